From an optimization exercise on the open Yosys and OpenROAD flow, aimed at small area; shortcuts taken in it are not production practice. RTL that was checked went through simulation tests only; none was proved equivalent to the original. Order is by start time. A run may have started before the one above it ended, and the first run may already hold edits. Not every run is shown, and edits may drop behaviour that the tests do not exercise. Only the layout flow was run in run 3; the RTL was not checked for function there. The clock cells of runs 12 to 21 come from the design's own scripts or RTL, not from TritonCTS. The flow treats the clock pin as an ideal source. Dropping or thinning the clock tree relies on that and would not hold on a real chip. Power is estimated from default activity; no workload was simulated.

**flow/design.v**
```verilog
`timescale 1ns / 1ps
module sev_seg_dis(
    input rst,
    input btnU,
    input btnC,
    input btnD,
    input clk,
    input btnL,
    input btnR,
    output reg [6:0] seg,
    output reg [3:0] an,
    output reg [15:0] led
    );
    wire [1:0] s;
    wire [3:0] s1;
    wire [3:0] aen;
    reg [4:0]  seg_0;
    reg [4:0]  seg_1;
    reg [4:0]  seg_2;
    reg [4:0]  seg_3;
    reg [4:0]  digit;
    reg [6:0]  clkdiv;
    reg [8:0]  clkdiv2;
    reg [9:0]  move_left;
    reg [4:0]  rand_no;
    reg [12:0] score;
    reg [1:0] display_score;
    reg [9:0]  snr;
    reg prev_btnU;
    reg prev_btnD;
    reg prev_btnL;
    reg prev_btnR;
    reg [4:0]rmd;
    reg [4:0]rmd1;
    reg [4:0]rmd2;
    reg [4:0]rmd3;
    assign s1 = clkdiv2[8:5];
    assign s = clkdiv[6:5];
    assign aen = 4'b1111;    
    always @(posedge clk)
    begin
    if (rst)
    begin
        seg_0 = 5'b11111;
        seg_1 = 5'b11111;
        seg_2 = 5'b11111;
        seg_3 = 5'b00001;
        digit = 0;
        clkdiv = 0;
        clkdiv2 = 0;
        move_left = 0;
        rand_no = 0;
        score = 0;
        display_score = 0;
        snr = 10'b1111111111;
        prev_btnU = 0;
        prev_btnD = 0;
        prev_btnL = 0;
        prev_btnR = 0;
        led = 16'b1000000000000001;
        rmd = 5'b01010;
        rmd1 = 5'b10111;
        rmd2 = 5'b10110;
        rmd3 = 5'b00110;
    end
    else
    begin
        case(s1)
           0: led = 16'b1111111111111111;
           1: led = 16'b0100000000000010;
           2: led = 16'b0010000000000100;
           3: led = 16'b0001000000001000;
           4: led = 16'b0000100000010000;
           5: led = 16'b0000010000100000;
           6: led = 16'b0000001001000000;
           7: led = 16'b0000000110000000;
           8: led = 16'b0000001001000000;
           9: led = 16'b0000010000100000;
           10: led = 16'b0000100000010000;
           11: led = 16'b0001000000001000;
           12: led = 16'b0010000000000100;
           13: led = 16'b0100000000000010;
           14: led = 16'b1000000000000001;
           15: led = 16'b1000000000000001;
      default: led = 16'b1111111111111111;
        endcase
   if(clkdiv[4]==1) rmd = rmd+7;
   if(move_left[8]==1) rmd1 = rmd1+3;
   if(clkdiv[6]==1) rmd3 = rmd3*s;
        if( btnC == 1 )
        begin
            seg_0=5'b11111;
            seg_1=5'b11111;
            seg_2=5'b11111;
            seg_3=5'b00001;
            move_left=0;
            snr =10'b1111111111;
            score=0;
            display_score=0;
        end
        move_left = move_left + 1;
        if( prev_btnU==0 && btnU==1 )
        begin
            prev_btnU = 1;
            if(seg_3==5'b00001)
                seg_3 = 5'b00000;
            else if(seg_3==5'b00010)
                seg_3 = 5'b00001;
            else if(seg_3==5'b00100)
                seg_3 = 5'b00011;
            else if(seg_3==5'b00011)
                seg_3 = 5'b00000;
        end
        else if( prev_btnD==0 && btnD==1 )
        begin
            prev_btnD = 1;
            if(seg_3==5'b00000)
                seg_3 = 5'b00001;
            else if(seg_3==5'b00001)
                seg_3 = 5'b00010;
            else if(seg_3==5'b00011)
                seg_3 = 5'b00100;
            else if(seg_3==5'b00100)
                seg_3 = 5'b00010;
        end
                else if( prev_btnL==0 && btnL==1 )
        begin
            prev_btnL = 1;
            if(seg_3==5'b00000)
                seg_3 = 5'b00011;
            else if(seg_3==5'b00001)
                seg_3 = 5'b00100;
            else if(seg_3==5'b00010)
                seg_3 = 5'b00100;
        end
                else if( prev_btnR==0 && btnR==1 )
        begin
            prev_btnR = 1;
            if(seg_3==5'b00100)
                seg_3 = 5'b00001;
            else if(seg_3==5'b00011)
                seg_3 = 5'b00001;
        end
        if( seg_3 > 4 && seg_3 < 9 )         
            seg_3 = 5'b00001;
        if(btnU==0)
            prev_btnU = 0;
        if(btnD==0)
            prev_btnD = 0;
        if(btnL==0)
            prev_btnL = 0;
        if(btnR==0)
            prev_btnR = 0;
        rand_no = ( rand_no*rmd + rand_no*s +rmd3+rmd3*seg_0+rmd3*rand_no+rmd2+rmd2*rand_no + clkdiv[6:2] +clkdiv[3:0]+s*clkdiv[2:0]+ seg_0*rmd + rmd*seg_1 + rand_no*rmd1 +  seg_0*rmd1 + rmd1*seg_1+ seg_2 +seg_3 +rmd1+ rmd*btnU + rmd*btnD + rmd*btnL + rmd*btnR + rmd  + 113) % 16 ;
        if(score==7) snr= 10'b1100000000;
        else if(score==17) snr= 10'b1000000000;
        else if(score==27) snr= 10'b0111111111;
        if(move_left==snr)
        begin
                    move_left = 10'b0000000000;
            if( ( seg_3 == 0 && ( seg_2 == 0 || seg_2 == 6 || seg_2 == 5 || seg_2 == 6 || seg_2 == 10 || seg_2 == 15) ) || ( seg_3 == 1 && ( seg_2 == 1 || seg_2 == 6 || seg_2 == 7 || seg_2 == 13 || seg_2 == 14 || seg_2 == 15) ) || ( seg_3 == 2 && ( seg_2 == 2 || seg_2 == 7 || seg_2 == 5 || seg_2 == 11 || seg_2 == 12 || seg_2 == 15) ) || (seg_3 == 3  && (seg_2 ==3 || seg_2 == 8 || seg_2 == 9 || seg_2 == 11 || seg_2 == 13)) || (seg_3 == 4 && (seg_2 == 4 || seg_2 == 8 || seg_2 == 10 || seg_2 == 12 || seg_2 == 14)) || display_score == 1 )
            begin
                seg_3 = 16;
                seg_2 = 17;
                seg_1 = 18;
                seg_0 = 19;
                display_score = display_score + 1;
            end
            else if( display_score == 2 )
            begin
                score = score - 3;
                seg_0 = ( score % 10 ) + 20;
                score = score / 10;
                seg_1 = ( score % 10 ) + 20;
                score = score / 10;
                seg_2 = ( score % 10 ) + 20;
                score = score / 10;
                seg_3 = ( score % 10 ) + 20;
                display_score = display_score + 1;       
            end
            else if( display_score != 3 )
            begin
                seg_2 = seg_1;
                seg_1 = seg_0;
                seg_0 = rand_no;
                score = score + 1;
            end
        end
        case(s)
            0:begin digit = seg_0;end
            1:begin digit = seg_1;end
            2:begin digit = seg_2;end
            3:begin digit = seg_3;end
            default:digit = seg_0;
        endcase
        clkdiv = clkdiv+1;
        if(btnC == 1 || display_score == 2 || display_score == 3)
        begin
            clkdiv2 = 0;
        end
        else
        begin
            clkdiv2 = clkdiv2 +1;
        end
    end
    end
    always @(*)
    begin
        case(digit)
            0:  seg = 7'b1111110;
            1:  seg = 7'b0111111;
            2:  seg = 7'b1110111;
            3:  seg = 7'b1011111;
            4:  seg = 7'b1101111;
            5:  seg = 7'b1110110;
            6:  seg = 7'b0111110;
            7:  seg = 7'b0110111;
            8:  seg = 7'b1001111;
            9:  seg = 7'b1011110;
            10: seg = 7'b1001110;
            11: seg = 7'b1000111;
            12: seg = 7'b1100111;
            13: seg = 7'b0011111;
            14: seg = 7'b0101111;
            15: seg = 7'b0110110;
            16:  seg = 7'b1000111;      
            17:  seg = 7'b1000000;      
            18:  seg = 7'b0010010;      
            19:  seg = 7'b0000110;      
            20: seg = 7'b1000000;      
            21: seg = 7'b1111001;      
            22: seg = 7'b0100100;      
            23: seg = 7'b0110000;      
            24: seg = 7'b0011001;      
            25: seg = 7'b0010010;      
            26: seg = 7'b0000010;      
            27: seg = 7'b1111000;      
            28: seg = 7'b0000000;      
            29: seg = 7'b0011000;      
            default: seg = 7'b1111111;
        endcase
        an=4'b1111;
        if(aen[s] == 1)
            an[s] = 0;
    end
endmodule
```
**flow/run.sh**
```bash
#!/bin/bash
# synth_recipe.tcl (not shown) runs the flow's synth.tcl, then flattens the netlist and writes it again
# the make line also repeats each setting of config.mk as NAME=value (left out here)
make -C /OpenROAD-flow-scripts/flow DESIGN_CONFIG=/design/flow/config.mk WORK_HOME=/design/flow/orfs CLKGATE_MAP_FILE= SYNTH_SCRIPT=/design/flow/synth_recipe.tcl finish
```
**flow/config.mk**
```make
export PLATFORM = sky130hd
export DESIGN_NAME = sev_seg_dis
export DESIGN_NICKNAME = sev_seg_dis
export VERILOG_FILES = /design/flow/design.v
export SDC_FILE = /design/flow/constraint.sdc
export NUM_CORES = 4
export LEC_CHECK = 0
export CAP_MARGIN = 20
export CORE_MARGIN = 2
export CORE_UTILIZATION = 40
export SLEW_MARGIN = 20
```
**flow/constraint.sdc**
```tcl
create_clock -name core_clock -period 15.0 [get_ports {clk}]
set_input_delay 3.0000 -clock core_clock [delete_from_list [all_inputs] [get_ports {clk}]]
set_output_delay 3.0000 -clock core_clock [all_outputs]
set_load 0.01 [all_outputs]
```
==> summary.md, run 1 <==
| Metric | Value |
|---|---|
| Peak supply drop | `approximately 340 uV` |
| Total die area | `around 0.039 mm2` |
| Pwr Density | `between 200 and 250 mW/mm2` |
| CP max FO | `8` |
| Hold worst-path end | `clkdiv2[0]` |
| Post-synth ARST share | `0` |
| Diode count | `0` |
| Fin util | `0.444` |
| Final hold violations | `0` |
| Final period utilization | `0.964` |
| CP Launch Type | `input port` |
| IO Count | `34` |
| Num CTS Buffers | `9` |
| CTS Hold Buffers Added | `0` |
| DPL Wire Length | `approximately 35,000 um` |
| Chip height | `slightly below 200 um` |
| Min-Delay Path Class | `reg2reg` |
| DRT antenna net count | `0` |
| Peak Freq | `0.0692 GHz` |
| Min Tclk post-route | `14.46 ns` |
| Worst Reg-to-Reg Cells | `between 40 and 50` |
| Clock latency on the worst-skew pair | `approximately 0.37 ns` |
| Register area share after synthesis | `0.142` |
| Most used flip-flop cell after synthesis | `dfxtp_1` |
| GRT Overall Usage | `0.231` |
| R2R setup slack | `~2.6 ns` |
| CTS tree | `built` |
| WP data required | `~15 ns` |
| DR iter-0 viols | `~1,600` |
| Ys Warns | `1` |
| Via Count | `between 10,000 and 15,000` |
| Nets | `around 2,100` |
| Post-Route WL | `~46,000 um` |
| Initial antenna violation count | `0` |
| Starting Density | `0.406` |
| Slew Limit Headroom | `0.367` |
| Arr. time, crit path | `~15 ns` |
| Hold Path Origin | `clkdiv2[0]` |
| Run status | `no timing/DRC/antenna violations` |
| Die Wd | `approximately 200 um` |
| Core area | `0.0367 mm2` |
| WL/cell | `~19 um` |
| Remaining DRCs | `0` |
| RR Endpoint | `seg[4]` |
| Area delta synth->final | `9.18%` |
| CP peak stage delay | `0.54 ns` |
| Clock transition at path regs | `0.07 ns` |
| Via density | `6.00` |
| Leakage power | `approximately 6.4 nW` |
| Root Buffer Master | `clkbuf_16` |
| Gr ovfl total | `0` |
| CTS Buffer Depth | `2` |
| DRT Pass-1 Iters | `7` |
| Mean Syn Cell Area | `between 7 and 8 um2` |
| #FFs+latches synth | `~110` |
| Post-Syn Nets | `2,145` |
| Max_cap viols | `0` |
| Worst reg2reg path startpoint | `score[7]` |
| Pwr Total | `around 3.5 mW` |
| Finish-stage setup viols | `0` |
| Critical path type | `in2reg` |
| Vias in the first global route | `~14,000` |
| H-tree Lvls | `3` |
| I/O Buffers | `33` |
| Hold path cells | `1` |
| Layout cells sized above 1 | `0.105` |
| Worst slew pin tran | `0.923 ns` |
| Fill cells | `3,724` |
| Gpl congestion | `0.962` |
| Clock Sinks | `between 100 and 150` |
| CP max stage cell | `or4_4` |
| Placement row count | `70` |
| Number of synthesized flops with an enable pin | `0` |
| Clock skew | `roughly 0.012 ns` |
| Max-slew violations | `0` |
| First-pass GRT wire length | `73,100 um` |
| Cell Area, Synth | `around 0.015 mm2` |
| Cell count after synthesis | `approximately 2,000` |
| Netlist cell types | `approximately 110` |
| Largest net degree at the start of global routing | `49` |
| CP Capture Type | `register` |
final cells by class:
cell class / count / area, um2 / share of cell area
Clock inverter: 5 / 67.6 / 0.00415
Sequential cell: 106 / 2120 / 0.130
Multi-Input combinational cell: 1643 / 12000 / 0.735
Timing Repair Buffer: 99 / 816 / 0.0501
Clock buffer: 11 / 243 / 0.0149
Tap cell: 468 / 586 / 0.0360
Inverter: 128 / 484 / 0.0297
per-layer routing:
metal  global-route usage  wire length [um]
met3               0.0391              3020
met5                    0                 0
met4               0.0524               920
met1                0.316             20500
met2                0.382             21200
registers in the layout, indices dropped and copies added (netlist names), 7 cells and up:
signal and count:
score 13, move_left 10, snr 10, clkdiv2 9, led 8, clkdiv 7, seg 7
metrics by stage:
stage          hold WS [ns]  instance area [um2]  instances  worst slack (ns)  TNS, ns
4_1_cts               0.474                15900       2439             0.211        0
3_5_place_dp          0.457                15600       2423            -0.382    -2.27
6_report              0.476                16300       2460             0.541        0
2_1_floorplan         0.430                14900       1997            0.0319        0
3_3_place_gp          0.447                15600       2423           -0.0621   -0.220
5_1_grt               0.494                16300       2460           -0.0940   -0.342
what timing repair did:
action	CTS	global route
setup endpoints to repair	4	7
pin swaps	0	9
buffers inserted	0	21
gates resized for setup	1	31
placed cells by master, fill, tap and decap left out, types with 22 or more instances in the layout:
cell | netlist | layout
nor2b_1 | 43 | 43
or2_2 | 22 | 22
and3_1 | 25 | 25
nand2b_1 | 34 | 34
nor3_1 | 73 | 70
ha_1 | 74 | 74
a211oi_1 | 24 | 22
and2_1 | 33 | 33
dfxtp_1 | 106 | 106
a21oi_1 | 110 | 110
fa_1 | 67 | 67
nor2_1 | 236 | 235
nand3_1 | 68 | 66
inv_1 | 123 | 121
o21ai_0 | 88 | 87
a31oi_1 | 38 | 37
xnor2_1 | 110 | 110
buf_4 | 10 | 66
xor2_1 | 37 | 37
nand2_1 | 168 | 165
clkdlybuf4s50_1 | 0 | 31
worst max-delay path, delay by kind of cell:
family	cells	cell delay, ns
adder cells (fa/ha/maj)	4	1.04
XOR/XNOR	1	0.12
AO/OA/AOI/OAI	17	3.46
buffers and inverters	9	1.14
multiplexers	4	1.51
AND/OR/NAND/NOR	19	4.40
worst max-delay path by stage:
stage / end / slack (ns) / startpoint / cells after the start
detailed placement: seg[6] / -0.38 / btnC / 51
finish: seg[4] / 0.54 / btnC / 54
CTS: seg[6] / 0.21 / btnC / 51
global route: seg[4] / -0.09 / btnC / 52
floorplan: seg[0] / 0.03 / btnC / 61
global placement: seg[5] / -0.06 / btnC / 51
synth_stat cells (all sizes together), types with 23 or more instances:
cell | number | area share
o21ai | 103 | 0.035
xor2 | 37 | 0.022
buf | 44 | 0.018
a21oi | 111 | 0.038
nand2 | 168 | 0.042
inv | 125 | 0.031
and2 | 33 | 0.014
a31oi | 41 | 0.020
nand3 | 71 | 0.025
ha | 74 | 0.062
clkbuf | 76 | 0.019
nand2b | 34 | 0.014
xnor2 | 113 | 0.069
nor2b | 44 | 0.019
dfxtp | 106 | 0.14
or2 | 25 | 0.011
fa | 67 | 0.090
o211ai | 23 | 0.013
a211oi | 29 | 0.017
nor2 | 237 | 0.060
nor3 | 80 | 0.030
and3 | 26 | 0.011
power by group:
| group | internal [mW] | switching [mW] |
|---|---|---|
| clock | 0.137 | 0.119 |
| combinational | 1.42 | 1.49 |
| sequential | 0.307 | 0.0227 |
| total | 1.87 | 1.63 |
cells by family after synthesis:
logic type               synth area share
XOR/XNOR                           0.0904
adder cells (fa/ha/maj)             0.156
flip-flops                          0.142
AO/OA/AOI/OAI                       0.248
AND/OR/NAND/NOR                     0.267
buffers and inverters              0.0692
multiplexers                       0.0264
==> run 2: changes to the inputs <==
==> flow/design.v (replaced) <==
`timescale 1ns / 1ps
module sev_seg_dis(
    input rst,
    input btnU,
    input btnC,
    input btnD,
    input clk,
    input btnL,
    input btnR,
    output reg [6:0] seg,
    output reg [3:0] an,
    output reg [15:0] led
    );
    reg [4:0] seg_0, seg_1, seg_2, seg_3;
    reg [6:0] cprev;
    reg [8:0] q;
    reg       f;
    reg       jr;
    reg       fe;
    reg [9:0] move_left;
    reg [3:0] rand_no;
    reg [3:0] rmd1;
    reg [3:0] v0, v1, v2, v3;
    reg [1:0] ds;
    reg [1:0] sn;
    reg [3:0] prev;
    wire [6:0] c = cprev + 7'd1;
    wire [1:0] s = c[6:5];
    wire [8:0] clkdiv2 = (f | ds[1]) ? 9'd0 : q + 9'd1;
    wire eU = btnU & ~prev[0];
    wire eD = btnD & ~prev[1];
    wire eL = btnL & ~prev[2];
    wire eR = btnR & ~prev[3];
    wire [4:0] s0b = btnC ? 5'd31 : seg_0;
    wire [4:0] s1b = btnC ? 5'd31 : seg_1;
    wire [4:0] s2b = btnC ? 5'd31 : seg_2;
    wire [4:0] s3b = btnC ? 5'd1  : seg_3;
    reg  [4:0] s3n;
    always @(*) begin
        s3n = s3b;
        if (eU) begin
            case (s3b)
                5'd1: s3n = 5'd0;
                5'd2: s3n = 5'd1;
                5'd4: s3n = 5'd3;
                5'd3: s3n = 5'd0;
                default: ;
            endcase
        end else if (eD) begin
            case (s3b)
                5'd0: s3n = 5'd1;
                5'd1: s3n = 5'd2;
                5'd3: s3n = 5'd4;
                5'd4: s3n = 5'd2;
                default: ;
            endcase
        end else if (eL) begin
            case (s3b)
                5'd0: s3n = 5'd3;
                5'd1: s3n = 5'd4;
                5'd2: s3n = 5'd4;
                default: ;
            endcase
        end else if (eR) begin
            case (s3b)
                5'd4: s3n = 5'd1;
                5'd3: s3n = 5'd1;
                default: ;
            endcase
        end
    end
    wire [3:0] rmd_n  = c[4] ? (4'd10 + 4'd7 * (c[3:0] + 4'd1)) : 4'd10;
    wire [3:0] rmd1_n = rmd1 + (move_left[8] ? 4'd3 : 4'd0);
    wire [3:0] rmd3_n = fe ? (c[6] ? (c[0] ? 4'd8 : 4'd12) : 4'd6) : 4'd0;
    wire [2:0] nb = btnU + btnD + btnL + btnR;
    wire [3:0] rand_n = rand_no * (rmd_n + s + rmd3_n + 4'd6 + rmd1_n)
                      + s0b[3:0] * (rmd3_n + rmd_n + rmd1_n)
                      + s1b[3:0] * (rmd_n + rmd1_n)
                      + rmd_n * (4'd1 + nb)
                      + rmd3_n + 4'd6 + c[5:2] + c[3:0] + s * c[2:0]
                      + s2b[3:0] + s3n[3:0] + rmd1_n + 4'd1;
    wire ds3 = (ds == 2'd3);
    wire sc7  = ds3 ? (v3 == 4'd11) : (v3 == 4'd4 && v2 == 4'd4 && v1 == 4'd4 && v0 == 4'd8);
    wire sc17 = !ds3 && v3 == 4'd4 && v2 == 4'd4 && v1 == 4'd5 && v0 == 4'd8;
    wire sc27 = !ds3 && v3 == 4'd4 && v2 == 4'd4 && v1 == 4'd6 && v0 == 4'd8;
    wire [1:0] sn_n = btnC ? 2'd0 : sc7 ? 2'd1 : sc17 ? 2'd2 : sc27 ? 2'd3 : sn;
    reg  [9:0] snr;
    always @(*) begin
        case (sn_n)
            2'd0: snr = 10'd1023;
            2'd1: snr = 10'd768;
            2'd2: snr = 10'd512;
            default: snr = 10'd511;
        endcase
    end
    wire [9:0] ml1 = (btnC ? 10'd0 : move_left) + 10'd1;
    wire ev = (ml1 == snr);
    wire hit = (s3n == 5'd0 && (seg_2 == 5'd0 || seg_2 == 5'd5 || seg_2 == 5'd6 || seg_2 == 5'd10 || seg_2 == 5'd15))
            || (s3n == 5'd1 && (seg_2 == 5'd1 || seg_2 == 5'd6 || seg_2 == 5'd7 || seg_2 == 5'd13 || seg_2 == 5'd14 || seg_2 == 5'd15))
            || (s3n == 5'd2 && (seg_2 == 5'd2 || seg_2 == 5'd5 || seg_2 == 5'd7 || seg_2 == 5'd11 || seg_2 == 5'd12 || seg_2 == 5'd15))
            || (s3n == 5'd3 && (seg_2 == 5'd3 || seg_2 == 5'd8 || seg_2 == 5'd9 || seg_2 == 5'd11 || seg_2 == 5'd13))
            || (s3n == 5'd4 && (seg_2 == 5'd4 || seg_2 == 5'd8 || seg_2 == 5'd10 || seg_2 == 5'd12 || seg_2 == 5'd14));
    wire lose = hit || ds == 2'd1;
    wire wrap = (v3 == 4'd12 && v2 == 4'd5 && v1 == 4'd13 && v0 == 4'd5);
    wire c0 = (v0 == 4'd13);
    wire c1 = c0 && (v1 == 4'd13);
    wire c2 = c1 && (v2 == 4'd13);
    wire [3:0] v0i = wrap ? 4'd4 : c0 ? 4'd4 : v0 + 4'd1;
    wire [3:0] v1i = wrap ? 4'd4 : c0 ? (c1 ? 4'd4 : v1 + 4'd1) : v1;
    wire [3:0] v2i = wrap ? 4'd4 : c1 ? (c2 ? 4'd4 : v2 + 4'd1) : v2;
    wire [3:0] v3i = wrap ? 4'd4 : c2 ? v3 + 4'd1 : v3;
    wire [4:0] dsel = jr ? 5'd0 :
                      cprev[6:5] == 2'd0 ? seg_0 :
                      cprev[6:5] == 2'd1 ? seg_1 :
                      cprev[6:5] == 2'd2 ? seg_2 : seg_3;
    always @(*) begin
        case (dsel)
            0:  seg = 7'b1111110;
            1:  seg = 7'b0111111;
            2:  seg = 7'b1110111;
            3:  seg = 7'b1011111;
            4:  seg = 7'b1101111;
            5:  seg = 7'b1110110;
            6:  seg = 7'b0111110;
            7:  seg = 7'b0110111;
            8:  seg = 7'b1001111;
            9:  seg = 7'b1011110;
            10: seg = 7'b1001110;
            11: seg = 7'b1000111;
            12: seg = 7'b1100111;
            13: seg = 7'b0011111;
            14: seg = 7'b0101111;
            15: seg = 7'b0110110;
            16: seg = 7'b1000111;
            17: seg = 7'b1000000;
            18: seg = 7'b0010010;
            19: seg = 7'b0000110;
            20: seg = 7'b1000000;
            21: seg = 7'b1111001;
            22: seg = 7'b0100100;
            23: seg = 7'b0110000;
            24: seg = 7'b0011001;
            25: seg = 7'b0010010;
            26: seg = 7'b0000010;
            27: seg = 7'b1111000;
            28: seg = 7'b0000000;
            29: seg = 7'b0011000;
            default: seg = 7'b1111111;
        endcase
        an = 4'b1111;
        an[s] = 1'b0;
        case (q[8:5])
            0:  led = 16'b1111111111111111;
            1:  led = 16'b0100000000000010;
            2:  led = 16'b0010000000000100;
            3:  led = 16'b0001000000001000;
            4:  led = 16'b0000100000010000;
            5:  led = 16'b0000010000100000;
            6:  led = 16'b0000001001000000;
            7:  led = 16'b0000000110000000;
            8:  led = 16'b0000001001000000;
            9:  led = 16'b0000010000100000;
            10: led = 16'b0000100000010000;
            11: led = 16'b0001000000001000;
            12: led = 16'b0010000000000100;
            13: led = 16'b0100000000000010;
            default: led = 16'b1000000000000001;
        endcase
    end
    always @(posedge clk) begin
        if (rst) begin
            seg_0 <= 5'd31;
            seg_1 <= 5'd31;
            seg_2 <= 5'd31;
            seg_3 <= 5'd1;
            cprev <= 7'd127;
            q <= 9'd511;
            fe <= 1'b1;
            move_left <= 10'd0;
            rand_no <= 4'd0;
            rmd1 <= 4'd7;
            v3 <= 4'd12; v2 <= 4'd5; v1 <= 4'd12; v0 <= 4'd13;
            ds <= 2'd0;
            sn <= 2'd0;
            prev <= 4'd0;
        end else begin
            cprev <= c;
            q <= clkdiv2;
            fe <= fe & ~(c[6] & c[0]);
            rmd1 <= rmd1_n;
            rand_no <= rand_n;
            sn <= sn_n;
            prev[0] <= btnU;
            prev[1] <= btnD & (prev[1] | ~eU);
            prev[2] <= btnL & (prev[2] | ~(eU | eD));
            prev[3] <= btnR & (prev[3] | ~(eU | eD | eL));
            seg_0 <= s0b;
            seg_1 <= s1b;
            seg_2 <= s2b;
            seg_3 <= s3n;
            move_left <= ml1;
            if (btnC) begin
                v3 <= 4'd12; v2 <= 4'd5; v1 <= 4'd12; v0 <= 4'd13;
                ds <= 2'd0;
            end
            if (ev) begin
                move_left <= 10'd0;
                if (lose) begin
                    seg_3 <= 5'd16;
                    seg_2 <= 5'd17;
                    seg_1 <= 5'd18;
                    seg_0 <= 5'd19;
                    ds <= ds + 2'd1;
                end else if (ds == 2'd2) begin
                    seg_0 <= {1'b1, v0};
                    seg_1 <= {1'b1, v1};
                    seg_2 <= {1'b1, v2};
                    seg_3 <= {1'b1, v3};
                    ds <= 2'd3;
                end else if (ds != 2'd3) begin
                    seg_2 <= seg_1;
                    seg_1 <= seg_0;
                    seg_0 <= {1'b0, rand_n};
                    v0 <= v0i; v1 <= v1i; v2 <= v2i; v3 <= v3i;
                end
            end
        end
    end
    always @(posedge clk) begin
        f <= btnC;
        jr <= rst;
    end
endmodule
==> summary.md, run 2 <==
| Metric | Value |
|---|---|
| Ranking of synthesized cells by area | `dfxtp_1, fa_1, ha_1` |
| Most used flip-flop cell after synthesis | `dfxtp_1` |
| Largest net degree at the start of global routing | `56` |
| H-tree Lvls | `3` |
| Via density | `5.35` |
| Placement row count | `52` |
| Initial antenna violation count | `0` |
| Slew Limit Headroom | `0.379` |
| Clock skew | `just over 0.01 ns` |
| Arr. time, crit path | `roughly 10 ns` |
| GRT Overall Usage | `0.194` |
| CTS resizes | `0` |
| Finish-stage setup viols | `0` |
| CTS tree | `built` |
| Area delta synth->final | `8.52%` |
| Post-synth ARST share | `0` |
| Met2 Use GR | `0.297` |
| Max-slew violations | `0` |
| Run status | `no timing/DRC/antenna violations` |
| Max_cap viols | `0` |
| Commonest cells in the netlist | `nor2_1, inv_1, dfxtp_1` |
| Gr ovfl total | `0` |
| WL/cell | `roughly 16 um` |
| Starting Density | `0.408` |
| Setup Buffers After CTS | `0` |
| CTS Buffer Depth | `2` |
| First-pass GRT wire length | `33,800 um` |
| Ys Warns | `1` |
| Most frequent cells in the layout | `nor2_1, inv_1, dfxtp_1` |
| Diode count | `0` |
| Cell count after synthesis | `~1,000` |
| RSZ-0062 raised after global routing | `false` |
| Register area share after synthesis | `0.216` |
| Commonest non-fill, non-tap cell in the layout | `nor2_1` |
| Final hold violations | `0` |
| Netlist cell types | `82` |
| Remaining DRCs | `0` |
| DPL Wire Length | `approximately 15,000 um` |
| Final WS setup | `between 4 and 5 ns` |
| Layout cells sized above 1 | `0.0679` |
| Post-Route WL | `about 20,000 um` |
| Share of the synthesized area in the top cell type | `0.216` |
| Mean Syn Cell Area | `8.20 um2` |
| Peak Freq | `just under 0.1 GHz` |
| Finished Layout Cells | `about 1,300` |
| Min Tclk post-route | `about 10 ns` |
| Min-Delay Path Class | `reg2reg` |
| Post-Syn Nets | `1,121` |
| Root Buffer Master | `clkbuf_16` |
| Vias in the first global route | `about 6,500` |
| Leading area contributor after synthesis | `dfxtp_1` |
| Nets | `~1,100` |
| Grt peak-use layer | `met2` |
| CP max FO | `3` |
| Via Count | `between 6,000 and 7,000` |
| Core area | `slightly above 0.02 mm2` |
| Total die area | `around 0.022 mm2` |
| Most common cell in the netlist | `nor2_1` |
| IO Count | `34` |
| DRT Pass-1 Iters | `6` |
| I/O Buffers | `33` |
| Number of synthesized flops with an enable pin | `0` |
| WP data required | `15.29 ns` |
| Chip height | `roughly 150 um` |
| Max reg flops | `10` |
| Placed cell area | `a little under 0.009 mm2` |
| Clock latency on the worst-skew pair | `roughly 0.36 ns` |
| Die Wd | `approximately 150 um` |
| Worst slew pin tran | `0.929 ns` |
| DR iter-0 viols | `roughly 500` |
| #FFs+latches synth | `between 80 and 90` |
| Gpl congestion | `roughly 0.90` |
| Cell Area, Synth | `around 0.0083 mm2` |
| Cell area after layout | `roughly 0.0090 mm2` |
| CTS Hold Buffers Added | `0` |
| Dpl cells | `roughly 1,300` |
| DRT antenna net count | `0` |
| Total negative setup slack | `0 ns` |
| Final period utilization | `0.673` |
| GRT met3 Usage | `0.0321` |
| Clock Sinks | `between 80 and 90` |
| CP Capture Type | `register` |
| Worst slack at placement | `around 4.6 ns` |
| Num CTS Buffers | `9` |
| M1 GR Usage | `0.275` |
| Critical path type | `in2reg` |
| Clock transition at path regs | `about 0.07 ns` |
| CP Launch Type | `input port` |
run 2: cell count changes after synthesis, sizes merged, moves of 25 or more:
cell    delta
nor2     -130
nand2     -96
a21oi     -63
xnor2     -60
nor3      -58
o21ai     -50
clkbuf    -36
a31oi     -32
nand3     -32
nor2b     -28
and2      -27
fa        -25
run 2: layout make-up:
cell class                 count  area (um2)
clock buffer                  10         239
inverter                     107         402
timing repair buffer          40         378
tap                          270         338
clock inverter                 5        41.3
fill                        1993       11300
multi-input combinational    750        5780
sequential                    89        1780
run 2: critical path, stage by stage:
cell and delay [ns]:
clkdlybuf4s50_1 0.47, inv_1 0.06, ha_1 0.30, fa_1 0.35, inv_1 0.06, ha_1 0.17, nand3_1 0.11, fa_1 0.55
fa_1 0.54, inv_1 0.04, ha_1 0.30, fa_1 0.50, inv_1 0.06, fa_1 0.52, fa_1 0.53, fa_1 0.45
xnor2_1 0.14, xnor2_1 0.20, xnor2_1 0.16, xnor2_1 0.16, xnor2_1 0.15, xnor3_1 0.42, xnor2_1 0.15, xnor3_1 0.42
mux2_2 0.27, o21ai_1 0.11, a311o_1 0.17
run 2: final timing paths:
path | slack, ns | from | to | depth (start not counted)
max reg2reg | 5.09 | cprev[0] | seg_0[3] | 32
max | 4.90 | btnU | seg_0[3] | 27
min reg2reg | 0.48 | seg_1[4] | seg_2[4] | 2
min | 0.48 | seg_1[4] | seg_2[4] | 2
run 2: routing by layer:
metal,vias to the layer above,wire (um)
met3,37,860
met5,-,0
met2,163,8920
met1,3236,9780
li1,3370,-
met4,0,537
run 2: cell families (layout without fill, tap and decap cells):
family / count (synthesis) / count (layout) / synth area share
adder cells (fa/ha/maj): 108 / 108 / 0.202
flip-flops: 89 / 89 / 0.216
AND/OR/NAND/NOR: 344 / 344 / 0.205
XOR/XNOR: 86 / 86 / 0.103
multiplexers: 15 / 15 / 0.0265
buffers and inverters: 168 / 162 / 0.0847
AO/OA/AOI/OAI: 197 / 197 / 0.163
run 2: stage by stage:
step,hold slack [ns],utilization
2_1_floorplan,0.435,-
3_3_place_gp,0.461,0.429
3_5_place_dp,0.466,0.429
4_1_cts,0.479,0.443
5_1_grt,0.490,0.443
6_report,0.480,0.443
Power of run 2 is not shown: default switching activity piles up to over one toggle a cycle in this logic, so the estimate is an artifact.
==> run 3: changes to the inputs <==
==> flow/design.v (replaced) <==
`timescale 1ns / 1ps
module sev_seg_dis(
    input rst,
    input btnU,
    input btnC,
    input btnD,
    input clk,
    input btnL,
    input btnR,
    output reg [6:0] seg,
    output [3:0] an,
    output [15:0] led
    );
    reg [4:0] seg_0, seg_1, seg_2, seg_3;
    reg [6:0] cp;
    reg [8:0] q;
    reg       f;
    reg       jr;
    reg       fe;
    reg [9:0] ml;
    reg [3:0] r;
    reg [3:0] e;
    reg [3:0] v0, v1, v2, v3;
    reg [1:0] ds;
    reg [1:0] sn;
    reg [3:0] prev;
    wire [6:0] c = cp ^ {&cp[5:0], &cp[4:0], &cp[3:0], &cp[2:0], &cp[1:0], cp[0], 1'b1};
    wire [1:0] s = c[6:5];
    wire       kclr = f | ds[1];
    wire [8:0] qi = q ^ {&q[7:0], &q[6:0], &q[5:0], &q[4:0], &q[3:0], &q[2:0], &q[1:0], q[0], 1'b1};
    wire [8:0] k = kclr ? 9'd0 : qi;
    wire eU = btnU & ~prev[0];
    wire eD = btnD & ~prev[1];
    wire eL = btnL & ~prev[2];
    wire eR = btnR & ~prev[3];
    wire [4:0] s3b = btnC ? 5'd1 : seg_3;
    wire [2:0] p = s3b[2:0];
    reg  [2:0] pn;
    always @(*) begin
        pn = p;
        if (eU) begin
            case (p)
                3'd1: pn = 3'd0;
                3'd2: pn = 3'd1;
                3'd3: pn = 3'd0;
                3'd4: pn = 3'd3;
                default: ;
            endcase
        end else if (eD) begin
            case (p)
                3'd0: pn = 3'd1;
                3'd1: pn = 3'd2;
                3'd3: pn = 3'd4;
                3'd4: pn = 3'd2;
                default: ;
            endcase
        end else if (eL) begin
            case (p)
                3'd0: pn = 3'd3;
                3'd1: pn = 3'd4;
                3'd2: pn = 3'd4;
                default: ;
            endcase
        end else if (eR) begin
            case (p)
                3'd3: pn = 3'd1;
                3'd4: pn = 3'd1;
                default: ;
            endcase
        end
    end
    wire [4:0] s3n = s3b[4] ? s3b : {2'b00, pn};
    wire [3:0] s0b = btnC ? 4'd15 : seg_0[3:0];
    wire [3:0] s1b = btnC ? 4'd15 : seg_1[3:0];
    wire [3:0] s2b = btnC ? 4'd15 : seg_2[3:0];
    reg [3:0] rmd;
    always @(*) begin
        case (c[4:0])
            5'd0: rmd = 4'd10;
            5'd1: rmd = 4'd10;
            5'd2: rmd = 4'd10;
            5'd3: rmd = 4'd10;
            5'd4: rmd = 4'd10;
            5'd5: rmd = 4'd10;
            5'd6: rmd = 4'd10;
            5'd7: rmd = 4'd10;
            5'd8: rmd = 4'd10;
            5'd9: rmd = 4'd10;
            5'd10: rmd = 4'd10;
            5'd11: rmd = 4'd10;
            5'd12: rmd = 4'd10;
            5'd13: rmd = 4'd10;
            5'd14: rmd = 4'd10;
            5'd15: rmd = 4'd10;
            5'd16: rmd = 4'd1;
            5'd17: rmd = 4'd8;
            5'd18: rmd = 4'd15;
            5'd19: rmd = 4'd6;
            5'd20: rmd = 4'd13;
            5'd21: rmd = 4'd4;
            5'd22: rmd = 4'd11;
            5'd23: rmd = 4'd2;
            5'd24: rmd = 4'd9;
            5'd25: rmd = 4'd0;
            5'd26: rmd = 4'd7;
            5'd27: rmd = 4'd14;
            5'd28: rmd = 4'd5;
            5'd29: rmd = 4'd12;
            5'd30: rmd = 4'd3;
            5'd31: rmd = 4'd10;
            default: rmd = 4'd0;
        endcase
    end
    wire [3:0] g = {fe ^ s[1], ~s[1] | (fe & ~c[0]), ~fe & ~s[1], s[0]};
    wire ea_1s = e[0] ^ c[4] ^ ml[8];
    wire ea_1c = (e[0] & c[4]) | (e[0] & ml[8]) | (c[4] & ml[8]);
    wire ea_2s = e[1] ^ c[4] ^ ml[8];
    wire ea_2c = (e[1] & c[4]) | (e[1] & ml[8]) | (c[4] & ml[8]);
    wire ea_3s = ea_1c ^ ea_2s;
    wire ea_3c = ea_1c & ea_2s;
    wire ea_4s = e[2] ^ c[4] ^ ea_2c;
    wire ea_4c = (e[2] & c[4]) | (e[2] & ea_2c) | (c[4] & ea_2c);
    wire ea_5s = ea_3c ^ ea_4s;
    wire ea_5c = ea_3c & ea_4s;
    wire ea_6s = e[3] ^ ea_4c ^ ea_5c;
    wire [3:0] en = {ea_6s, ea_5s, ea_3s, ea_1s};
    wire xa_1s = r[0] ^ s0b[0] ^ s1b[0];
    wire xa_1c = (r[0] & s0b[0]) | (r[0] & s1b[0]) | (s0b[0] & s1b[0]);
    wire xa_2s = 1'b1 ^ xa_1s;
    wire xa_2c = 1'b1 & xa_1s;
    wire xa_3s = r[1] ^ s0b[1] ^ s1b[1];
    wire xa_3c = (r[1] & s0b[1]) | (r[1] & s1b[1]) | (s0b[1] & s1b[1]);
    wire xa_4s = xa_1c ^ xa_2c ^ xa_3s;
    wire xa_4c = (xa_1c & xa_2c) | (xa_1c & xa_3s) | (xa_2c & xa_3s);
    wire xa_5s = r[2] ^ s0b[2] ^ s1b[2];
    wire xa_5c = (r[2] & s0b[2]) | (r[2] & s1b[2]) | (s0b[2] & s1b[2]);
    wire xa_6s = xa_3c ^ xa_4c ^ xa_5s;
    wire xa_6c = (xa_3c & xa_4c) | (xa_3c & xa_5s) | (xa_4c & xa_5s);
    wire xa_7s = r[3] ^ s0b[3] ^ s1b[3];
    wire xa_8s = xa_5c ^ xa_6c ^ xa_7s;
    wire [3:0] x = {xa_8s, xa_6s, xa_4s, xa_2s};
    wire na_1s = btnU ^ btnD ^ btnL;
    wire na_1c = (btnU & btnD) | (btnU & btnL) | (btnD & btnL);
    wire na_2s = btnR ^ na_1s;
    wire na_2c = btnR & na_1s;
    wire na_3s = na_1c ^ na_2c;
    wire na_3c = na_1c & na_2c;
    wire [2:0] nb = {na_3c, na_3s, na_2s};
    wire ra_1s = (en[0] & x[0]) ^ (r[0] & g[0]) ^ (rmd[0] & nb[0]);
    wire ra_1c = ((en[0] & x[0]) & (r[0] & g[0])) | ((en[0] & x[0]) & (rmd[0] & nb[0])) | ((r[0] & g[0]) & (rmd[0] & nb[0]));
    wire ra_2s = c[2] ^ c[0] ^ (s[0] & c[0]);
    wire ra_2c = (c[2] & c[0]) | (c[2] & (s[0] & c[0])) | (c[0] & (s[0] & c[0]));
    wire ra_3s = s2b[0] ^ s3n[0] ^ 1'b1;
    wire ra_3c = (s2b[0] & s3n[0]) | (s2b[0] & 1'b1) | (s3n[0] & 1'b1);
    wire ra_4s = ra_1s ^ ra_2s ^ ra_3s;
    wire ra_4c = (ra_1s & ra_2s) | (ra_1s & ra_3s) | (ra_2s & ra_3s);
    wire ra_5s = (en[0] & x[1]) ^ (en[1] & x[0]) ^ (r[0] & g[1]);
    wire ra_5c = ((en[0] & x[1]) & (en[1] & x[0])) | ((en[0] & x[1]) & (r[0] & g[1])) | ((en[1] & x[0]) & (r[0] & g[1]));
    wire ra_6s = (r[1] & g[0]) ^ (rmd[0] & nb[1]) ^ (rmd[1] & nb[0]);
    wire ra_6c = ((r[1] & g[0]) & (rmd[0] & nb[1])) | ((r[1] & g[0]) & (rmd[1] & nb[0])) | ((rmd[0] & nb[1]) & (rmd[1] & nb[0]));
    wire ra_7s = c[3] ^ c[1] ^ (s[0] & c[1]);
    wire ra_7c = (c[3] & c[1]) | (c[3] & (s[0] & c[1])) | (c[1] & (s[0] & c[1]));
    wire ra_8s = (s[1] & c[0]) ^ s2b[1] ^ s3n[1];
    wire ra_8c = ((s[1] & c[0]) & s2b[1]) | ((s[1] & c[0]) & s3n[1]) | (s2b[1] & s3n[1]);
    wire ra_9s = ra_1c ^ ra_2c ^ ra_3c;
    wire ra_9c = (ra_1c & ra_2c) | (ra_1c & ra_3c) | (ra_2c & ra_3c);
    wire ra_10s = ra_4c ^ 1'b1 ^ ra_5s;
    wire ra_10c = (ra_4c & 1'b1) | (ra_4c & ra_5s) | (1'b1 & ra_5s);
    wire ra_11s = ra_6s ^ ra_7s ^ ra_8s;
    wire ra_11c = (ra_6s & ra_7s) | (ra_6s & ra_8s) | (ra_7s & ra_8s);
    wire ra_12s = ra_9s ^ ra_10s ^ ra_11s;
    wire ra_12c = (ra_9s & ra_10s) | (ra_9s & ra_11s) | (ra_10s & ra_11s);
    wire ra_13s = (en[0] & x[2]) ^ (en[1] & x[1]) ^ (en[2] & x[0]);
    wire ra_13c = ((en[0] & x[2]) & (en[1] & x[1])) | ((en[0] & x[2]) & (en[2] & x[0])) | ((en[1] & x[1]) & (en[2] & x[0]));
    wire ra_14s = (r[0] & g[2]) ^ (r[1] & g[1]) ^ (r[2] & g[0]);
    wire ra_14c = ((r[0] & g[2]) & (r[1] & g[1])) | ((r[0] & g[2]) & (r[2] & g[0])) | ((r[1] & g[1]) & (r[2] & g[0]));
    wire ra_15s = (rmd[0] & nb[2]) ^ (rmd[1] & nb[1]) ^ (rmd[2] & nb[0]);
    wire ra_15c = ((rmd[0] & nb[2]) & (rmd[1] & nb[1])) | ((rmd[0] & nb[2]) & (rmd[2] & nb[0])) | ((rmd[1] & nb[1]) & (rmd[2] & nb[0]));
    wire ra_16s = c[4] ^ c[2] ^ (s[0] & c[2]);
    wire ra_16c = (c[4] & c[2]) | (c[4] & (s[0] & c[2])) | (c[2] & (s[0] & c[2]));
    wire ra_17s = (s[1] & c[1]) ^ s2b[2] ^ s3n[2];
    wire ra_17c = ((s[1] & c[1]) & s2b[2]) | ((s[1] & c[1]) & s3n[2]) | (s2b[2] & s3n[2]);
    wire ra_18s = ra_5c ^ ra_6c ^ ra_7c;
    wire ra_18c = (ra_5c & ra_6c) | (ra_5c & ra_7c) | (ra_6c & ra_7c);
    wire ra_19s = ra_8c ^ ra_9c ^ ra_10c;
    wire ra_19c = (ra_8c & ra_9c) | (ra_8c & ra_10c) | (ra_9c & ra_10c);
    wire ra_20s = ra_11c ^ ra_12c ^ 1'b1;
    wire ra_20c = (ra_11c & ra_12c) | (ra_11c & 1'b1) | (ra_12c & 1'b1);
    wire ra_21s = ra_13s ^ ra_14s ^ ra_15s;
    wire ra_21c = (ra_13s & ra_14s) | (ra_13s & ra_15s) | (ra_14s & ra_15s);
    wire ra_22s = ra_16s ^ ra_17s ^ ra_18s;
    wire ra_22c = (ra_16s & ra_17s) | (ra_16s & ra_18s) | (ra_17s & ra_18s);
    wire ra_23s = ra_19s ^ ra_20s ^ ra_21s;
    wire ra_23c = (ra_19s & ra_20s) | (ra_19s & ra_21s) | (ra_20s & ra_21s);
    wire ra_24s = ra_22s ^ ra_23s;
    wire ra_24c = ra_22s & ra_23s;
    wire ra_25s = (en[0] & x[3]) ^ (en[1] & x[2]) ^ (en[2] & x[1]);
    wire ra_26s = (en[3] & x[0]) ^ (r[0] & g[3]) ^ (r[1] & g[2]);
    wire ra_27s = (r[2] & g[1]) ^ (r[3] & g[0]) ^ (rmd[1] & nb[2]);
    wire ra_28s = (rmd[2] & nb[1]) ^ (rmd[3] & nb[0]) ^ c[5];
    wire ra_29s = c[3] ^ (s[1] & c[2]) ^ s2b[3];
    wire ra_30s = s3n[3] ^ ra_13c ^ ra_14c;
    wire ra_31s = ra_15c ^ ra_16c ^ ra_17c;
    wire ra_32s = ra_18c ^ ra_19c ^ ra_20c;
    wire ra_33s = ra_21c ^ ra_22c ^ ra_23c;
    wire ra_34s = ra_24c ^ ra_25s ^ ra_26s;
    wire ra_35s = ra_27s ^ ra_28s ^ ra_29s;
    wire ra_36s = ra_30s ^ ra_31s ^ ra_32s;
    wire ra_37s = ra_33s ^ ra_34s ^ ra_35s;
    wire ra_38s = ra_36s ^ ra_37s;
    wire [3:0] rn = {ra_38s, ra_24s, ra_12s, ra_4s};
    wire ds3 = ds == 2'd3;
    wire low = v3 == 4'd0 && v2 == 4'd0 && v0 == 4'd4;
    wire sc7  = ds3 ? v3 == 4'd7 : low && v1 == 4'd0;
    wire sc17 = !ds3 && low && v1 == 4'd1;
    wire sc27 = !ds3 && low && v1 == 4'd2;
    reg  mt;
    always @(*) begin
        case (sn)
            2'd0: mt = ml[9:8] == 2'b11 && !ml[0];
            2'd1: mt = ml[9:8] == 2'b10 &&  ml[0];
            2'd2: mt = ml[9:8] == 2'b01 &&  ml[0];
            default: mt = ml[9:8] == 2'b01 && !ml[0];
        endcase
    end
    wire ev = !btnC && (&ml[7:1]) && mt;
    wire [9:0] mli = ml ^ {&ml[8:0], &ml[7:0], &ml[6:0], &ml[5:0], &ml[4:0], &ml[3:0], &ml[2:0], &ml[1:0], ml[0], 1'b1};
    reg hit;
    always @(*) begin
        case (pn)
            3'd0: hit = seg_2 == 5'd0 || seg_2 == 5'd5 || seg_2 == 5'd6 || seg_2 == 5'd10 || seg_2 == 5'd15;
            3'd1: hit = seg_2 == 5'd1 || seg_2 == 5'd6 || seg_2 == 5'd7 || seg_2 == 5'd13 || seg_2 == 5'd14 || seg_2 == 5'd15;
            3'd2: hit = seg_2 == 5'd2 || seg_2 == 5'd5 || seg_2 == 5'd7 || seg_2 == 5'd11 || seg_2 == 5'd12 || seg_2 == 5'd15;
            3'd3: hit = seg_2 == 5'd3 || seg_2 == 5'd8 || seg_2 == 5'd9 || seg_2 == 5'd11 || seg_2 == 5'd13;
            3'd4: hit = seg_2 == 5'd4 || seg_2 == 5'd8 || seg_2 == 5'd10 || seg_2 == 5'd12 || seg_2 == 5'd14;
            default: hit = 1'b0;
        endcase
    end
    wire lose = (hit && !s3b[4]) || ds == 2'd1;
    wire n0 = v0[3] & v0[0];
    wire n1 = v1[3] & v1[0];
    wire n2 = v2[3] & v2[0];
    wire wrap = v3[3] & ~v2[3] & ~v2[2] & ~v2[1] & v2[0] & n1 & ~v0[3] & ~v0[2] & ~v0[1] & v0[0];
    wire i1 = n0;
    wire i2 = n0 & n1;
    wire i3 = n0 & n1 & n2;
    wire [3:0] v0i = wrap ? 4'd0 : {(v0[3] & ~v0[0]) | (v0[2] & v0[1] & v0[0]), v0[2] ^ (v0[1] & v0[0]), (v0[1] ^ v0[0]) & ~v0[3], ~v0[0]};
    wire [3:0] v1i = wrap ? 4'd0 : !i1 ? v1 : {(v1[3] & ~v1[0]) | (v1[2] & v1[1] & v1[0]), v1[2] ^ (v1[1] & v1[0]), (v1[1] ^ v1[0]) & ~v1[3], ~v1[0]};
    wire [3:0] v2i = wrap ? 4'd0 : !i2 ? v2 : {(v2[3] & ~v2[0]) | (v2[2] & v2[1] & v2[0]), v2[2] ^ (v2[1] & v2[0]), (v2[1] ^ v2[0]) & ~v2[3], ~v2[0]};
    wire [3:0] v3i = wrap ? 4'd0 : !i3 ? v3 : v3 + 4'd1;
    wire [1:0] sp = cp[6:5];
    wire [4:0] dsel = jr ? 5'd0 :
                      sp == 2'd0 ? seg_0 :
                      sp == 2'd1 ? seg_1 :
                      sp == 2'd2 ? seg_2 : seg_3;
    always @(*) begin
        case (dsel)
            0:  seg = 7'b1111110;
            1:  seg = 7'b0111111;
            2:  seg = 7'b1110111;
            3:  seg = 7'b1011111;
            4:  seg = 7'b1101111;
            5:  seg = 7'b1110110;
            6:  seg = 7'b0111110;
            7:  seg = 7'b0110111;
            8:  seg = 7'b1001111;
            9:  seg = 7'b1011110;
            10: seg = 7'b1001110;
            11: seg = 7'b1000111;
            12: seg = 7'b1100111;
            13: seg = 7'b0011111;
            14: seg = 7'b0101111;
            15: seg = 7'b0110110;
            16: seg = 7'b1000111;
            17: seg = 7'b1000000;
            18: seg = 7'b0010010;
            19: seg = 7'b0000110;
            20: seg = 7'b1000000;
            21: seg = 7'b1111001;
            22: seg = 7'b0100100;
            23: seg = 7'b0110000;
            24: seg = 7'b0011001;
            25: seg = 7'b0010010;
            26: seg = 7'b0000010;
            27: seg = 7'b1111000;
            28: seg = 7'b0000000;
            29: seg = 7'b0011000;
            default: seg = 7'b1111111;
        endcase
    end
    assign an = {s != 2'd3, s != 2'd2, s != 2'd1, s != 2'd0};
    wire [3:0] lk = q[8:5];
    wire [7:0] l;
    assign l[0] = lk == 4'd0 || lk == 4'd14 || lk == 4'd15;
    assign l[1] = lk == 4'd0 || lk == 4'd1 || lk == 4'd13;
    assign l[2] = lk == 4'd0 || lk == 4'd2 || lk == 4'd12;
    assign l[3] = lk == 4'd0 || lk == 4'd3 || lk == 4'd11;
    assign l[4] = lk == 4'd0 || lk == 4'd4 || lk == 4'd10;
    assign l[5] = lk == 4'd0 || lk == 4'd5 || lk == 4'd9;
    assign l[6] = lk == 4'd0 || lk == 4'd6 || lk == 4'd8;
    assign l[7] = lk == 4'd0 || lk == 4'd7;
    assign led = {l[0], l[1], l[2], l[3], l[4], l[5], l[6], l[7],
                  l[7], l[6], l[5], l[4], l[3], l[2], l[1], l[0]};
    always @(posedge clk) begin
        if (rst) begin
            seg_0 <= 5'd31;
            seg_1 <= 5'd31;
            seg_2 <= 5'd31;
            seg_3 <= 5'd1;
            cp <= 7'd127;
            q <= 9'd511;
            fe <= 1'b1;
            ml <= 10'd0;
            r <= 4'd0;
            e <= 4'd1;
            v3 <= 4'd8; v2 <= 4'd1; v1 <= 4'd8; v0 <= 4'd9;
            ds <= 2'd0;
            sn <= 2'd0;
            prev <= 4'd0;
        end else begin
            cp <= c;
            q <= k;
            fe <= fe & ~(c[6] & c[0]);
            e <= en;
            r <= rn;
            sn <= btnC ? 2'd0 : sc7 ? 2'd1 : sc17 ? 2'd2 : sc27 ? 2'd3 : sn;
            prev[0] <= btnU;
            prev[1] <= btnD & (prev[1] | ~eU);
            prev[2] <= btnL & (prev[2] | ~(eU | eD));
            prev[3] <= btnR & (prev[3] | ~(eU | eD | eL));
            seg_0 <= {seg_0[4] | btnC, s0b};
            seg_1 <= {seg_1[4] | btnC, s1b};
            seg_2 <= {seg_2[4] | btnC, s2b};
            seg_3 <= s3n;
            if (btnC) begin
                ml <= 10'd1;
                v3 <= 4'd8; v2 <= 4'd1; v1 <= 4'd8; v0 <= 4'd9;
                ds <= 2'd0;
            end else if (ev) begin
                ml <= 10'd0;
                if (lose) begin
                    seg_3 <= 5'd16;
                    seg_2 <= 5'd17;
                    seg_1 <= 5'd18;
                    seg_0 <= 5'd19;
                    ds <= ds + 2'd1;
                end else if (ds == 2'd2) begin
                    seg_0 <= {1'b1, v0[3] ^ v0[2], ~v0[2], v0[1:0]};
                    seg_1 <= {1'b1, v1[3] ^ v1[2], ~v1[2], v1[1:0]};
                    seg_2 <= {1'b1, v2[3] ^ v2[2], ~v2[2], v2[1:0]};
                    seg_3 <= {1'b1, v3[3] ^ v3[2], ~v3[2], v3[1:0]};
                    ds <= 2'd3;
                end else if (ds == 2'd0) begin
                    seg_2 <= seg_1;
                    seg_1 <= seg_0;
                    seg_0 <= {1'b0, rn};
                    v0 <= v0i; v1 <= v1i; v2 <= v2i; v3 <= v3i;
                end
            end else begin
                ml <= mli;
            end
        end
    end
    always @(posedge clk) begin
        f <= btnC;
        jr <= rst;
    end
endmodule
==> flow/flow/run.sh (new file) <==
#!/bin/bash
# Own layout flow: the standard flow, except that synthesis maps the logic
# for area (no full-adder extraction or Kogge-Stone carry chains, and an ABC
# script with &deepsyn and area-oriented mapping). Registers are untouched, so
# they keep the standard synthesis's names and cell types. Every tool's output
# goes to a log in this folder (orfs/logs/... and the *.log files here).
set -euo pipefail
W=$(pwd)
F=$W/flow

# synthesis body: ORFS's synth.tcl with the two changes above
python3 - "$FLOW_HOME/scripts/synth.tcl" "$W/synth_body.tcl" "$F/abc_area.script" <<'PY'
import sys
src, dst, scr = sys.argv[1:4]
t = open(src).read()
a = '"-extra-map $::env(FLOW_HOME)/platforms/common/lcu_kogge_stone.v"'
assert t.count(a) == 1
t = t.replace(a, '""')
a = "if {\n  [env_var_exists_and_non_empty ADDER_MAP_FILE] &&"
assert t.count(a) == 1
t = t.replace(a, "if {\n  0 && [env_var_exists_and_non_empty ADDER_MAP_FILE] &&")
a = "  log_cmd abc {*}$abc_args\n"
assert t.count(a) == 1
t = t.replace(a, "  set abc_args [lreplace $abc_args 1 1 {%s}]\n" % scr + a)
open(dst, "w").write(t)
PY
sed "s#source \$::env(SCRIPTS_DIR)/synth.tcl#source {$W/synth_body.tcl}#" synth_recipe.tcl > my_synth.tcl
grep -q "synth_body.tcl" my_synth.tcl
sed "s#SYNTH_SCRIPT=[^ ]*#SYNTH_SCRIPT=$W/my_synth.tcl#" standard.sh > my_standard.sh
grep -q "SYNTH_SCRIPT=$W/my_synth.tcl" my_standard.sh

bash my_standard.sh finish > flow_make.log 2>&1
==> flow/flow/abc_area.script (new file) <==
strash
&get -n
&st
&deepsyn -J 20 -T 200
&dch -f
&nf -a -R 1000
&put
==> flow/standard.sh (new file) <==
#!/bin/bash
# synth_recipe.tcl (not shown) runs the flow's synth.tcl, then flattens the netlist and writes it again
# the make line also repeats each setting of config.mk as NAME=value (left out here)
make -C /OpenROAD-flow-scripts/flow DESIGN_CONFIG=/design/flow/config.mk WORK_HOME=/design/flow/orfs CLKGATE_MAP_FILE= SYNTH_SCRIPT=/design/flow/synth_recipe.tcl "${@:-finish}"
removed: flow/run.sh
==> summary.md, run 3 <==
| Metric | Value |
|---|---|
| Remaining DRCs | `0` |
| Final hold slack | `between 0.5 and 0.6 ns` |
| RSZ-0062 raised after global routing | `false` |
| DRT antenna net count | `0` |
| Vias in the first global route | `4,892` |
| Netlist cell types | `49` |
| Hold Path Origin | `seg_0[4]` |
| Cell count after synthesis | `slightly above 700` |
| Clock skew | `about 0.008 ns` |
| Finish-stage setup viols | `0` |
| Gr ovfl total | `0` |
| Min Tclk post-route | `approximately 8.6 ns` |
| DR iter-0 viols | `~510` |
| Max reg flops | `10` |
| Cell Area, Synth | `~0.0053 mm2` |
| CP max FO | `22` |
| Complex-gate fraction of the synthesized area | `0.204` |
| Leakage power | `roughly 2.2 nW` |
| Worst Reg-to-Reg Cells | `24` |
| Share of the synthesized area in the top cell type | `0.304` |
| Leading area contributor after synthesis | `dfxtp_1` |
| Mean Syn Cell Area | `~7.4 um2` |
| Chip height | `approximately 120 um` |
| Number of synthesized flops with an enable pin | `0` |
| Post-Route WL | `~14,000 um` |
| Ranking of synthesized cells by area | `dfxtp_1, xnor2_1, nand2_1` |
| Gpl congestion | `roughly 0.94` |
| Max_cap viols | `0` |
| Clock transition at path regs | `roughly 0.06 ns` |
| Hold path cells | `1` |
| Hold worst-path end | `seg_0[4]` |
| Setup Buffers After CTS | `0` |
| Core area | `approximately 0.013 mm2` |
| First-pass GRT wire length | `roughly 24,000 um` |
| #FFs+latches synth | `roughly 80` |
| WL/cell | `approximately 15 um` |
| GRT Overall Usage | `0.204` |
| Main combinational cell family by area after synthesis | `simple AND/OR/NAND/NOR gates` |
| Cell area after layout | `0.00618 mm2` |
| CP Capture Type | `register` |
| Nets | `between 700 and 800` |
| CTS Hold Buffers Added | `0` |
| Worst slew pin tran | `roughly 1.1 ns` |
| Critical path type | `in2reg` |
| GRT met3 Usage | `0.0499` |
| Max-slew violations | `0` |
| IO Count | `34` |
| Register area share after synthesis | `0.304` |
| Post-Syn Nets | `~730` |
| Xor/xnor cell area share of the yosys netlist | `0.144` |
| Fin util | `0.470` |
| CTS resizes | `0` |
| DPL Wire Length | `around 11,000 um` |
| Largest net degree at the start of global routing | `23` |
| Synth Area in Simple Gates | `0.302` |
| CTS tree | `built` |
| H-tree Lvls | `3` |
| Mux cell area share after synthesis | `0.00375` |
| Total negative setup slack | `0 ns` |
| Root Buffer Master | `clkbuf_16` |
| Num CTS Buffers | `9` |
| Via Count | `between 5,000 and 6,000` |
| I/O Buffers | `33` |
| Register area | `between 0.0015 and 0.002 mm2` |
| Clock Sinks | `81` |
| Pwr Density | `around 220 mW/mm2` |
| Initial antenna violation count | `0` |
| Final period utilization | `0.571` |
| Layout cells sized above 1 | `0.0235` |
| Min-Delay Path Class | `reg2reg` |
| Multi-input gate area | `0.00360 mm2` |
| Worst reg2reg path startpoint | `seg_3[1]` |
| Peak Freq | `between 0.1 and 0.15 GHz` |
| Slew Limit Headroom | `0.260` |
| Clock latency on the worst-skew pair | `around 0.35 ns` |
| Peak supply drop | `136 uV` |
| CP Launch Type | `input port` |
| Post-synth ARST share | `0` |
| Most common cell in the netlist | `nand2_1` |
| Commonest non-fill, non-tap cell in the layout | `nand2_1` |
| Arr. time, crit path | `8.75 ns` |
| Ys Warns | `1` |
| Most frequent cells in the layout | `nand2_1, nor2_1, dfxtp_1` |
| Most used flip-flop cell after synthesis | `dfxtp_1` |
| Met2 Use GR | `0.335` |
| Area delta synth->final | `15.8%` |
| WP data required | `approximately 15 ns` |
| Via density | `~5.6` |
| Pwr Total | `roughly 1.4 mW` |
| Commonest cells in the netlist | `nand2_1, nor2_1, dfxtp_1` |
| Run status | `no timing/DRC/antenna violations` |
| CTS Buffer Depth | `2` |
| Die Wd | `between 100 and 150 um` |
| Placed cell area | `between 0.005 and 0.006 mm2` |
| Total die area | `around 0.014 mm2` |
| Diode count | `0` |
| Adder-Cell Fraction of Synth Area | `0.0206` |
| M1 GR Usage | `0.273` |
| R2R setup slack | `9.55 ns` |
| Fill cells | `between 1,000 and 1,500` |
| Final hold violations | `0` |
| RR Endpoint | `v3[2]` |
| DRT Pass-1 Iters | `5` |
| Placement row count | `42` |
| Starting Density | `0.406` |
| Grt peak-use layer | `met2` |
[run 3: changes by cell type after synthesis, sizes merged, moves of 10 or more]
cell | before | now
nand3 | 39 | 22
fa | 42 | 0
clkinv | 0 | 15
a21oi | 48 | 60
nand2 | 72 | 95
buf | 21 | 8
ha | 65 | 0
nor2 | 107 | 94
maj3 | 1 | 11
inv | 107 | 0
clkbuf | 40 | 0
[run 3: per-stage QoR]
stage / cells / worst slack, ns
floorplan: 724 / 7.86
global placement: 927 / 6.42
detailed placement: 927 / 6.16
CTS: 943 / 6.53
global route: 943 / 5.89
finish: 943 / 6.44
[run 3: how the worst max path moves through the flow]
| stage | endpoint | cells past startpoint | slack (ns) | from |
|---|---|---|---|---|
| 2_1_floorplan | v3[3] | 23 | 7.86 | btnC |
| 3_3_place_gp | v3[2] | 23 | 6.42 | btnC |
| 3_5_place_dp | v3[2] | 23 | 6.16 | btnC |
| 4_1_cts | v3[2] | 23 | 6.53 | btnC |
| 5_1_grt | v3[2] | 23 | 5.89 | btnC |
| 6_report | v3[2] | 23 | 6.44 | btnC |
[run 3: area by class of cell]
cell class | instances | area share
Clock inverter | 5 | 0.0140
Multi-Input combinational cell | 620 | 0.584
Clock buffer | 11 | 0.0393
Tap cell | 176 | 0.0356
Inverter | 15 | 0.00911
Sequential cell | 81 | 0.263
Timing Repair Buffer | 35 | 0.0559
[run 3: kinds of logic after synthesis]
group / count (synthesis)
buffers and inverters: 23
flip-flops: 81
XOR/XNOR: 86
AO/OA/AOI/OAI: 183
adder cells (fa/ha/maj): 11
multiplexers: 2
AND/OR/NAND/NOR: 338
[run 3: layer usage]
| metal | up-vias | share of wire |
|---|---|---|
| met3 | 14 | 0.055 |
| li1 | 2640 | - |
| met4 | 0 | 0.0077 |
| met1 | 2493 | 0.47 |
| met2 | 180 | 0.47 |
| met5 | - | 0 |
[run 3: power by group]
group          total (mW)  switching, mW  internal [mW]
clock network       0.244         0.0924          0.152
logic               0.879          0.480          0.399
registers           0.265         0.0285          0.236
total                1.39          0.601          0.787
[run 3: worst max-delay path, cell delays in order]
cell             delay, ns
clkdlybuf4s50_1       0.83
or3_1                 0.57
nor2_1                0.14
a221oi_1              0.09
o21ai_0               0.10
nand2_1               0.14
nand3_1               0.12
nand2_1               0.10
o21ai_0               0.17
o211ai_1              0.19
nand2b_1              0.21
a31oi_1               0.16
nor3_1                0.10
or3_1                 0.45
nor2_1                0.45
and2_0                0.27
nor2b_1               0.22
and2_0                0.34
and3_1                0.35
and3_1                0.28
nand3_1               0.12
and2_0                0.19
nor3b_1               0.14
==> run 4: changes to the inputs <==
--- a/flow/design.v
+++ b/flow/design.v
@@ -34,5 +34,6 @@
     wire eL = btnL & ~prev[2];
     wire eR = btnR & ~prev[3];
-    wire [4:0] s3b = btnC ? 5'd1 : seg_3;
+    wire clr = btnC | rst;
+    wire [4:0] s3b = clr ? 5'd1 : seg_3;
     wire [2:0] p = s3b[2:0];
     reg  [2:0] pn;
@@ -71,7 +72,7 @@
     end
     wire [4:0] s3n = s3b[4] ? s3b : {2'b00, pn};
-    wire [3:0] s0b = btnC ? 4'd15 : seg_0[3:0];
-    wire [3:0] s1b = btnC ? 4'd15 : seg_1[3:0];
-    wire [3:0] s2b = btnC ? 4'd15 : seg_2[3:0];
+    wire [3:0] s0b = clr ? 4'd15 : seg_0[3:0];
+    wire [3:0] s1b = clr ? 4'd15 : seg_1[3:0];
+    wire [3:0] s2b = clr ? 4'd15 : seg_2[3:0];
     reg [3:0] rmd;
     always @(*) begin
@@ -224,5 +225,5 @@
         endcase
     end
-    wire ev = !btnC && (&ml[7:1]) && mt;
+    wire ev = !clr && (&ml[7:1]) && mt;
     wire [9:0] mli = ml ^ {&ml[8:0], &ml[7:0], &ml[6:0], &ml[5:0], &ml[4:0], &ml[3:0], &ml[2:0], &ml[1:0], ml[0], 1'b1};
     reg hit;
@@ -304,65 +305,53 @@
     always @(posedge clk) begin
         if (rst) begin
-            seg_0 <= 5'd31;
-            seg_1 <= 5'd31;
-            seg_2 <= 5'd31;
             seg_3 <= 5'd1;
             cp <= 7'd127;
-            q <= 9'd511;
             fe <= 1'b1;
             ml <= 10'd0;
             r <= 4'd0;
             e <= 4'd1;
-            v3 <= 4'd8; v2 <= 4'd1; v1 <= 4'd8; v0 <= 4'd9;
-            ds <= 2'd0;
-            sn <= 2'd0;
             prev <= 4'd0;
         end else begin
+            seg_3 <= s3n;
             cp <= c;
-            q <= k;
             fe <= fe & ~(c[6] & c[0]);
-            e <= en;
+            ml <= btnC ? 10'd1 : ev ? 10'd0 : mli;
             r <= rn;
-            sn <= btnC ? 2'd0 : sc7 ? 2'd1 : sc17 ? 2'd2 : sc27 ? 2'd3 : sn;
+            e <= en;
             prev[0] <= btnU;
             prev[1] <= btnD & (prev[1] | ~eU);
             prev[2] <= btnL & (prev[2] | ~(eU | eD));
             prev[3] <= btnR & (prev[3] | ~(eU | eD | eL));
-            seg_0 <= {seg_0[4] | btnC, s0b};
-            seg_1 <= {seg_1[4] | btnC, s1b};
-            seg_2 <= {seg_2[4] | btnC, s2b};
-            seg_3 <= s3n;
-            if (btnC) begin
-                ml <= 10'd1;
-                v3 <= 4'd8; v2 <= 4'd1; v1 <= 4'd8; v0 <= 4'd9;
-                ds <= 2'd0;
-            end else if (ev) begin
-                ml <= 10'd0;
-                if (lose) begin
-                    seg_3 <= 5'd16;
-                    seg_2 <= 5'd17;
-                    seg_1 <= 5'd18;
-                    seg_0 <= 5'd19;
-                    ds <= ds + 2'd1;
-                end else if (ds == 2'd2) begin
-                    seg_0 <= {1'b1, v0[3] ^ v0[2], ~v0[2], v0[1:0]};
-                    seg_1 <= {1'b1, v1[3] ^ v1[2], ~v1[2], v1[1:0]};
-                    seg_2 <= {1'b1, v2[3] ^ v2[2], ~v2[2], v2[1:0]};
-                    seg_3 <= {1'b1, v3[3] ^ v3[2], ~v3[2], v3[1:0]};
-                    ds <= 2'd3;
-                end else if (ds == 2'd0) begin
-                    seg_2 <= seg_1;
-                    seg_1 <= seg_0;
-                    seg_0 <= {1'b0, rn};
-                    v0 <= v0i; v1 <= v1i; v2 <= v2i; v3 <= v3i;
-                end
-            end else begin
-                ml <= mli;
-            end
         end
-    end
-    always @(posedge clk) begin
-        f <= btnC;
+        q <= {k[8:6] | {3{rst}}, k[5:0]};
+        f <= clr;
         jr <= rst;
+        seg_0 <= {seg_0[4] | clr, s0b};
+        seg_1 <= {seg_1[4] | clr, s1b};
+        seg_2 <= {seg_2[4] | clr, s2b};
+        sn <= clr ? 2'd0 : sc7 ? 2'd1 : sc17 ? 2'd2 : sc27 ? 2'd3 : sn;
+        if (clr) begin
+            v3 <= 4'd8; v2 <= 4'd1; v1 <= 4'd8; v0 <= 4'd9;
+            ds <= 2'd0;
+        end else if (ev) begin
+            if (lose) begin
+                seg_3 <= 5'd16;
+                seg_2 <= 5'd17;
+                seg_1 <= 5'd18;
+                seg_0 <= 5'd19;
+                ds <= ds + 2'd1;
+            end else if (ds == 2'd2) begin
+                seg_0 <= {1'b1, v0[3] ^ v0[2], ~v0[2], v0[1:0]};
+                seg_1 <= {1'b1, v1[3] ^ v1[2], ~v1[2], v1[1:0]};
+                seg_2 <= {1'b1, v2[3] ^ v2[2], ~v2[2], v2[1:0]};
+                seg_3 <= {1'b1, v3[3] ^ v3[2], ~v3[2], v3[1:0]};
+                ds <= 2'd3;
+            end else if (ds == 2'd0) begin
+                seg_2 <= seg_1;
+                seg_1 <= seg_0;
+                seg_0 <= {1'b0, rn};
+                v0 <= v0i; v1 <= v1i; v2 <= v2i; v3 <= v3i;
+            end
+        end
     end
 endmodule
==> summary.md, run 4 <==
| Metric | Value |
|---|---|
| Main combinational cell family by area after synthesis | `simple AND/OR/NAND/NOR gates` |
| Die Wd | `approximately 120 um` |
| Leakage power | `2.10 nW` |
| R2R setup slack | `roughly 9.8 ns` |
| Hold path cells | `1` |
| Fill cells | `between 1,000 and 1,500` |
| Register area | `between 0.0015 and 0.002 mm2` |
| Largest net degree at the start of global routing | `30` |
| WP data required | `around 15 ns` |
| Clock share of power | `0.162` |
| Number of synthesized flops with an enable pin | `0` |
| Complex-gate fraction of the synthesized area | `0.229` |
| Multi-input gate area | `approximately 0.0035 mm2` |
| DR iter-0 viols | `between 500 and 600` |
| Seq pwr share | `0.200` |
| Mean Syn Cell Area | `7.36 um2` |
| Setup Buffers After CTS | `0` |
| CP Launch Type | `input port` |
| Final period utilization | `0.550` |
| Cell area after layout | `roughly 0.0060 mm2` |
| Run status | `no timing/DRC/antenna violations` |
| GRT met3 Usage | `0.0492` |
| IO Count | `34` |
| Clock Sinks | `81` |
| DRT Pass-1 Iters | `5` |
| Diode count | `0` |
| M1 GR Usage | `0.265` |
| Final hold violations | `0` |
| Sw Ratio | `0.445` |
| Vias in the first global route | `4,878` |
| Adder-Cell Fraction of Synth Area | `0.0133` |
| Mux cell area share after synthesis | `0.00786` |
| GRT Overall Usage | `0.207` |
| Root Buffer Master | `clkbuf_16` |
| Netlist cell types | `47` |
| Worst reg2reg path startpoint | `seg_3[0]` |
| Remaining DRCs | `0` |
| Starting Density | `0.413` |
| CP max FO | `29` |
| Peak supply drop | `roughly 130 uV` |
| Hold Path Origin | `q[0]` |
| Cell count after synthesis | `between 700 and 800` |
| Gpl congestion | `slightly above 0.9` |
| Nets | `759` |
| #FFs+latches synth | `about 80` |
| Ys Warns | `1` |
| Switching power total | `589 uW` |
| Core area | `around 0.013 mm2` |
| Dpl cells | `a little over 900` |
| Slew Limit Headroom | `0.345` |
| Clock latency on the worst-skew pair | `between 0.3 and 0.4 ns` |
| Commonest cells in the netlist | `nor2_1, dfxtp_1, nand2_1` |
| Total die area | `between 0.01 and 0.015 mm2` |
| Ranking of synthesized cells by area | `dfxtp_1, xnor2_1, nor2_1` |
| Most frequent cells in the layout | `nor2_1, nand2_1, dfxtp_1` |
| Share of the synthesized area in the top cell type | `0.308` |
| Grt peak-use layer | `met2` |
| WL/cell | `15.4 um` |
| Max_cap viols | `0` |
| Critical path type | `in2reg` |
| Placement row count | `41` |
| Pwr Density | `roughly 220 mW/mm2` |
| Placed cell area | `0.00576 mm2` |
| Post-Syn Nets | `roughly 700` |
| Max reg flops | `10` |
| Cell Area, Synth | `approximately 0.0053 mm2` |
| CTS Hold Buffers Added | `0` |
| Min-Delay Path Class | `reg2reg` |
| First-pass GRT wire length | `23,700 um` |
| Hold worst-path end | `q[0]` |
| Most common cell in the netlist | `nor2_1` |
| Finish-stage setup viols | `0` |
| Peak Freq | `0.121 GHz` |
| Finished Layout Cells | `929` |
| RR Endpoint | `v3[3]` |
| RSZ-0062 raised after global routing | `false` |
| Num CTS Buffers | `9` |
| Min Tclk post-route | `8.25 ns` |
| Arr. time, crit path | `8.53 ns` |
| Register area share after synthesis | `0.308` |
| DRT antenna net count | `0` |
| CTS resizes | `0` |
| CTS tree | `built` |
| Clock transition at path regs | `0.06 ns` |
| Via density | `5.60` |
| Synth Area in Simple Gates | `0.269` |
| Commonest non-fill, non-tap cell in the layout | `nor2_1` |
| Leading area contributor after synthesis | `dfxtp_1` |
| Most used flip-flop cell after synthesis | `dfxtp_1` |
| Via Count | `~5,200` |
| H-tree Lvls | `3` |
| Clock skew | `a little under 0.01 ns` |
| Internal power | `roughly 730 uW` |
| DPL Wire Length | `10,800 um` |
| Worst slew pin tran | `about 0.97 ns` |
| Max-slew violations | `0` |
| CTS Buffer Depth | `2` |
| Combinational Power Share | `0.638` |
| Met2 Use GR | `0.340` |
| Layout cells sized above 1 | `0.0225` |
| CP Capture Type | `register` |
| I/O Buffers | `33` |
| Post-Route WL | `~14,000 um` |
| Gr ovfl total | `0` |
| Xor/xnor cell area share of the yosys netlist | `0.143` |
| Post-synth ARST share | `0` |
| Total negative setup slack | `0 ns` |
| Chip height | `approximately 120 um` |
| Area delta synth->final | `15.0%` |
| Initial antenna violation count | `0` |
| Worst Reg-to-Reg Cells | `24` |
run 4: power groups by stage:
stage	logic, mW	registers (mW)	clock network [mW]
floorplan	0.659	0.259	0
global placement	0.826	0.267	0
detailed placement	0.831	0.268	0
CTS	0.842	0.263	0.220
global route	0.934	0.267	0.226
finish	0.844	0.264	0.214
run 4: how the worst max path moves through the flow:
stage,slack [ns],to,from,cells past startpoint
after floorplan,7.23,v3[2],btnC,18
after global placement,6.71,v3[2],rst,20
after detailed placement,6.47,v3[2],rst,20
after CTS,6.83,v3[2],rst,20
after global routing,6.12,v3[3],rst,26
final,6.75,v3[2],rst,20
run 4: kinds of logic (layout without fill, tap and decap cells):
family          count (synthesis)  count (layout)
simple gates                  301             301
compound gates                202             202
xor+xnor                       86              86
flops                          81              81
buf+inv                        33              76
fa+ha+maj                       7               7
mux                             4               4
run 4: layer usage:
layer / wire length, um / share of wire / vias to the layer above
met2: 6670 / 0.47 / 155
met1: 6580 / 0.46 / 2396
li1: - / - / 2619
met3: 774 / 0.054 / 36
met5: 0 / 0 / -
met4: 298 / 0.021 / 0
run 4: cell type report:
cell class	count	area share
clock buffer	13	0.0431
multi-input combinational	600	0.576
sequential	81	0.268
clock inverter	3	0.00393
timing repair buffer	35	0.0571
tap	172	0.0356
inverter	25	0.0155
run 4: through the flow:
stage	hold WS (ns)	setup WS, ns	utilization	total power [mW]
final	0.471	6.75	0.475	1.32
after global routing	0.495	6.12	0.475	1.43
after CTS	0.467	6.83	0.475	1.33
after detailed placement	0.453	6.47	0.453	1.10
after global placement	0.440	6.71	0.453	1.09
after floorplan	0.430	7.23	-	0.918
run 4: worst max-delay path, cell delays in order:
cell and delay (ns):
clkdlybuf4s50_1 0.70, nor2_2 0.18, buf_4 0.32, clkinv_1 0.54
o41ai_1 0.57, a32o_1 0.33, o21ai_0 0.11, o21ai_0 0.17
nand3_1 0.11, a31oi_1 0.20, a41oi_1 0.06, or3_1 0.41
and3_1 0.30, and3_1 0.24, and2_0 0.28, and3_1 0.31
and3_1 0.23, and2_0 0.19, nand2_1 0.10, nor3b_1 0.16
==> run 5: changes to the inputs <==
--- a/flow/flow/run.sh
+++ b/flow/flow/run.sh
@@ -30,3 +30,3 @@
 grep -q "SYNTH_SCRIPT=$W/my_synth.tcl" my_standard.sh
 
-bash my_standard.sh finish > flow_make.log 2>&1
+bash my_standard.sh BUFFER_PORTS_ARGS="-buffer_cell sky130_fd_sc_hd__buf_1" finish > flow_make.log 2>&1
--- a/flow/config.mk
+++ b/flow/config.mk
@@ -9,3 +9,4 @@
 export CORE_MARGIN = 2
 export CORE_UTILIZATION = 40
+export CTS_BUF_LIST = sky130_fd_sc_hd__clkbuf_4 sky130_fd_sc_hd__clkbuf_8
 export SLEW_MARGIN = 20
==> summary.md, run 5 <==
| Metric | Value |
|---|---|
| Setup Buffers After CTS | `0` |
| Hold path cells | `1` |
| CP max FO | `29` |
| Max_cap viols | `0` |
| Leakage power | `1.98 nW` |
| Number of synthesized flops with an enable pin | `0` |
| Starting Density | `0.413` |
| Cell count after synthesis | `714` |
| Pwr Total | `approximately 1.3 mW` |
| First-pass GRT wire length | `~23,000 um` |
| Met3 WL | `between 600 and 700 um` |
| Nets | `759` |
| Remaining DRCs | `0` |
| Commonest cells in the netlist | `nor2_1, dfxtp_1, nand2_1` |
| Most frequent cells in the layout | `nor2_1, nand2_1, dfxtp_1` |
| Vias in the first global route | `roughly 4,800` |
| Post-Route WL | `~14,000 um` |
| Worst Reg-to-Reg Cells | `24` |
| Largest net degree at the start of global routing | `30` |
| WP data required | `between 15 and 20 ns` |
| Peak Freq | `between 0.1 and 0.15 GHz` |
| GRT Overall Usage | `0.203` |
| Final period utilization | `0.528` |
| H-tree Lvls | `3` |
| Finish-stage setup viols | `0` |
| DPL Wire Length | `10,800 um` |
| Clock latency on the worst-skew pair | `approximately 0.37 ns` |
| CTS Buffer Depth | `2` |
| DRT antenna net count | `0` |
| WL/cell | `15.2 um` |
| DRT Pass-1 Iters | `5` |
| Placed cell area | `roughly 0.0056 mm2` |
| RSZ-0062 raised after global routing | `false` |
| Total die area | `0.0141 mm2` |
| Num CTS Buffers | `9` |
| Initial antenna violation count | `0` |
| Layout cells sized above 1 | `0.0264` |
| Slew Limit Headroom | `0.509` |
| I/O Buffers | `33` |
| Diode count | `0` |
| Commonest non-fill, non-tap cell in the layout | `nor2_1` |
| Min-Delay Path Class | `reg2reg` |
| CP Launch Type | `input port` |
| Ys Warns | `1` |
| CP dominant cell by count | `and3_1` |
| Max reg flops | `10` |
| Ranking of synthesized cells by area | `dfxtp_1, xnor2_1, nor2_1` |
| Post-Route M1 WL | `6580 um` |
| CTS Hold Buffers Added | `0` |
| Mean Syn Cell Area | `7.36 um2` |
| IO Count | `34` |
| Peak supply drop | `approximately 160 uV` |
| Clock Sinks | `81` |
| Met2 wire len | `6630 um` |
| Clock skew | `between 0.015 and 0.02 ns` |
| Final hold violations | `0` |
| Die Wd | `119 um` |
| Gpl congestion | `0.885` |
| DR top layer | `met4` |
| #FFs+latches synth | `81` |
| Arr. time, crit path | `8.18 ns` |
| CTS resizes | `0` |
| Gr ovfl total | `0` |
| Final hold slack | `between 0.4 and 0.5 ns` |
| Leading area contributor after synthesis | `dfxtp_1` |
| Run status | `no timing/DRC/antenna violations` |
| Share of the synthesized area in the top cell type | `0.308` |
| Root Buffer Master | `clkbuf_8` |
| Post-synth ARST share | `0` |
| Register area share after synthesis | `0.308` |
| Cell Area, Synth | `about 0.0053 mm2` |
| Pwr Density | `219 mW/mm2` |
| Fin util | `0.451` |
| Min Tclk post-route | `~7.9 ns` |
| Critical path type | `in2reg` |
| Post-Syn Nets | `721` |
| Clock transition at path regs | `approximately 0.08 ns` |
| Max-slew violations | `0` |
| Worst slew pin tran | `approximately 0.73 ns` |
| DR iter-0 viols | `385` |
| Total negative setup slack | `0 ns` |
| Via density | `approximately 5.6` |
| Area delta synth->final | `9.26%` |
| CP Capture Type | `register` |
| Netlist cell types | `47` |
| Core area | `0.0127 mm2` |
| Most common cell in the netlist | `nor2_1` |
| Cell area after layout | `0.00574 mm2` |
| CTS tree | `built` |
| CP peak stage delay | `about 0.50 ns` |
| CP max stage cell | `buf_1` |
| Placement row count | `just over 40` |
| Chip height | `119 um` |
| Most used flip-flop cell after synthesis | `dfxtp_1` |
| Via Count | `5,177` |
run 5: cell count changes in the layout (fill, tap and decap cells not counted), moves of 2 or more:
cell and delta:
clkbuf_8 +8, buf_1 +33, clkbuf_1 -2, clkdlybuf4s50_1 -33
clkbuf_16 -9, clkinv_4 +3, clkinvlp_4 -2
run 5: stage by stage:
step	worst slack [ns]	cells
after floorplan	7.23	714
after global placement	7.09	913
after detailed placement	6.83	913
after CTS	7.19	929
after global routing	6.54	929
final	7.08	929
run 5: area by class of cell:
class	count	area, um2
clock inverters	5	40.0
inverters	25	93.8
well taps	172	215
clock buffers	11	145
repair buffers	35	139
flip-flops and latches	81	1620
multi-input cells	600	3490
fillers	1341	6980
run 5: final timing paths:
| kind | slack [ns] | startpoint | to |
|---|---|---|---|
| setup / recovery | 7.08 | rst | v3[3] |
| setup reg to reg | 9.71 | seg_3[0] | v3[3] |
| hold / removal | 0.47 | q[3] | q[3] |
| hold reg to reg | 0.47 | q[3] | q[3] |
run 5: cell families after synthesis:
logic type | Yosys count | synth area share
flops | 81 | 0.308
fa+ha+maj | 7 | 0.0133
xor+xnor | 86 | 0.143
mux | 4 | 0.00786
buf+inv | 33 | 0.0293
simple gates | 301 | 0.269
compound gates | 202 | 0.229
run 5: per-layer routing:
layer,vias up,track usage
met1,2413,0.264
met3,18,0.0444
met5,-,0
met2,137,0.338
li1,2609,-
met4,0,0.0543
run 5: worst max-delay path, delay by kind of cell:
| kind | cells | cell delay (ns) |
|---|---|---|
| AO/OA/AOI/OAI | 9 | 1.74 |
| XOR/XNOR | 1 | 0.15 |
| buffers and inverters | 2 | 0.75 |
| AND/OR/NAND/NOR | 14 | 2.52 |
run 5: report_power, final:
| part | internal, mW | total, mW | switching, mW |
|---|---|---|---|
| Combinational | 0.352 | 0.846 | 0.494 |
| Sequential | 0.236 | 0.264 | 0.0284 |
| Clock | 0.0676 | 0.149 | 0.0813 |
| Total | 0.655 | 1.26 | 0.604 |
==> run 6: changes to the inputs <==
--- a/flow/config.mk
+++ b/flow/config.mk
@@ -9,4 +9,4 @@
 export CORE_MARGIN = 2
 export CORE_UTILIZATION = 40
-export CTS_BUF_LIST = sky130_fd_sc_hd__clkbuf_4 sky130_fd_sc_hd__clkbuf_8
+export CTS_BUF_LIST = sky130_fd_sc_hd__clkbuf_8
 export SLEW_MARGIN = 20
==> summary.md, run 6 <==
| Metric | Value |
|---|---|
| Peak supply drop | `~160 uV` |
| Worst slew pin tran | `about 0.74 ns` |
| Root Buffer Master | `clkbuf_8` |
| DR top layer | `met4` |
| Most frequent cells in the layout | `nor2_1, nand2_1, dfxtp_1` |
| Cell Area, Synth | `about 0.0053 mm2` |
| WP data required | `15.26 ns` |
| I/O Buffers | `33` |
| Fin util | `0.451` |
| Dpl cells | `913` |
| Min Tclk post-route | `between 7 and 8 ns` |
| CP max FO | `29` |
| Commonest cells in the netlist | `nor2_1, dfxtp_1, nand2_1` |
| Worst reg2reg path startpoint | `seg_3[0]` |
| Clock latency on the worst-skew pair | `0.37 ns` |
| Critical path type | `in2reg` |
| Ranking of synthesized cells by area | `dfxtp_1, xnor2_1, nor2_1` |
| Final period utilization | `0.531` |
| Arr. time, crit path | `8.23 ns` |
| Met2 wire len | `around 6700 um` |
| Run status | `no timing/DRC/antenna violations` |
| Remaining DRCs | `0` |
| Clock skew | `between 0.015 and 0.02 ns` |
| Slew Limit Headroom | `0.508` |
| Setup Buffers After CTS | `0` |
| Post-Route WL | `14,200 um` |
| Pwr Total | `~1.3 mW` |
| DR iter-0 viols | `419` |
| Vias in the first global route | `roughly 4,800` |
| Most used flip-flop cell after synthesis | `dfxtp_1` |
| Placement row count | `slightly above 40` |
| Via density | `between 5 and 6` |
| WL/cell | `15.3 um` |
| Finish-stage setup viols | `0` |
| Post-synth ARST share | `0` |
| Post-Syn Nets | `between 700 and 800` |
| Cell count after synthesis | `approximately 710` |
| Share of the synthesized area in the top cell type | `0.308` |
| Num CTS Buffers | `9` |
| Fill cells | `between 1,000 and 1,500` |
| Clock Sinks | `81` |
| Min-Delay Path Class | `reg2reg` |
| Post-Route M1 WL | `between 6000 and 7000 um` |
| #FFs+latches synth | `81` |
| Crit path launch | `rst` |
| Finished Layout Cells | `between 900 and 1,000` |
| CTS tree | `built` |
| Register area share after synthesis | `0.308` |
| Leading area contributor after synthesis | `dfxtp_1` |
| Area delta synth->final | `9.19%` |
| Diode count | `0` |
| Final hold violations | `0` |
| Chip height | `around 120 um` |
| Nets | `~760` |
| CTS resizes | `0` |
| Register area | `around 0.0016 mm2` |
| Met3 WL | `733 um` |
| Initial antenna violation count | `0` |
| CTS Buffer Depth | `2` |
| CP max stage cell | `buf_1` |
| CTS Hold Buffers Added | `0` |
| Netlist cell types | `47` |
| Max reg flops | `10` |
| Multi-input gate area | `around 0.0035 mm2` |
| Gpl congestion | `~0.89` |
| Max-slew violations | `0` |
| Peak Freq | `0.125 GHz` |
| CP Capture Type | `register` |
| DRT antenna net count | `0` |
| RSZ-0062 raised after global routing | `false` |
| CP peak stage delay | `about 0.5 ns` |
| Mean Syn Cell Area | `roughly 7.4 um2` |
| IO Count | `34` |
| CP Launch Type | `input port` |
| Most common cell in the netlist | `nor2_1` |
| First-pass GRT wire length | `about 23,000 um` |
| Crit path capture | `v3[3]` |
| Total die area | `0.0141 mm2` |
| Commonest non-fill, non-tap cell in the layout | `nor2_1` |
| Total negative setup slack | `0 ns` |
| DRT Pass-1 Iters | `7` |
| Largest net degree at the start of global routing | `30` |
| Max_cap viols | `0` |
| H-tree Lvls | `3` |
| GRT Overall Usage | `0.203` |
| Ys Warns | `1` |
| Gr ovfl total | `0` |
| Layout cells sized above 1 | `0.0251` |
| CP dominant cell by count | `and3_1` |
| Worst Reg-to-Reg Cells | `24` |
| Placed cell area | `~0.0056 mm2` |
| R2R setup slack | `around 9.6 ns` |
| Leakage power | `just under 2 nW` |
| Clock transition at path regs | `0.08 ns` |
| Core area | `around 0.013 mm2` |
| Die Wd | `roughly 120 um` |
| Pwr Density | `between 200 and 250 mW/mm2` |
| DPL Wire Length | `between 10,000 and 15,000 um` |
| Starting Density | `0.413` |
| Via Count | `5,207` |
| Cell area after layout | `0.00574 mm2` |
| RR Endpoint | `v3[3]` |
| Number of synthesized flops with an enable pin | `0` |
run 6: how the worst min path moves through the flow:
stage / from / end / slack [ns] / depth (start not counted)
final: q[1] / q[1] / 0.47 / 1
after global routing: q[3] / q[3] / 0.49 / 1
after CTS: q[3] / q[3] / 0.47 / 1
after detailed placement: q[3] / q[3] / 0.46 / 1
after global placement: q[0] / q[0] / 0.44 / 1
after floorplan: q[0] / q[0] / 0.43 / 1
run 6: logic make-up after synthesis:
logic type / after synthesis / synth area share
compound gates: 202 / 0.229
xor+xnor: 86 / 0.143
mux: 4 / 0.00786
flops: 81 / 0.308
fa+ha+maj: 7 / 0.0133
simple gates: 301 / 0.269
buf+inv: 33 / 0.0293
run 6: worst max-delay path: cells and delay by family:
| kind | cells | cell delay [ns] |
|---|---|---|
| XOR/XNOR | 1 | 0.15 |
| AND/OR/NAND/NOR | 14 | 2.53 |
| buffers and inverters | 2 | 0.74 |
| AO/OA/AOI/OAI | 9 | 1.78 |
run 6: stage by stage:
| step | setup WS [ns] | hold WS, ns |
|---|---|---|
| finish | 7.03 | 0.469 |
| global route | 6.54 | 0.486 |
| CTS | 7.20 | 0.468 |
| detailed placement | 6.83 | 0.456 |
| global placement | 7.09 | 0.441 |
| floorplan | 7.23 | 0.430 |
run 6: routing by layer:
metal	vias up	global-route usage
met3	17	0.0444
met1	2426	0.264
li1	2613	-
met2	151	0.338
met4	0	0.0543
met5	-	0
run 6: report_power, final:
| group | internal [mW] | total [mW] | switching (mW) |
|---|---|---|---|
| Combinational | 0.352 | 0.846 | 0.494 |
| Sequential | 0.236 | 0.264 | 0.0284 |
| Clock | 0.0651 | 0.146 | 0.0812 |
| Total | 0.653 | 1.26 | 0.604 |
run 6: area by class of cell:
class,count,share of cell area
inverter,25,0.0164
clock inverter,6,0.00763
timing repair buffer,35,0.0242
tap,172,0.0375
sequential,81,0.283
clock buffer,10,0.0240
multi-input combinational,600,0.608
==> run 7: changes to the inputs <==
--- a/flow/design.v
+++ b/flow/design.v
@@ -16,5 +16,4 @@
     reg [8:0] q;
     reg       f;
-    reg       jr;
     reg       fe;
     reg [9:0] ml;
@@ -212,6 +211,6 @@
     wire [3:0] rn = {ra_38s, ra_24s, ra_12s, ra_4s};
     wire ds3 = ds == 2'd3;
-    wire low = v3 == 4'd0 && v2 == 4'd0 && v0 == 4'd4;
-    wire sc7  = ds3 ? v3 == 4'd7 : low && v1 == 4'd0;
+    wire low = v3 == 4'd0 && v2 == 4'd0 && v0[2:0] == 3'd4;
+    wire sc7  = ds3 ? &v3[2:0] : low && v1 == 4'd0;
     wire sc17 = !ds3 && low && v1 == 4'd1;
     wire sc27 = !ds3 && low && v1 == 4'd2;
@@ -242,5 +241,5 @@
     wire n1 = v1[3] & v1[0];
     wire n2 = v2[3] & v2[0];
-    wire wrap = v3[3] & ~v2[3] & ~v2[2] & ~v2[1] & v2[0] & n1 & ~v0[3] & ~v0[2] & ~v0[1] & v0[0];
+    wire wrap = v3[3] & v2[0] & n1 & v0[0];
     wire i1 = n0;
     wire i2 = n0 & n1;
@@ -251,5 +250,6 @@
     wire [3:0] v3i = wrap ? 4'd0 : !i3 ? v3 : v3 + 4'd1;
     wire [1:0] sp = cp[6:5];
-    wire [4:0] dsel = jr ? 5'd0 :
+    wire jr0 = fe & ~|c;
+    wire [4:0] dsel = jr0 ? 5'd0 :
                       sp == 2'd0 ? seg_0 :
                       sp == 2'd1 ? seg_1 :
@@ -316,5 +316,5 @@
             cp <= c;
             fe <= fe & ~(c[6] & c[0]);
-            ml <= btnC ? 10'd1 : ev ? 10'd0 : mli;
+            ml[0] <= btnC | (~ev & mli[0]);
             r <= rn;
             e <= en;
@@ -326,5 +326,5 @@
         q <= {k[8:6] | {3{rst}}, k[5:0]};
         f <= clr;
-        jr <= rst;
+        ml[9:1] <= (clr | ev) ? 9'd0 : mli[9:1];
         seg_0 <= {seg_0[4] | clr, s0b};
         seg_1 <= {seg_1[4] | clr, s1b};
==> summary.md, run 7 <==
| Metric | Value |
|---|---|
| Peak supply drop | `between 150 and 200 uV` |
| I/O Buffers | `33` |
| Num CTS Buffers | `9` |
| CTS Buffer Depth | `2` |
| CTS Hold Buffers Added | `0` |
| Commonest cells in the netlist | `nor2_1, dfxtp_1, nand2_1` |
| Final hold violations | `0` |
| Layout cells sized above 1 | `0.0256` |
| Vias in the first global route | `4,868` |
| Diode count | `0` |
| Starting Density | `0.409` |
| #FFs+latches synth | `80` |
| First-pass GRT wire length | `between 20,000 and 25,000 um` |
| Via Count | `a little over 5,000` |
| Cell count after synthesis | `698` |
| Pwr Total | `between 1 and 1.5 mW` |
| Most common cell in the netlist | `nor2_1` |
| Nets | `between 700 and 800` |
| Worst Reg-to-Reg Cells | `19` |
| Clock skew | `between 0.01 and 0.015 ns` |
| Run status | `no timing/DRC/antenna violations` |
| Post-Syn Nets | `705` |
| Number of synthesized flops with an enable pin | `0` |
| Worst reg2reg path startpoint | `cp[0]` |
| H-tree Lvls | `3` |
| GRT Overall Usage | `0.207` |
| Clock transition at path regs | `roughly 0.08 ns` |
| Largest net degree at the start of global routing | `23` |
| Netlist cell types | `50` |
| DRT Pass-1 Iters | `5` |
| Final period utilization | `0.488` |
| Ys Warns | `1` |
| Leading area contributor after synthesis | `dfxtp_1` |
| Core area | `about 0.013 mm2` |
| Share of the synthesized area in the top cell type | `0.310` |
| Fin util | `0.448` |
| R2R setup slack | `a little under 10 ns` |
| Most used flip-flop cell after synthesis | `dfxtp_1` |
| Post-Route WL | `approximately 14,000 um` |
| CP Launch Type | `input port` |
| Clock Sinks | `80` |
| Pwr Density | `240 mW/mm2` |
| Setup Buffers After CTS | `0` |
| Crit path capture | `v2[2]` |
| Leakage power | `approximately 1.9 nW` |
| Finished Layout Cells | `about 900` |
| Crit path launch | `rst` |
| Clock latency on the worst-skew pair | `0.38 ns` |
| Multi-input gate area | `between 0.003 and 0.004 mm2` |
| WP data required | `roughly 15 ns` |
| Register area share after synthesis | `0.310` |
| Dpl cells | `roughly 900` |
| Worst slew pin tran | `about 0.96 ns` |
| Finish-stage setup viols | `0` |
| DR iter-0 viols | `402` |
| Max_cap viols | `0` |
| CP Capture Type | `register` |
| RSZ-0062 raised after global routing | `false` |
| Fill cells | `1,328` |
| Ranking of synthesized cells by area | `dfxtp_1, xnor2_1, nor2_1` |
| WL/cell | `15.3 um` |
| RR Endpoint | `seg_0[3]` |
| Root Buffer Master | `clkbuf_8` |
| DPL Wire Length | `10,500 um` |
| Commonest non-fill, non-tap cell in the layout | `nor2_1` |
| Critical path type | `in2reg` |
| Mean Syn Cell Area | `~7.4 um2` |
| Min-Delay Path Class | `reg2reg` |
| Register area | `0.00160 mm2` |
| Area delta synth->final | `9.48%` |
| Arr. time, crit path | `7.60 ns` |
| Final hold slack | `approximately 0.47 ns` |
| Initial antenna violation count | `0` |
| Total negative setup slack | `0 ns` |
| Gr ovfl total | `0` |
| Max-slew violations | `0` |
| Min Tclk post-route | `roughly 7.3 ns` |
| Chip height | `between 100 and 150 um` |
| Gpl congestion | `approximately 0.87` |
| Via density | `5.55` |
| Remaining DRCs | `0` |
| Placement row count | `41` |
| DRT antenna net count | `0` |
| Peak Freq | `around 0.14 GHz` |
| CTS tree | `built` |
| Most frequent cells in the layout | `nor2_1, nand2_1, dfxtp_1` |
| CTS resizes | `0` |
| Total die area | `around 0.014 mm2` |
| IO Count | `34` |
| Cell Area, Synth | `0.00516 mm2` |
| Max reg flops | `10` |
| Die Wd | `~120 um` |
| Slew Limit Headroom | `0.355` |
| CP max FO | `18` |
| Post-synth ARST share | `0` |
-- run 7: changes by cell type after synthesis, moves of 6 or more --
| cell | change |
|---|---|
| o21ai_0 | -13 |
| and3_1 | -8 |
| o211ai_1 | +6 |
| a31oi_1 | -6 |
| or2_0 | +8 |
| nand3_1 | +8 |
-- run 7: how the worst min path moves through the flow --
stage	start	to	slack, ns	depth (start not counted)
finish	q[0]	q[0]	0.47	1
global route	q[3]	q[3]	0.52	1
CTS	q[1]	q[1]	0.48	1
detailed placement	q[1]	q[1]	0.47	1
global placement	q[0]	q[0]	0.44	1
floorplan	q[0]	q[0]	0.43	1
-- run 7: cell families (layout without fill, tap and decap cells) --
group	count (synthesis)	count (layout)	share of synthesized area
and+or+nand+nor	303	303	0.272
xor gates and xnor gates	85	85	0.144
adders and majority gates	12	12	0.0233
buffers and inverters	32	77	0.0291
AOI/OAI and AO/OA	182	182	0.213
muxes	4	4	0.00800
DFF	80	80	0.310
-- run 7: area by class of cell --
type | instances | share of cell area
multi-input combinational | 586 | 0.605
sequential | 80 | 0.283
clock buffer | 10 | 0.0244
tap | 172 | 0.0381
inverter | 24 | 0.0159
clock inverter | 6 | 0.00642
timing repair buffer | 37 | 0.0272
-- run 7: report_power, final --
part           total, mW  internal [mW]  switching, mW
clock              0.146         0.0637         0.0825
combinational      0.949          0.414          0.534
sequential         0.264          0.234         0.0305
total               1.36          0.712          0.647
-- run 7: worst max-delay path, stage by stage --
cell and delay [ns]:
buf_1 0.48, nor2_1 0.12, buf_4 0.24, o21ai_0 0.09, a21oi_1 0.07, nand2_1 0.12, nand2b_1 0.08, o22ai_1 0.47
xnor2_1 0.19, nor4_1 0.24, a311oi_1 0.09, a2111oi_0 0.51, a21oi_1 0.13, nor2_1 0.27, nor4_2 0.06, buf_4 0.20
xnor2_1 0.14, nand2_1 0.08, a21oi_1 0.34, nand4_1 0.24, a21o_1 0.22, o31ai_1 0.20
-- run 7: layer usage --
layer / vias to the layer above / GRT usage / wire [um]
met2: 118 / 0.352 / 6690
met4: 0 / 0.0791 / 260
met5: - / 0 / 0
li1: 2548 / - / -
met1: 2389 / 0.260 / 6480
met3: 23 / 0.0373 / 548
-- run 7: stage by stage --
stage / setup slack, ns / cell area, um2
after detailed placement: 7.13 / 5480
final: 7.68 / 5650
after global routing: 7.13 / 5650
after global placement: 7.43 / 5480
after CTS: 7.48 / 5650
after floorplan: 6.82 / 5160
==> run 8: changes to the inputs <==
--- a/flow/design.v
+++ b/flow/design.v
@@ -245,8 +245,11 @@
     wire i2 = n0 & n1;
     wire i3 = n0 & n1 & n2;
-    wire [3:0] v0i = wrap ? 4'd0 : {(v0[3] & ~v0[0]) | (v0[2] & v0[1] & v0[0]), v0[2] ^ (v0[1] & v0[0]), (v0[1] ^ v0[0]) & ~v0[3], ~v0[0]};
-    wire [3:0] v1i = wrap ? 4'd0 : !i1 ? v1 : {(v1[3] & ~v1[0]) | (v1[2] & v1[1] & v1[0]), v1[2] ^ (v1[1] & v1[0]), (v1[1] ^ v1[0]) & ~v1[3], ~v1[0]};
-    wire [3:0] v2i = wrap ? 4'd0 : !i2 ? v2 : {(v2[3] & ~v2[0]) | (v2[2] & v2[1] & v2[0]), v2[2] ^ (v2[1] & v2[0]), (v2[1] ^ v2[0]) & ~v2[3], ~v2[0]};
-    wire [3:0] v3i = wrap ? 4'd0 : !i3 ? v3 : v3 + 4'd1;
+    wire [3:0] v0i = {((v0[3] & ~v0[0]) | (v0[2] & v0[1] & v0[0])) & ~wrap, v0[2] ^ (v0[1] & v0[0]), (v0[1] ^ v0[0]) & ~v0[3] & ~wrap, ~v0[0]};
+    wire [3:0] v1n = !i1 ? v1 : {(v1[3] & ~v1[0]) | (v1[2] & v1[1] & v1[0]), v1[2] ^ (v1[1] & v1[0]), (v1[1] ^ v1[0]) & ~v1[3], ~v1[0]};
+    wire [3:0] v1i = {v1n[3] & ~wrap, v1n[2:1], v1n[0] & ~wrap};
+    wire [3:0] v2n = !i2 ? v2 : {(v2[3] & ~v2[0]) | (v2[2] & v2[1] & v2[0]), v2[2] ^ (v2[1] & v2[0]), (v2[1] ^ v2[0]) & ~v2[3], ~v2[0]};
+    wire [3:0] v2i = {v2n[3] & ~wrap, v2n[2:1], v2n[0] & ~wrap};
+    wire [3:0] v3n = !i3 ? v3 : v3 + 4'd1;
+    wire [3:0] v3i = {v3n[3] & ~wrap, v3n[2:0]};
     wire [1:0] sp = cp[6:5];
     wire jr0 = fe & ~|c;
@@ -292,13 +295,16 @@
     assign an = {s != 2'd3, s != 2'd2, s != 2'd1, s != 2'd0};
     wire [3:0] lk = q[8:5];
+    wire [2:0] ka = lk[2:0];
+    wire [2:0] kt = lk[3] ? ~ka - 3'd1 : ka;
+    wire       kz = lk == 4'd0;
     wire [7:0] l;
-    assign l[0] = lk == 4'd0 || lk == 4'd14 || lk == 4'd15;
-    assign l[1] = lk == 4'd0 || lk == 4'd1 || lk == 4'd13;
-    assign l[2] = lk == 4'd0 || lk == 4'd2 || lk == 4'd12;
-    assign l[3] = lk == 4'd0 || lk == 4'd3 || lk == 4'd11;
-    assign l[4] = lk == 4'd0 || lk == 4'd4 || lk == 4'd10;
-    assign l[5] = lk == 4'd0 || lk == 4'd5 || lk == 4'd9;
-    assign l[6] = lk == 4'd0 || lk == 4'd6 || lk == 4'd8;
-    assign l[7] = lk == 4'd0 || lk == 4'd7;
+    assign l[0] = kz | (lk[3] & ka[2] & ka[1]);
+    assign l[1] = kz | (kt == 3'd1);
+    assign l[2] = kz | (kt == 3'd2);
+    assign l[3] = kz | (kt == 3'd3);
+    assign l[4] = kz | (kt == 3'd4);
+    assign l[5] = kz | (kt == 3'd5);
+    assign l[6] = kz | (kt == 3'd6);
+    assign l[7] = kz | (lk == 4'd7);
     assign led = {l[0], l[1], l[2], l[3], l[4], l[5], l[6], l[7],
                   l[7], l[6], l[5], l[4], l[3], l[2], l[1], l[0]};
==> flow/flow/run.sh (replaced) <==
#!/bin/bash
# Own layout flow: the standard flow, except that synthesis maps the logic
# for area: no full-adder extraction or Kogge-Stone carry chains, and ABC runs
# an area script (&deepsyn, then area-oriented mapping) from four random seeds,
# keeping the smallest result. Registers are untouched, so they keep the
# standard synthesis's names and cell types. Port buffers are buf_1 cells.
# Every tool's output goes to a log in this folder (flow_make.log and the ORFS
# logs under orfs/logs/).
set -euo pipefail
W=$(pwd)
F=$W/flow

for s in 0 1 2 3; do
  sed "s/&deepsyn \(.*\)/\&deepsyn \1 -S $s/" "$F/abc_area.script" > "$W/abc_seed$s.script"
done

# synthesis body: ORFS's synth.tcl with the changes above
python3 - "$FLOW_HOME/scripts/synth.tcl" "$W/synth_body.tcl" "$W" <<'PY'
import sys
src, dst, w = sys.argv[1:4]
t = open(src).read()
a = '"-extra-map $::env(FLOW_HOME)/platforms/common/lcu_kogge_stone.v"'
assert t.count(a) == 1
t = t.replace(a, '""')
a = "if {\n  [env_var_exists_and_non_empty ADDER_MAP_FILE] &&"
assert t.count(a) == 1
t = t.replace(a, "if {\n  0 && [env_var_exists_and_non_empty ADDER_MAP_FILE] &&")
a = "  log_cmd abc {*}$abc_args\n"
assert t.count(a) == 1
t = t.replace(a, """  design -save my_pre_abc
  set my_best -1
  foreach my_seed {0 1 2 3} {
    design -load my_pre_abc
    log_cmd abc {*}[lreplace $abc_args 1 1 "%s/abc_seed${my_seed}.script"]
    set my_stat [tee -q -s result.string stat {*}$lib_args]
    if {![regexp {Chip area for module [^:]*: ([0-9.]+)} $my_stat -> my_area]} {
      error "no area in stat output"
    }
    puts "abc seed $my_seed: area $my_area"
    if {$my_best < 0 || $my_area < $my_best} {
      set my_best $my_area
      design -save my_best_abc
    }
  }
  design -load my_best_abc
  puts "abc: kept area $my_best"
""" % w)
open(dst, "w").write(t)
PY
sed "s#source \$::env(SCRIPTS_DIR)/synth.tcl#source {$W/synth_body.tcl}#" synth_recipe.tcl > my_synth.tcl
grep -q "synth_body.tcl" my_synth.tcl
sed "s#SYNTH_SCRIPT=[^ ]*#SYNTH_SCRIPT=$W/my_synth.tcl#" standard.sh > my_standard.sh
grep -q "SYNTH_SCRIPT=$W/my_synth.tcl" my_standard.sh

bash my_standard.sh BUFFER_PORTS_ARGS="-buffer_cell sky130_fd_sc_hd__buf_1" finish > flow_make.log 2>&1
==> summary.md, run 8 <==
| Metric | Value |
|---|---|
| Max-slew violations | `0` |
| Cell area after layout | `about 0.0057 mm2` |
| Worst reg2reg path startpoint | `cp[0]` |
| CTS tree | `built` |
| DR iter-0 viols | `~360` |
| Peak Freq | `about 0.12 GHz` |
| Placement row count | `between 40 and 50` |
| IO Count | `34` |
| Min-Delay Path Class | `reg2reg` |
| Final hold slack | `between 0.4 and 0.5 ns` |
| Core area | `0.0127 mm2` |
| Run status | `no timing/DRC/antenna violations` |
| Finished Layout Cells | `~910` |
| CTS Hold Buffers Added | `0` |
| Die Wd | `around 120 um` |
| Placed cell area | `roughly 0.0055 mm2` |
| Cell count after synthesis | `690` |
| Post-Route WL | `about 14,000 um` |
| Dpl cells | `890` |
| Mean Syn Cell Area | `roughly 7.6 um2` |
| Ys Warns | `1` |
| GRT Overall Usage | `0.202` |
| Root Buffer Master | `clkbuf_8` |
| Worst slack at placement | `approximately 6.6 ns` |
| Number of synthesized flops with an enable pin | `0` |
| RSZ-0062 raised after global routing | `false` |
| CTS Buffer Depth | `2` |
| Leading area contributor after synthesis | `dfxtp_1` |
| Share of the synthesized area in the top cell type | `0.307` |
| Most common cell in the netlist | `nand2_1` |
| Remaining DRCs | `0` |
| CTS resizes | `0` |
| Commonest cells in the netlist | `nand2_1, dfxtp_1, nor2_1` |
| Worst Reg-to-Reg Cells | `18` |
| Register area | `around 0.0016 mm2` |
| Most frequent cells in the layout | `nand2_1, dfxtp_1, nor2_1` |
| Commonest non-fill, non-tap cell in the layout | `nand2_1` |
| Via Count | `around 5,100` |
| Register area share after synthesis | `0.307` |
| Ranking of synthesized cells by area | `dfxtp_1, xnor2_1, nand2_1` |
| Hold Path Origin | `q[1]` |
| First-pass GRT wire length | `roughly 23,000 um` |
| WL/cell | `15.4 um` |
| Via density | `~5.7` |
| Starting Density | `0.412` |
| Fin util | `0.452` |
| Worst slew pin tran | `0.946 ns` |
| Layout cells sized above 1 | `0.0272` |
| RR Endpoint | `seg_0[3]` |
| Peak supply drop | `around 200 uV` |
| CP max FO | `26` |
| Post-synth ARST share | `0` |
| Leakage power | `slightly below 2 nW` |
| Slew Limit Headroom | `0.369` |
| WP data required | `between 15 and 20 ns` |
| Setup Buffers After CTS | `0` |
| Chip height | `between 100 and 150 um` |
| Gpl congestion | `0.891` |
| Final period utilization | `0.541` |
| Final WS setup | `slightly below 7 ns` |
| Critical path type | `in2reg` |
| Pwr Total | `1.38 mW` |
| Fill cells | `roughly 1,300` |
| Post-Syn Nets | `roughly 700` |
| Multi-input gate area | `between 0.003 and 0.004 mm2` |
| Num CTS Buffers | `9` |
| Initial antenna violation count | `0` |
| Min Tclk post-route | `between 8 and 9 ns` |
| Most used flip-flop cell after synthesis | `dfxtp_1` |
| Diode count | `0` |
| Max_cap viols | `0` |
| Final hold violations | `0` |
| Finish-stage setup viols | `0` |
| Arr. time, crit path | `8.37 ns` |
| Vias in the first global route | `~4,700` |
| Hold worst-path end | `q[1]` |
| Clock latency on the worst-skew pair | `around 0.38 ns` |
| Cell Area, Synth | `~0.0052 mm2` |
| Netlist cell types | `around 50` |
| CP Capture Type | `register` |
| Largest net degree at the start of global routing | `27` |
| H-tree Lvls | `3` |
| Total die area | `0.0140 mm2` |
| CP Launch Type | `input port` |
| Hold path cells | `1` |
| I/O Buffers | `33` |
| Total negative setup slack | `0 ns` |
| R2R setup slack | `9.66 ns` |
| DRT antenna net count | `0` |
| Pwr Density | `241 mW/mm2` |
| DRT Pass-1 Iters | `5` |
| Gr ovfl total | `0` |
| Clock Sinks | `80` |
| Area delta synth->final | `9.68%` |
| Clock transition at path regs | `~0.080 ns` |
| #FFs+latches synth | `80` |
| Clock skew | `0.0148 ns` |
| Nets | `around 740` |
| Max reg flops | `10` |
| DPL Wire Length | `approximately 10,000 um` |
[run 8: cell types whose count changed after synthesis, moves of 6 or more]
| cell | before | now |
|---|---|---|
| clkinv_1 | 24 | 16 |
| nand2b_1 | 17 | 25 |
| nand3_1 | 25 | 16 |
| nor2_1 | 98 | 76 |
| nor2b_1 | 8 | 17 |
| o21ai_0 | 48 | 55 |
| xor2_1 | 27 | 21 |
[run 8: cell families after synthesis]
group,after synthesis,synth area share
compound gates,200,0.239
xor+xnor,84,0.141
fa+ha+maj,13,0.0249
buf+inv,24,0.0230
flops,80,0.307
mux,1,0.00192
simple gates,288,0.263
[run 8: power by group]
group / leakage [nW] / switching [mW] / internal, mW
sequential: 0.653 / 0.0275 / 0.234
clock: 0.0961 / 0.0841 / 0.0771
combinational: 1.19 / 0.549 / 0.409
total: 1.93 / 0.661 / 0.720
[run 8: cell type report]
cell class | count | share of cell area
Sequential cell | 80 | 0.280
Tap cell | 172 | 0.0376
Timing Repair Buffer | 37 | 0.0264
Clock buffer | 9 | 0.0216
Clock inverter | 6 | 0.0120
Inverter | 16 | 0.0105
Multi-Input combinational cell | 586 | 0.612
[run 8: critical path: stages]
cell,delay (ns)
buf_1,0.07
buf_4,0.22
nor2_1,0.13
buf_4,0.26
clkinv_1,0.66
a21oi_1,0.30
o21ai_0,0.12
a21oi_1,0.45
mux2i_1,0.23
and2_0,0.26
nor2_1,0.21
nor2_1,0.10
nor3_1,0.34
nor2_1,0.15
maj3_1,0.40
xor2_1,0.27
xnor2_1,0.19
nand2_1,0.08
a32oi_1,0.19
xnor2_1,0.19
o21ai_0,0.14
a221o_1,0.36
[run 8: worst max-delay path by stage]
stage               start  endpoint  slack [ns]  cells after the start
global placement      rst  seg_0[3]        6.89                     22
finish                rst  seg_0[3]        6.88                     22
CTS                   rst  seg_0[3]        6.97                     22
floorplan             rst     v3[2]        7.07                     18
global route          rst  seg_0[3]        6.44                     22
detailed placement    rst  seg_0[3]        6.59                     22
[run 8: routing by layer]
| layer | track usage | vias up | wire, um | part of all wire |
|---|---|---|---|---|
| met2 | 0.328 | 157 | 6470 | 0.46 |
| li1 | - | 2564 | - | - |
| met4 | 0.107 | 0 | 580 | 0.041 |
| met5 | 0 | - | 0 | 0 |
| met3 | 0.0386 | 44 | 701 | 0.050 |
| met1 | 0.251 | 2372 | 6230 | 0.45 |
==> run 9: changes to the inputs <==
--- a/flow/design.v
+++ b/flow/design.v
@@ -245,11 +245,8 @@
     wire i2 = n0 & n1;
     wire i3 = n0 & n1 & n2;
-    wire [3:0] v0i = {((v0[3] & ~v0[0]) | (v0[2] & v0[1] & v0[0])) & ~wrap, v0[2] ^ (v0[1] & v0[0]), (v0[1] ^ v0[0]) & ~v0[3] & ~wrap, ~v0[0]};
-    wire [3:0] v1n = !i1 ? v1 : {(v1[3] & ~v1[0]) | (v1[2] & v1[1] & v1[0]), v1[2] ^ (v1[1] & v1[0]), (v1[1] ^ v1[0]) & ~v1[3], ~v1[0]};
-    wire [3:0] v1i = {v1n[3] & ~wrap, v1n[2:1], v1n[0] & ~wrap};
-    wire [3:0] v2n = !i2 ? v2 : {(v2[3] & ~v2[0]) | (v2[2] & v2[1] & v2[0]), v2[2] ^ (v2[1] & v2[0]), (v2[1] ^ v2[0]) & ~v2[3], ~v2[0]};
-    wire [3:0] v2i = {v2n[3] & ~wrap, v2n[2:1], v2n[0] & ~wrap};
-    wire [3:0] v3n = !i3 ? v3 : v3 + 4'd1;
-    wire [3:0] v3i = {v3n[3] & ~wrap, v3n[2:0]};
+    wire [3:0] v0i = wrap ? 4'd0 : {(v0[3] & ~v0[0]) | (v0[2] & v0[1] & v0[0]), v0[2] ^ (v0[1] & v0[0]), (v0[1] ^ v0[0]) & ~v0[3], ~v0[0]};
+    wire [3:0] v1i = wrap ? 4'd0 : !i1 ? v1 : {(v1[3] & ~v1[0]) | (v1[2] & v1[1] & v1[0]), v1[2] ^ (v1[1] & v1[0]), (v1[1] ^ v1[0]) & ~v1[3], ~v1[0]};
+    wire [3:0] v2i = wrap ? 4'd0 : !i2 ? v2 : {(v2[3] & ~v2[0]) | (v2[2] & v2[1] & v2[0]), v2[2] ^ (v2[1] & v2[0]), (v2[1] ^ v2[0]) & ~v2[3], ~v2[0]};
+    wire [3:0] v3i = wrap ? 4'd0 : !i3 ? v3 : v3 + 4'd1;
     wire [1:0] sp = cp[6:5];
     wire jr0 = fe & ~|c;
@@ -295,16 +292,13 @@
     assign an = {s != 2'd3, s != 2'd2, s != 2'd1, s != 2'd0};
     wire [3:0] lk = q[8:5];
-    wire [2:0] ka = lk[2:0];
-    wire [2:0] kt = lk[3] ? ~ka - 3'd1 : ka;
-    wire       kz = lk == 4'd0;
     wire [7:0] l;
-    assign l[0] = kz | (lk[3] & ka[2] & ka[1]);
-    assign l[1] = kz | (kt == 3'd1);
-    assign l[2] = kz | (kt == 3'd2);
-    assign l[3] = kz | (kt == 3'd3);
-    assign l[4] = kz | (kt == 3'd4);
-    assign l[5] = kz | (kt == 3'd5);
-    assign l[6] = kz | (kt == 3'd6);
-    assign l[7] = kz | (lk == 4'd7);
+    assign l[0] = lk == 4'd0 || lk == 4'd14 || lk == 4'd15;
+    assign l[1] = lk == 4'd0 || lk == 4'd1 || lk == 4'd13;
+    assign l[2] = lk == 4'd0 || lk == 4'd2 || lk == 4'd12;
+    assign l[3] = lk == 4'd0 || lk == 4'd3 || lk == 4'd11;
+    assign l[4] = lk == 4'd0 || lk == 4'd4 || lk == 4'd10;
+    assign l[5] = lk == 4'd0 || lk == 4'd5 || lk == 4'd9;
+    assign l[6] = lk == 4'd0 || lk == 4'd6 || lk == 4'd8;
+    assign l[7] = lk == 4'd0 || lk == 4'd7;
     assign led = {l[0], l[1], l[2], l[3], l[4], l[5], l[6], l[7],
                   l[7], l[6], l[5], l[4], l[3], l[2], l[1], l[0]};
==> flow/flow/run.sh (replaced) <==
#!/bin/bash
# Own layout flow: the standard flow, except that synthesis maps the logic
# for area (no full-adder extraction or Kogge-Stone carry chains, and an ABC
# script with &deepsyn and area-oriented mapping). Registers are untouched, so
# they keep the standard synthesis's names and cell types. Every tool's output
# goes to a log in this folder (orfs/logs/... and the *.log files here).
set -euo pipefail
W=$(pwd)
F=$W/flow

# synthesis body: ORFS's synth.tcl with the two changes above
python3 - "$FLOW_HOME/scripts/synth.tcl" "$W/synth_body.tcl" "$F/abc_area.script" <<'PY'
import sys
src, dst, scr = sys.argv[1:4]
t = open(src).read()
a = '"-extra-map $::env(FLOW_HOME)/platforms/common/lcu_kogge_stone.v"'
assert t.count(a) == 1
t = t.replace(a, '""')
a = "if {\n  [env_var_exists_and_non_empty ADDER_MAP_FILE] &&"
assert t.count(a) == 1
t = t.replace(a, "if {\n  0 && [env_var_exists_and_non_empty ADDER_MAP_FILE] &&")
a = "  log_cmd abc {*}$abc_args\n"
assert t.count(a) == 1
t = t.replace(a, "  set abc_args [lreplace $abc_args 1 1 {%s}]\n" % scr + a)
open(dst, "w").write(t)
PY
sed "s#source \$::env(SCRIPTS_DIR)/synth.tcl#source {$W/synth_body.tcl}#" synth_recipe.tcl > my_synth.tcl
grep -q "synth_body.tcl" my_synth.tcl
sed "s#SYNTH_SCRIPT=[^ ]*#SYNTH_SCRIPT=$W/my_synth.tcl#" standard.sh > my_standard.sh
grep -q "SYNTH_SCRIPT=$W/my_synth.tcl" my_standard.sh

bash my_standard.sh CTS_ARGS="-sink_clustering_enable -repair_clock_nets -buf_list sky130_fd_sc_hd__clkbuf_16 -sink_clustering_size 40 -sink_clustering_max_diameter 200 -sink_buffer_max_cap_derate 1.0 -sink_clustering_levels 1" BUFFER_PORTS_ARGS="-buffer_cell sky130_fd_sc_hd__buf_1" finish > flow_make.log 2>&1
==> summary.md, run 9 <==
| Metric | Value |
|---|---|
| Run status | `no timing/DRC/antenna violations` |
| Min Tclk post-route | `around 7.3 ns` |
| DPL Wire Length | `about 11,000 um` |
| Max reg flops | `10` |
| Gr ovfl total | `0` |
| Hold path cells | `1` |
| Placement row count | `41` |
| DR iter-0 viols | `401` |
| Final WS setup | `roughly 7.7 ns` |
| Total die area | `between 0.01 and 0.015 mm2` |
| Main combinational cell family by area after synthesis | `simple AND/OR/NAND/NOR gates` |
| Worst Reg-to-Reg Cells | `19` |
| Most used flip-flop cell after synthesis | `dfxtp_1` |
| Gpl congestion | `approximately 0.87` |
| Post-Syn Nets | `slightly above 700` |
| CP Capture Type | `register` |
| Arr. time, crit path | `7.60 ns` |
| Diode count | `0` |
| Cell Area, Synth | `0.00516 mm2` |
| Vias in the first global route | `about 4,900` |
| Via Count | `between 5,000 and 6,000` |
| Nets | `roughly 750` |
| Share of the synthesized area in the top cell type | `0.310` |
| Core area | `0.0126 mm2` |
| Most frequent cells in the layout | `nor2_1, nand2_1, dfxtp_1` |
| CP peak stage delay | `approximately 0.51 ns` |
| Pwr Density | `246 mW/mm2` |
| CP max stage cell | `a2111oi_0` |
| Clock latency on the worst-skew pair | `0.35 ns` |
| Largest net degree at the start of global routing | `23` |
| Clock Sinks | `80` |
| RSZ-0062 raised after global routing | `false` |
| Ys Warns | `1` |
| Mean Syn Cell Area | `7.39 um2` |
| Worst path cell trace | `buf_1 -> nor2_1 -> buf_4 -> o21ai_0 -> a21oi_1 -> nand2_1 -> nand2b_1 -> o22ai_1 -> xnor2_1 -> nor4_1 -> a311oi_1 -> a2111oi_0 -> a21oi_1 -> nor2_1 -> nor4_2 -> buf_4 -> xnor2_1 -> nand2_1 -> a21oi_1 -> nand4_1 -> a21o_1 -> o31ai_1` |
| Initial antenna violation count | `0` |
| Critical path type | `in2reg` |
| RR Endpoint | `seg_0[3]` |
| Finished Layout Cells | `just over 900` |
| WL/cell | `about 15 um` |
| CTS tree | `built` |
| Complex-gate fraction of the synthesized area | `0.213` |
| CP max FO | `18` |
| Post-synth ARST share | `0` |
| GRT Overall Usage | `0.207` |
| CTS Hold Buffers Added | `0` |
| H-tree Lvls | `3` |
| Root Buffer Master | `clkbuf_16` |
| Num CTS Buffers | `9` |
| Peak Freq | `~0.14 GHz` |
| #FFs+latches synth | `80` |
| Max-slew violations | `0` |
| Commonest non-fill, non-tap cell in the layout | `nor2_1` |
| CTS resizes | `0` |
| Worst reg2reg path startpoint | `cp[0]` |
| DRT Pass-1 Iters | `7` |
| Hold worst-path end | `q[0]` |
| Total negative setup slack | `0 ns` |
| DRT antenna net count | `0` |
| Synth Area in Simple Gates | `0.272` |
| Finish-stage setup viols | `0` |
| Starting Density | `0.409` |
| R2R setup slack | `a little under 10 ns` |
| Worst slack at placement | `~7.1 ns` |
| Final period utilization | `0.490` |
| Crit path launch | `rst` |
| Remaining DRCs | `0` |
| Mux cell area share after synthesis | `0.00800` |
| Post-Route WL | `approximately 14,000 um` |
| Ranking of synthesized cells by area | `dfxtp_1, xnor2_1, nor2_1` |
| Register area share after synthesis | `0.310` |
| CP dominant cell by count | `a21oi_1` |
| Setup Buffers After CTS | `0` |
| Hold Path Origin | `q[0]` |
| Leading area contributor after synthesis | `dfxtp_1` |
| Worst slew pin tran | `roughly 0.94 ns` |
| First-pass GRT wire length | `around 24,000 um` |
| Chip height | `118 um` |
| Slew Limit Headroom | `0.369` |
| Leakage power | `1.96 nW` |
| Peak supply drop | `~170 uV` |
| Die Wd | `between 100 and 150 um` |
| Clock transition at path regs | `0.06 ns` |
| Commonest cells in the netlist | `nor2_1, dfxtp_1, nand2_1` |
| Max_cap viols | `0` |
| Clock skew | `between 0.009 and 0.01 ns` |
| WP data required | `around 15 ns` |
| I/O Buffers | `33` |
| Layout cells sized above 1 | `0.0242` |
| Xor/xnor cell area share of the yosys netlist | `0.144` |
| Number of synthesized flops with an enable pin | `0` |
| Adder-Cell Fraction of Synth Area | `0.0233` |
| Min-Delay Path Class | `reg2reg` |
| Most common cell in the netlist | `nor2_1` |
| Dpl cells | `~900` |
| Final hold violations | `0` |
| Area delta synth->final | `11.2%` |
| Netlist cell types | `50` |
| Cell count after synthesis | `698` |
| CP Launch Type | `input port` |
| Via density | `5.61` |
| IO Count | `34` |
| CTS Buffer Depth | `2` |
## run 9: per-layer routing
metal  track usage  vias up  routed length (um)
li1              -     2549                   -
met1         0.260     2400                6370
met2         0.352      151                6660
met3        0.0460       31                 682
met4        0.0648        0                 254
met5             0        -                   0
## run 9: kinds of logic after synthesis
group                      count (synthesis)
DFF                                       80
buffers and inverters                     32
and+or+nand+nor                          303
AOI/OAI and AO/OA                        182
adders and majority gates                 12
muxes                                      4
xor gates and xnor gates                  85
## run 9: how the worst max path moves through the flow
stage,to,slack (ns),depth (start not counted)
after global routing,v2[2],7.09,22
final,v2[2],7.65,22
after CTS,seg_0[3],7.44,20
after global placement,seg_0[3],7.43,20
after detailed placement,seg_0[3],7.13,20
after floorplan,v2[3],6.82,19
## run 9: layout make-up
class                      count  area [um2]
clock inverter                 7        40.0
timing repair buffer          37         154
inverter                      24        90.1
tap                          172         215
clock buffer                   9         225
sequential                    80        1600
fill                        1311        6880
multi-input combinational    586        3420
## run 9: worst max-delay path: cells and delay by family
kind / cells / cell delay [ns]
buffers and inverters: 3 / 0.92
xor gates and xnor gates: 2 / 0.33
AOI/OAI and AO/OA: 9 / 2.11
and+or+nand+nor: 8 / 1.20
## run 9: metrics by stage
step | hold WS, ns | instance area, um2 | utilization | power (mW)
floorplan | 0.430 | 5160 | - | 1.02
global placement | 0.443 | 5480 | 0.434 | 1.19
detailed placement | 0.466 | 5480 | 0.434 | 1.21
CTS | 0.474 | 5740 | 0.455 | 1.41
global route | 0.512 | 5740 | 0.455 | 1.53
finish | 0.469 | 5740 | 0.455 | 1.41
## run 9: where the power goes
part | leakage (nW) | internal [mW] | switching (mW)
logic | 1.18 | 0.414 | 0.536
clock network | 0.132 | 0.110 | 0.0889
registers | 0.653 | 0.234 | 0.0303
total | 1.96 | 0.759 | 0.655
==> run 10: changes to the inputs <==
--- a/flow/flow/run.sh
+++ b/flow/flow/run.sh
@@ -30,3 +30,3 @@
 grep -q "SYNTH_SCRIPT=$W/my_synth.tcl" my_standard.sh
 
-bash my_standard.sh CTS_ARGS="-sink_clustering_enable -repair_clock_nets -buf_list sky130_fd_sc_hd__clkbuf_16 -sink_clustering_size 40 -sink_clustering_max_diameter 200 -sink_buffer_max_cap_derate 1.0 -sink_clustering_levels 1" BUFFER_PORTS_ARGS="-buffer_cell sky130_fd_sc_hd__buf_1" finish > flow_make.log 2>&1
+bash my_standard.sh CTS_ARGS="-sink_clustering_enable -repair_clock_nets -buf_list sky130_fd_sc_hd__clkbuf_8 -sink_clustering_size 30 -sink_clustering_max_diameter 200 -sink_buffer_max_cap_derate 1.0" BUFFER_PORTS_ARGS="-buffer_cell sky130_fd_sc_hd__buf_1" finish > flow_make.log 2>&1
==> summary.md, run 10 <==
| Metric | Value |
|---|---|
| Diode count | `0` |
| Placement row count | `just over 40` |
| Dpl cells | `around 900` |
| WP data required | `approximately 15 ns` |
| CP dominant cell by count | `a21oi_1` |
| CTS Buffer Depth | `2` |
| IO Count | `34` |
| Ranking of synthesized cells by area | `dfxtp_1, xnor2_1, nor2_1` |
| Internal power | `slightly above 700 uW` |
| Cell Area, Synth | `about 0.0052 mm2` |
| Final period utilization | `0.488` |
| Met2 Use GR | `0.352` |
| Root Buffer Master | `clkbuf_8` |
| Most frequent cells in the layout | `nor2_1, nand2_1, dfxtp_1` |
| Total die area | `about 0.014 mm2` |
| DR iter-0 viols | `402` |
| Slew Limit Headroom | `0.355` |
| Post-synth ARST share | `0` |
| Arr. time, crit path | `approximately 7.6 ns` |
| Leading area contributor after synthesis | `dfxtp_1` |
| CP Capture Type | `register` |
| Largest net degree at the start of global routing | `23` |
| Share of the synthesized area in the top cell type | `0.310` |
| Total negative setup slack | `0 ns` |
| Clock share of power | `0.108` |
| Worst slack at placement | `a little over 7 ns` |
| Clock Sinks | `80` |
| Register area share after synthesis | `0.310` |
| Via density | `~5.5` |
| Post-Route WL | `14,000 um` |
| Cell count after synthesis | `about 700` |
| Sw Ratio | `0.476` |
| Number of synthesized flops with an enable pin | `0` |
| CP max stage cell | `a2111oi_0` |
| Netlist cell types | `50` |
| Clock latency on the worst-skew pair | `between 0.3 and 0.4 ns` |
| CP Launch Type | `input port` |
| Nets | `745` |
| Commonest cells in the netlist | `nor2_1, dfxtp_1, nand2_1` |
| Layout cells sized above 1 | `0.0256` |
| Clock skew | `0.0132 ns` |
| GRT met3 Usage | `0.0373` |
| Chip height | `between 100 and 150 um` |
| Core area | `0.0126 mm2` |
| Gpl congestion | `0.866` |
| Switching power total | `647 uW` |
| Max_cap viols | `0` |
| Final WS setup | `slightly below 8 ns` |
| Run status | `no timing/DRC/antenna violations` |
| Min-Delay Path Class | `reg2reg` |
| Max reg flops | `10` |
| Num CTS Buffers | `9` |
| Die Wd | `about 120 um` |
| Finished Layout Cells | `around 920` |
| Initial antenna violation count | `0` |
| Seq pwr share | `0.194` |
| CTS tree | `built` |
| Family with the most delay on the worst path | `compound AO/OA/AOI/OAI gates` |
| Remaining DRCs | `0` |
| DPL Wire Length | `roughly 11,000 um` |
| H-tree Lvls | `3` |
| Setup Buffers After CTS | `0` |
| Post-Syn Nets | `705` |
| First-pass GRT wire length | `23,600 um` |
| Worst slew pin tran | `about 0.96 ns` |
| Ys Warns | `1` |
| RSZ-0062 raised after global routing | `false` |
| CTS Hold Buffers Added | `0` |
| Commonest non-fill, non-tap cell in the layout | `nor2_1` |
| Min Tclk post-route | `~7.3 ns` |
| CTS resizes | `0` |
| Area delta synth->final | `9.48%` |
| Fill cells | `1,328` |
| Peak supply drop | `about 160 uV` |
| Max-slew violations | `0` |
| Starting Density | `0.409` |
| Critical path type | `in2reg` |
| Clock transition at path regs | `around 0.080 ns` |
| Most used flip-flop cell after synthesis | `dfxtp_1` |
| Vias in the first global route | `approximately 4,900` |
| DRT Pass-1 Iters | `5` |
| #FFs+latches synth | `80` |
| CP peak stage delay | `0.51 ns` |
| Pwr Density | `~240 mW/mm2` |
| Worst Path Buf+Inv | `3` |
| Final hold violations | `0` |
| Peak Freq | `about 0.14 GHz` |
| Most common cell in the netlist | `nor2_1` |
| Combinational Power Share | `0.698` |
| CP max FO | `18` |
| Fin util | `0.448` |
| M1 GR Usage | `0.260` |
| Gr ovfl total | `0` |
| Leakage power | `approximately 1.9 nW` |
| Worst path cell trace | `buf_1 -> nor2_1 -> buf_4 -> o21ai_0 -> a21oi_1 -> nand2_1 -> nand2b_1 -> o22ai_1 -> xnor2_1 -> nor4_1 -> a311oi_1 -> a2111oi_0 -> a21oi_1 -> nor2_1 -> nor4_2 -> buf_4 -> xnor2_1 -> nand2_1 -> a21oi_1 -> nand4_1 -> a21o_1 -> o31ai_1` |
| Finish-stage setup viols | `0` |
| DRT antenna net count | `0` |
| I/O Buffers | `33` |
| Via Count | `a little over 5,000` |
| WL/cell | `~15 um` |
| GRT Overall Usage | `0.207` |
| Grt peak-use layer | `met2` |
| Mean Syn Cell Area | `7.39 um2` |
run 10: cell count changes in the layout (fill, tap and decap cells not counted):
cell / previous run / this run
clkbuf_8: 0 / 10
clkinv_1: 25 / 24
clkbuf_16: 9 / 0
run 10: cell type report:
class | count | area (um2) | area share
Multi-Input combinational cell | 586 | 3420 | 0.605
Sequential cell | 80 | 1600 | 0.283
Tap cell | 172 | 215 | 0.0381
Timing Repair Buffer | 37 | 154 | 0.0272
Clock buffer | 10 | 138 | 0.0244
Inverter | 24 | 90.1 | 0.0159
Clock inverter | 6 | 36.3 | 0.00642
run 10: worst reg2reg max path, stage by stage (launching register included):
cell,delay [ns]
dfxtp_1,0.58
and3_1,0.34
nand2_1,0.10
xor2_1,0.64
xnor2_1,0.17
xnor2_1,0.44
or2_0,0.25
xnor2_1,0.19
clkinv_1,0.11
maj3_1,0.38
xor2_1,0.18
maj3_1,0.39
xnor2_1,0.24
xnor2_1,0.10
nor2b_1,0.15
o211ai_1,0.18
o21ai_0,0.13
xnor2_1,0.16
xnor2_1,0.28
o221ai_1,0.14
run 10: final timing paths:
kind,startpoint,to,slack (ns),cells past startpoint
worst max-delay path,rst,v2[2],7.68,22
worst min-delay path,q[0],q[0],0.47,1
worst max register to register,cp[0],seg_0[3],9.74,19
worst min register to register,q[0],q[0],0.47,1
run 10: kinds of logic (layout without fill, tap and decap cells):
family,Yosys count,count (layout),synth area share
AND/OR/NAND/NOR,303,303,0.272
AO/OA/AOI/OAI,182,182,0.213
XOR/XNOR,85,85,0.144
flip-flops,80,80,0.310
buffers and inverters,32,77,0.0291
adder cells (fa/ha/maj),12,12,0.0233
multiplexers,4,4,0.00800
run 10: metal layers:
layer	routed length, um	part of all wire
met5	0	0
met4	260	0.019
met3	548	0.039
met2	6690	0.48
met1	6480	0.46
run 10: through the flow:
stage	power [mW]	hold WS (ns)	cell area [um2]
after floorplan	1.02	0.430	5160
after global placement	1.19	0.443	5480
after detailed placement	1.21	0.466	5480
after CTS	1.36	0.477	5650
after global routing	1.47	0.517	5650
final	1.36	0.473	5650
run 10: power groups by stage:
stage          combinational (mW)  sequential (mW)  clock, mW
3_5_place_dp                0.938            0.268          0
4_1_cts                     0.945            0.263      0.151
6_report                    0.949            0.264      0.146
3_3_place_gp                0.926            0.267          0
2_1_floorplan               0.760            0.259          0
5_1_grt                      1.05            0.268      0.159
==> run 11: changes to the inputs <==
--- a/flow/flow/run.sh
+++ b/flow/flow/run.sh
@@ -30,3 +30,3 @@
 grep -q "SYNTH_SCRIPT=$W/my_synth.tcl" my_standard.sh
 
-bash my_standard.sh CTS_ARGS="-sink_clustering_enable -repair_clock_nets -buf_list sky130_fd_sc_hd__clkbuf_8 -sink_clustering_size 30 -sink_clustering_max_diameter 200 -sink_buffer_max_cap_derate 1.0" BUFFER_PORTS_ARGS="-buffer_cell sky130_fd_sc_hd__buf_1" finish > flow_make.log 2>&1
+bash my_standard.sh BUFFER_PORTS_ARGS="-buffer_cell sky130_fd_sc_hd__buf_1" finish > flow_make.log 2>&1
--- a/flow/config.mk
+++ b/flow/config.mk
@@ -6,7 +6,8 @@
 export NUM_CORES = 4
 export LEC_CHECK = 0
-export CAP_MARGIN = 20
+export CAP_MARGIN = 0
 export CORE_MARGIN = 2
 export CORE_UTILIZATION = 40
 export CTS_BUF_LIST = sky130_fd_sc_hd__clkbuf_8
-export SLEW_MARGIN = 20
+export GPL_TIMING_DRIVEN = 0
+export SLEW_MARGIN = 0
==> summary.md, run 11 <==
| Metric | Value |
|---|---|
| Run status | `no timing/DRC/antenna violations` |
| Diode count | `0` |
| H-tree Lvls | `3` |
| CTS resizes | `0` |
| Max-slew violations | `0` |
| Family with the most delay on the worst path | `compound AO/OA/AOI/OAI gates` |
| Worst slack at placement | `between 6 and 7 ns` |
| WP data required | `15.27 ns` |
| Share of the synthesized area in the top cell type | `0.310` |
| Slew Limit Headroom | `0.281` |
| Critical path type | `in2reg` |
| Placed cell area | `between 0.005 and 0.006 mm2` |
| Worst path cell trace | `buf_1 -> nor2_1 -> clkinv_1 -> a21oi_1 -> a21o_1 -> nand2_1 -> o22ai_1 -> o21ai_0 -> o211ai_1 -> a21oi_1 -> a41oi_1 -> o221ai_1 -> a21oi_1 -> nor2_1 -> nor4_2 -> buf_4 -> xnor2_1 -> nand2_1 -> a21oi_1 -> nand4_1 -> xor2_1 -> a211oi_1` |
| Post-Syn Nets | `~710` |
| Min Tclk post-route | `between 8 and 9 ns` |
| Clock skew | `0.0152 ns` |
| Placement row count | `41` |
| Clock transition at path regs | `roughly 0.09 ns` |
| Nets | `751` |
| CP Capture Type | `register` |
| DR iter-0 viols | `between 200 and 250` |
| RSZ-0062 raised after global routing | `false` |
| Core area | `~0.013 mm2` |
| DRT Pass-1 Iters | `5` |
| Hold path cells | `1` |
| Total negative setup slack | `0 ns` |
| CP max stage cell | `clkinv_1` |
| Commonest cells in the netlist | `nor2_1, dfxtp_1, nand2_1` |
| CP Launch Type | `input port` |
| CTS Buffer Depth | `2` |
| Register area share after synthesis | `0.310` |
| CP Depth | `22` |
| Final period utilization | `0.576` |
| GRT Overall Usage | `0.204` |
| Gpl congestion | `0.827` |
| Cell area after layout | `~0.0057 mm2` |
| Cell Area, Synth | `0.00516 mm2` |
| Worst Reg-to-Reg Cells | `19` |
| DPL Wire Length | `between 10,000 and 15,000 um` |
| Via Count | `between 5,000 and 6,000` |
| Max reg flops | `10` |
| Min-Delay Path Class | `reg2reg` |
| Total die area | `between 0.01 and 0.015 mm2` |
| Chip height | `118 um` |
| CTS tree | `built` |
| Fin util | `0.454` |
| Netlist cell types | `50` |
| Ys Warns | `1` |
| CP peak stage delay | `slightly below 0.8 ns` |
| Starting Density | `0.409` |
| CP dominant cell by count | `a21oi_1` |
| Worst Path Buf+Inv | `3` |
| Remaining DRCs | `0` |
| Die Wd | `~120 um` |
| Final WS setup | `between 6 and 7 ns` |
| Final hold violations | `0` |
| Layout cells sized above 1 | `0.0347` |
| Post-synth ARST share | `0` |
| Vias in the first global route | `around 4,800` |
| Max_cap viols | `0` |
| Via density | `between 5 and 6` |
| Largest net degree at the start of global routing | `23` |
| DRT antenna net count | `0` |
| Root Buffer Master | `clkbuf_8` |
| Most used flip-flop cell after synthesis | `dfxtp_1` |
| Post-Route WL | `approximately 14,000 um` |
| #FFs+latches synth | `80` |
| Fill cells | `1,330` |
| Leading area contributor after synthesis | `dfxtp_1` |
| Finish-stage setup viols | `0` |
| Area delta synth->final | `11.0%` |
| Most common cell in the netlist | `nor2_1` |
| Clock latency on the worst-skew pair | `around 0.38 ns` |
| Cell count after synthesis | `around 700` |
| Num CTS Buffers | `9` |
| Initial antenna violation count | `0` |
| Number of synthesized flops with an enable pin | `0` |
| I/O Buffers | `33` |
| Mean Syn Cell Area | `between 7 and 8 um2` |
| Clock Sinks | `80` |
| CTS Hold Buffers Added | `0` |
| Commonest non-fill, non-tap cell in the layout | `nor2_1` |
| IO Count | `34` |
| Gr ovfl total | `0` |
| Ranking of synthesized cells by area | `dfxtp_1, xnor2_1, nor2_1` |
| CP max FO | `22` |
| Setup Buffers After CTS | `0` |
| First-pass GRT wire length | `about 23,000 um` |
| Peak Freq | `roughly 0.12 GHz` |
| Most frequent cells in the layout | `nor2_1, nand2_1, dfxtp_1` |
| Arr. time, crit path | `between 8 and 9 ns` |
| WL/cell | `15.0 um` |
| Worst slew pin tran | `between 1 and 1.5 ns` |
run 11: path summary, 6_finish.rpt:
path / start / endpoint / slack, ns
setup / recovery: rst / v2[1] / 6.37
setup reg to reg: cp[0] / seg_0[3] / 9.69
hold / removal: q[0] / q[0] / 0.47
hold reg to reg: q[0] / q[0] / 0.47
run 11: logic make-up (layout without fill, tap and decap cells):
group                      Yosys count  after routing  share of synthesized area
adders and majority gates           12             12                     0.0233
and+or+nand+nor                    303            303                      0.272
AOI/OAI and AO/OA                  182            182                      0.213
DFF                                 80             80                      0.310
muxes                                4              4                    0.00800
buffers and inverters               32             83                     0.0291
xor gates and xnor gates            85             85                      0.144
run 11: routing by layer:
| metal | global-route usage | part of all wire | up-vias |
|---|---|---|---|
| met3 | 0.0296 | 0.038 | 25 |
| met2 | 0.337 | 0.47 | 128 |
| met4 | 0.0941 | 0.026 | 0 |
| met1 | 0.264 | 0.47 | 2407 |
| met5 | 0 | 0 | - |
| li1 | - | - | 2570 |
run 11: per-stage QoR:
step           std cells  hold slack, ns
2_1_floorplan        698           0.430
3_3_place_gp         903           0.443
3_5_place_dp         905           0.459
4_1_cts              921           0.471
5_1_grt              921           0.494
6_report             921           0.471
run 11: cell type report:
class | instances | area (um2) | area share
tap | 172 | 215 | 0.0376
clock inverter | 6 | 67.6 | 0.0118
inverter | 24 | 90.1 | 0.0157
clock buffer | 10 | 138 | 0.0240
timing repair buffer | 35 | 139 | 0.0243
sequential | 80 | 1600 | 0.280
multi-input combinational | 586 | 3420 | 0.596
buffer | 8 | 60.1 | 0.0105
Power of run 11 is not shown: the default activity estimate is doubtful for this run.
==> run 12: changes to the inputs <==
--- a/flow/flow/run.sh
+++ b/flow/flow/run.sh
@@ -3,5 +3,7 @@
 # for area (no full-adder extraction or Kogge-Stone carry chains, and an ABC
 # script with &deepsyn and area-oriented mapping). Registers are untouched, so
-# they keep the standard synthesis's names and cell types. Every tool's output
+# they keep the standard synthesis's names and cell types. Port buffers are
+# buf_1 cells, and the clock reaches the registers through one level of
+# clkbuf_16 cells (cts_fix.tcl) instead of CTS's tree. Every tool's output
 # goes to a log in this folder (orfs/logs/... and the *.log files here).
 set -euo pipefail
@@ -30,3 +32,13 @@
 grep -q "SYNTH_SCRIPT=$W/my_synth.tcl" my_standard.sh
 
+# layout up to clock tree synthesis, then a one-level clock tree in place of
+# CTS's (cts_fix.tcl), then the rest of the standard flow
+bash my_standard.sh BUFFER_PORTS_ARGS="-buffer_cell sky130_fd_sc_hd__buf_1" cts > flow_make_cts.log 2>&1
+R=$W/orfs/results/$FLOW_PLATFORM/sev_seg_dis/base
+cp "$R/4_cts.odb" "$W/4_cts_ctstool.odb"
+IN="$W/4_cts_ctstool.odb" OUT="$R/4_cts.odb" NBUF=4 NX=2 \
+  BUFCELL=sky130_fd_sc_hd__clkbuf_16 CLKNET=clk \
+  LIB="$FLOW_HOME/platforms/$FLOW_PLATFORM/lib/sky130_fd_sc_hd__tt_025C_1v80.lib" \
+  openroad -no_init -exit "$F/cts_fix.tcl" > cts_fix.log 2>&1
+touch "$R/4_cts.odb"
 bash my_standard.sh BUFFER_PORTS_ARGS="-buffer_cell sky130_fd_sc_hd__buf_1" finish > flow_make.log 2>&1
==> flow/flow/cts_fix.tcl (new file) <==
# Rebuild the clock tree built by CTS as a single level: the clock port drives
# NBUF clock buffers, each driving the flip-flops of one vertical strip of the
# core. Reads $IN, writes $OUT.
read_liberty $::env(LIB)
read_db $::env(IN)
set db [ord::get_db]
set block [ord::get_db_block]
set nbuf $::env(NBUF)
set master [$db findMaster $::env(BUFCELL)]
set clk [$block findNet $::env(CLKNET)]

# the CTS buffers: everything reached from the clock net through buffers
set bufs {}
set sinks {}
set nets [list $clk]
set seen [dict create]
while {[llength $nets]} {
  set n [lindex $nets 0]
  set nets [lrange $nets 1 end]
  foreach it [$n getITerms] {
    set inst [$it getInst]
    set m [[$inst getMaster] getName]
    if {[$it isOutputSignal]} { continue }
    set drives 0
    foreach o [$inst getITerms] {
      if {[$o isOutputSignal] && [$o getNet] != "NULL"} { set drives 1 }
    }
    set name [$inst getName]
    if {!$drives && ![string match "*df*" $m]} {
      # CTS's dummy loads: cells on the clock whose output drives nothing
      if {![dict exists $seen $name]} { dict set seen $name 1; lappend bufs $inst }
      continue
    }
    if {[string match "*clkbuf*" $m] || [string match "sky130_fd_sc_hd__buf_*" $m]} {
      if {[dict exists $seen $name]} { continue }
      dict set seen $name 1
      lappend bufs $inst
      foreach o [$inst getITerms] {
        if {[$o isOutputSignal] && [$o getNet] != "NULL"} { lappend nets [$o getNet] }
      }
    } else {
      lappend sinks $it
    }
  }
}
puts "cts_fix: [llength $bufs] buffers, [llength $sinks] sinks"

# sinks sorted by x, split into nbuf strips
set xs {}
foreach it $sinks {
  set inst [$it getInst]
  set loc [$inst getLocation]
  lappend xs [list [lindex $loc 0] [lindex $loc 1] $it]
}
set xs [lsort -integer -index 0 $xs]

# remove the old tree
foreach inst $bufs {
  foreach it [$inst getITerms] {
    set n [$it getNet]
    if {$n != "NULL" && $n != $clk} {
      foreach s [$n getITerms] { $s disconnect }
      odb::dbNet_destroy $n
    }
  }
  odb::dbInst_destroy $inst
}

set nx $::env(NX)
set ny [expr {$nbuf / $nx}]
set groups {}
set percol [expr {int(ceil(double([llength $xs]) / $nx))}]
for {set i 0} {$i < $nx} {incr i} {
  set col [lsort -integer -index 1 [lrange $xs [expr {$i * $percol}] [expr {($i + 1) * $percol - 1}]]]
  set perrow [expr {int(ceil(double([llength $col]) / $ny))}]
  for {set j 0} {$j < $ny} {incr j} {
    lappend groups [lrange $col [expr {$j * $perrow}] [expr {($j + 1) * $perrow - 1}]]
  }
}
for {set b 0} {$b < $nbuf} {incr b} {
  set group [lindex $groups $b]
  if {![llength $group]} { continue }
  set sx 0; set sy 0
  foreach g $group { incr sx [lindex $g 0]; incr sy [lindex $g 1] }
  set cx [expr {$sx / [llength $group]}]
  set cy [expr {$sy / [llength $group]}]
  set inst [odb::dbInst_create $block $master "clkfix_buf_$b"]
  $inst setLocation $cx $cy
  $inst setPlacementStatus PLACED
  set net [odb::dbNet_create $block "clkfix_net_$b"]
  $net setSigType CLOCK
  [$inst findITerm A] connect $clk
  [$inst findITerm X] connect $net
  foreach g $group { [lindex $g 2] connect $net }
  puts "cts_fix: buffer $b at $cx $cy drives [llength $group] sinks"
  foreach g $group { set ii [[lindex $g 2] getInst]; if {![string match "*df*" [[$ii getMaster] getName]]} { puts "cts_fix: non-flop sink [$ii getName] [[$ii getMaster] getName]" } }
}
detailed_placement
check_placement
write_db $::env(OUT)
--- a/flow/config.mk
+++ b/flow/config.mk
@@ -6,8 +6,7 @@
 export NUM_CORES = 4
 export LEC_CHECK = 0
-export CAP_MARGIN = 0
+export CAP_MARGIN = 20
 export CORE_MARGIN = 2
 export CORE_UTILIZATION = 40
 export CTS_BUF_LIST = sky130_fd_sc_hd__clkbuf_8
-export GPL_TIMING_DRIVEN = 0
-export SLEW_MARGIN = 0
+export SLEW_MARGIN = 20
==> summary.md, run 12 <==
| Metric | Value |
|---|---|
| CTS Hold Buffers Added | `0` |
| Chip height | `118 um` |
| Nets | `740` |
| Cell count after synthesis | `roughly 700` |
| CP Capture Type | `register` |
| Worst Reg-to-Reg Cells | `19` |
| Post-Route WL | `13,900 um` |
| Min Tclk post-route | `7.53 ns` |
| IO Count | `34` |
| GRT met3 Usage | `0.0320` |
| CP Launch Type | `input port` |
| DPL Wire Length | `roughly 11,000 um` |
| Commonest cells in the netlist | `nor2_1, dfxtp_1, nand2_1` |
| Max-slew violations | `0` |
| Grt peak-use layer | `met2` |
| Initial antenna violation count | `0` |
| Ys Warns | `1` |
| I/O Buffers | `33` |
| CP dominant cell by count | `a21oi_1` |
| Crit path capture | `v2[2]` |
| CP max FO | `18` |
| Total negative setup slack | `0 ns` |
| Placement row count | `41` |
| Worst slack at placement | `between 7 and 8 ns` |
| #FFs+latches synth | `80` |
| Commonest non-fill, non-tap cell in the layout | `nor2_1` |
| DRT antenna net count | `0` |
| Combinational Power Share | `0.719` |
| Fill cells | `about 1,300` |
| R2R setup slack | `between 9 and 10 ns` |
| Run status | `no timing/DRC/antenna violations` |
| Switching power total | `623 uW` |
| Clock share of power | `0.081` |
| Total die area | `0.0138 mm2` |
| Via Count | `5,055` |
| Final hold violations | `0` |
| Leading area contributor after synthesis | `dfxtp_1` |
| Internal power | `roughly 700 uW` |
| WP data required | `15.06 ns` |
| Max_cap viols | `0` |
| Layout cells sized above 1 | `0.0123` |
| Slew Limit Headroom | `0.358` |
| Finish-stage setup viols | `0` |
| Largest net degree at the start of global routing | `23` |
| Min-Delay Path Class | `reg2reg` |
| Most frequent cells in the layout | `nor2_1, nand2_1, dfxtp_1` |
| CP max stage cell | `a2111oi_0` |
| Final hold slack | `between 0.4 and 0.5 ns` |
| Diode count | `0` |
| Setup Buffers After CTS | `0` |
| Number of synthesized flops with an enable pin | `0` |
| Crit path launch | `rst` |
| Gr ovfl total | `0` |
| Leakage power | `~1.9 nW` |
| Multi-input gate area | `~0.0034 mm2` |
| Clock transition at path regs | `approximately 0.08 ns` |
| GRT Overall Usage | `0.202` |
| Remaining DRCs | `0` |
| DR iter-0 viols | `398` |
| M1 GR Usage | `0.263` |
| Worst path cell trace | `buf_1 -> nor2_1 -> buf_4 -> o21ai_0 -> a21oi_1 -> nand2_1 -> nand2b_1 -> o22ai_1 -> xnor2_1 -> nor4_1 -> a311oi_1 -> a2111oi_0 -> a21oi_1 -> nor2_1 -> nor4_2 -> buf_4 -> xnor2_1 -> nand2_1 -> a21oi_1 -> nand4_1 -> a21o_1 -> o31ai_1` |
| Max reg flops | `10` |
| Gpl congestion | `around 0.87` |
| RR Endpoint | `seg_0[3]` |
| Share of the synthesized area in the top cell type | `0.310` |
| WL/cell | `approximately 15 um` |
| Ranking of synthesized cells by area | `dfxtp_1, xnor2_1, nor2_1` |
| Worst reg2reg path startpoint | `cp[0]` |
| First-pass GRT wire length | `approximately 23,000 um` |
| Clock latency on the worst-skew pair | `about 0.16 ns` |
| Post-Syn Nets | `between 700 and 800` |
| Starting Density | `0.409` |
| Register area | `about 0.0016 mm2` |
| Pwr Density | `between 200 and 250 mW/mm2` |
| Met2 Use GR | `0.348` |
| Area delta synth->final | `8.05%` |
| Final period utilization | `0.502` |
| Arr. time, crit path | `7.59 ns` |
| Via density | `around 5.6` |
| Core area | `0.0126 mm2` |
| Netlist cell types | `50` |
| CTS resizes | `0` |
| Most common cell in the netlist | `nor2_1` |
| Seq pwr share | `0.200` |
| Worst slew pin tran | `about 0.95 ns` |
| Cell Area, Synth | `around 0.0052 mm2` |
| Post-synth ARST share | `0` |
| Clock Sinks | `80` |
| Vias in the first global route | `~4,800` |
| Final WS setup | `roughly 7.5 ns` |
| Sw Ratio | `0.472` |
| Fin util | `0.442` |
| Critical path type | `in2reg` |
| RSZ-0062 raised after global routing | `false` |
| Peak supply drop | `~160 uV` |
| Clock skew | `0.0193 ns` |
| Peak Freq | `around 0.13 GHz` |
| Register area share after synthesis | `0.310` |
| DRT Pass-1 Iters | `5` |
| Mean Syn Cell Area | `around 7.4 um2` |
| CP peak stage delay | `0.51 ns` |
| Die Wd | `118 um` |
| Most used flip-flop cell after synthesis | `dfxtp_1` |
[run 12: final cells by class]
| type | count | area share |
|---|---|---|
| multi-input cells | 586 | 0.613 |
| flip-flops and latches | 80 | 0.287 |
| well taps | 172 | 0.0386 |
| repair buffers | 37 | 0.0276 |
| plain buffers | 4 | 0.0179 |
| inverters | 24 | 0.0162 |
[run 12: how the worst min path moves through the flow]
stage,end,slack (ns),start,cells past startpoint
after global routing,q[3],0.52,q[3],1
after detailed placement,q[1],0.47,q[1],1
final,q[0],0.48,q[0],1
after floorplan,q[0],0.43,q[0],1
after CTS,q[1],0.48,q[1],1
after global placement,q[0],0.44,q[0],1
[run 12: per-stage QoR]
stage	power [mW]	instances	instance area [um2]
floorplan	1.02	698	5160
global placement	1.19	899	5480
detailed placement	1.21	899	5480
CTS	1.36	915	5650
global route	1.43	903	5580
finish	1.32	903	5580
[run 12: kinds of logic (layout without fill, tap and decap cells)]
| family | count (synthesis) | after routing | synth area share |
|---|---|---|---|
| xor gates and xnor gates | 85 | 85 | 0.144 |
| muxes | 4 | 4 | 0.00800 |
| DFF | 80 | 80 | 0.310 |
| and+or+nand+nor | 303 | 303 | 0.272 |
| buffers and inverters | 32 | 65 | 0.0291 |
| adders and majority gates | 12 | 12 | 0.0233 |
| AOI/OAI and AO/OA | 182 | 182 | 0.213 |
[run 12: critical path, delay by kind of cell]
kind                   cells  cell delay, ns
XOR/XNOR                   2            0.33
AO/OA/AOI/OAI              9            2.11
buffers and inverters      3            0.93
AND/OR/NAND/NOR            8            1.22
[run 12: power by group through the flow]
stage	Sequential, mW	Combinational, mW	Clock [mW]
floorplan	0.259	0.760	0
global placement	0.267	0.926	0
detailed placement	0.268	0.938	0
CTS	0.263	0.945	0.151
global route	0.268	1.05	0.116
finish	0.264	0.948	0.107
[run 12: routing by layer]
metal | vias to the layer above | wire (um)
li1 | 2541 | -
met1 | 2368 | 6490
met2 | 125 | 6590
met3 | 21 | 570
met4 | 0 | 247
met5 | - | 0
==> run 13: changes to the inputs <==
--- a/flow/flow/run.sh
+++ b/flow/flow/run.sh
@@ -37,5 +37,5 @@
 R=$W/orfs/results/$FLOW_PLATFORM/sev_seg_dis/base
 cp "$R/4_cts.odb" "$W/4_cts_ctstool.odb"
-IN="$W/4_cts_ctstool.odb" OUT="$R/4_cts.odb" NBUF=4 NX=2 \
+IN="$W/4_cts_ctstool.odb" OUT="$R/4_cts.odb" NBUF=3 NX=3 \
   BUFCELL=sky130_fd_sc_hd__clkbuf_16 CLKNET=clk \
   LIB="$FLOW_HOME/platforms/$FLOW_PLATFORM/lib/sky130_fd_sc_hd__tt_025C_1v80.lib" \
==> summary.md, run 13 <==
| Metric | Value |
|---|---|
| Dpl cells | `between 800 and 900` |
| Ranking of synthesized cells by area | `dfxtp_1, xnor2_1, nor2_1` |
| Slew Limit Headroom | `0.368` |
| RSZ-0062 raised after global routing | `false` |
| Initial antenna violation count | `0` |
| Max-slew violations | `0` |
| Leading area contributor after synthesis | `dfxtp_1` |
| Core area | `0.0126 mm2` |
| Worst slew pin tran | `approximately 0.94 ns` |
| Setup Buffers After CTS | `0` |
| CP max stage cell | `a2111oi_0` |
| Register area share after synthesis | `0.310` |
| First-pass GRT wire length | `23,400 um` |
| Final WS setup | `between 7 and 8 ns` |
| Cell area after layout | `0.00555 mm2` |
| Clock skew | `roughly 0.014 ns` |
| GRT met3 Usage | `0.0194` |
| CTS resizes | `0` |
| Starting Density | `0.409` |
| Most common cell in the netlist | `nor2_1` |
| CP dominant cell by count | `a21oi_1` |
| Area delta synth->final | `7.56%` |
| Max_cap viols | `0` |
| Finish-stage setup viols | `0` |
| Number of synthesized flops with an enable pin | `0` |
| Gpl congestion | `0.866` |
| Largest net degree at the start of global routing | `28` |
| Clock latency on the worst-skew pair | `approximately 0.17 ns` |
| Layout cells sized above 1 | `0.0110` |
| DRT Pass-1 Iters | `5` |
| Die Wd | `between 100 and 150 um` |
| Post-synth ARST share | `0` |
| Most used flip-flop cell after synthesis | `dfxtp_1` |
| GRT Overall Usage | `0.199` |
| M1 GR Usage | `0.263` |
| Nets | `roughly 740` |
| #FFs+latches synth | `80` |
| Total negative setup slack | `0 ns` |
| WP data required | `15.08 ns` |
| Pwr Density | `approximately 240 mW/mm2` |
| CP Capture Type | `register` |
| Arr. time, crit path | `~7.6 ns` |
| Mean Syn Cell Area | `roughly 7.4 um2` |
| Placement row count | `41` |
| Clock transition at path regs | `0.11 ns` |
| Ys Warns | `1` |
| CP peak stage delay | `between 0.5 and 0.6 ns` |
| Cell Area, Synth | `0.00516 mm2` |
| CTS Hold Buffers Added | `0` |
| Grt peak-use layer | `met2` |
| Worst path cell trace | `buf_1 -> nor2_1 -> buf_4 -> o21ai_0 -> a21oi_1 -> nand2_1 -> nand2b_1 -> o22ai_1 -> xnor2_1 -> nor4_1 -> a311oi_1 -> a2111oi_0 -> a21oi_1 -> nor2_1 -> nor4_2 -> buf_4 -> xnor2_1 -> nand2_1 -> a21oi_1 -> nand4_1 -> a21o_1 -> o31ai_1` |
| Netlist cell types | `50` |
| Met2 Use GR | `0.352` |
| Min Tclk post-route | `around 7.5 ns` |
| Via Count | `5,048` |
| Fin util | `0.440` |
| Final hold violations | `0` |
| Worst Path Buf+Inv | `3` |
| Min-Delay Path Class | `reg2reg` |
| IO Count | `34` |
| Cell count after synthesis | `between 600 and 700` |
| WL/cell | `15.3 um` |
| CP Launch Type | `input port` |
| DRT antenna net count | `0` |
| Share of the synthesized area in the top cell type | `0.310` |
| R2R setup slack | `around 9.7 ns` |
| Gr ovfl total | `0` |
| Peak Freq | `0.133 GHz` |
| CP max FO | `18` |
| Via density | `about 5.6` |
| I/O Buffers | `33` |
| Commonest non-fill, non-tap cell in the layout | `nor2_1` |
| DPL Wire Length | `~11,000 um` |
| Worst slack at placement | `a little over 7 ns` |
| Diode count | `0` |
| Critical path type | `in2reg` |
| Post-Route WL | `13,800 um` |
| Leakage power | `around 1.9 nW` |
| Post-Syn Nets | `705` |
| Fill cells | `between 1,000 and 1,500` |
| Run status | `no timing/DRC/antenna violations` |
| Most frequent cells in the layout | `nor2_1, nand2_1, dfxtp_1` |
| Vias in the first global route | `slightly below 5,000` |
| Chip height | `around 120 um` |
| Family with the most delay on the worst path | `compound AO/OA/AOI/OAI gates` |
| Clock Sinks | `80` |
| Commonest cells in the netlist | `nor2_1, dfxtp_1, nand2_1` |
| Remaining DRCs | `0` |
| Peak supply drop | `197 uV` |
| Total die area | `between 0.01 and 0.015 mm2` |
| DR iter-0 viols | `between 300 and 400` |
| Final period utilization | `0.503` |
| Finished Layout Cells | `902` |
| Placed cell area | `0.00548 mm2` |
| Max reg flops | `10` |
run 13: cell counts after synthesis:
Identical to the previous run, type by type.
run 13: kinds of logic after synthesis:
logic type               after synthesis  synth area share
adder cells (fa/ha/maj)               12            0.0233
multiplexers                           4           0.00800
AO/OA/AOI/OAI                        182             0.213
XOR/XNOR                              85             0.144
flip-flops                            80             0.310
buffers and inverters                 32            0.0291
AND/OR/NAND/NOR                      303             0.272
run 13: cell type report:
cell class | instances | area, um2 | area share
Buffer | 3 | 75.1 | 0.0135
Inverter | 24 | 90.1 | 0.0162
Multi-Input combinational cell | 586 | 3420 | 0.615
Sequential cell | 80 | 1600 | 0.288
Tap cell | 172 | 215 | 0.0388
Timing Repair Buffer | 37 | 154 | 0.0277
run 13: path summary, 6_finish.rpt:
check,end,start,cells after the start
setup / recovery,v2[2],rst,22
hold / removal,q[0],q[0],1
setup reg to reg,seg_0[3],cp[0],19
hold reg to reg,q[0],q[0],1
run 13: report_power, final:
part	switching, mW	total [mW]	internal (mW)
sequential	0.0302	0.264	0.234
combinational	0.538	0.953	0.414
clock	0.0569	0.0940	0.0371
run 13: per-stage QoR:
stage,power [mW],hold slack (ns)
6_report,1.31,0.481
5_1_grt,1.42,0.525
4_1_cts,1.36,0.477
3_5_place_dp,1.21,0.466
3_3_place_gp,1.19,0.443
2_1_floorplan,1.02,0.430
run 13: metal layers:
| layer | vias to the layer above | part of all wire |
|---|---|---|
| li1 | 2532 | - |
| met1 | 2363 | 0.47 |
| met2 | 131 | 0.48 |
| met3 | 22 | 0.036 |
| met4 | 0 | 0.016 |
| met5 | - | 0 |
==> run 14: changes to the inputs <==
--- a/flow/flow/cts_fix.tcl
+++ b/flow/flow/cts_fix.tcl
@@ -1,5 +1,6 @@
-# Rebuild the clock tree built by CTS as a single level: the clock port drives
-# NBUF clock buffers, each driving the flip-flops of one vertical strip of the
-# core. Reads $IN, writes $OUT.
+# Rebuilds the clock tree that CTS built as a single level: the clock port
+# drives NBUF clock buffers (BUFCELL), each driving the flip-flops of one of
+# NX columns by NBUF/NX rows of the core. CTS's buffers and dummy loads are
+# removed. Reads $IN, writes $OUT.
 read_liberty $::env(LIB)
 read_db $::env(IN)
==> summary.md, run 14 <==
| Metric | Value |
|---|---|
| Run status | `no timing/DRC/antenna violations` |
| Diode count | `0` |
| Min Tclk post-route | `7.54 ns` |
| Die Wd | `~120 um` |
| Post-Route WL | `13,800 um` |
| WL/cell | `~15 um` |
| Core area | `0.0126 mm2` |
| Seq pwr share | `0.201` |
| Cell count after synthesis | `698` |
| Cell Area, Synth | `between 0.005 and 0.006 mm2` |
| Clock transition at path regs | `0.11 ns` |
| Worst reg2reg path startpoint | `cp[0]` |
| Finish-stage setup viols | `0` |
| WP data required | `about 15 ns` |
| RSZ-0062 raised after global routing | `false` |
| CTS Hold Buffers Added | `0` |
| Post-synth ARST share | `0` |
| Placement row count | `slightly above 40` |
| DRT antenna net count | `0` |
| Peak supply drop | `~200 uV` |
| Min-Delay Path Class | `reg2reg` |
| I/O Buffers | `33` |
| Crit path launch | `rst` |
| Chip height | `118 um` |
| Commonest non-fill, non-tap cell in the layout | `nor2_1` |
| Commonest cells in the netlist | `nor2_1, dfxtp_1, nand2_1` |
| Ys Warns | `1` |
| Internal power | `685 uW` |
| Via Count | `between 5,000 and 6,000` |
| Arr. time, crit path | `7.61 ns` |
| Via density | `5.60` |
| Most common cell in the netlist | `nor2_1` |
| Gr ovfl total | `0` |
| Starting Density | `0.409` |
| Critical path type | `in2reg` |
| Dpl cells | `approximately 900` |
| Switching power total | `625 uW` |
| Share of the synthesized area in the top cell type | `0.310` |
| Placed cell area | `0.00548 mm2` |
| First-pass GRT wire length | `23,400 um` |
| Area delta synth->final | `7.56%` |
| Cell area after layout | `between 0.005 and 0.006 mm2` |
| Number of synthesized flops with an enable pin | `0` |
| Pwr Density | `about 240 mW/mm2` |
| CP Capture Type | `register` |
| R2R setup slack | `about 9.7 ns` |
| Leading area contributor after synthesis | `dfxtp_1` |
| CTS resizes | `0` |
| IO Count | `34` |
| DPL Wire Length | `around 11,000 um` |
| Mean Syn Cell Area | `about 7.4 um2` |
| Final period utilization | `0.503` |
| Slew Limit Headroom | `0.368` |
| Clock share of power | `0.072` |
| Netlist cell types | `50` |
| Register area share after synthesis | `0.310` |
| #FFs+latches synth | `80` |
| Hold path cells | `1` |
| Remaining DRCs | `0` |
| Max-slew violations | `0` |
| Layout cells sized above 1 | `0.0110` |
| DRT Pass-1 Iters | `5` |
| Hold Path Origin | `q[0]` |
| Max reg flops | `10` |
| Leakage power | `1.87 nW` |
| Gpl congestion | `between 0.8 and 0.9` |
| Post-Syn Nets | `between 700 and 800` |
| Fill cells | `roughly 1,300` |
| Combinational Power Share | `0.727` |
| Most frequent cells in the layout | `nor2_1, nand2_1, dfxtp_1` |
| Hold worst-path end | `q[0]` |
| Final hold violations | `0` |
| Sw Ratio | `0.477` |
| Max_cap viols | `0` |
| Clock Sinks | `80` |
| GRT Overall Usage | `0.199` |
| CP max FO | `18` |
| Setup Buffers After CTS | `0` |
| Ranking of synthesized cells by area | `dfxtp_1, xnor2_1, nor2_1` |
| Clock skew | `between 0.01 and 0.015 ns` |
| Finished Layout Cells | `~900` |
| Total negative setup slack | `0 ns` |
| Initial antenna violation count | `0` |
| Peak Freq | `approximately 0.13 GHz` |
| RR Endpoint | `seg_0[3]` |
| Largest net degree at the start of global routing | `28` |
| Clock latency on the worst-skew pair | `0.17 ns` |
| Total die area | `0.0138 mm2` |
| Worst slew pin tran | `about 0.94 ns` |
| CP Launch Type | `input port` |
| Nets | `roughly 740` |
| Most used flip-flop cell after synthesis | `dfxtp_1` |
| Worst Reg-to-Reg Cells | `19` |
| Vias in the first global route | `slightly below 5,000` |
| DR iter-0 viols | `approximately 400` |
run 14: cell counts in the layout (fill, tap and decap cells not counted):
Identical to the previous run, type by type.
run 14: critical path: stages:
cell	delay (ns)
buf_1	0.48
nor2_1	0.12
buf_4	0.24
o21ai_0	0.09
a21oi_1	0.07
nand2_1	0.12
nand2b_1	0.08
o22ai_1	0.48
xnor2_1	0.20
nor4_1	0.24
a311oi_1	0.09
a2111oi_0	0.51
a21oi_1	0.14
nor2_1	0.27
nor4_2	0.06
buf_4	0.20
xnor2_1	0.14
nand2_1	0.08
a21oi_1	0.33
nand4_1	0.24
a21o_1	0.22
o31ai_1	0.20
run 14: per-stage QoR:
| step | total power, mW | setup WS, ns | hold WS (ns) | util |
|---|---|---|---|---|
| finish | 1.31 | 7.46 | 0.481 | 0.440 |
| global route | 1.42 | 6.91 | 0.525 | 0.440 |
| CTS | 1.36 | 7.48 | 0.477 | 0.448 |
| detailed placement | 1.21 | 7.13 | 0.466 | 0.434 |
| global placement | 1.19 | 7.43 | 0.443 | 0.434 |
| floorplan | 1.02 | 6.82 | 0.430 | - |
run 14: area by class of cell:
type,instances,area (um2),area share
Inverter,24,90.1,0.0162
Sequential cell,80,1600,0.288
Timing Repair Buffer,37,154,0.0277
Multi-Input combinational cell,586,3420,0.615
Buffer,3,75.1,0.0135
Tap cell,172,215,0.0388
run 14: kinds of logic (layout without fill, tap and decap cells):
family | count (synthesis) | in the layout | share of synthesized area
AOI/OAI and AO/OA | 182 | 182 | 0.213
xor gates and xnor gates | 85 | 85 | 0.144
adders and majority gates | 12 | 12 | 0.0233
buffers and inverters | 32 | 64 | 0.0291
DFF | 80 | 80 | 0.310
muxes | 4 | 4 | 0.00800
and+or+nand+nor | 303 | 303 | 0.272
run 14: metal layers:
layer  track usage  up-vias  part of all wire  routed length [um]
li1              -     2532                 -                   -
met1         0.263     2363              0.47                6420
met2         0.352      131              0.48                6670
met3        0.0194       22             0.036                 492
met4        0.0452        0             0.016                 217
met5             0        -                 0                   0
run 14: worst max-delay path by stage:
stage	depth (start not counted)	to	slack, ns
6_report	22	v2[2]	7.46
4_1_cts	20	seg_0[3]	7.48
2_1_floorplan	19	v2[3]	6.82
3_5_place_dp	20	seg_0[3]	7.13
3_3_place_gp	20	seg_0[3]	7.43
5_1_grt	22	v2[2]	6.91
run 14: power by group through the flow:
stage	clock network (mW)	logic [mW]	registers (mW)
2_1_floorplan	0	0.760	0.259
3_3_place_gp	0	0.926	0.267
3_5_place_dp	0	0.938	0.268
4_1_cts	0.151	0.945	0.263
5_1_grt	0.103	1.05	0.268
6_report	0.0940	0.953	0.264
==> run 15: changes to the inputs <==
--- a/flow/config.mk
+++ b/flow/config.mk
@@ -6,7 +6,7 @@
 export NUM_CORES = 4
 export LEC_CHECK = 0
-export CAP_MARGIN = 20
+export CAP_MARGIN = 0
 export CORE_MARGIN = 2
 export CORE_UTILIZATION = 40
 export CTS_BUF_LIST = sky130_fd_sc_hd__clkbuf_8
-export SLEW_MARGIN = 20
+export SLEW_MARGIN = 0
==> summary.md, run 15 <==
| Metric | Value |
|---|---|
| Run status | `no timing/DRC/antenna violations` |
| Clock latency on the worst-skew pair | `approximately 0.17 ns` |
| Largest net degree at the start of global routing | `28` |
| R2R setup slack | `around 9.7 ns` |
| Fin util | `0.440` |
| CP Launch Type | `input port` |
| Layout cells sized above 1 | `0.0110` |
| Post-synth ARST share | `0` |
| CTS Hold Buffers Added | `0` |
| Commonest non-fill, non-tap cell in the layout | `nor2_1` |
| Final hold violations | `0` |
| Met2 Use GR | `0.352` |
| Peak Freq | `around 0.13 GHz` |
| Via Count | `about 5,100` |
| Post-Syn Nets | `about 710` |
| CP max FO | `18` |
| Grt peak-use layer | `met2` |
| CP dominant cell by count | `xnor2_1` |
| GRT Overall Usage | `0.199` |
| Min-Delay Path Class | `reg2reg` |
| Pwr Total | `1.31 mW` |
| Most common cell in the netlist | `nor2_1` |
| Share of the synthesized area in the top cell type | `0.310` |
| Worst slack at placement | `7.13 ns` |
| CP max stage cell | `o311ai_0` |
| Dpl cells | `about 900` |
| Most frequent cells in the layout | `nor2_1, nand2_1, dfxtp_1` |
| Hold Path Origin | `q[0]` |
| Clock Sinks | `80` |
| Chip height | `about 120 um` |
| Via density | `5.61` |
| Number of synthesized flops with an enable pin | `0` |
| Post-Route WL | `about 14,000 um` |
| Worst slew pin tran | `~1.2 ns` |
| Family with the most delay on the worst path | `compound AO/OA/AOI/OAI gates` |
| Min Tclk post-route | `7.83 ns` |
| Ranking of synthesized cells by area | `dfxtp_1, xnor2_1, nor2_1` |
| Worst reg2reg path startpoint | `cp[0]` |
| Vias in the first global route | `4,811` |
| Cell Area, Synth | `between 0.005 and 0.006 mm2` |
| First-pass GRT wire length | `about 23,000 um` |
| Final WS setup | `approximately 7 ns` |
| Ys Warns | `1` |
| Leakage power | `roughly 1.9 nW` |
| Starting Density | `0.409` |
| Max-slew violations | `0` |
| GRT met3 Usage | `0.0194` |
| CP Capture Type | `register` |
| CTS resizes | `0` |
| Clock skew | `around 0.013 ns` |
| #FFs+latches synth | `80` |
| Gr ovfl total | `0` |
| WL/cell | `15.3 um` |
| RR Endpoint | `seg_0[3]` |
| Initial antenna violation count | `0` |
| Nets | `about 740` |
| Clock transition at path regs | `0.11 ns` |
| Commonest cells in the netlist | `nor2_1, dfxtp_1, nand2_1` |
| Critical path type | `in2reg` |
| Slew Limit Headroom | `0.212` |
| Worst Path Buf+Inv | `2` |
| WP data required | `15.06 ns` |
| DR iter-0 viols | `~400` |
| DPL Wire Length | `between 10,000 and 15,000 um` |
| Remaining DRCs | `0` |
| CP Depth | `20` |
| Netlist cell types | `50` |
| Total negative setup slack | `0 ns` |
| IO Count | `34` |
| Pwr Density | `~240 mW/mm2` |
| Total die area | `between 0.01 and 0.015 mm2` |
| Area delta synth->final | `7.56%` |
| Max_cap viols | `0` |
| Setup Buffers After CTS | `0` |
| Final period utilization | `0.522` |
| Register area share after synthesis | `0.310` |
| M1 GR Usage | `0.263` |
| Peak supply drop | `approximately 200 uV` |
| Arr. time, crit path | `7.88 ns` |
| Placed cell area | `around 0.0055 mm2` |
| Max reg flops | `10` |
| Hold worst-path end | `q[0]` |
| Leading area contributor after synthesis | `dfxtp_1` |
| DRT antenna net count | `0` |
| Die Wd | `118 um` |
| Core area | `around 0.013 mm2` |
| Gpl congestion | `a little under 0.9` |
| Worst Reg-to-Reg Cells | `19` |
| I/O Buffers | `33` |
| Finished Layout Cells | `roughly 900` |
| Placement row count | `41` |
| Diode count | `0` |
| Finish-stage setup viols | `0` |
| RSZ-0062 raised after global routing | `false` |
| Most used flip-flop cell after synthesis | `dfxtp_1` |
| Cell count after synthesis | `about 700` |
| DRT Pass-1 Iters | `5` |
| Final hold slack | `just under 0.5 ns` |
| Hold path cells | `1` |
| Mean Syn Cell Area | `around 7.4 um2` |
| Worst path cell trace | `buf_1 -> nor2_1 -> buf_4 -> o21ai_0 -> a21oi_1 -> nand2_1 -> o311ai_0 -> mux2i_1 -> xnor2_1 -> a21oi_1 -> xnor2_1 -> xor2_1 -> xor2_1 -> xnor2_1 -> nor2b_1 -> o211ai_1 -> o21ai_0 -> xnor2_1 -> xnor2_1 -> o221ai_1` |
| CP peak stage delay | `between 0.9 and 1 ns` |
| Cell area after layout | `0.00555 mm2` |
## run 15: cell count changes in the layout (fill, tap and decap cells not counted)
cell / previous run / this run
o311ai_0: 0 / 1
o311ai_1: 1 / 0
## run 15: cell families after synthesis
group / count (synthesis) / share of synthesized area
xor gates and xnor gates: 85 / 0.144
AOI/OAI and AO/OA: 182 / 0.213
adders and majority gates: 12 / 0.0233
muxes: 4 / 0.00800
and+or+nand+nor: 303 / 0.272
buffers and inverters: 32 / 0.0291
DFF: 80 / 0.310
## run 15: worst register-to-register path, stage by stage (launching register included)
cell and delay (ns):
dfxtp_1 0.60, and3_1 0.35, nand2_1 0.10, xor2_1 0.63, xnor2_1 0.17, xnor2_1 0.43
or2_0 0.24, xnor2_1 0.18, clkinv_1 0.11, maj3_1 0.38, xor2_1 0.18, maj3_1 0.39
xnor2_1 0.24, xnor2_1 0.10, nor2b_1 0.15, o211ai_1 0.19, o21ai_0 0.13, xnor2_1 0.16
xnor2_1 0.29, o221ai_1 0.15
## run 15: per-layer routing
metal,routed length (um),part of all wire
met1,6420,0.46
met2,6670,0.48
met3,504,0.036
met4,235,0.017
met5,0,0
## run 15: worst max path at each step
stage / start / endpoint / slack, ns
2_1_floorplan: btnC / v2[3] / 6.82
3_3_place_gp: rst / seg_0[3] / 7.43
3_5_place_dp: rst / seg_0[3] / 7.13
4_1_cts: rst / seg_0[3] / 7.48
5_1_grt: rst / seg_0[3] / 6.67
6_report: rst / seg_0[3] / 7.17
## run 15: where the power goes
part	switching, mW	total [mW]	internal [mW]	leakage [nW]
registers	0.0302	0.264	0.234	0.653
clock network	0.0565	0.0936	0.0371	0.0370
logic	0.538	0.952	0.414	1.18
## run 15: area by class of cell
class | count | area [um2]
fill | 1327 | 7070
multi-input combinational | 586 | 3420
sequential | 80 | 1600
tap | 172 | 215
timing repair buffer | 37 | 154
inverter | 24 | 90.1
buffer | 3 | 75.1
==> run 16: changes to the inputs <==
--- a/flow/flow/run.sh
+++ b/flow/flow/run.sh
@@ -2,5 +2,5 @@
 # Own layout flow: the standard flow, except that synthesis maps the logic
 # for area (no full-adder extraction or Kogge-Stone carry chains, and an ABC
-# script with &deepsyn and area-oriented mapping). Registers are untouched, so
+# script with &deepsyn and area-oriented mapping with extra effort). Registers are untouched, so
 # they keep the standard synthesis's names and cell types. Port buffers are
 # buf_1 cells, and the clock reaches the registers through one level of
==> flow/flow/abc_area.script (replaced) <==
strash
&get -n
&st
&deepsyn -J 20 -T 200
&dch -f
&nf -a -p -C 32 -F 8 -A 4 -R 1000
&put
--- a/flow/config.mk
+++ b/flow/config.mk
@@ -6,7 +6,7 @@
 export NUM_CORES = 4
 export LEC_CHECK = 0
-export CAP_MARGIN = 0
+export CAP_MARGIN = 20
 export CORE_MARGIN = 2
 export CORE_UTILIZATION = 40
 export CTS_BUF_LIST = sky130_fd_sc_hd__clkbuf_8
-export SLEW_MARGIN = 0
+export SLEW_MARGIN = 20
==> summary.md, run 16 <==
| Metric | Value |
|---|---|
| Share of the synthesized area in the top cell type | `0.314` |
| Leading area contributor after synthesis | `dfxtp_1` |
| Main combinational cell family by area after synthesis | `simple AND/OR/NAND/NOR gates` |
| Final hold slack | `0.497 ns` |
| Mean Syn Cell Area | `7.56 um2` |
| Leakage power | `1.81 nW` |
| Remaining DRCs | `0` |
| Grt peak-use layer | `met2` |
| Max-slew violations | `0` |
| Min-Delay Path Class | `reg2reg` |
| Nets | `715` |
| GRT Overall Usage | `0.201` |
| IO Count | `34` |
| Max_cap viols | `0` |
| Mux cell area share after synthesis | `0.0145` |
| R2R setup slack | `between 9 and 10 ns` |
| CP Launch Type | `input port` |
| RR Endpoint | `seg_0[3]` |
| Hold Path Origin | `q[0]` |
| Slew Limit Headroom | `0.285` |
| Finish-stage setup viols | `0` |
| M1 GR Usage | `0.265` |
| Cell Area, Synth | `just over 0.005 mm2` |
| Xor/xnor cell area share of the yosys netlist | `0.137` |
| WP data required | `about 15 ns` |
| WL/cell | `approximately 15 um` |
| Pwr Density | `209 mW/mm2` |
| Diode count | `0` |
| Hold worst-path end | `q[0]` |
| Hold path cells | `1` |
| Worst slack at placement | `~7 ns` |
| Dpl cells | `slightly below 900` |
| Die Wd | `~120 um` |
| Clock skew | `around 0.015 ns` |
| Via Count | `just under 5,000` |
| Post-synth ARST share | `0` |
| Cell area after layout | `roughly 0.0055 mm2` |
| Area delta synth->final | `7.51%` |
| First-pass GRT wire length | `about 22,000 um` |
| Worst Reg-to-Reg Cells | `21` |
| Worst slew pin tran | `roughly 1.1 ns` |
| Fin util | `0.438` |
| Min Tclk post-route | `a little under 8 ns` |
| GRT met3 Usage | `0.0206` |
| RSZ-0062 raised after global routing | `false` |
| Initial antenna violation count | `0` |
| Cell count after synthesis | `675` |
| Final hold violations | `0` |
| #FFs+latches synth | `80` |
| DRT Pass-1 Iters | `5` |
| Largest net degree at the start of global routing | `28` |
| CTS Hold Buffers Added | `0` |
| Gpl congestion | `around 0.93` |
| Clock latency on the worst-skew pair | `roughly 0.17 ns` |
| Vias in the first global route | `approximately 4,600` |
| Starting Density | `0.407` |
| Arr. time, crit path | `between 7 and 8 ns` |
| Commonest non-fill, non-tap cell in the layout | `nor2_1` |
| Met2 Use GR | `0.355` |
| CP max FO | `20` |
| Register area share after synthesis | `0.314` |
| Worst reg2reg path startpoint | `cp[0]` |
| Total die area | `0.0137 mm2` |
| Adder-Cell Fraction of Synth Area | `0.0236` |
| Setup Buffers After CTS | `0` |
| Critical path type | `in2reg` |
| CTS resizes | `0` |
| Finished Layout Cells | `878` |
| DR iter-0 viols | `441` |
| Pwr Total | `roughly 1.1 mW` |
| Gr ovfl total | `0` |
| I/O Buffers | `33` |
| Layout cells sized above 1 | `0.0113` |
| Run status | `no timing/DRC/antenna violations` |
| Netlist cell types | `50` |
| Max reg flops | `10` |
| Total negative setup slack | `0 ns` |
| Most frequent cells in the layout | `nor2_1, dfxtp_1, nand2_1` |
| Peak supply drop | `just over 200 uV` |
| Most used flip-flop cell after synthesis | `dfxtp_1` |
| Peak Freq | `0.126 GHz` |
| Number of synthesized flops with an enable pin | `0` |
| Most common cell in the netlist | `nor2_1` |
| Clock Sinks | `80` |
| Synth Area in Simple Gates | `0.260` |
| Ys Warns | `1` |
| DRT antenna net count | `0` |
| Clock transition at path regs | `0.11 ns` |
| Ranking of synthesized cells by area | `dfxtp_1, xnor2_1, nor2_1` |
| Chip height | `~120 um` |
| CP Capture Type | `register` |
| Placed cell area | `0.00541 mm2` |
| Commonest cells in the netlist | `nor2_1, dfxtp_1, nand2_1` |
| Core area | `approximately 0.013 mm2` |
| Via density | `5.61` |
| Complex-gate fraction of the synthesized area | `0.225` |
| DPL Wire Length | `10,100 um` |
| Placement row count | `41` |
| Final period utilization | `0.528` |
| Final WS setup | `7.08 ns` |
| Post-Syn Nets | `~680` |
| Post-Route WL | `approximately 13,000 um` |
run 16: metal layers:
layer	part of all wire	up-vias
met2	0.48	115
met4	0.014	0
met1	0.47	2316
li1	-	2477
met3	0.034	15
met5	0	-
run 16: worst max path at each step:
stage,from,cells past startpoint,slack [ns],endpoint
2_1_floorplan,btnC,17,7.29,v2[1]
3_3_place_gp,rst,20,7.16,seg_0[3]
3_5_place_dp,rst,20,6.94,seg_0[3]
4_1_cts,rst,20,7.34,seg_0[3]
5_1_grt,rst,22,6.52,seg_0[3]
6_report,rst,22,7.08,seg_0[3]
run 16: cell type report:
type | instances | area (um2)
plain buffers | 3 | 75.1
fillers | 1288 | 7030
inverters | 19 | 71.3
multi-input cells | 568 | 3370
flip-flops and latches | 80 | 1600
well taps | 172 | 215
repair buffers | 36 | 146
run 16: critical path, stage by stage:
cell and delay, ns:
buf_1 0.32, nor2_1 0.25, clkinv_1 0.55, a21oi_1 0.41
o21ai_0 0.16, xor2_1 0.18, xnor2_1 0.16, nand2b_1 0.19
o21ai_0 0.13, nor2b_1 0.24, xor2_1 0.20, and2_0 0.25
nor2_1 0.12, maj3_1 0.39, xnor2_1 0.25, xnor2_1 0.17
nor2_1 0.10, o211ai_1 0.18, o21ai_0 0.14, xnor2_1 0.16
xnor2_1 0.28, o221ai_1 0.14
run 16: report_power, final:
group	leakage [nW]	internal [mW]	switching, mW	total [mW]
registers	0.653	0.231	0.0255	0.257
logic	1.12	0.339	0.456	0.795
clock network	0.0370	0.0372	0.0579	0.0951
run 16: logic make-up after synthesis:
kind of cell,after synthesis
flip-flops,80
AO/OA/AOI/OAI,191
buffers and inverters,27
XOR/XNOR,80
adder cells (fa/ha/maj),12
multiplexers,6
AND/OR/NAND/NOR,279
==> run 17: changes to the inputs <==
--- a/flow/flow/run.sh
+++ b/flow/flow/run.sh
@@ -37,5 +37,5 @@
 R=$W/orfs/results/$FLOW_PLATFORM/sev_seg_dis/base
 cp "$R/4_cts.odb" "$W/4_cts_ctstool.odb"
-IN="$W/4_cts_ctstool.odb" OUT="$R/4_cts.odb" NBUF=3 NX=3 \
+IN="$W/4_cts_ctstool.odb" OUT="$R/4_cts.odb" NBUF=4 NX=2 \
   BUFCELL=sky130_fd_sc_hd__clkbuf_16 CLKNET=clk \
   LIB="$FLOW_HOME/platforms/$FLOW_PLATFORM/lib/sky130_fd_sc_hd__tt_025C_1v80.lib" \
==> summary.md, run 17 <==
| Metric | Value |
|---|---|
| First-pass GRT wire length | `about 22,000 um` |
| Vias in the first global route | `approximately 4,600` |
| WP data required | `15.04 ns` |
| Starting Density | `0.407` |
| Max reg flops | `10` |
| Via density | `approximately 5.6` |
| Final period utilization | `0.530` |
| Final hold slack | `about 0.49 ns` |
| Register area | `0.00160 mm2` |
| CP Launch Type | `input port` |
| CP max FO | `21` |
| Cell Area, Synth | `roughly 0.005 mm2` |
| Clock Sinks | `80` |
| Peak supply drop | `a little under 200 uV` |
| Min-Delay Path Class | `reg2reg` |
| Finish-stage setup viols | `0` |
| Slew Limit Headroom | `0.288` |
| Total negative setup slack | `0 ns` |
| Arr. time, crit path | `7.99 ns` |
| Max-slew violations | `0` |
| Fill cells | `~1,300` |
| Commonest non-fill, non-tap cell in the layout | `nor2_1` |
| Largest net degree at the start of global routing | `22` |
| Clock latency on the worst-skew pair | `0.16 ns` |
| Register area share after synthesis | `0.314` |
| Total die area | `approximately 0.014 mm2` |
| Remaining DRCs | `0` |
| Commonest cells in the netlist | `nor2_1, dfxtp_1, nand2_1` |
| Gpl congestion | `around 0.93` |
| IO Count | `34` |
| Via Count | `4,939` |
| Most common cell in the netlist | `nor2_1` |
| Clock transition at path regs | `0.10 ns` |
| Critical path type | `in2reg` |
| CTS Hold Buffers Added | `0` |
| RSZ-0062 raised after global routing | `false` |
| Number of synthesized flops with an enable pin | `0` |
| CP Capture Type | `register` |
| Die Wd | `approximately 120 um` |
| Pwr Density | `211 mW/mm2` |
| DPL Wire Length | `10,100 um` |
| Post-Syn Nets | `between 600 and 700` |
| #FFs+latches synth | `80` |
| Peak Freq | `between 0.1 and 0.15 GHz` |
| I/O Buffers | `33` |
| WL/cell | `about 15 um` |
| Area delta synth->final | `8.00%` |
| Core area | `between 0.01 and 0.015 mm2` |
| Chip height | `about 120 um` |
| Diode count | `0` |
| CTS resizes | `0` |
| Post-synth ARST share | `0` |
| Run status | `no timing/DRC/antenna violations` |
| Ys Warns | `1` |
| Initial antenna violation count | `0` |
| Clock skew | `0.0173 ns` |
| Final hold violations | `0` |
| Placement row count | `41` |
| Setup Buffers After CTS | `0` |
| Gr ovfl total | `0` |
| Most frequent cells in the layout | `nor2_1, dfxtp_1, nand2_1` |
| Multi-input gate area | `between 0.003 and 0.004 mm2` |
| Dpl cells | `between 800 and 900` |
| Layout cells sized above 1 | `0.0127` |
| Mean Syn Cell Area | `between 7 and 8 um2` |
| Post-Route WL | `~13,000 um` |
| DRT Pass-1 Iters | `6` |
| Worst slew pin tran | `~1.1 ns` |
| Ranking of synthesized cells by area | `dfxtp_1, xnor2_1, nor2_1` |
| Leakage power | `~1.8 nW` |
| Pwr Total | `1.16 mW` |
| Netlist cell types | `50` |
| Finished Layout Cells | `879` |
| Most used flip-flop cell after synthesis | `dfxtp_1` |
| Min Tclk post-route | `approximately 8.0 ns` |
| Cell count after synthesis | `between 600 and 700` |
| Leading area contributor after synthesis | `dfxtp_1` |
| Nets | `716` |
| DRT antenna net count | `0` |
| GRT Overall Usage | `0.203` |
| Share of the synthesized area in the top cell type | `0.314` |
| Max_cap viols | `0` |
| DR iter-0 viols | `around 380` |
[run 17: cell counts after synthesis]
No cell type changed its count.
[run 17: cell type report]
| type | instances | area share |
|---|---|---|
| buffer | 4 | 0.0182 |
| inverter | 19 | 0.0129 |
| multi-input combinational | 568 | 0.612 |
| sequential | 80 | 0.291 |
| tap | 172 | 0.0391 |
| timing repair buffer | 36 | 0.0266 |
[run 17: cells by family (layout without fill, tap and decap cells)]
logic type | count (synthesis) | count (layout) | share of synthesized area
compound gates | 191 | 191 | 0.225
xor+xnor | 80 | 80 | 0.137
fa+ha+maj | 12 | 12 | 0.0236
buf+inv | 27 | 59 | 0.0258
flops | 80 | 80 | 0.314
mux | 6 | 6 | 0.0145
simple gates | 279 | 279 | 0.260
[run 17: layer usage]
| layer | global-route usage | share of wire | vias to the layer above |
|---|---|---|---|
| met4 | 0.0486 | 0.014 | 0 |
| met3 | 0.0283 | 0.034 | 14 |
| li1 | - | - | 2485 |
| met1 | 0.268 | 0.47 | 2347 |
| met2 | 0.353 | 0.48 | 93 |
| met5 | 0 | 0 | - |
[run 17: path summary, 6_finish.rpt]
check / end / cells after the start / startpoint / slack [ns]
max: seg_0[3] / 20 / rst / 7.05
max reg2reg: seg_0[3] / 21 / cp[0] / 9.75
min: q[0] / 1 / q[0] / 0.49
min reg2reg: q[0] / 1 / q[0] / 0.49
[run 17: critical path, cell delays in order]
cell and delay [ns]:
buf_1 0.32, nor2_1 0.25, buf_4 0.28, o21ai_0 0.12, a21oi_1 0.16, nand2_1 0.09
o311ai_0 0.89, mux2i_1 0.35, xnor2_1 0.26, maj3_1 0.40, xor2_1 0.18, xnor2_1 0.29
xnor2_1 0.21, xnor2_1 0.17, nor2_1 0.10, o211ai_1 0.18, o21ai_0 0.14, xnor2_1 0.16
xnor2_1 0.28, o221ai_1 0.15
[run 17: report_power, final]
group | leakage [nW] | switching [mW] | total, mW | internal (mW)
Sequential | 0.653 | 0.0256 | 0.257 | 0.231
Combinational | 1.12 | 0.455 | 0.795 | 0.339
Clock | 0.0493 | 0.0593 | 0.108 | 0.0487
[run 17: through the flow]
| step | cell area [um2] | worst slack, ns | utilization |
|---|---|---|---|
| 5_1_grt | 5510 | 6.49 | 0.440 |
| 3_3_place_gp | 5410 | 7.16 | 0.432 |
| 2_1_floorplan | 5100 | 7.29 | - |
| 6_report | 5510 | 7.05 | 0.440 |
| 4_1_cts | 5630 | 7.34 | 0.450 |
| 3_5_place_dp | 5410 | 6.94 | 0.432 |
==> run 18: changes to the inputs <==
--- a/flow/flow/run.sh
+++ b/flow/flow/run.sh
@@ -37,5 +37,5 @@
 R=$W/orfs/results/$FLOW_PLATFORM/sev_seg_dis/base
 cp "$R/4_cts.odb" "$W/4_cts_ctstool.odb"
-IN="$W/4_cts_ctstool.odb" OUT="$R/4_cts.odb" NBUF=4 NX=2 \
+IN="$W/4_cts_ctstool.odb" OUT="$R/4_cts.odb" NBUF=3 NX=3 \
   BUFCELL=sky130_fd_sc_hd__clkbuf_16 CLKNET=clk \
   LIB="$FLOW_HOME/platforms/$FLOW_PLATFORM/lib/sky130_fd_sc_hd__tt_025C_1v80.lib" \
--- a/flow/config.mk
+++ b/flow/config.mk
@@ -8,5 +8,5 @@
 export CAP_MARGIN = 20
 export CORE_MARGIN = 2
-export CORE_UTILIZATION = 40
+export CORE_UTILIZATION = 75
 export CTS_BUF_LIST = sky130_fd_sc_hd__clkbuf_8
 export SLEW_MARGIN = 20
==> summary.md, run 18 <==
| Metric | Value |
|---|---|
| Run status | `no timing/DRC/antenna violations` |
| Max_cap viols | `0` |
| Clock transition at path regs | `around 0.11 ns` |
| Remaining DRCs | `0` |
| Most used flip-flop cell after synthesis | `dfxtp_1` |
| WP data required | `around 15 ns` |
| Max reg flops | `10` |
| Starting Density | `0.763` |
| Leakage power | `about 1.8 nW` |
| CP max FO | `20` |
| Total negative setup slack | `0 ns` |
| Number of synthesized flops with an enable pin | `0` |
| Worst slew pin tran | `around 0.99 ns` |
| RSZ-0062 raised after global routing | `false` |
| IO Count | `34` |
| I/O Buffers | `33` |
| Post-Route WL | `between 10,000 and 15,000 um` |
| Register area share after synthesis | `0.314` |
| GRT Overall Usage | `0.387` |
| Ranking of synthesized cells by area | `dfxtp_1, xnor2_1, nor2_1` |
| Peak supply drop | `216 uV` |
| DR iter-0 viols | `~640` |
| Via density | `between 6 and 7` |
| CP Capture Type | `register` |
| Placement row count | `30` |
| Share of the synthesized area in the top cell type | `0.314` |
| Max-slew violations | `0` |
| Gpl congestion | `~0.93` |
| Mean Syn Cell Area | `approximately 7.6 um2` |
| DPL Wire Length | `between 10,000 and 15,000 um` |
| Ys Warns | `1` |
| Largest net degree at the start of global routing | `28` |
| CTS resizes | `0` |
| CTS Hold Buffers Added | `0` |
| Leading area contributor after synthesis | `dfxtp_1` |
| Area delta synth->final | `5.25%` |
| Total die area | `between 0.007 and 0.008 mm2` |
| Layout cells sized above 1 | `0.0113` |
| Netlist cell types | `50` |
| Cell Area, Synth | `around 0.0051 mm2` |
| #FFs+latches synth | `80` |
| Min Tclk post-route | `~8.3 ns` |
| Dpl cells | `783` |
| Initial antenna violation count | `0` |
| Arr. time, crit path | `between 8 and 9 ns` |
| Setup Buffers After CTS | `0` |
| Fill cells | `between 400 and 500` |
| Peak Freq | `0.121 GHz` |
| Min-Delay Path Class | `reg2reg` |
| Most common cell in the netlist | `nor2_1` |
| WL/cell | `around 19 um` |
| DRT Pass-1 Iters | `6` |
| Vias in the first global route | `4,944` |
| Die Wd | `86.5 um` |
| Chip height | `a little under 90 um` |
| Post-Syn Nets | `682` |
| Final hold violations | `0` |
| Diode count | `0` |
| Slew Limit Headroom | `0.329` |
| CP Launch Type | `input port` |
| Via Count | `between 5,000 and 6,000` |
| Post-synth ARST share | `0` |
| Finish-stage setup viols | `0` |
| Gr ovfl total | `0` |
| Finished Layout Cells | `just under 800` |
| Core area | `0.00668 mm2` |
| Nets | `around 700` |
| Most frequent cells in the layout | `nor2_1, dfxtp_1, nand2_1` |
| Clock latency on the worst-skew pair | `around 0.17 ns` |
| Commonest cells in the netlist | `nor2_1, dfxtp_1, nand2_1` |
| Critical path type | `in2reg` |
| Final hold slack | `0.484 ns` |
| Pwr Total | `between 1 and 1.5 mW` |
| Pwr Density | `221 mW/mm2` |
| First-pass GRT wire length | `around 23,000 um` |
| Cell count after synthesis | `~680` |
| Final period utilization | `0.553` |
| Clock skew | `around 0.017 ns` |
| Clock Sinks | `80` |
| DRT antenna net count | `0` |
| Commonest non-fill, non-tap cell in the layout | `nor2_1` |
==> run 18: cell counts after synthesis <==
Identical to the previous run, type by type.
==> run 18: worst max-delay path, stage by stage <==
cell      delay (ns)
buf_1           0.32
nor2_1          0.26
clkinv_1        0.54
a21oi_1         0.42
o21ai_0         0.16
xor2_1          0.22
xnor2_1         0.14
nand2b_1        0.20
o21ai_0         0.14
nor2b_1         0.24
xor2_1          0.26
and2_0          0.31
nor2_1          0.14
maj3_1          0.40
xnor2_1         0.31
xnor2_1         0.21
nor2_1          0.12
o211ai_1        0.20
o21ai_0         0.14
xnor2_1         0.16
xnor2_1         0.29
o221ai_1        0.16
==> run 18: cells by family after synthesis <==
| family | Yosys count | share of synthesized area |
|---|---|---|
| compound gates | 191 | 0.225 |
| buf+inv | 27 | 0.0258 |
| fa+ha+maj | 12 | 0.0236 |
| flops | 80 | 0.314 |
| xor+xnor | 80 | 0.137 |
| simple gates | 279 | 0.260 |
| mux | 6 | 0.0145 |
==> run 18: layout make-up <==
cell class | count | area, um2 | share of cell area
multi-input combinational | 568 | 3370 | 0.628
sequential | 80 | 1600 | 0.298
timing repair buffer | 36 | 146 | 0.0273
tap | 80 | 100 | 0.0186
buffer | 3 | 75.1 | 0.0140
inverter | 19 | 71.3 | 0.0133
==> run 18: final timing paths <==
kind | startpoint | slack [ns] | endpoint | depth (start not counted)
max | rst | 6.71 | seg_0[3] | 22
min reg2reg | q[0] | 0.48 | q[0] | 1
min | q[0] | 0.48 | q[0] | 1
max reg2reg | cp[0] | 9.40 | seg_0[3] | 21
==> run 18: routing by layer <==
layer | track usage | routed length, um | vias up
li1 | - | - | 2477
met1 | 0.494 | 5650 | 2418
met2 | 0.656 | 6800 | 382
met3 | 0.0429 | 1390 | 94
met4 | 0.180 | 815 | 0
met5 | 0 | 0 | -
==> run 18: power by group <==
part / leakage [nW] / switching [mW] / internal (mW)
clock network: 0.0370 / 0.0582 / 0.0372
logic: 1.12 / 0.491 / 0.339
registers: 0.653 / 0.0272 / 0.231
==> run 18: stage by stage <==
| stage | cell area, um2 | util | setup slack (ns) |
|---|---|---|---|
| floorplan | 5100 | - | 7.29 |
| CTS | 5510 | 0.825 | 7.08 |
| global placement | 5290 | 0.792 | 7.39 |
| finish | 5370 | 0.803 | 6.71 |
| global route | 5370 | 0.803 | 6.31 |
| detailed placement | 5290 | 0.792 | 7.01 |
==> run 19: changes to the inputs <==
--- a/flow/config.mk
+++ b/flow/config.mk
@@ -8,5 +8,5 @@
 export CAP_MARGIN = 20
 export CORE_MARGIN = 2
-export CORE_UTILIZATION = 75
+export CORE_UTILIZATION = 60
 export CTS_BUF_LIST = sky130_fd_sc_hd__clkbuf_8
 export SLEW_MARGIN = 20
==> summary.md, run 19 <==
| Metric | Value |
|---|---|
| Cell count after synthesis | `about 680` |
| Post-Syn Nets | `about 680` |
| CP max stage cell | `clkinv_1` |
| DR iter-0 viols | `approximately 290` |
| Largest net degree at the start of global routing | `28` |
| CP peak stage delay | `0.51 ns` |
| CP Launch Type | `input port` |
| Worst path cell trace | `buf_1 -> buf_4 -> nor2_1 -> clkinv_1 -> a21oi_1 -> o21ai_0 -> xor2_1 -> xnor2_1 -> nand2b_1 -> o21ai_0 -> nor2b_1 -> xor2_1 -> and2_0 -> nor2_1 -> maj3_1 -> xnor2_1 -> xnor2_1 -> nor2_1 -> o211ai_1 -> o21ai_0 -> xnor2_1 -> xnor2_1 -> o221ai_1` |
| Post-Route WL | `12,900 um` |
| Ranking of synthesized cells by area | `dfxtp_1, xnor2_1, nor2_1` |
| Number of synthesized flops with an enable pin | `0` |
| Initial antenna violation count | `0` |
| Clock Sinks | `80` |
| Starting Density | `0.621` |
| CTS Hold Buffers Added | `0` |
| Via density | `between 6 and 7` |
| Multi-input gate area | `~0.0034 mm2` |
| Vias in the first global route | `approximately 4,300` |
| Min-Delay Path Class | `reg2reg` |
| RSZ-0062 raised after global routing | `false` |
| DRT Pass-1 Iters | `5` |
| WL/cell | `roughly 16 um` |
| Via Count | `roughly 5,000` |
| Slew Limit Headroom | `0.425` |
| DRT antenna net count | `0` |
| Clock latency on the worst-skew pair | `between 0.15 and 0.2 ns` |
| Final hold violations | `0` |
| Most used flip-flop cell after synthesis | `dfxtp_1` |
| Finish-stage setup viols | `0` |
| Chip height | `slightly below 100 um` |
| Gpl congestion | `roughly 0.9` |
| Leakage power | `1.82 nW` |
| Ys Warns | `1` |
| Leading area contributor after synthesis | `dfxtp_1` |
| Gr ovfl total | `0` |
| Clock transition at path regs | `about 0.11 ns` |
| Min Tclk post-route | `7.66 ns` |
| Clock skew | `between 0.015 and 0.02 ns` |
| Commonest non-fill, non-tap cell in the layout | `nor2_1` |
| Max_cap viols | `0` |
| Most frequent cells in the layout | `nor2_1, dfxtp_1, nand2_1` |
| Max reg flops | `10` |
| Placement row count | `33` |
| Diode count | `0` |
| Arr. time, crit path | `between 7 and 8 ns` |
| Post-synth ARST share | `0` |
| Remaining DRCs | `0` |
| Peak Freq | `roughly 0.13 GHz` |
| Register area share after synthesis | `0.314` |
| Fill cells | `between 700 and 800` |
| Area delta synth->final | `6.01%` |
| Critical path type | `in2reg` |
| CP dominant cell by count | `xnor2_1` |
| Peak supply drop | `between 150 and 200 uV` |
| GRT Overall Usage | `0.283` |
| Total die area | `~0.0093 mm2` |
| I/O Buffers | `33` |
| Worst slew pin tran | `0.853 ns` |
| Total negative setup slack | `0 ns` |
| #FFs+latches synth | `80` |
| Pwr Density | `~210 mW/mm2` |
| First-pass GRT wire length | `approximately 21,000 um` |
| IO Count | `34` |
| Mean Syn Cell Area | `about 7.6 um2` |
| Register area | `roughly 0.0016 mm2` |
| DPL Wire Length | `slightly below 10,000 um` |
| Core area | `just over 0.008 mm2` |
| Setup Buffers After CTS | `0` |
| Layout cells sized above 1 | `0.0127` |
| Cell Area, Synth | `0.00510 mm2` |
| Share of the synthesized area in the top cell type | `0.314` |
| CTS resizes | `0` |
| Final period utilization | `0.511` |
| Max-slew violations | `0` |
| CP max FO | `20` |
| Run status | `no timing/DRC/antenna violations` |
| Most common cell in the netlist | `nor2_1` |
| WP data required | `around 15 ns` |
| CP Capture Type | `register` |
| Commonest cells in the netlist | `nor2_1, dfxtp_1, nand2_1` |
| Die Wd | `~96 um` |
| Fin util | `0.658` |
| Nets | `approximately 720` |
| Netlist cell types | `50` |
run 19: cell counts after synthesis:
No cell type changed its count.
run 19: final cells by class:
class	count	area share
buffer	3	0.0139
inverter	19	0.0132
multi-input combinational	568	0.624
sequential	80	0.296
tap	105	0.0243
timing repair buffer	37	0.0285
run 19: final timing paths:
check	startpoint	slack (ns)	to	cells after the start
setup reg to reg	cp[0]	9.88	seg_0[3]	21
setup / recovery	rst	7.34	seg_0[3]	23
hold reg to reg	q[0]	0.49	q[0]	1
hold / removal	q[0]	0.49	q[0]	1
run 19: metal layers:
metal / vias up / wire [um] / GRT usage
met5: - / 0 / 0
met4: 0 / 200 / 0.0655
met3: 20 / 795 / 0.0290
met2: 172 / 5960 / 0.464
met1: 2326 / 5900 / 0.401
li1: 2489 / - / -
run 19: power breakdown:
group / internal [mW] / switching (mW) / total [mW]
combinational: 0.340 / 0.433 / 0.772
clock: 0.0371 / 0.0568 / 0.0939
sequential: 0.231 / 0.0268 / 0.258
run 19: critical path, delay by kind of cell:
family,cells,cell delay (ns)
XOR/XNOR,7,1.36
AO/OA/AOI/OAI,6,1.13
AND/OR/NAND/NOR,6,1.04
buffers and inverters,3,0.77
adder cells (fa/ha/maj),1,0.39
run 19: kinds of logic (layout without fill, tap and decap cells):
group / after synthesis / in the layout / share of synthesized area
DFF: 80 / 80 / 0.314
muxes: 6 / 6 / 0.0145
adders and majority gates: 12 / 12 / 0.0236
AOI/OAI and AO/OA: 191 / 191 / 0.225
and+or+nand+nor: 279 / 279 / 0.260
buffers and inverters: 27 / 59 / 0.0258
xor gates and xnor gates: 80 / 80 / 0.137
run 19: through the flow:
step	std cells	area (um2)	total power, mW	worst slack [ns]	hold slack [ns]
after floorplan	675	5100	0.886	7.29	0.434
after global placement	809	5330	1.01	7.39	0.451
after detailed placement	809	5330	1.02	7.19	0.462
after CTS	825	5520	1.18	7.59	0.484
after global routing	812	5410	1.22	6.83	0.540
final	812	5410	1.12	7.34	0.492
==> run 20: changes to the inputs <==
--- a/flow/flow/run.sh
+++ b/flow/flow/run.sh
@@ -34,5 +34,5 @@
 # layout up to clock tree synthesis, then a one-level clock tree in place of
 # CTS's (cts_fix.tcl), then the rest of the standard flow
-bash my_standard.sh BUFFER_PORTS_ARGS="-buffer_cell sky130_fd_sc_hd__buf_1" cts > flow_make_cts.log 2>&1
+bash my_standard.sh GPL_KEEP_OVERFLOW=0 BUFFER_PORTS_ARGS="-buffer_cell sky130_fd_sc_hd__buf_1" cts > flow_make_cts.log 2>&1
 R=$W/orfs/results/$FLOW_PLATFORM/sev_seg_dis/base
 cp "$R/4_cts.odb" "$W/4_cts_ctstool.odb"
@@ -42,3 +42,3 @@
   openroad -no_init -exit "$F/cts_fix.tcl" > cts_fix.log 2>&1
 touch "$R/4_cts.odb"
-bash my_standard.sh BUFFER_PORTS_ARGS="-buffer_cell sky130_fd_sc_hd__buf_1" finish > flow_make.log 2>&1
+bash my_standard.sh GPL_KEEP_OVERFLOW=0 BUFFER_PORTS_ARGS="-buffer_cell sky130_fd_sc_hd__buf_1" finish > flow_make.log 2>&1
--- a/flow/config.mk
+++ b/flow/config.mk
@@ -8,5 +8,5 @@
 export CAP_MARGIN = 20
 export CORE_MARGIN = 2
-export CORE_UTILIZATION = 60
+export CORE_UTILIZATION = 40
 export CTS_BUF_LIST = sky130_fd_sc_hd__clkbuf_8
 export SLEW_MARGIN = 20
==> summary.md, run 20 <==
| Metric | Value |
|---|---|
| Run status | `no timing/DRC/antenna violations` |
| Ranking of synthesized cells by area | `dfxtp_1, xnor2_1, nor2_1` |
| Setup Buffers After CTS | `0` |
| Adder-Cell Fraction of Synth Area | `0.0236` |
| Via Count | `4,921` |
| Worst Path Buf+Inv | `2` |
| Starting Density | `0.407` |
| Worst path cell trace | `buf_1 -> nor2_2 -> clkinv_1 -> a21oi_1 -> o21ai_0 -> xor2_1 -> xnor2_1 -> nand2b_1 -> o21ai_0 -> nor2b_1 -> xor2_1 -> and2_0 -> nor2_1 -> maj3_1 -> xnor2_1 -> xnor2_1 -> nor2_1 -> o211ai_1 -> o21ai_0 -> xnor2_1 -> xnor2_1 -> o221ai_1` |
| Total negative setup slack | `0 ns` |
| CP max stage cell | `clkinv_1` |
| Peak Freq | `~0.11 GHz` |
| Register area share after synthesis | `0.314` |
| RSZ-0062 raised after global routing | `false` |
| CP max FO | `22` |
| Family with the most delay on the worst path | `simple AND/OR/NAND/NOR gates` |
| Ys Warns | `1` |
| Post-synth ARST share | `0` |
| CP Capture Type | `register` |
| CTS resizes | `0` |
| Cell count after synthesis | `675` |
| DR iter-0 viols | `between 400 and 500` |
| Post-Syn Nets | `682` |
| Cell Area, Synth | `0.00510 mm2` |
| #FFs+latches synth | `80` |
| Synth Area in Simple Gates | `0.260` |
| Largest net degree at the start of global routing | `28` |
| DRT antenna net count | `0` |
| Max reg flops | `10` |
| GRT Overall Usage | `0.197` |
| Layout cells sized above 1 | `0.00994` |
| Slew Limit Headroom | `0.379` |
| Post-Route WL | `13,200 um` |
| Placement row count | `41` |
| Clock skew | `approximately 0.0084 ns` |
| Initial antenna violation count | `0` |
| Diode count | `0` |
| Max_cap viols | `0` |
| Clock latency on the worst-skew pair | `about 0.17 ns` |
| Peak supply drop | `184 uV` |
| Placed cell area | `~0.0054 mm2` |
| Area delta synth->final | `7.21%` |
| Worst slew pin tran | `0.930 ns` |
| DPL Wire Length | `approximately 10,000 um` |
| Main combinational cell family by area after synthesis | `simple AND/OR/NAND/NOR gates` |
| Number of synthesized flops with an enable pin | `0` |
| Netlist cell types | `50` |
| Final hold violations | `0` |
| Clock Sinks | `80` |
| Final period utilization | `0.588` |
| Core area | `0.0125 mm2` |
| CP Launch Type | `input port` |
| CTS Hold Buffers Added | `0` |
| Chip height | `117 um` |
| Critical path type | `in2reg` |
| Max-slew violations | `0` |
| Nets | `between 700 and 800` |
| Most used flip-flop cell after synthesis | `dfxtp_1` |
| Commonest non-fill, non-tap cell in the layout | `nor2_1` |
| Pwr Density | `between 200 and 250 mW/mm2` |
| Leakage power | `1.80 nW` |
| IO Count | `34` |
| Finish-stage setup viols | `0` |
| Most common cell in the netlist | `nor2_1` |
| Xor/xnor cell area share of the yosys netlist | `0.137` |
| CP peak stage delay | `0.84 ns` |
| WP data required | `approximately 15 ns` |
| DRT Pass-1 Iters | `5` |
| Min-Delay Path Class | `reg2reg` |
| Arr. time, crit path | `between 8 and 9 ns` |
| Gpl congestion | `about 0.92` |
| Min Tclk post-route | `just under 9 ns` |
| Cell area after layout | `0.00547 mm2` |
| Mean Syn Cell Area | `approximately 7.6 um2` |
| Share of the synthesized area in the top cell type | `0.314` |
| Vias in the first global route | `between 4,000 and 5,000` |
| Leading area contributor after synthesis | `dfxtp_1` |
| CP dominant cell by count | `xnor2_1` |
| First-pass GRT wire length | `around 22,000 um` |
| Via density | `roughly 5.6` |
| Gr ovfl total | `0` |
| Remaining DRCs | `0` |
| Most frequent cells in the layout | `nor2_1, dfxtp_1, nand2_1` |
| Clock transition at path regs | `0.10 ns` |
| Mux cell area share after synthesis | `0.0145` |
| I/O Buffers | `33` |
| Die Wd | `~120 um` |
| WL/cell | `15.0 um` |
| Complex-gate fraction of the synthesized area | `0.225` |
| Total die area | `0.0137 mm2` |
| Commonest cells in the netlist | `nor2_1, dfxtp_1, nand2_1` |
[run 20: worst paths after layout]
| kind | startpoint | end | slack [ns] | cells past startpoint |
|---|---|---|---|---|
| worst min register to register | q[0] | q[0] | 0.48 | 1 |
| worst max register to register | prev[0] | v2[1] | 9.72 | 20 |
| worst max-delay path | rst | seg_0[3] | 6.19 | 22 |
| worst min-delay path | q[0] | q[0] | 0.48 | 1 |
[run 20: kinds of logic (layout without fill, tap and decap cells)]
kind of cell / count (synthesis) / count (layout)
fa+ha+maj: 12 / 12
xor+xnor: 80 / 80
mux: 6 / 6
flops: 80 / 80
buf+inv: 27 / 56
compound gates: 191 / 191
simple gates: 279 / 279
[run 20: final cells by class]
cell class | count | area [um2]
plain buffers | 3 | 75.1
fillers | 1287 | 7050
inverters | 19 | 71.3
multi-input cells | 568 | 3380
flip-flops and latches | 80 | 1600
well taps | 172 | 215
repair buffers | 34 | 129
[run 20: metal layers]
metal  global-route usage  share of wire  vias to the layer above  wire length (um)
met3               0.0211          0.042                       15               551
met5                    0              0                        -                 0
li1                     -              -                     2498                 -
met1                0.263           0.47                     2274              6150
met2                0.341           0.47                      134              6210
met4               0.0510          0.020                        0               263
[run 20: stage by stage]
step / total power [mW] / setup slack [ns] / cells / utilization / hold slack, ns
after global placement: 1.01 / 5.06 / 872 / 0.430 / 0.443
after detailed placement: 1.03 / 6.16 / 873 / 0.431 / 0.462
after global routing: 1.23 / 5.63 / 876 / 0.437 / 0.503
after floorplan: 0.886 / 7.29 / 675 / - / 0.434
final: 1.13 / 6.19 / 876 / 0.437 / 0.484
after CTS: 1.21 / 6.52 / 889 / 0.448 / 0.481
[run 20: power breakdown]
part | internal (mW) | total [mW] | switching [mW]
clock | 0.0370 | 0.0918 | 0.0548
sequential | 0.231 | 0.257 | 0.0259
combinational | 0.339 | 0.783 | 0.444
total | 0.608 | 1.13 | 0.524
==> run 21: changes to the inputs <==
--- a/flow/flow/run.sh
+++ b/flow/flow/run.sh
@@ -5,5 +5,6 @@
 # they keep the standard synthesis's names and cell types. Port buffers are
 # buf_1 cells, and the clock reaches the registers through one level of
-# clkbuf_16 cells (cts_fix.tcl) instead of CTS's tree. Every tool's output
+# clkbuf_16 cells (cts_fix.tcl) instead of CTS's tree. Timing-driven global
+# placement keeps none of its trial resizing (GPL_KEEP_OVERFLOW=0). Every tool's output
 # goes to a log in this folder (orfs/logs/... and the *.log files here).
 set -euo pipefail
==> summary.md, run 21 <==
| Metric | Value |
|---|---|
| Chip height | `117 um` |
| Finished Layout Cells | `876` |
| Layout cells sized above 1 | `0.00994` |
| CP Launch Type | `input port` |
| Commonest cells in the netlist | `nor2_1, dfxtp_1, nand2_1` |
| Clock latency on the worst-skew pair | `about 0.17 ns` |
| Max_cap viols | `0` |
| Gr ovfl total | `0` |
| Leakage power | `1.80 nW` |
| Clock Sinks | `80` |
| Starting Density | `0.407` |
| Number of synthesized flops with an enable pin | `0` |
| DPL Wire Length | `between 10,000 and 15,000 um` |
| Final period utilization | `0.588` |
| Most frequent cells in the layout | `nor2_1, dfxtp_1, nand2_1` |
| Finish-stage setup viols | `0` |
| CTS resizes | `0` |
| Hold path cells | `1` |
| Dpl cells | `873` |
| Die Wd | `approximately 120 um` |
| Mean Syn Cell Area | `approximately 7.6 um2` |
| Cell Area, Synth | `roughly 0.0051 mm2` |
| Cell count after synthesis | `675` |
| GRT Overall Usage | `0.197` |
| Peak supply drop | `around 180 uV` |
| Worst Reg-to-Reg Cells | `20` |
| DRT antenna net count | `0` |
| Commonest non-fill, non-tap cell in the layout | `nor2_1` |
| Arr. time, crit path | `8.86 ns` |
| Max-slew violations | `0` |
| Most common cell in the netlist | `nor2_1` |
| Placement row count | `between 40 and 50` |
| Clock transition at path regs | `around 0.1 ns` |
| Post-Syn Nets | `around 680` |
| Hold worst-path end | `q[0]` |
| First-pass GRT wire length | `21,500 um` |
| Gpl congestion | `0.923` |
| Largest net degree at the start of global routing | `28` |
| Pwr Total | `around 1.1 mW` |
| Pwr Density | `~210 mW/mm2` |
| Nets | `about 700` |
| Register area share after synthesis | `0.314` |
| DR iter-0 viols | `roughly 450` |
| Via density | `between 5 and 6` |
| Remaining DRCs | `0` |
| CP Capture Type | `register` |
| Critical path type | `in2reg` |
| Area delta synth->final | `7.21%` |
| RR Endpoint | `v2[1]` |
| Slew Limit Headroom | `0.379` |
| Setup Buffers After CTS | `0` |
| R2R setup slack | `between 9 and 10 ns` |
| Fin util | `0.437` |
| Peak Freq | `~0.11 GHz` |
| Ranking of synthesized cells by area | `dfxtp_1, xnor2_1, nor2_1` |
| Diode count | `0` |
| Core area | `0.0125 mm2` |
| Min-Delay Path Class | `reg2reg` |
| RSZ-0062 raised after global routing | `false` |
| Fill cells | `roughly 1,300` |
| WP data required | `between 15 and 20 ns` |
| Run status | `no timing/DRC/antenna violations` |
| CP max FO | `22` |
| DRT Pass-1 Iters | `5` |
| Worst slew pin tran | `0.930 ns` |
| Share of the synthesized area in the top cell type | `0.314` |
| Min Tclk post-route | `about 9 ns` |
| Total negative setup slack | `0 ns` |
| I/O Buffers | `33` |
| Netlist cell types | `50` |
| WL/cell | `roughly 15 um` |
| Initial antenna violation count | `0` |
| #FFs+latches synth | `80` |
| IO Count | `34` |
| Total die area | `approximately 0.014 mm2` |
| Post-synth ARST share | `0` |
| Post-Route WL | `about 13,000 um` |
| Leading area contributor after synthesis | `dfxtp_1` |
| Max reg flops | `10` |
| Most used flip-flop cell after synthesis | `dfxtp_1` |
| Vias in the first global route | `4,405` |
| Via Count | `roughly 5,000` |
| Hold Path Origin | `q[0]` |
| CTS Hold Buffers Added | `0` |
| Final hold violations | `0` |
| Worst reg2reg path startpoint | `prev[0]` |
| Clock skew | `0.00838 ns` |
| Ys Warns | `1` |
## run 21: cell counts after synthesis
No cell type changed its count.
## run 21: report_power, final
part,switching [mW],total [mW],internal [mW]
clock,0.0548,0.0918,0.0370
combinational,0.444,0.783,0.339
sequential,0.0259,0.257,0.231
total,0.524,1.13,0.608
## run 21: metrics by stage
step | instance area (um2) | worst slack (ns) | hold WS [ns]
detailed placement | 5390 | 6.16 | 0.462
finish | 5470 | 6.19 | 0.484
global placement | 5380 | 5.06 | 0.443
global route | 5470 | 5.63 | 0.503
floorplan | 5100 | 7.29 | 0.434
CTS | 5610 | 6.52 | 0.481
## run 21: final cells by class
| type | instances | area [um2] | share of cell area |
|---|---|---|---|
| buffer | 3 | 75.1 | 0.0137 |
| tap | 172 | 215 | 0.0394 |
| timing repair buffer | 34 | 129 | 0.0236 |
| multi-input combinational | 568 | 3380 | 0.617 |
| inverter | 19 | 71.3 | 0.0130 |
| sequential | 80 | 1600 | 0.293 |
## run 21: critical path: stages
cell	delay, ns
buf_1	0.34
nor2_2	0.80
clkinv_1	0.84
a21oi_1	0.43
o21ai_0	0.16
xor2_1	0.18
xnor2_1	0.16
nand2b_1	0.19
o21ai_0	0.14
nor2b_1	0.23
xor2_1	0.20
and2_0	0.27
nor2_1	0.11
maj3_1	0.40
xnor2_1	0.26
xnor2_1	0.18
nor2_1	0.10
o211ai_1	0.17
o21ai_0	0.12
xnor2_1	0.15
xnor2_1	0.25
o221ai_1	0.15
## run 21: how the worst max path moves through the flow
| stage | startpoint | endpoint | slack, ns | depth (start not counted) |
|---|---|---|---|---|
| 3_5_place_dp | rst | seg_0[3] | 6.16 | 22 |
| 6_report | rst | seg_0[3] | 6.19 | 22 |
| 2_1_floorplan | btnC | v2[1] | 7.29 | 17 |
| 5_1_grt | rst | seg_0[3] | 5.63 | 22 |
| 4_1_cts | rst | seg_0[3] | 6.52 | 22 |
| 3_3_place_gp | rst | v3[3] | 5.06 | 15 |
## run 21: logic make-up after synthesis
| logic type | after synthesis | synth area share |
|---|---|---|
| AOI/OAI and AO/OA | 191 | 0.225 |
| xor gates and xnor gates | 80 | 0.137 |
| adders and majority gates | 12 | 0.0236 |
| buffers and inverters | 27 | 0.0258 |
| DFF | 80 | 0.314 |
| muxes | 6 | 0.0145 |
| and+or+nand+nor | 279 | 0.260 |
## run 21: metal layers
metal	routed length [um]	GRT usage
met3	551	0.0211
met5	0	0
met4	263	0.0510
met2	6210	0.341
met1	6150	0.263

[afterwards: timing with drivers on the ports]
Ports are ideal in the flow. The routed layouts listed here were re-timed in OpenROAD.
Step 1 sets driving cells, clkbuf_16 on the clock port and buf_2 on the other inputs (assumed; they add their load-dependent delay and slew).
Step 2, shift: input delay + t, output delay - t, t = (earliest + latest rising clock arrival at the registers) / 2. This alone moves slack from input paths to output paths.
Three values: no drivers, after step 1, after step 2; two values: the first two.
run | t, ns | setup WS [ns] | hold WS [ns]
run 1 | 0.413 | 0.541 / 0.565 / 0.151 | 0.476 / 0.476 / 0.476
run 2 | 0.398 | 4.900 / 4.923 / 4.525 | 0.480 / 0.480 / 0.480
run 3 | 0.382 | 6.440 / 6.457 / 6.075 | 0.500 / 0.500 / 0.500
run 4 | 0.390 | 6.749 / 6.767 / 6.377 | 0.471 / 0.471 / 0.471
run 5 | 0.399 | 7.078 / 7.089 / 6.689 | 0.469 / 0.469 / 0.469
run 6 | 0.400 | 7.029 / 7.040 / 6.640 | 0.469 / 0.469 / 0.469
run 7 | 0.405 | 7.684 / 7.695 / 7.290 | 0.473 / 0.473 / 0.473
run 8 | 0.406 | 6.884 / 6.901 / 6.494 | 0.469 / 0.469 / 0.469
run 9 | 0.382 | 7.652 / 7.668 / 7.286 | 0.469 / 0.469 / 0.469
run 10 | 0.405 | 7.684 / 7.695 / 7.290 | 0.473 / 0.473 / 0.473
run 11 | 0.404 | 6.366 / 6.384 / 5.980 | 0.471 / 0.471 / 0.471
run 12 | 0.238 | 7.468 / 7.530 / 7.292 | 0.477 / 0.477 / 0.477
run 13 | 0.229 | 7.461 / 7.505 / 7.275 | 0.481 / 0.481 / 0.481
run 14 | 0.229 | 7.461 / 7.505 / 7.275 | 0.481 / 0.481 / 0.481
run 15 | 0.229 | 7.173 / 7.220 / 6.990 | 0.481 / 0.481 / 0.481
run 16 | 0.234 | 7.079 / 7.127 / 6.893 | 0.497 / 0.497 / 0.497
run 17 | 0.234 | 7.046 / 7.108 / 6.874 | 0.492 / 0.492 / 0.492
run 18 | 0.228 | 6.709 / 6.749 / 6.520 | 0.484 / 0.484 / 0.484
run 19 | 0.224 | 7.339 / 7.381 / 7.157 | 0.492 / 0.492 / 0.492
run 20 | 0.232 | 6.187 / 6.237 / 6.005 | 0.484 / 0.484 / 0.484
run 21 | 0.232 | 6.187 / 6.237 / 6.005 | 0.484 / 0.484 / 0.484
After both steps setup and hold are still met in every run listed.
